What follows belongs to an exercise in optimizing a design on an open flow for small area; a production flow would make more cautious choices. RTL that was checked went through simulation tests only; none was proved equivalent to the original. Order is by start time. A run may have started before the one above it ended, and the first run may already hold edits. Some runs may be left out. An edit can pass the tests and still lose a function that they never use. Function not checked in runs 4, 5, 12, 13, 20 and 21: the RTL went through the layout flow alone.

===== design/flow/run.sh =====
#!/bin/bash
# synth_recipe.tcl (not shown) runs the flow's synth.tcl, then flattens the netlist and writes it again
# the make line also repeats each setting of config.mk as NAME=value (left out here)
make -C /OpenROAD-flow-scripts/flow DESIGN_CONFIG=/design/flow/config.mk WORK_HOME=/design/flow/orfs CLKGATE_MAP_FILE= SYNTH_SCRIPT=/design/flow/synth_recipe.tcl finish

===== design/flow/config.mk =====
export PLATFORM = sky130hd
export DESIGN_NAME = physic
export DESIGN_NICKNAME = physic
export VERILOG_FILES = /design/flow/design.v
export SDC_FILE = /design/flow/constraint.sdc
export NUM_CORES = 4
export LEC_CHECK = 0
export CAP_MARGIN = 20
export CORE_MARGIN = 2
export CORE_UTILIZATION = 40
export PLACE_DENSITY = 0.6
export SLEW_MARGIN = 20

===== design/flow/constraint.sdc =====
create_clock -name core_clock -period 10.0 [get_ports {clk}]
set_input_delay 2.0000 -clock core_clock [delete_from_list [all_inputs] [get_ports {clk}]]
set_output_delay 2.0000 -clock core_clock [all_outputs]
set_load 0.01 [all_outputs]

===== design/flow/design.v =====
module physic (
    input wire clk,
    input wire rst_n,
    input wire en,  
    input wire p1_move_left, p1_move_right, p1_jump, p1_smash,
    input wire p2_move_left, p2_move_right, p2_jump, p2_smash,
    input wire p1_cover, 
    input wire p2_cover, 
    output wire [9:0] p1_pos_x, p1_pos_y,
    output wire [9:0] p2_pos_x, p2_pos_y,
    output wire [9:0] ball_pos_x, ball_pos_y,
    output wire p1_is_smash,   
    output wire p2_is_smash,   
    output wire ball_is_smash,    
    output reg game_over,
    output reg [1:0] winner,
    output reg valid
);
    localparam signed [15:0] SCALE = 16'd64; 
    localparam signed [15:0] GRAVITY      = 16'd25;    
    localparam signed [15:0] JUMP_FORCE   = 16'd650;   
    localparam signed [15:0] MOVE_SPEED   = 16'd200;   
    localparam signed [15:0] SMASH_X      = 16'd500;   
    localparam signed [15:0] SMASH_Y      = 16'd100;  
    localparam signed [15:0] SMASH_g      = 16'd333;
    localparam signed [15:0] BOUNCE_Y     = -16'd750;  
    localparam signed [15:0] FRICTION = 16'd3;
    localparam signed [19:0] FRICTION_SPEED = 20'd400;
    localparam signed [15:0] SPEED_THRESHOLD = 16'd600; 
    localparam signed [19:0] FLOOR_Y      = 20'd480 * SCALE;
    localparam signed [19:0] SCREEN_W     = 20'd640 * SCALE;
    localparam signed [19:0] BALL_SIZE    = 20'd80  * SCALE;
    localparam signed [19:0] P_H          = 20'd128 * SCALE;
    localparam signed [19:0] P_W          = 20'd128 * SCALE;
    localparam signed [19:0] P1_HIT_START = 20'd64  * SCALE; 
    localparam signed [19:0] P1_HIT_END   = 20'd124 * SCALE;
    localparam signed [19:0] P2_HIT_START = 20'd4   * SCALE; 
    localparam signed [19:0] P2_HIT_END   = 20'd64  * SCALE;
    localparam signed [19:0] HIT_HEAD_H   = 20'd40 * SCALE;
    localparam signed [19:0] NET_H        = 20'd180 * SCALE;
    localparam signed [19:0] NET_X        = 20'd320 * SCALE;
    localparam signed [19:0] BALL_START_L = 20'd120 * SCALE;
    localparam signed [19:0] BALL_START_R = 20'd440 * SCALE;
    reg signed [19:0] p1_x, p1_y, p1_vy;
    reg signed [19:0] p2_x, p2_y, p2_vy;
    reg signed [19:0] ball_x, ball_y, ball_vx, ball_vy;
    reg p1_air, p2_air;
    reg [9:0] cooldown;  
    assign p1_pos_x = p1_x >>> 6;
    assign p1_pos_y = p1_y >>> 6;
    assign p2_pos_x = p2_x >>> 6;
    assign p2_pos_y = p2_y >>> 6;
    assign ball_pos_x = ball_x >>> 6;
    assign ball_pos_y = ball_y >>> 6;
    wire signed [19:0] next_ball_x = ball_x + ball_vx;
    wire signed [19:0] next_ball_y = ball_y + ball_vy + GRAVITY;
    wire p1_hit = (ball_x + BALL_SIZE > p1_x + P1_HIT_START) && (ball_x < p1_x + P1_HIT_END) &&
                  (ball_y + BALL_SIZE > p1_y) && (ball_y < p1_y + P_H);
    wire p2_hit = (ball_x + BALL_SIZE > p2_x + P2_HIT_START) && (ball_x < p2_x + P2_HIT_END) &&
                  (ball_y + BALL_SIZE > p2_y) && (ball_y < p2_y + P_H);
    wire signed [15:0] abs_ball_vx = (ball_vx < 0) ? -ball_vx : ball_vx;
    wire signed [15:0] abs_ball_vy = (ball_vy < 0) ? -ball_vy : ball_vy;
    assign ball_is_smash = (abs_ball_vx > SPEED_THRESHOLD) || (abs_ball_vy > SPEED_THRESHOLD);
    assign p1_is_smash = p1_hit && p1_smash;
    assign p2_is_smash = p2_hit && p2_smash;
    always @(posedge clk or negedge rst_n) begin
        if (!rst_n) begin
            p1_x <= 100 * SCALE; p1_y <= (480 - 128) * SCALE; p1_vy <= 0; p1_air <= 0;
            p2_x <= 520 * SCALE; p2_y <= (480 - 128) * SCALE; p2_vy <= 0; p2_air <= 0;
            ball_x <= BALL_START_L; 
            ball_y <= 50  * SCALE;
            ball_vx <= 0; ball_vy <= 0;
            game_over <= 0; winner <= 0; valid <= 0; cooldown <= 0;
        end 
        else if (en) begin  
            valid <= 1;
            if (p1_move_left && p1_x > 0) p1_x <= p1_x - MOVE_SPEED;
            if (p1_move_right && p1_x < (NET_X - P_W)) p1_x <= p1_x + MOVE_SPEED;
            if (p1_jump && !p1_air) begin p1_vy <= -JUMP_FORCE; p1_air <= 1; end
            else if (p1_air) begin
                p1_vy <= p1_vy + GRAVITY;  
                p1_y <= p1_y + p1_vy;
                if (p1_y >= FLOOR_Y - P_H && p1_vy > 0) begin  
                    p1_y <= FLOOR_Y - P_H; p1_vy <= 0; p1_air <= 0;
                end
            end
            if (p2_move_left && p2_x > (NET_X)) p2_x <= p2_x - MOVE_SPEED;
            if (p2_move_right && p2_x < (SCREEN_W - P_W)) p2_x <= p2_x + MOVE_SPEED;
            if (p2_jump && !p2_air) begin p2_vy <= -JUMP_FORCE; p2_air <= 1; end
            else if (p2_air) begin
                p2_vy <= p2_vy + GRAVITY;
                p2_y <= p2_y + p2_vy;
                if (p2_y >= FLOOR_Y - P_H && p2_vy > 0) begin
                    p2_y <= FLOOR_Y - P_H; p2_vy <= 0; p2_air <= 0;
                end
            end
            if (ball_vx > FRICTION_SPEED) begin
                ball_vx <= ball_vx - FRICTION; 
            end
            else if (ball_vx < -FRICTION_SPEED) begin
                ball_vx <= ball_vx + FRICTION;
            end
            ball_vy <= ball_vy + GRAVITY;
            ball_x <= ball_x + ball_vx;
            ball_y <= ball_y + ball_vy;
            if (cooldown > 0) cooldown <= cooldown - 1;
            else if (p1_hit || p2_hit) begin
                cooldown <= 15;  
                if (p1_hit) begin
                    if ((ball_y + (BALL_SIZE >>> 1)) < (p1_y + HIT_HEAD_H)) begin
                        ball_y <= p1_y - BALL_SIZE;  
                        if (p1_smash) begin
                            if(p1_air) begin
                                ball_vx <= SMASH_X + SMASH_X * ((p1_move_right)?2:1);
                                ball_vy <= SMASH_Y; 
                            end
                            else begin
                                ball_vx <= SMASH_g + SMASH_g * ((p1_move_right)?2:1);
                                ball_vy <= (-SMASH_g) + (-SMASH_g) * ((p1_move_right)?2:1);                                
                            end
                        end
                        else begin
                            if ((ball_x + (BALL_SIZE >>> 1)) > (p1_x + (P_W >>> 1))) 
                                ball_vx <= ball_vx + 5 * SCALE; 
                            else 
                                ball_vx <= ball_vx - 5 * SCALE;
                            if (ball_vy > -8*SCALE) ball_vy <= BOUNCE_Y;
                            else ball_vy <= -ball_vy;
                        end
                    end 
                    else begin
                        if ((ball_x + (BALL_SIZE >>> 1)) > (p1_x + (P_W >>> 1))) begin
                            ball_x <= p1_x + P1_HIT_END + 1;
                            ball_vx <= 16'd400;  
                        end else begin
                            ball_x <= p1_x + P1_HIT_START - BALL_SIZE - 1;
                            ball_vx <= -16'd400;  
                        end
                        if (ball_vy < 0) ball_vy <= 0; 
                    end
                end 
                else if (p2_hit) begin
                    if ((ball_y + (BALL_SIZE >>> 1)) < (p2_y + HIT_HEAD_H)) begin
                        ball_y <= p2_y - BALL_SIZE;
                        if (p2_smash) begin
                            if(p2_air) begin
                                ball_vx <= (-SMASH_X) + (-SMASH_X) * ((p2_move_left)?2:1);
                                ball_vy <= SMASH_Y; 
                            end
                            else begin
                                ball_vx <= (-SMASH_g) + (-SMASH_g) * ((p2_move_left)?2:1);
                                ball_vy <= (-SMASH_g) + (-SMASH_g) * ((p2_move_left)?2:1);
                            end
                        end
                        else begin
                            if ((ball_x + (BALL_SIZE >>> 1)) > (p2_x + (P_W >>> 1))) 
                                ball_vx <= ball_vx + 5 * SCALE;
                            else 
                                ball_vx <= ball_vx - 5 * SCALE;
                            if (ball_vy > -8*SCALE) ball_vy <= BOUNCE_Y;
                            else ball_vy <= -ball_vy;
                        end
                    end
                    else begin
                        if ((ball_x + (BALL_SIZE >>> 1)) > (p2_x + (P_W >>> 1))) begin
                            ball_x <= p2_x + P2_HIT_END + 1;
                            ball_vx <= 16'd400;
                        end else begin
                            ball_x <= p2_x + P2_HIT_START - BALL_SIZE - 1;
                            ball_vx <= -16'd400;
                        end
                        if (ball_vy < 0) ball_vy <= 0;
                    end
                end
            end
            if (ball_x <= 1) begin 
                ball_x <= 2; 
                ball_vx <= -ball_vx; 
            end
            else if (ball_x >= SCREEN_W - BALL_SIZE - 1) begin
                ball_x <= SCREEN_W - BALL_SIZE - 2;
                ball_vx <= -ball_vx;
            end
            if (ball_y >= FLOOR_Y - BALL_SIZE) begin
                game_over <= 1;
                winner <= (ball_x < NET_X) ? 2 : 1;
                ball_y <= FLOOR_Y - BALL_SIZE; ball_vx <= 0; ball_vy <= 0;
            end
            if(ball_y <= 0) begin
                ball_y <= 1;
                ball_vy <= - ball_vy;
            end
            if (next_ball_y + BALL_SIZE > FLOOR_Y - NET_H && next_ball_x + BALL_SIZE > NET_X - 3*SCALE && next_ball_x < NET_X + 3*SCALE) begin
                if ((ball_y + (BALL_SIZE >>> 1) + ((BALL_SIZE >>> 2))) < (FLOOR_Y - NET_H)) begin 
                    if (ball_vy > 0) begin
                        ball_vy <= -ball_vy; 
                    end
                end
                else begin  
                    if ((ball_x + (BALL_SIZE >>> 1)) < NET_X) begin 
                        if (ball_vx > 0) begin
                            ball_vx <= -ball_vx;
                            ball_x <= NET_X - 3*SCALE - BALL_SIZE - 2;
                        end
                    end
                    else begin 
                        if (ball_vx < 0) begin
                            ball_vx <= -ball_vx;
                            ball_x <= NET_X + 3*SCALE + 2;
                        end
                    end
                end
            end
            if (game_over) begin
                p1_x <= 100 * SCALE; p1_y <= (480 - 128) * SCALE; p1_vy <= 0; p1_air <= 0;
                p2_x <= 520 * SCALE; p2_y <= (480 - 128) * SCALE; p2_vy <= 0; p2_air <= 0;
                ball_y <= 50 * SCALE; 
                ball_vx <= 0; 
                ball_vy <= 0;
                if (winner == 1) ball_x <= BALL_START_R;
                else ball_x <= BALL_START_L;
                game_over <= 0;
            end
        end 
        else begin
            valid <= 0;
        end
    end
endmodule

==> results_dict.tcl, run 1 <==
set metrics [dict create \
    postCtsSetupRepairBufs 0 \
    worst_pin_slew_ns 1.15 \
    period_minus_slack_ns 7.96 \
    endpoint "p2_is_smash" \
    clock_skew_ns 0.0281 \
    vias 28926 \
    ys_async_sr_fraction 1.00 \
    port_buffers 77 \
    multi_input_area_um2 21300 \
    path_buf_inv 3 \
    cts_inserted_buffers 30 \
    crit_top_cell "nor3_1" \
    cts-resized-gates 0 \
    synthCells 3749 \
    cts_tree "done" \
    gp_congestion 0.974 \
    drive_gt1_frac 0.0542 \
    htree_num_levels 1 \
    r2r-start "p2_y[16]$_DFFE_PN0P_" \
    globalRouteTotalUtil 0.280 \
    crit_path_cell_trace "clkinv_1 -> nor3_1 -> nand3_1 -> xnor2_1 -> ha_1 -> inv_1 -> a2111oi_2 -> o22ai_1 -> a2111oi_0 -> o311ai_1 -> a2111o_1 -> nor3_1 -> clkdlybuf4s50_1" \
    path_max_fanout 8 \
    dr.pass1.iters 8 \
    setup_tns_ns 0 \
    synth_flop_cell "dfrtp_1" \
    drv_slew 0 \
    cts.sinks 210 \
    core_area_um2 70300 \
    synthesis.area_um2 28500 \
    critical_path_class "reg -> out" \
    holdPathStages 2 \
    cts_max_path_buffers 3 \
    fmax_mhz 126 \
    setup_viol 0 \
    drt-initial-drc-count 3123 \
    grt.overflow.total 0 \
    seq_area_um2 5280 \
    synth.most_common_cell "nand2_1" \
    synth_area_leader_cell "dfrtp_1" \
    nets 4000 \
    grt_first_pass_wirelength_um 163000 \
    cp.depth 13 \
    io_pins 80 \
    r2r_end "ball_vx[5]$_DFFE_PN0P_" \
    die_x_um 271 \
    synthTopCellsByCount "336 x nand2_1, 332 x ha_1, 299 x o21ai_0, 268 x a21oi_1, 252 x nor2_1" \
    drc 0 \
    r2r_cells 17 \
    antenna_found_initial 3 \
    crit_arrival_ns 5.96 \
    cts.clk_slew.worst_paths_ns 0.06 \
    drtAntennaViolNets 0 \
    rsz0062_at_grt "false" \
    fp.dieArea_um2 73400 \
    ctsHoldBuffers 0 \
    synth_seq_cells 210 \
    first_global_vias 26660 \
    die_height_um 271 \
    crit_start "p2_y[16]$_DFFE_PN0P_" \
    avgSynthCellArea_um2 7.60 \
    clockRootBuffer "clkbuf_16" \
    synth_cell_type_count 101 \
    critical_path_required_ns 8.00 \
    start_util 0.405 \
    r2r_slack_ns 3.47 \
    post_synth_main_area_contributors "dfrtp_1 17%, ha_1 15%, xnor2_1 6.2%, o21ai_0 5.3%, a21oi_1 4.7%" \
    crit_path_end_kind "primary output" \
    start_kind "register" \
    avgViaCountPerCell 6.27 \
    max_cap_violations 0 \
    ys_seq_area_frac 0.185 \
    rows 97 \
    grt_max_degree 95 \
    period_share 0.796 \
    crit_family "compound AO/OA/AOI/OAI gates" \
    clk_latency_ns 0.63 \
    cpMaxStageDelayCell "a2111oi_2" \
    relSlewSlack 0.229 \
    wire_per_inst_um 23.2 \
    hold_viol 0 \
    netlist.area_leader.share 0.169 \
    area_growth_pct 7.52 \
    yosys_warnings 1 \
    worstHoldPathType "reg -> reg" \
    dpl.hpwl_um 79500 \
    synth_edf_count 0 \
    drt_wl_total_um 107000 \
    status "timing/DRC/antenna clean" \
    n_fill_cell 7137 \
    cp_slowest_stage_delay_ns 0.82 \
]
stage by stage:
step	worst slack (ns)	std cells	cell area, um^2	hold WS (ns)	util
after floorplan	4.49	3749	28500	0.461	-
after global placement	2.79	4557	29600	0.489	0.422
after detailed placement	2.75	4557	29600	0.505	0.422
after CTS	2.09	4612	30600	0.517	0.436
final	2.04	4613	30600	0.517	0.436
after global routing	1.75	4612	30600	0.568	0.436
worst register-to-register path: stages, from the launching register on:
cell and delay, ns:
dfrtp_1 0.52, clkinv_1 0.30, nor3_1 0.35, nand3_1 0.17
xnor2_1 0.18, ha_1 0.33, inv_1 0.06, a2111oi_2 0.82
o22ai_1 0.20, a2111oi_0 0.46, o311ai_1 0.22, a2111o_1 0.62
o21ai_2 0.32, nand2_1 0.73, a221oi_1 0.72, a21oi_1 0.08
nor3_1 0.24, a211o_1 0.14
cell usage in the layout (no fill, tap or decap), types with 38 or more instances in the layout:
cell type / instances
a21o_1: 53
a21oi_1: 268
a31oi_1: 53
and3_1: 57
buf_4: 50
clkdlybuf4s50_1: 75
dfrtp_1: 192
ha_1: 332
inv_1: 192
mux2i_1: 43
nand2_1: 336
nand3_1: 118
nand4_1: 38
nor2_1: 252
nor3_1: 112
nor4_1: 45
o211ai_1: 42
o21ai_0: 295
o22ai_1: 75
xnor2_1: 203
xor2_1: 92
area by class of cell:
type,count,area share
multi-input cells,3077,0.695
diodes,1,0.0000817
inverters,204,0.0250
flip-flops and latches,210,0.172
well taps,940,0.0384
clock buffers,42,0.0270
repair buffers,126,0.0373
clock inverters,13,0.00462
state kept, by name (all words and copies together), names as in the netlist, 2 cells and up:
signal	cells
p2_x	17
ball_y	20
winner	2
ball_x	20
p2_vy	20
ball_vx	20
p1_x	17
cooldown	10
p1_vy	20
p1_y	20
ball_vy	20
p2_y	20
per-layer routing:
layer | GRT usage | up-vias | wire [um]
met5 | 0 | - | 0
met4 | 0.105 | 0 | 4730
li1 | - | 13607 | -
met1 | 0.371 | 13858 | 45000
met2 | 0.458 | 1206 | 48700
met3 | 0.0422 | 255 | 8640
how the worst min path moves through the flow:
stage | startpoint | endpoint | slack, ns
finish | cooldown[1]$_DFFE_PN0P_ | cooldown[1]$_DFFE_PN0P_ | 0.52
floorplan | cooldown[2]$_DFFE_PN0P_ | cooldown[2]$_DFFE_PN0P_ | 0.46
global route | cooldown[1]$_DFFE_PN0P_ | cooldown[1]$_DFFE_PN0P_ | 0.57
detailed placement | cooldown[2]$_DFFE_PN0P_ | cooldown[2]$_DFFE_PN0P_ | 0.50
CTS | cooldown[2]$_DFFE_PN0P_ | cooldown[2]$_DFFE_PN0P_ | 0.52
global placement | cooldown[2]$_DFFE_PN0P_ | cooldown[2]$_DFFE_PN0P_ | 0.49
kinds of logic (layout without fill, tap and decap cells):
family	Yosys count	after routing	share of synthesized area
buf+inv	462	385	0.0704
fa+ha+maj	338	338	0.150
xor+xnor	297	297	0.0918
simple gates	1185	1185	0.206
other cells	0	1	0
flops	210	210	0.185
mux	51	51	0.0182
compound gates	1206	1206	0.279
Power of run 1 is not shown: the default activity estimate is doubtful for this run.
==> inputs of run 2 (changes only) <==
==> design/flow/design.v (replaced) <==
module physic (
    input wire clk,
    input wire rst_n,
    input wire en,
    input wire p1_move_left, p1_move_right, p1_jump, p1_smash,
    input wire p2_move_left, p2_move_right, p2_jump, p2_smash,
    input wire p1_cover,
    input wire p2_cover,
    output wire [9:0] p1_pos_x, p1_pos_y,
    output wire [9:0] p2_pos_x, p2_pos_y,
    output wire [9:0] ball_pos_x, ball_pos_y,
    output wire p1_is_smash,
    output wire p2_is_smash,
    output wire ball_is_smash,
    output reg game_over,
    output reg [1:0] winner,
    output reg valid
);
    function [1:0] fadd;    
        input a, b, ci;
        fadd = {(a & b) | (ci & (a ^ b)), a ^ b ^ ci};
    endfunction
    function bor;           
        input a, b, bi;
        bor = (~a & b) | (~(a ^ b) & bi);
    endfunction
    wire [19:0] K5120 = 20'd5120, K2560 = 20'd2560, K3840 = 20'd3840, K4096 = 20'd4096;
    wire [19:0] K7936 = 20'd7936, K8192 = 20'd8192, K256 = 20'd256, K5145 = 20'd5145;
    wire [19:0] K22528 = 20'd22528;
    reg  [4:0] c;
    wire busy  = |c;
    wire run   = en | busy;
    wire first = ~busy;
    wire last  = (c == 5'd19);
    always @(posedge clk or negedge rst_n)
        if (!rst_n) c <= 5'd0;
        else        c <= (run & ~last) ? c + 5'd1 : 5'd0;
    reg [10:0] x1_r;  reg [14:0] y1_r;  reg [10:0] v1_r;  reg a1;
    reg [12:0] x2_r;  reg [14:0] y2_r;  reg [10:0] v2_r;  reg a2;
    reg [19:0] bx_r, by_r, vx_r, vy_r;
    reg [3:0]  cd;
    reg f_x1L, f_x1R, f_x2L, f_x2R, f_ld1, f_ld2;
    reg f_frp, f_frn, f_h1, f_h2, f_hd1, f_hd2, f_sd1, f_sd2;
    reg f_vym, f_vyn, f_nbt, f_nbl, f_nbr, f_wl, f_wr, f_fl, f_wn, f_ce, f_bsm;
    assign p1_pos_x   = {2'b00, x1_r[10:3]};
    assign p1_pos_y   = {1'b0, y1_r[14:6]};
    assign p2_pos_x   = x2_r[12:3];
    assign p2_pos_y   = {1'b0, y2_r[14:6]};
    assign ball_pos_x = bx_r[15:6];
    assign ball_pos_y = by_r[15:6];
    assign p1_is_smash   = f_h1 & p1_smash;
    assign p2_is_smash   = f_h2 & p2_smash;
    assign ball_is_smash = f_bsm;
    wire wx1 = (c >= 5'd3) & (c <= 5'd13);
    wire wx2 = (c >= 5'd3) & (c <= 5'd15);
    wire wy  = (c <= 5'd14);
    wire wv  = (c <= 5'd9);
    wire ox1 = wx1 & x1_r[0];
    wire ox2 = wx2 & x2_r[0];
    wire oy1 = wy & y1_r[0];
    wire oy2 = wy & y2_r[0];
    wire ov1 = wv ? v1_r[0] : v1_r[10];
    wire ov2 = wv ? v2_r[0] : v2_r[10];
    wire obx = bx_r[0];
    wire oby = by_r[0];
    wire ovx = vx_r[0];
    wire ovy = vy_r[0];
    wire cdz    = (cd == 4'd0);
    wire hit    = cdz & (f_h1 | f_h2);
    wire hp1    = f_h1;
    wire hd     = hp1 ? f_hd1 : f_hd2;
    wire sd     = hp1 ? f_sd1 : f_sd2;
    wire sm     = hp1 ? p1_smash : p2_smash;
    wire air    = hp1 ? a1 : a2;
    wire dirb   = hp1 ? p1_move_right : p2_move_left;
    wire header = hit & hd;
    wire body   = hit & ~hd;
    wire nbs    = f_nbl | f_nbr;
    wire wall   = f_wl | f_wr;
    wire mvR1 = p1_move_right & f_x1R;
    wire mvL1 = p1_move_left & f_x1L & ~mvR1;
    wire mvR2 = p2_move_right & f_x2R;
    wire mvL2 = p2_move_left & f_x2L & ~mvR2;
    wire js1  = p1_jump & ~a1;
    wire js2  = p2_jump & ~a2;
    wire ld1  = a1 & f_ld1;
    wire ld2  = a2 & f_ld2;
    reg [9:0] acy;
    wire [19:0] kx1 = go_k(game_over, mvR1, mvL1, 20'd6400);
    wire [1:0]  sx1 = fadd(~game_over & ox1, kx1[c], ~first & acy[0]);
    wire nx1 = sx1[0];
    wire [19:0] kx2 = go_k(game_over, mvR2, mvL2, 20'd33280);
    wire [1:0]  sx2 = fadd(~game_over & ox2, kx2[c], ~first & acy[1]);
    wire nx2 = sx2[0];
    function [19:0] go_k;
        input g, r, l;
        input [19:0] home;
        go_k = g ? home : r ? 20'd200 : l ? -20'd200 : 20'd0;
    endfunction
    wire y1set = game_over | ld1;
    wire [1:0] sy1 = fadd(~y1set & oy1,
                          y1set ? K22528[c] : (a1 & ov1),
                          ~first & acy[2]);
    wire ny1 = sy1[0];
    wire [19:0] kv1 = y1set ? 20'd0 : js1 ? -20'd650 : a1 ? 20'd25 : 20'd0;
    wire [1:0] sv1 = fadd(~(y1set | js1) & ov1, kv1[c], ~first & acy[3]);
    wire nv1 = sv1[0];
    wire y2set = game_over | ld2;
    wire [1:0] sy2 = fadd(~y2set & oy2,
                          y2set ? K22528[c] : (a2 & ov2),
                          ~first & acy[4]);
    wire ny2 = sy2[0];
    wire [19:0] kv2 = y2set ? 20'd0 : js2 ? -20'd650 : a2 ? 20'd25 : 20'd0;
    wire [1:0] sv2 = fadd(~(y2set | js2) & ov2, kv2[c], ~first & acy[5]);
    wire nv2 = sv2[0];
    reg vxA, vxN;
    reg [19:0] vxK;
    always @* begin
        vxA = 1'b0; vxN = 1'b0; vxK = 20'd0;
        if (game_over) ;
        else if (nbs | (~f_fl & wall)) vxN = 1'b1;
        else if (f_fl) ;
        else if (header & sm) begin
            if (air) vxK = dirb ? 20'd1500 : 20'd1000;
            else     vxK = dirb ? 20'd999  : 20'd666;
            if (~hp1) vxK = -vxK;
        end
        else if (header) begin vxA = 1'b1; vxK = sd ? 20'd320 : -20'd320; end
        else if (body)   vxK = sd ? 20'd400 : -20'd400;
        else if (f_frp)  begin vxA = 1'b1; vxK = -20'd3; end
        else if (f_frn)  begin vxA = 1'b1; vxK = 20'd3; end
        else vxA = 1'b1;
    end
    wire [1:0] svx = fadd(vxA & ovx, vxN ? ~ovx : vxK[c], first ? vxN : acy[6]);
    wire nvx = svx[0];
    reg vyA, vyN;
    reg [19:0] vyK;
    always @* begin
        vyA = 1'b0; vyN = 1'b0; vyK = 20'd0;
        if (game_over) ;
        else if (f_nbt | f_ce) vyN = 1'b1;
        else if (f_fl) ;
        else if (header & sm) vyK = air ? 20'd100 : dirb ? -20'd999 : -20'd666;
        else if (header) begin
            if (f_vym) vyK = -20'd750;
            else       vyN = 1'b1;
        end
        else if (body & f_vyn) ;
        else begin vyA = 1'b1; vyK = 20'd25; end
    end
    wire [1:0] svy = fadd(vyA & ovy, vyN ? ~ovy : vyK[c], first ? vyN : acy[7]);
    wire nvy = svy[0];
    reg [1:0] bxA;    
    reg bxV;          
    reg [19:0] bxK;
    always @* begin
        bxA = 2'd0; bxV = 1'b0; bxK = 20'd0;
        if (game_over)  bxK = (winner == 2'd1) ? 20'd28160 : 20'd7680;
        else if (f_nbl) bxK = 20'd15166;
        else if (f_nbr) bxK = 20'd20674;
        else if (f_wl)  bxK = 20'd2;
        else if (f_wr)  bxK = 20'd35838;
        else if (body) begin
            bxA = hp1 ? 2'd2 : 2'd3;
            if (hp1) bxK = sd ? 20'd7937 : -20'd1025;
            else     bxK = sd ? 20'd4097 : -20'd4865;
        end
        else begin bxA = 2'd1; bxV = 1'b1; end
    end
    wire abx = (bxA == 2'd1) ? obx : (bxA == 2'd2) ? ox1 : (bxA == 2'd3) ? ox2 : 1'b0;
    wire [1:0] sbx = fadd(abx, bxV ? ovx : bxK[c], ~first & acy[8]);
    wire nbx = sbx[0];
    reg [1:0] byA;    
    reg byV;
    reg [19:0] byK;
    always @* begin
        byA = 2'd0; byV = 1'b0; byK = 20'd0;
        if (game_over)  byK = 20'd3200;
        else if (f_ce)  byK = 20'd1;
        else if (f_fl)  byK = 20'd25600;
        else if (header) begin byA = hp1 ? 2'd2 : 2'd3; byK = -20'd5120; end
        else begin byA = 2'd1; byV = 1'b1; end
    end
    wire aby = (byA == 2'd1) ? oby : (byA == 2'd2) ? oy1 : (byA == 2'd3) ? oy2 : 1'b0;
    wire [1:0] sby = fadd(aby, byV ? ovy : byK[c], ~first & acy[9]);
    wire nby = sby[0];
    always @(posedge clk)
        acy <= {sby[1], sbx[1], svy[1], svx[1], sv2[1], sy2[1], sv1[1], sy1[1], sx2[1], sx1[1]};
    reg [15:0] dcy;
    wire [1:0] d0  = fadd(nbx, K5120[c], ~first & dcy[0]);    
    wire [1:0] d1  = fadd(nbx, K2560[c], ~first & dcy[1]);    
    wire [1:0] d2  = fadd(nby, K5120[c], ~first & dcy[2]);    
    wire [1:0] d3  = fadd(nby, K2560[c], ~first & dcy[3]);    
    wire [1:0] d4  = fadd(nby, K3840[c], ~first & dcy[4]);    
    wire [1:0] d5  = fadd(nx1, K4096[c], ~first & dcy[5]);    
    wire [1:0] d6  = fadd(nx1, K7936[c], ~first & dcy[6]);    
    wire [1:0] d7  = fadd(ny1, K8192[c], ~first & dcy[7]);    
    wire [1:0] d8  = fadd(ny1, K2560[c], ~first & dcy[8]);    
    wire [1:0] d9  = fadd(nx2, K256[c], ~first & dcy[9]);    
    wire [1:0] d10 = fadd(nx2, K4096[c], ~first & dcy[10]);   
    wire [1:0] d11 = fadd(ny2, K8192[c], ~first & dcy[11]);   
    wire [1:0] d12 = fadd(ny2, K2560[c], ~first & dcy[12]);   
    wire [1:0] d13 = fadd(nby, nvy, ~first & dcy[13]);                    
    wire [1:0] d14 = fadd(d13[0], K5145[c], ~first & dcy[14]);  
    wire [1:0] d15 = fadd(nbx, nvx, ~first & dcy[15]);                    
    always @(posedge clk)
        dcy <= {d15[1], d14[1], d13[1], d12[1], d11[1], d10[1], d9[1], d8[1],
                d7[1], d6[1], d5[1], d4[1], d3[1], d2[1], d1[1], d0[1]};
    wire xA = d0[0], xB = d1[0], yA = d2[0], yB = d3[0], yC = d4[0];
    wire x1a = d5[0], x1b = d6[0], y1b = d7[0], y1c = d8[0];
    wire x2a = d9[0], x2b = d10[0], y2b = d11[0], y2c = d12[0];
    wire nyA = d14[0], nxs = d15[0];
    reg [24:0] cq;
    wire lst = last;
    wire [19:0] K400 = 20'd400, KM400 = -20'd400, KM512 = -20'd512;
    wire [19:0] K19200 = 20'd19200, K15168 = 20'd15168, K20672 = 20'd20672;
    wire [19:0] K20480 = 20'd20480, K1 = 20'd1, K35839 = 20'd35839, K25600 = 20'd25600;
    wire c0  = bor((x1a) ^ lst, (xA) ^ lst, ~first & cq[0]);         
    wire c1  = bor((nbx) ^ lst, (x1b) ^ lst, ~first & cq[1]);        
    wire c2  = bor((ny1) ^ lst, (yA) ^ lst, ~first & cq[2]);         
    wire c3  = bor((nby) ^ lst, (y1b) ^ lst, ~first & cq[3]);        
    wire c4  = bor((x2a) ^ lst, (xA) ^ lst, ~first & cq[4]);
    wire c5  = bor((nbx) ^ lst, (x2b) ^ lst, ~first & cq[5]);
    wire c6  = bor((ny2) ^ lst, (yA) ^ lst, ~first & cq[6]);
    wire c7  = bor((nby) ^ lst, (y2b) ^ lst, ~first & cq[7]);
    wire c8  = bor((yB) ^ lst, (y1c) ^ lst, ~first & cq[8]);         
    wire c9  = bor((yB) ^ lst, (y2c) ^ lst, ~first & cq[9]);         
    wire c10 = bor((x1a) ^ lst, (xB) ^ lst, ~first & cq[10]);         
    wire c11 = bor((x2b) ^ lst, (xB) ^ lst, ~first & cq[11]);
    wire c12 = bor((K400[c]) ^ lst, (nvx) ^ lst, ~first & cq[12]);    
    wire c13 = bor((nvx) ^ lst, (KM400[c]) ^ lst, ~first & cq[13]);   
    wire c14 = bor((KM512[c]) ^ lst, (nvy) ^ lst, ~first & cq[14]);   
    wire c15 = bor((K19200[c]) ^ lst, (nyA) ^ lst, ~first & cq[15]);  
    wire c16 = bor((K15168[c]) ^ lst, (nxs) ^ lst, ~first & cq[16]);  
    wire c17 = bor((nxs) ^ lst, (K20672[c]) ^ lst, ~first & cq[17]);  
    wire c18 = bor((yC) ^ lst, (K19200[c]) ^ lst, ~first & cq[18]);   
    wire c19 = bor((xB) ^ lst, (K20480[c]) ^ lst, ~first & cq[19]);   
    wire c20 = bor((K1[c]) ^ lst, (nbx) ^ lst, ~first & cq[20]);      
    wire c21 = bor((nbx) ^ lst, (K35839[c]) ^ lst, ~first & cq[21]);  
    wire c22 = bor((nby) ^ lst, (K25600[c]) ^ lst, ~first & cq[22]);  
    wire c23 = bor((nbx) ^ lst, (K20480[c]) ^ lst, ~first & cq[23]);  
    wire c24 = bor((1'b0) ^ lst, (nby) ^ lst, ~first & cq[24]);       
    reg nzx, nzy;
    wire nzx_n = (~first & nzx) | nvx;
    wire nzy_n = (~first & nzy) | nvy;
    reg [5:0] sq;
    wire hold16 = (c >= 5'd16);
    wire [15:0] K600 = 16'd600, K32768 = 16'd32768, K64936 = 16'd64936;
    wire [3:0] cl = c[3:0];
    wire s0 = hold16 ? sq[0] : bor(K600[cl],   nvx, ~first & sq[0]);   
    wire s1 = hold16 ? sq[1] : bor(K32768[cl], nvx, ~first & sq[1]);   
    wire s2 = hold16 ? sq[2] : bor(nvx, K64936[cl], ~first & sq[2]);   
    wire s3 = hold16 ? sq[3] : bor(K600[cl],   nvy, ~first & sq[3]);
    wire s4 = hold16 ? sq[4] : bor(K32768[cl], nvy, ~first & sq[4]);
    wire s5 = hold16 ? sq[5] : bor(nvy, K64936[cl], ~first & sq[5]);
    always @(posedge clk) begin
        cq <= {c24, c23, c22, c21, c20, c19, c18, c17, c16, c15, c14, c13,
               c12, c11, c10, c9, c8, c7, c6, c5, c4, c3, c2, c1, c0};
        nzx <= nzx_n;
        nzy <= nzy_n;
        sq <= {s5, s4, s3, s2, s1, s0};
    end
    wire bsm_x = nvx ? (sq[1] & sq[2]) : (sq[0] & ~vx_r[16]);
    wire bsm_y = nvy ? (sq[4] & sq[5]) : (sq[3] & ~vy_r[16]);
    localparam [19:0] R_X1 = 20'd6400, R_Y = 20'd22528, R_X2 = 20'd33280;
    localparam [19:0] R_BX = 20'd7680, R_BY = 20'd3200;
    always @(posedge clk or negedge rst_n) begin
        if (!rst_n) begin
            x1_r <= R_X1[13:3]; y1_r <= R_Y[14:0]; v1_r <= 11'd0; a1 <= 1'b0;
            x2_r <= R_X2[15:3]; y2_r <= R_Y[14:0]; v2_r <= 11'd0; a2 <= 1'b0;
            bx_r <= R_BX; by_r <= R_BY; vx_r <= 20'd0; vy_r <= 20'd0;
            cd <= 4'd0; game_over <= 1'b0; winner <= 2'd0; valid <= 1'b0;
            f_x1L <= 1'b1; f_x1R <= 1'b1; f_x2L <= 1'b1; f_x2R <= 1'b0;
            f_ld1 <= 1'b0; f_ld2 <= 1'b0;
            f_frp <= 1'b0; f_frn <= 1'b0; f_h1 <= 1'b0; f_h2 <= 1'b0;
            f_hd1 <= 1'b1; f_hd2 <= 1'b1; f_sd1 <= 1'b0; f_sd2 <= 1'b0;
            f_vym <= 1'b1; f_vyn <= 1'b0; f_nbt <= 1'b0; f_nbl <= 1'b0; f_nbr <= 1'b0;
            f_wl <= 1'b0; f_wr <= 1'b0; f_fl <= 1'b0; f_wn <= 1'b1; f_ce <= 1'b0;
            f_bsm <= 1'b0;
        end else begin
            valid <= last;
            if (run) begin
                bx_r <= {nbx, bx_r[19:1]};
                by_r <= {nby, by_r[19:1]};
                vx_r <= {nvx, vx_r[19:1]};
                vy_r <= {nvy, vy_r[19:1]};
                if (wx1) x1_r <= {nx1, x1_r[10:1]};
                if (wx2) x2_r <= {nx2, x2_r[12:1]};
                if (wy) begin
                    y1_r <= {ny1, y1_r[14:1]};
                    y2_r <= {ny2, y2_r[14:1]};
                end
                if (wv) begin
                    v1_r[9:0] <= {nv1, v1_r[9:1]};
                    v2_r[9:0] <= {nv2, v2_r[9:1]};
                end
            end
            if (last) begin
                v1_r[10] <= nv1;
                v2_r[10] <= nv2;
                a1 <= ~game_over & (js1 | (a1 & ~f_ld1));
                a2 <= ~game_over & (js2 | (a2 & ~f_ld2));
                cd <= ~cdz ? cd - 4'd1 : (f_h1 | f_h2) ? 4'd15 : 4'd0;
                game_over <= ~game_over & f_fl;
                winner <= f_fl ? (f_wn ? 2'd2 : 2'd1) : winner;
                f_x1L <= |x1_r;
                f_x1R <= ~(x1_r[10] & x1_r[9]);
                f_x2L <= (x2_r > 13'd2560);
                f_x2R <= ~x2_r[12];
                f_ld1 <= ({nv1, v1_r[9:0]} == 11'd675);
                f_ld2 <= ({nv2, v2_r[9:0]} == 11'd675);
                f_h1  <= c0 & c1 & c2 & c3;
                f_h2  <= c4 & c5 & c6 & c7;
                f_hd1 <= c8;
                f_hd2 <= c9;
                f_sd1 <= c10;
                f_sd2 <= c11;
                f_frp <= c12;
                f_frn <= c13;
                f_vym <= c14;
                f_vyn <= nvy;
                f_nbt <= c15 & c16 & c17 & c18 & ~nvy & nzy_n;
                f_nbl <= c15 & c16 & c17 & ~c18 & c19 & ~nvx & nzx_n;
                f_nbr <= c15 & c16 & c17 & ~c18 & ~c19 & nvx;
                f_wl  <= ~c20;
                f_wr  <= ~c21;
                f_fl  <= ~c22;
                f_wn  <= c23;
                f_ce  <= ~c24;
                f_bsm <= bsm_x | bsm_y;
            end
        end
    end
endmodule
--- a/design/flow/config.mk
+++ b/design/flow/config.mk
@@ -6,4 +6,5 @@
 export NUM_CORES = 4
 export LEC_CHECK = 0
+export ABC_AREA = 1
 export CAP_MARGIN = 20
 export CORE_MARGIN = 2
==> run 2 against run 1 <==
  * Setup slack improved by 1.3 ns
  * Utilization increased by 1.9 points
  * Sequential share of layout area increased by 25 points
  * Cell area decreased by 52%
  * Register-to-register slack improved by 0.58 ns
  * Via count decreased by 66%
  * Synthesized cell count decreased by 59%
  * Final cell count decreased by 57%
  * Clock skew decreased by 0.016 ns
  * Synthesized area decreased by 54%
  * Sequential cell count increased by 45
==> results_dict.tcl, run 2 <==
set metrics [dict create \
    gp_congestion 0.937 \
    yosys_warnings 1 \
    r2r_slack_ns 4.05 \
    max_cap_violations 0 \
    dpl.hpwl_um 22100 \
    die_height_um 185 \
    cpMaxStageDelayCell "fa_1" \
    largest_reg_flops 25 \
    globalRouteMet1Util 0.265 \
    ys_seq_area_frac 0.470 \
    drive_gt1_frac 0.0940 \
    relSlewSlack 0.359 \
    nets 1602 \
    dr.pass1.iters 5 \
    drt-initial-drc-count 633 \
    drtAntennaViolNets 0 \
    fp.dieArea_um2 34300 \
    mostFrequentLayoutCell "nand2_1" \
    synth_cell_type_count 57 \
    vias 9758 \
    synthTopCellsByCount "248 x nand2_1, 206 x inv_1, 171 x dfrtp_1, 157 x nor2_1, 133 x o21ai_0" \
    antenna_found_initial 0 \
    synthesis.area_um2 13100 \
    synth_area_leader_cell "dfrtp_1" \
    synth_edf_count 6 \
    setup_viol 0 \
    htree_num_levels 1 \
    drc 0 \
    period_minus_slack_ns 6.65 \
    synth_seq_cells 255 \
    clock_skew_ns 0.0123 \
    core_area_um2 32500 \
    crit_path_end_kind "register" \
    critical_path_class "in -> reg" \
    fmax_mhz 150 \
    area_growth_pct 12.5 \
    post_synth_main_area_contributors "dfrtp_1 33%, dfxtp_1 8.1%, nand2_1 7.1%, inv_1 5.9%, o21ai_0 5.1%" \
    critical_path_required_ns 10.40 \
    cp_slowest_stage_delay_ns 0.67 \
    hold_viol 0 \
    worst_pin_slew_ns 0.961 \
    drt_wl_total_um 30700 \
    cts.clk_slew.worst_paths_ns 0.06 \
    globalRouteTotalUtil 0.185 \
    globalRouteMet2Util 0.290 \
    postCtsSetupRepairBufs 0 \
    globalRouteMet3Util 0.0232 \
    instances_no_fill 1984 \
    setup_tns_ns 0 \
    cts.sinks 255 \
    regMostFlops "cq" \
    cts-resized-gates 0 \
    avgSynthCellArea_um2 8.61 \
    grt.overflow.total 0 \
    gr-max-usage-layer "met2" \
    cts_max_path_buffers 3 \
    avgViaCountPerCell 4.92 \
    netlist.area_leader.share 0.326 \
    first_global_vias 9421 \
    start_kind "input port" \
    ys_async_sr_fraction 0.769 \
    dpl-instance-area_um2 13700 \
    antenna_cells 0 \
    finalInstanceArea_um2 14800 \
    n_fill_cell 3188 \
    synthCells 1525 \
    dp.cells 1930 \
    drv_slew 0 \
    synth_flop_cell "dfrtp_1" \
    ctsHoldBuffers 0 \
    layout_common_cells "247 x nand2_1, 206 x inv_1, 171 x dfrtp_1" \
    io_pins 80 \
    synth.most_common_cell "nand2_1" \
    rsz0062_at_grt "false" \
    crit_arrival_ns 7.05 \
    clk_latency_ns 0.56 \
    die_x_um 185 \
    clockRootBuffer "clkbuf_16" \
    worstHoldPathType "reg -> reg" \
    path_max_fanout 6 \
    port_buffers 73 \
    cts_tree "done" \
    status "timing/DRC/antenna clean" \
    cts_inserted_buffers 29 \
    grt_max_degree 119 \
    fin_util 0.455 \
    period_share 0.665 \
    start_util 0.405 \
    grt_first_pass_wirelength_um 50300 \
    rows 66 \
    wire_per_inst_um 15.5 \
]
run 2: changes by cell type in the layout (fill, tap and decap cells not counted), sizes merged, moves of 61 or more:
cell	delta
o21ai	-163
xnor2	-196
xor2	-79
a21oi	-172
ha	-288
nand2	-80
nor2	-88
nand3	-61
o22ai	-71
nor3	-100
run 2: path summary, 6_finish.rpt:
| path | depth (start not counted) | endpoint | startpoint |
|---|---|---|---|
| max reg2reg | 16 | f_nbt$_DFFE_PN0P_ | c[0]$_DFF_PN0_ |
| max | 29 | f_nbr$_DFFE_PN0P_ | p2_move_left |
| min | 2 | nzy$_DFF_P_ | nzy$_DFF_P_ |
| min in group asynchronous | 1 | x2_r[9]$_DFFE_PN0P_ | rst_n |
| min reg2reg | 2 | nzy$_DFF_P_ | nzy$_DFF_P_ |
| max in group asynchronous | 3 | y1_r[10]$_DFFE_PN0P_ | rst_n |
run 2: layout make-up:
| cell class | instances | area, um^2 | area share |
|---|---|---|---|
| clock buffer | 39 | 833 | 0.0564 |
| clock inverter | 15 | 223 | 0.0151 |
| inverter | 212 | 796 | 0.0539 |
| multi-input combinational | 938 | 5380 | 0.364 |
| sequential | 255 | 6180 | 0.418 |
| tap | 442 | 553 | 0.0374 |
| timing repair buffer | 83 | 810 | 0.0548 |
run 2: metal layers:
metal | wire length [um] | vias to the layer above
met5 | 0 | -
met3 | 1250 | 63
met2 | 14000 | 204
li1 | - | 4848
met4 | 974 | 0
met1 | 14500 | 4643
run 2: cell families (layout without fill, tap and decap cells):
family,count (synthesis),count (layout),share of synthesized area
AOI/OAI and AO/OA,320,320,0.138
buffers and inverters,335,349,0.122
other,1,4,0.000286
adders and majority gates,70,70,0.0816
DFF,255,255,0.470
and+or+nand+nor,518,518,0.170
xor gates and xnor gates,22,22,0.0147
muxes,4,4,0.00333
run 2: critical path, delay by kind of cell:
kind	cells	cell delay [ns]
fa+ha+maj	4	1.78
buf+inv	7	1.11
simple gates	13	1.05
compound gates	4	0.88
xor+xnor	1	0.24
run 2: through the flow:
stage	setup slack, ns	hold WS (ns)
global route	2.89	0.497
finish	3.35	0.464
CTS	3.35	0.457
floorplan	4.05	0.417
global placement	2.85	0.432
detailed placement	2.76	0.441
Power of run 2 is not shown: the default activity estimate is doubtful for this run.
==> inputs of run 3 (changes only) <==
--- a/design/flow/config.mk
+++ b/design/flow/config.mk
@@ -9,5 +9,8 @@
 export CAP_MARGIN = 20
 export CORE_MARGIN = 2
-export CORE_UTILIZATION = 40
-export PLACE_DENSITY = 0.6
+export CORE_UTILIZATION = 60
+export CTS_BUF_LIST = sky130_fd_sc_hd__clkbuf_2 sky130_fd_sc_hd__clkbuf_4 sky130_fd_sc_hd__clkbuf_8
+export CTS_CLUSTER_DIAMETER = 60
+export CTS_CLUSTER_SIZE = 20
+export PLACE_DENSITY = 0.7
 export SLEW_MARGIN = 20
==> run 3 against run 2 <==
  * Still clean on timing, DRC and antenna
  * Clock-buffer cell count down 15
  * Routed wire length decreased by 6.0%
  * Sequential cell count stayed put
  * Via count barely moved
  * Synthesized cell count is the same
  * Final cell count decreased by 8.9%
  * Global-route usage up 6.9 points
  * Largest cell class unchanged
==> results_dict.tcl, run 3 <==
set metrics [dict create \
    status "timing/DRC/antenna clean" \
    r2r_end "f_nbr$_DFFE_PN0P_" \
    ys_seq_area_frac 0.470 \
    worst_pin_slew_ns 0.954 \
    yosys.area_share.simple 0.170 \
    synth_cell_type_count 57 \
    worstHoldPathType "reg -> reg" \
    largest_reg_flops 25 \
    ctsHoldBuffers 0 \
    period_share 0.666 \
    crit_arrival_ns 7.15 \
    synth.most_common_cell "nand2_1" \
    post_synth_main_area_contributors "dfrtp_1 33%, dfxtp_1 8.1%, nand2_1 7.1%, inv_1 5.9%, o21ai_0 5.1%" \
    globalRouteTotalUtil 0.253 \
    max_cap_violations 0 \
    synth_flop_cell "dfrtp_1" \
    drv_slew 0 \
    endpoint "f_nbr$_DFFE_PN0P_" \
    synth_xor_area_frac 0.0147 \
    postCtsSetupRepairBufs 0 \
    cts.sinks 255 \
    wire_per_inst_um 16.0 \
    avgViaCountPerCell 5.39 \
    finalInstanceArea_um2 14100 \
    dpl.hpwl_um 20700 \
    drt_wl_total_um 28900 \
    antenna_found_initial 0 \
    synthesis.area_um2 13100 \
    core_area_um2 21600 \
    met3_length_um 1500 \
    critical_path_class "in -> reg" \
    regMostFlops "cq" \
    nets 1595 \
    path_max_fanout 6 \
    htree_num_levels 1 \
    hold_viol 0 \
    setup_viol 0 \
    holdPathStages 2 \
    r2r_slack_ns 4.39 \
    rsz0062_at_grt "false" \
    fmax_mhz 150 \
    grt_max_degree 124 \
    start_util 0.607 \
    drive_gt1_frac 0.0884 \
    worst_slack_ns 3.34 \
    cp.depth 29 \
    antenna_cells 0 \
    clk_latency_ns 0.58 \
    cpMaxStageDelayCell "fa_1" \
    synthAdderAreaFrac 0.0816 \
    drc 0 \
    first_global_vias 9507 \
    crit_start "p2_move_left" \
    drtAntennaViolNets 0 \
    clockRootBuffer "clkbuf_8" \
    cts.clk_slew.worst_paths_ns 0.11 \
    port_buffers 73 \
    io_pins 80 \
    setup_tns_ns 0 \
    dpl-instance-area_um2 13500 \
    avgSynthCellArea_um2 8.61 \
    cts_tree "done" \
    r2r_cells 28 \
    highest_layer "met4" \
    cts_inserted_buffers 23 \
    die_height_um 152 \
    wl_met1_um 13400 \
    grt_first_pass_wirelength_um 48200 \
    cts_max_path_buffers 3 \
    synthMuxAreaShare 0.00333 \
    relSlewSlack 0.364 \
    crit_path_end_kind "register" \
    rows 54 \
    cp_slowest_stage_delay_ns 0.65 \
    mostFrequentLayoutCell "nand2_1" \
    layout_common_cells "247 x nand2_1, 206 x inv_1, 171 x dfrtp_1" \
    crit_family "adder cells" \
    ys_async_sr_fraction 0.769 \
    start_kind "input port" \
    fp.dieArea_um2 23100 \
    r2r-start "f_h1$_DFFE_PN0P_" \
    die_x_um 152 \
    cts-resized-gates 0 \
    synthTopCellsByCount "248 x nand2_1, 206 x inv_1, 171 x dfrtp_1, 157 x nor2_1, 133 x o21ai_0" \
    synth_seq_cells 255 \
    dr.pass1.iters 4 \
    gp_congestion 0.949 \
    synth_area_leader_cell "dfrtp_1" \
    period_minus_slack_ns 6.66 \
    synth_top_family_by_area "simple AND/OR/NAND/NOR gates" \
    critical_path_required_ns 10.49 \
    synth_edf_count 6 \
    vias 9753 \
    netlist.area_leader.share 0.326 \
    synthCells 1525 \
    grt.overflow.total 0 \
    wl_met2_um 13200 \
    yosys_warnings 1 \
    path_buf_inv 7 \
    area_growth_pct 7.12 \
    clock_skew_ns 0.0410 \
    synth_compound_area_frac 0.138 \
    pre_cts_ws_ns 2.78 \
    drt-initial-drc-count 692 \
]
==> run 3: metrics by stage <==
step / cells / utilization / hold slack (ns)
2_1_floorplan: 1528 / - / 0.417
3_3_place_gp: 1766 / 0.624 / 0.429
3_5_place_dp: 1766 / 0.624 / 0.434
4_1_cts: 1807 / 0.649 / 0.463
5_1_grt: 1808 / 0.651 / 0.504
6_report: 1808 / 0.651 / 0.460
==> run 3: worst min path at each step <==
stage                              from                  end  slack, ns
floorplan                   nzy$_DFF_P_          nzy$_DFF_P_       0.42
global placement            nzy$_DFF_P_          nzy$_DFF_P_       0.43
detailed placement          nzy$_DFF_P_          nzy$_DFF_P_       0.43
CTS                         nzy$_DFF_P_          nzy$_DFF_P_       0.46
global route        vy_r[7]$_DFFE_PN0N_  vy_r[6]$_DFFE_PN0N_       0.50
finish                      nzy$_DFF_P_          nzy$_DFF_P_       0.46
==> run 3: cell type report <==
class / count / area (um^2)
Fill cell: 1858 / 7550
Tap cell: 280 / 350
Clock buffer: 24 / 324
Sequential cell: 255 / 6180
Multi-Input combinational cell: 938 / 5380
Clock inverter: 17 / 215
Timing Repair Buffer: 82 / 822
Inverter: 212 / 796
==> run 3: worst reg2reg max path: cells and delay by family, from the launching register on <==
| kind | cells | cell delay, ns |
|---|---|---|
| AO/OA/AOI/OAI | 4 | 1.08 |
| XOR/XNOR | 1 | 0.25 |
| AND/OR/NAND/NOR | 13 | 1.08 |
| flip-flops | 1 | 0.37 |
| adder cells (fa/ha/maj) | 4 | 1.79 |
| buffers and inverters | 6 | 0.96 |
==> run 3: cells by family (layout without fill, tap and decap cells) <==
kind of cell	Yosys count	count (layout)
DFF	255	255
buffers and inverters	335	335
and+or+nand+nor	518	518
muxes	4	4
AOI/OAI and AO/OA	320	320
adders and majority gates	70	70
other	1	4
xor gates and xnor gates	22	22
==> run 3: layer usage <==
metal	vias to the layer above	GRT usage
met1	4655	0.369
met3	45	0.0342
met2	222	0.406
met5	-	0
li1	4831	-
met4	0	0.0645
Power of run 3 is not shown: the default activity estimate is doubtful for this run.
==> inputs of run 4 (changes only) <==
--- a/design/flow/design.v
+++ b/design/flow/design.v
@@ -25,6 +25,5 @@
         bor = (~a & b) | (~(a ^ b) & bi);
     endfunction
-    wire [19:0] K5120 = 20'd5120, K2560 = 20'd2560, K3840 = 20'd3840, K4096 = 20'd4096;
-    wire [19:0] K7936 = 20'd7936, K8192 = 20'd8192, K256 = 20'd256, K5145 = 20'd5145;
+    wire [19:0] K5145 = 20'd5145;
     wire [19:0] K22528 = 20'd22528;
     reg  [4:0] c;
@@ -187,74 +186,90 @@
     always @(posedge clk)
         acy <= {sby[1], sbx[1], svy[1], svx[1], sv2[1], sy2[1], sv1[1], sy1[1], sx2[1], sx1[1]};
-    reg [15:0] dcy;
-    wire [1:0] d0  = fadd(nbx, K5120[c], ~first & dcy[0]);    
-    wire [1:0] d1  = fadd(nbx, K2560[c], ~first & dcy[1]);    
-    wire [1:0] d2  = fadd(nby, K5120[c], ~first & dcy[2]);    
-    wire [1:0] d3  = fadd(nby, K2560[c], ~first & dcy[3]);    
-    wire [1:0] d4  = fadd(nby, K3840[c], ~first & dcy[4]);    
-    wire [1:0] d5  = fadd(nx1, K4096[c], ~first & dcy[5]);    
-    wire [1:0] d6  = fadd(nx1, K7936[c], ~first & dcy[6]);    
-    wire [1:0] d7  = fadd(ny1, K8192[c], ~first & dcy[7]);    
-    wire [1:0] d8  = fadd(ny1, K2560[c], ~first & dcy[8]);    
-    wire [1:0] d9  = fadd(nx2, K256[c], ~first & dcy[9]);    
-    wire [1:0] d10 = fadd(nx2, K4096[c], ~first & dcy[10]);   
-    wire [1:0] d11 = fadd(ny2, K8192[c], ~first & dcy[11]);   
-    wire [1:0] d12 = fadd(ny2, K2560[c], ~first & dcy[12]);   
-    wire [1:0] d13 = fadd(nby, nvy, ~first & dcy[13]);                    
-    wire [1:0] d14 = fadd(d13[0], K5145[c], ~first & dcy[14]);  
-    wire [1:0] d15 = fadd(nbx, nvx, ~first & dcy[15]);                    
-    always @(posedge clk)
-        dcy <= {d15[1], d14[1], d13[1], d12[1], d11[1], d10[1], d9[1], d8[1],
-                d7[1], d6[1], d5[1], d4[1], d3[1], d2[1], d1[1], d0[1]};
-    wire xA = d0[0], xB = d1[0], yA = d2[0], yB = d3[0], yC = d4[0];
-    wire x1a = d5[0], x1b = d6[0], y1b = d7[0], y1c = d8[0];
-    wire x2a = d9[0], x2b = d10[0], y2b = d11[0], y2c = d12[0];
+    reg [2:0] dcy;
+    wire [1:0] d13 = fadd(nby, nvy, ~first & dcy[0]);            
+    wire [1:0] d14 = fadd(d13[0], K5145[c], ~first & dcy[1]);    
+    wire [1:0] d15 = fadd(nbx, nvx, ~first & dcy[2]);            
     wire nyA = d14[0], nxs = d15[0];
-    reg [24:0] cq;
+    function maj;
+        input a, b, ci;
+        maj = (a & b) | (ci & (a | b));
+    endfunction
+    reg [3:0] scy;
+    wire e0 = nbx ^ nx1 ^ (~first & scy[0]);       
+    wire e1 = nby ^ ny1 ^ (~first & scy[1]);       
+    wire e2 = nbx ^ nx2 ^ (~first & scy[2]);       
+    wire e3 = nby ^ ny2 ^ (~first & scy[3]);       
+    wire e0h = nbx | scy[0], e1h = nby | scy[1], e2h = nbx | scy[2], e3h = nby | scy[3];
+    reg [9:0] gq;
+    wire [20:0] KM1024 = -21'd1024, K7936 = 21'd7936, K1536 = 21'd1536, KM5120 = -21'd5120;
+    wire [20:0] K8192 = 21'd8192, KM4864 = -21'd4864, K4096 = 21'd4096;
+    wire g0 = (last ? maj(KM1024[20], ~e0h, bor(KM1024[c], e0, gq[0])) : bor(KM1024[c], e0, ~first & gq[0]));    
+    wire g1 = (last ? maj(e0h, ~K7936[20], bor(e0, K7936[c], gq[1])) : bor(e0, K7936[c], ~first & gq[1]));     
+    wire g2 = (last ? maj(K1536[20], ~e0h, bor(K1536[c], e0, gq[2])) : bor(K1536[c], e0, ~first & gq[2]));     
+    wire g3 = (last ? maj(KM5120[20], ~e1h, bor(KM5120[c], e1, gq[3])) : bor(KM5120[c], e1, ~first & gq[3]));    
+    wire g4 = (last ? maj(e1h, ~K8192[20], bor(e1, K8192[c], gq[4])) : bor(e1, K8192[c], ~first & gq[4]));     
+    wire g5 = (last ? maj(KM4864[20], ~e2h, bor(KM4864[c], e2, gq[5])) : bor(KM4864[c], e2, ~first & gq[5]));    
+    wire g6 = (last ? maj(e2h, ~K4096[20], bor(e2, K4096[c], gq[6])) : bor(e2, K4096[c], ~first & gq[6]));     
+    wire g7 = (last ? maj(K1536[20], ~e2h, bor(K1536[c], e2, gq[7])) : bor(K1536[c], e2, ~first & gq[7]));     
+    wire g8 = (last ? maj(KM5120[20], ~e3h, bor(KM5120[c], e3, gq[8])) : bor(KM5120[c], e3, ~first & gq[8]));    
+    wire g9 = (last ? maj(e3h, ~K8192[20], bor(e3, K8192[c], gq[9])) : bor(e3, K8192[c], ~first & gq[9]));     
+    reg [17:0] cq;
     wire lst = last;
     wire [19:0] K400 = 20'd400, KM400 = -20'd400, KM512 = -20'd512;
     wire [19:0] K19200 = 20'd19200, K15168 = 20'd15168, K20672 = 20'd20672;
-    wire [19:0] K20480 = 20'd20480, K1 = 20'd1, K35839 = 20'd35839, K25600 = 20'd25600;
-    wire c0  = bor((x1a) ^ lst, (xA) ^ lst, ~first & cq[0]);         
-    wire c1  = bor((nbx) ^ lst, (x1b) ^ lst, ~first & cq[1]);        
-    wire c2  = bor((ny1) ^ lst, (yA) ^ lst, ~first & cq[2]);         
-    wire c3  = bor((nby) ^ lst, (y1b) ^ lst, ~first & cq[3]);        
-    wire c4  = bor((x2a) ^ lst, (xA) ^ lst, ~first & cq[4]);
-    wire c5  = bor((nbx) ^ lst, (x2b) ^ lst, ~first & cq[5]);
-    wire c6  = bor((ny2) ^ lst, (yA) ^ lst, ~first & cq[6]);
-    wire c7  = bor((nby) ^ lst, (y2b) ^ lst, ~first & cq[7]);
-    wire c8  = bor((yB) ^ lst, (y1c) ^ lst, ~first & cq[8]);         
-    wire c9  = bor((yB) ^ lst, (y2c) ^ lst, ~first & cq[9]);         
-    wire c10 = bor((x1a) ^ lst, (xB) ^ lst, ~first & cq[10]);         
-    wire c11 = bor((x2b) ^ lst, (xB) ^ lst, ~first & cq[11]);
-    wire c12 = bor((K400[c]) ^ lst, (nvx) ^ lst, ~first & cq[12]);    
-    wire c13 = bor((nvx) ^ lst, (KM400[c]) ^ lst, ~first & cq[13]);   
-    wire c14 = bor((KM512[c]) ^ lst, (nvy) ^ lst, ~first & cq[14]);   
-    wire c15 = bor((K19200[c]) ^ lst, (nyA) ^ lst, ~first & cq[15]);  
-    wire c16 = bor((K15168[c]) ^ lst, (nxs) ^ lst, ~first & cq[16]);  
-    wire c17 = bor((nxs) ^ lst, (K20672[c]) ^ lst, ~first & cq[17]);  
-    wire c18 = bor((yC) ^ lst, (K19200[c]) ^ lst, ~first & cq[18]);   
-    wire c19 = bor((xB) ^ lst, (K20480[c]) ^ lst, ~first & cq[19]);   
-    wire c20 = bor((K1[c]) ^ lst, (nbx) ^ lst, ~first & cq[20]);      
-    wire c21 = bor((nbx) ^ lst, (K35839[c]) ^ lst, ~first & cq[21]);  
-    wire c22 = bor((nby) ^ lst, (K25600[c]) ^ lst, ~first & cq[22]);  
-    wire c23 = bor((nbx) ^ lst, (K20480[c]) ^ lst, ~first & cq[23]);  
-    wire c24 = bor((1'b0) ^ lst, (nby) ^ lst, ~first & cq[24]);       
+    wire [19:0] K1 = 20'd1, K35839 = 20'd35839, K25600 = 20'd25600, K20480 = 20'd20480;
+    wire [19:0] K15360 = 20'd15360, K17920 = 20'd17920;
+    wire [19:0] KW5120 = 20'd519168, KW2560 = 20'd521728, KW3840 = 20'd520448;
+    wire c12 = bor((K400[c]) ^ lst, (nvx) ^ lst, ~first & cq[0]);    
+    wire c13 = bor((nvx) ^ lst, (KM400[c]) ^ lst, ~first & cq[1]);   
+    wire c14 = bor((KM512[c]) ^ lst, (nvy) ^ lst, ~first & cq[2]);   
+    wire c15 = bor((K19200[c]) ^ lst, (nyA) ^ lst, ~first & cq[3]);  
+    wire c16 = bor((K15168[c]) ^ lst, (nxs) ^ lst, ~first & cq[4]);  
+    wire c17 = bor((nxs) ^ lst, (K20672[c]) ^ lst, ~first & cq[5]);  
+    wire c18 = bor((nby) ^ lst, (K15360[c]) ^ lst, ~first & cq[6]);  
+    wire c19 = bor((nbx) ^ lst, (K17920[c]) ^ lst, ~first & cq[7]);  
+    wire c20 = bor((K1[c]) ^ lst, (nbx) ^ lst, ~first & cq[8]);      
+    wire c21 = bor((nbx) ^ lst, (K35839[c]) ^ lst, ~first & cq[9]);  
+    wire c22 = bor((nby) ^ lst, (K25600[c]) ^ lst, ~first & cq[10]);  
+    wire c23 = bor((nbx) ^ lst, (K20480[c]) ^ lst, ~first & cq[11]);  
+    wire c24 = bor((1'b0) ^ lst, (nby) ^ lst, ~first & cq[12]);       
+    wire c25 = bor((nbx) ^ lst, (KW5120[c]) ^ lst, ~first & cq[13]);  
+    wire c26 = bor((nbx) ^ lst, (KW2560[c]) ^ lst, ~first & cq[14]);  
+    wire c27 = bor((nby) ^ lst, (KW5120[c]) ^ lst, ~first & cq[15]);  
+    wire c28 = bor((nby) ^ lst, (KW2560[c]) ^ lst, ~first & cq[16]);  
+    wire c29 = bor((nby) ^ lst, (KW3840[c]) ^ lst, ~first & cq[17]);  
+    wire h1a = c25 & g0;            
+    wire h1b = g1;                  
+    wire h1c = c27 & g3;            
+    wire h1d = g4;                  
+    wire h2a = c25 & g5;            
+    wire h2b = g6;                  
+    wire h2c = c27 & g8;
+    wire h2d = g9;
+    wire hd1n = ~c28 | e1h;         
+    wire hd2n = ~c28 | e3h;
+    wire sd1n = c26 & g2;           
+    wire sd2n = c26 & g7;           
+    wire ntop = ~c29 | c18;         
+    wire nlft = ~c26 | c19;         
     reg nzx, nzy;
     wire nzx_n = (~first & nzx) | nvx;
     wire nzy_n = (~first & nzy) | nvy;
     reg [5:0] sq;
-    wire hold16 = (c >= 5'd16);
-    wire [15:0] K600 = 16'd600, K32768 = 16'd32768, K64936 = 16'd64936;
-    wire [3:0] cl = c[3:0];
-    wire s0 = hold16 ? sq[0] : bor(K600[cl],   nvx, ~first & sq[0]);   
-    wire s1 = hold16 ? sq[1] : bor(K32768[cl], nvx, ~first & sq[1]);   
-    wire s2 = hold16 ? sq[2] : bor(nvx, K64936[cl], ~first & sq[2]);   
-    wire s3 = hold16 ? sq[3] : bor(K600[cl],   nvy, ~first & sq[3]);
-    wire s4 = hold16 ? sq[4] : bor(K32768[cl], nvy, ~first & sq[4]);
-    wire s5 = hold16 ? sq[5] : bor(nvy, K64936[cl], ~first & sq[5]);
+    wire lo16 = ~c[4];
+    wire wx = lo16 & nvx, wyv = lo16 & nvy;
+    wire [19:0] K600 = 20'd600, K32768 = 20'd32768, K64936 = 20'd64936;
+    wire s0 = bor(K600[c],   wx, ~first & sq[0]);   
+    wire s1 = bor(K32768[c], wx, ~first & sq[1]);   
+    wire s2 = bor(wx, K64936[c], ~first & sq[2]);   
+    wire s3 = bor(K600[c],   wyv, ~first & sq[3]);
+    wire s4 = bor(K32768[c], wyv, ~first & sq[4]);
+    wire s5 = bor(wyv, K64936[c], ~first & sq[5]);
     always @(posedge clk) begin
-        cq <= {c24, c23, c22, c21, c20, c19, c18, c17, c16, c15, c14, c13,
-               c12, c11, c10, c9, c8, c7, c6, c5, c4, c3, c2, c1, c0};
+        dcy <= {d15[1], d14[1], d13[1]};
+        scy <= {bor(nby, ny2, ~first & scy[3]), bor(nbx, nx2, ~first & scy[2]),
+                bor(nby, ny1, ~first & scy[1]), bor(nbx, nx1, ~first & scy[0])};
+        gq <= {g9, g8, g7, g6, g5, g4, g3, g2, g1, g0};
+        cq <= {c29, c28, c27, c26, c25, c24, c23, c22, c21, c20, c19, c18, c17, c16, c15, c14, c13, c12};
         nzx <= nzx_n;
         nzy <= nzy_n;
@@ -310,17 +325,17 @@
                 f_ld1 <= ({nv1, v1_r[9:0]} == 11'd675);
                 f_ld2 <= ({nv2, v2_r[9:0]} == 11'd675);
-                f_h1  <= c0 & c1 & c2 & c3;
-                f_h2  <= c4 & c5 & c6 & c7;
-                f_hd1 <= c8;
-                f_hd2 <= c9;
-                f_sd1 <= c10;
-                f_sd2 <= c11;
+                f_h1  <= h1a & h1b & h1c & h1d;
+                f_h2  <= h2a & h2b & h2c & h2d;
+                f_hd1 <= hd1n;
+                f_hd2 <= hd2n;
+                f_sd1 <= sd1n;
+                f_sd2 <= sd2n;
                 f_frp <= c12;
                 f_frn <= c13;
                 f_vym <= c14;
                 f_vyn <= nvy;
-                f_nbt <= c15 & c16 & c17 & c18 & ~nvy & nzy_n;
-                f_nbl <= c15 & c16 & c17 & ~c18 & c19 & ~nvx & nzx_n;
-                f_nbr <= c15 & c16 & c17 & ~c18 & ~c19 & nvx;
+                f_nbt <= c15 & c16 & c17 & ntop & ~nvy & nzy_n;
+                f_nbl <= c15 & c16 & c17 & ~ntop & nlft & ~nvx & nzx_n;
+                f_nbr <= c15 & c16 & c17 & ~ntop & ~nlft & nvx;
                 f_wl  <= ~c20;
                 f_wr  <= ~c21;
==> design/flow/flow/run.sh (new file) <==
#!/bin/bash
# Own layout flow: the standard flow (standard.sh, unchanged synthesis and steps), with
# the smallest buffer for the port buffers and clock tree synthesis without dummy loads.
set -euo pipefail
export BUFFER_PORTS_ARGS="-buffer_cell sky130_fd_sc_hd__buf_1"
export CTS_ARGS="-sink_clustering_enable -repair_clock_nets -dont_use_dummy_load -buf_list sky130_fd_sc_hd__clkbuf_4 -sink_clustering_size 12 -sink_clustering_max_diameter 40"
bash standard.sh > standard_flow.log 2>&1
==> design/flow/standard.sh (new file) <==
#!/bin/bash
# synth_recipe.tcl (not shown) runs the flow's synth.tcl, then flattens the netlist and writes it again
# the make line also repeats each setting of config.mk as NAME=value (left out here)
make -C /OpenROAD-flow-scripts/flow DESIGN_CONFIG=/design/flow/config.mk WORK_HOME=/design/flow/orfs CLKGATE_MAP_FILE= SYNTH_SCRIPT=/design/flow/synth_recipe.tcl "${@:-finish}"
--- a/design/flow/config.mk
+++ b/design/flow/config.mk
@@ -10,7 +10,4 @@
 export CORE_MARGIN = 2
 export CORE_UTILIZATION = 60
-export CTS_BUF_LIST = sky130_fd_sc_hd__clkbuf_2 sky130_fd_sc_hd__clkbuf_4 sky130_fd_sc_hd__clkbuf_8
-export CTS_CLUSTER_DIAMETER = 60
-export CTS_CLUSTER_SIZE = 20
 export PLACE_DENSITY = 0.7
 export SLEW_MARGIN = 20
removed: design/flow/run.sh
==> run 4 against run 3 <==
  * Still clean
  * Fmax increased by 3.2%
  * Critical path depth down 2
  * Sequential share of layout area grew 1.4 points
  * Synthesized cell count is 5.2% higher
  * Clock-buffer cell count rose by 11
  * Hold slack worse by 0.032 ns
  * Die area fell by 0.63%
  * Utilization is 2.4 points lower
  * Global-route usage rose by 2.0 points
  * Critical path type unchanged
==> results_dict.tcl, run 4 <==
set metrics [dict create \
    status "timing/DRC/antenna clean" \
    synth_area_leader_cell "dfrtp_1" \
    min_from "vx_r[2]$_DFFE_PN0N_" \
    crit_start "p2_move_left" \
    grt_max_degree 144 \
    cts.sinks 249 \
    period_share 0.646 \
    grt.overflow.total 0 \
    synth_top_family_by_area "simple AND/OR/NAND/NOR gates" \
    critical_path_required_ns 10.57 \
    dpl.hpwl_um 21100 \
    r2r-start "c[1]$_DFF_PN0_" \
    rsz0062_at_grt "false" \
    drv_slew 0 \
    die_height_um 151 \
    layout_common_cells "468 x nand2_1, 171 x dfrtp_1, 167 x inv_1" \
    ys_seq_area_frac 0.460 \
    clock_skew_ns 0.0878 \
    synth_flop_cell "dfrtp_1" \
    area_growth_pct 1.54 \
    drive_gt1_frac 0.0882 \
    synthMuxAreaShare 0.000863 \
    gp_congestion 0.935 \
    period_minus_slack_ns 6.46 \
    synthTopCellsByCount "470 x nand2_1, 171 x dfrtp_1, 167 x inv_1, 122 x nor2_1, 115 x o21ai_0" \
    avgViaCountPerCell 5.47 \
    yosys.area_share.simple 0.221 \
    synth_xor_area_frac 0.00336 \
    grt_first_pass_wirelength_um 49100 \
    start_util 0.617 \
    crit_path_end_kind "register" \
    synthAdderAreaFrac 0.0788 \
    hold_viol 0 \
    ys_async_sr_fraction 0.787 \
    first_global_vias 9747 \
    path_max_fanout 7 \
    clk_latency_ns 0.65 \
    netlist.area_leader.share 0.328 \
    die_x_um 151 \
    yosys_warnings 1 \
    core_area_um2 21200 \
    post_synth_main_area_contributors "dfrtp_1 33%, nand2_1 14%, dfxtp_1 8.1%, ha_1 5.3%, dfstp_2 5.0%" \
    wire_per_inst_um 16.1 \
    fp.dieArea_um2 22900 \
    htree_num_levels 2 \
    avgSynthCellArea_um2 8.13 \
    start_kind "input port" \
    synth_compound_area_frac 0.122 \
    worstHoldPathType "reg -> reg" \
    drc 0 \
    relSlewSlack 0.363 \
    vias 10259 \
    max_cap_violations 0 \
    fmax_mhz 155 \
    dr.pass1.iters 6 \
    mostFrequentLayoutCell "nand2_1" \
    crit_arrival_ns 7.03 \
    postCtsSetupRepairBufs 0 \
    drtAntennaViolNets 0 \
    setup_tns_ns 0 \
    clockRootBuffer "clkbuf_4" \
    critical_path_class "in -> reg" \
    globalRouteTotalUtil 0.274 \
    setup_viol 0 \
    synth_cell_type_count 59 \
    ctsHoldBuffers 0 \
    cts_inserted_buffers 35 \
    antenna_found_initial 1 \
    cts_tree "done" \
    cts-resized-gates 0 \
    drt_wl_total_um 30200 \
    cts_max_path_buffers 3 \
    io_pins 80 \
    synth_seq_cells 249 \
    port_buffers 73 \
    worst_pin_slew_ns 0.955 \
    rows 53 \
    synthesis.area_um2 13000 \
    synth_edf_count 0 \
    synthCells 1604 \
    nets 1685 \
    cts.clk_slew.worst_paths_ns 0.12 \
    drt-initial-drc-count 876 \
    n_fill_cell 1968 \
    synth.most_common_cell "nand2_1" \
]
## run 4: changes by cell type in the layout (fill, tap and decap cells not counted), moves of 11 or more
| cell | change |
|---|---|
| nand2_1 | +221 |
| buf_1 | +72 |
| clkdlybuf4s50_1 | -72 |
| inv_1 | -39 |
| nor2_1 | -36 |
| a21oi_1 | -35 |
| clkbuf_4 | +35 |
| clkbuf_8 | -24 |
| o21ai_0 | -18 |
| ha_1 | +11 |
## run 4: cells by family (layout without fill, tap and decap cells)
kind of cell,Yosys count,count (layout)
AND/OR/NAND/NOR,700,700
other,1,6
flip-flops,249,249
buffers and inverters,307,298
XOR/XNOR,5,5
AO/OA/AOI/OAI,269,269
multiplexers,1,1
adder cells (fa/ha/maj),72,72
## run 4: cell type report
| cell class | count | area, um^2 | share of cell area |
|---|---|---|---|
| antenna | 2 | 5.00 | 0.000378 |
| clock buffer | 35 | 263 | 0.0198 |
| inverter | 181 | 682 | 0.0515 |
| multi-input combinational | 1051 | 5600 | 0.423 |
| sequential | 249 | 6000 | 0.453 |
| tap | 275 | 344 | 0.0260 |
| timing repair buffer | 82 | 358 | 0.0270 |
## run 4: critical path: stages
cell and delay, ns:
buf_1 0.16, inv_1 0.11, o21ai_0 0.43, inv_1 0.14
ha_1 0.33, or2_2 0.30, nand2_1 0.08, nand2_1 0.05
a21oi_1 0.14, a21oi_1 0.09, o21ai_0 0.10, nand3_1 0.10
nand2_1 0.09, nand2_1 0.05, nand2_1 0.05, nand2_1 0.07
fa_1 0.74, inv_1 0.16, fa_1 0.49, xnor2_1 0.27
inv_1 0.08, ha_1 0.28, a31o_2 0.16, nand3_1 0.13
nor2_2 0.23, o21ai_1 0.11, o22ai_2 0.09
## run 4: worst paths after layout
check                                  endpoint  slack [ns]  cells after the start
hold / removal              vx_r[1]$_DFFE_PN0N_        0.43                      2
hold reg to reg             vx_r[1]$_DFFE_PN0N_        0.43                      2
min in group asynchronous   x2_r[5]$_DFFE_PN0P_        1.44                      1
max in group asynchronous  vy_r[15]$_DFFE_PN0N_        7.33                      2
setup / recovery              f_nbl$_DFFE_PN0P_        3.54                     27
setup reg to reg              f_nbl$_DFFE_PN0P_        4.15                     21
## run 4: per-stage QoR
| step | worst slack, ns | util | instance area [um^2] | hold WS, ns | instances |
|---|---|---|---|---|---|
| floorplan | 3.93 | - | 13100 | 0.419 | 1607 |
| global placement | 3.00 | 0.613 | 13000 | 0.429 | 1838 |
| detailed placement | 3.01 | 0.613 | 13000 | 0.434 | 1838 |
| CTS | 3.66 | 0.626 | 13200 | 0.431 | 1873 |
| global route | 3.23 | 0.626 | 13200 | 0.462 | 1875 |
| finish | 3.54 | 0.626 | 13200 | 0.428 | 1875 |
## run 4: routing by layer
| layer | routed length (um) | vias up | global-route usage |
|---|---|---|---|
| met5 | 0 | - | 0 |
| met4 | 986 | 0 | 0.0930 |
| met3 | 1910 | 73 | 0.0461 |
| met2 | 13700 | 319 | 0.431 |
| met1 | 13600 | 4815 | 0.387 |
| li1 | - | 5052 | - |
Power of run 4 is not shown: the default activity estimate is doubtful for this run.
==> inputs of run 5 (changes only) <==
==> design/flow/flow/run.sh (replaced) <==
#!/bin/bash
# Own layout flow: the standard flow (standard.sh, unchanged synthesis and steps), with
# the smallest buffer for the port buffers and clock tree synthesis without dummy loads.
set -euo pipefail
export BUFFER_PORTS_ARGS="-buffer_cell sky130_fd_sc_hd__buf_1"
export CTS_ARGS="-sink_clustering_enable -repair_clock_nets -dont_use_dummy_load -buf_list sky130_fd_sc_hd__clkbuf_8 -sink_clustering_size 20 -sink_clustering_max_diameter 50"
bash standard.sh > standard_flow.log 2>&1
==> run 5 against run 4 <==
  * Utilization increased by 0.56 points
  * Cell area is 0.89% higher
  * First-iteration DRC count fell by 6.7%
  * Hold slack better by 0.023 ns
  * Fmax is 1.3% lower
  * Non-clock buffer count did not move
  * Critical path type unchanged
  * Setup slack lost 0.085 ns
  * Critical path depth unchanged
  * Still clean on timing, DRC and antenna
  * Sequential cell count stayed put
  * Sequential share of layout area shrank 0.40 points
  * Global-route usage fell by 0.23 points
  * Final cell count decreased by 0.48%
==> results_dict.tcl, run 5 <==
set metrics [dict create \
    htree_num_levels 1 \
    drc 0 \
    netlist.area_leader.share 0.328 \
    grt.overflow.total 0 \
    clk_latency_ns 0.58 \
    wire_per_inst_um 16.2 \
    rows 53 \
    gp_congestion 0.935 \
    cts_inserted_buffers 28 \
    worst_pin_slew_ns 1.01 \
    dp.cells 1838 \
    drt_wl_total_um 30200 \
    avgSynthCellArea_um2 8.13 \
    dpl.hpwl_um 21100 \
    ctsHoldBuffers 0 \
    cts.clk_slew.worst_paths_ns 0.07 \
    ys_seq_area_frac 0.460 \
    drtAntennaViolNets 0 \
    start_kind "input port" \
    rsz0062_at_grt "false" \
    max_cap_violations 0 \
    crit_arrival_ns 7.03 \
    first_global_vias 9646 \
    clockRootBuffer "clkbuf_8" \
    drive_gt1_frac 0.0842 \
    grt_first_pass_wirelength_um 49000 \
    vias 10218 \
    dr.pass1.iters 5 \
    synthTopCellsByCount "470 x nand2_1, 171 x dfrtp_1, 167 x inv_1, 122 x nor2_1, 115 x o21ai_0" \
    critical_path_class "in -> reg" \
    crit_path_end_kind "register" \
    setup_tns_ns 0 \
    hold_viol 0 \
    core_area_um2 21200 \
    die_x_um 151 \
    start_util 0.617 \
    synthesis.area_um2 13000 \
    min_from "nzx$_DFF_P_" \
    synth_edf_count 0 \
    setup_viol 0 \
    synth_seq_cells 249 \
    clock_skew_ns 0.0608 \
    post_synth_main_area_contributors "dfrtp_1 33%, nand2_1 14%, dfxtp_1 8.1%, ha_1 5.3%, dfstp_2 5.0%" \
    antenna_cells 0 \
    layout_common_cells "468 x nand2_1, 171 x dfrtp_1, 167 x inv_1" \
    period_minus_slack_ns 6.54 \
    grt_max_degree 144 \
    period_share 0.654 \
    finalInstanceArea_um2 13400 \
    area_growth_pct 2.45 \
    relSlewSlack 0.324 \
    r2r-start "c[1]$_DFF_PN0_" \
    crit_start "p2_move_left" \
    synthCells 1604 \
    io_pins 80 \
    instances_no_fill 1866 \
    synth_area_leader_cell "dfrtp_1" \
    port_buffers 73 \
    cts_max_path_buffers 3 \
    globalRouteTotalUtil 0.272 \
    ys_async_sr_fraction 0.787 \
    antenna_found_initial 0 \
    synth_flop_cell "dfrtp_1" \
    die_height_um 151 \
    cts.sinks 249 \
    status "timing/DRC/antenna clean" \
    drv_slew 0 \
    dpl-instance-area_um2 13000 \
    drt-initial-drc-count 817 \
    avgViaCountPerCell 5.48 \
    synth.most_common_cell "nand2_1" \
    critical_path_required_ns 10.49 \
    worstHoldPathType "reg -> reg" \
    synth_cell_type_count 59 \
    fp.dieArea_um2 22900 \
    fmax_mhz 153 \
    mostFrequentLayoutCell "nand2_1" \
    path_max_fanout 7 \
    cts-resized-gates 0 \
    nets 1678 \
    yosys_warnings 1 \
    cts_tree "done" \
    postCtsSetupRepairBufs 0 \
]
[run 5: changes by cell type in the layout (fill, tap and decap cells not counted), sizes merged]
cell,before,now
diode,2,0
clkbuf,36,29
[run 5: path summary, 6_finish.rpt]
path	end	slack, ns	depth (start not counted)
hold / removal	nzx$_DFF_P_	0.45	2
hold reg to reg	nzx$_DFF_P_	0.45	2
min in group asynchronous	x1_r[10]$_DFFE_PN0P_	1.54	1
max in group asynchronous	bx_r[1]$_DFFE_PN0N_	7.25	2
setup reg to reg	f_nbl$_DFFE_PN0P_	4.17	20
setup / recovery	f_nbl$_DFFE_PN0P_	3.46	27
[run 5: critical path: stages]
cell	delay, ns
buf_1	0.16
inv_1	0.11
o21ai_0	0.43
inv_1	0.14
ha_1	0.33
or2_2	0.30
nand2_1	0.08
nand2_1	0.05
a21oi_1	0.14
a21oi_1	0.09
o21ai_0	0.10
nand3_1	0.10
nand2_1	0.09
nand2_1	0.05
nand2_1	0.06
nand2_1	0.07
fa_1	0.74
inv_1	0.16
fa_1	0.49
xnor2_1	0.28
inv_1	0.08
ha_1	0.28
a31o_2	0.16
nand3_1	0.13
nor2_2	0.22
o21ai_1	0.11
o22ai_2	0.09
[run 5: layer usage]
metal / global-route usage / part of all wire
met5: 0 / 0
met4: 0.0897 / 0.034
met3: 0.0401 / 0.061
met2: 0.428 / 0.46
met1: 0.388 / 0.45
[run 5: final cells by class]
cell class | count | area [um^2]
fill | 1946 | 7790
sequential | 249 | 6000
multi-input combinational | 1051 | 5600
inverter | 181 | 682
clock buffer | 28 | 385
timing repair buffer | 82 | 358
tap | 275 | 344
[run 5: logic make-up (layout without fill, tap and decap cells)]
group                    after synthesis  after routing  share of synthesized area
buffers and inverters                307            291                      0.114
adder cells (fa/ha/maj)               72             72                     0.0788
flip-flops                           249            249                      0.460
XOR/XNOR                               5              5                    0.00336
AO/OA/AOI/OAI                        269            269                      0.122
multiplexers                           1              1                   0.000863
AND/OR/NAND/NOR                      700            700                      0.221
other                                  1              4                   0.000287
[run 5: metrics by stage]
stage / hold WS (ns) / setup WS (ns) / utilization
after floorplan: 0.419 / 3.93 / -
final: 0.452 / 3.46 / 0.632
after global routing: 0.479 / 3.14 / 0.632
after CTS: 0.451 / 3.57 / 0.632
after global placement: 0.429 / 3.00 / 0.613
after detailed placement: 0.434 / 3.01 / 0.613
Power of run 5 is not shown: the default activity estimate is doubtful for this run.
==> inputs of run 6 (changes only) <==
--- a/design/flow/design.v
+++ b/design/flow/design.v
@@ -23,5 +23,5 @@
     function bor;           
         input a, b, bi;
-        bor = (~a & b) | (~(a ^ b) & bi);
+        bor = (~a & b) | (bi & (~a | b));
     endfunction
     wire [19:0] K5145 = 20'd5145;
@@ -86,15 +86,18 @@
     wire ld2  = a2 & f_ld2;
     reg [9:0] acy;
-    wire [19:0] kx1 = go_k(game_over, mvR1, mvL1, 20'd6400);
-    wire [1:0]  sx1 = fadd(~game_over & ox1, kx1[c], ~first & acy[0]);
+    wire [19:0] M200 = 20'd200, M6400 = 20'd6400, M33280 = 20'd33280, M650 = 20'd650, M25 = 20'd25;
+    wire [19:0] M1500 = 20'd1500, M1000 = 20'd1000, M999 = 20'd999, M666 = 20'd666, M320 = 20'd320;
+    wire [19:0] M400 = 20'd400, M3 = 20'd3, M100 = 20'd100, M750 = 20'd750;
+    wire [19:0] M28160 = 20'd28160, M7680 = 20'd7680, M15166 = 20'd15166, M20674 = 20'd20674;
+    wire [19:0] M2 = 20'd2, M35838 = 20'd35838, M7937 = 20'd7937, M1025 = 20'd1025, M4097 = 20'd4097;
+    wire [19:0] M4865 = 20'd4865, M3200 = 20'd3200, M1 = 20'd1, M25600 = 20'd25600, M5120 = 20'd5120;
+    wire x1m = (game_over & M6400[c]) | (~game_over & (mvR1 | mvL1) & M200[c]);
+    wire x1s = ~game_over & ~mvR1 & mvL1;
+    wire [1:0] sx1 = fadd(~game_over & ox1, x1s ^ x1m, first ? x1s : acy[0]);
     wire nx1 = sx1[0];
-    wire [19:0] kx2 = go_k(game_over, mvR2, mvL2, 20'd33280);
-    wire [1:0]  sx2 = fadd(~game_over & ox2, kx2[c], ~first & acy[1]);
+    wire x2m = (game_over & M33280[c]) | (~game_over & (mvR2 | mvL2) & M200[c]);
+    wire x2s = ~game_over & ~mvR2 & mvL2;
+    wire [1:0] sx2 = fadd(~game_over & ox2, x2s ^ x2m, first ? x2s : acy[1]);
     wire nx2 = sx2[0];
-    function [19:0] go_k;
-        input g, r, l;
-        input [19:0] home;
-        go_k = g ? home : r ? 20'd200 : l ? -20'd200 : 20'd0;
-    endfunction
     wire y1set = game_over | ld1;
     wire [1:0] sy1 = fadd(~y1set & oy1,
@@ -102,6 +105,7 @@
                           ~first & acy[2]);
     wire ny1 = sy1[0];
-    wire [19:0] kv1 = y1set ? 20'd0 : js1 ? -20'd650 : a1 ? 20'd25 : 20'd0;
-    wire [1:0] sv1 = fadd(~(y1set | js1) & ov1, kv1[c], ~first & acy[3]);
+    wire v1s = ~y1set & js1;                               
+    wire v1m = (v1s & M650[c]) | (~y1set & ~js1 & a1 & M25[c]);
+    wire [1:0] sv1 = fadd(~(y1set | js1) & ov1, v1s ^ v1m, first ? v1s : acy[3]);
     wire nv1 = sv1[0];
     wire y2set = game_over | ld2;
@@ -110,77 +114,94 @@
                           ~first & acy[4]);
     wire ny2 = sy2[0];
-    wire [19:0] kv2 = y2set ? 20'd0 : js2 ? -20'd650 : a2 ? 20'd25 : 20'd0;
-    wire [1:0] sv2 = fadd(~(y2set | js2) & ov2, kv2[c], ~first & acy[5]);
+    wire v2s = ~y2set & js2;
+    wire v2m = (v2s & M650[c]) | (~y2set & ~js2 & a2 & M25[c]);
+    wire [1:0] sv2 = fadd(~(y2set | js2) & ov2, v2s ^ v2m, first ? v2s : acy[5]);
     wire nv2 = sv2[0];
-    reg vxA, vxN;
-    reg [19:0] vxK;
+    reg vxA, vxV, vxS;
+    reg m1500, m1000, m999, m666, m320, m400, m3;
     always @* begin
-        vxA = 1'b0; vxN = 1'b0; vxK = 20'd0;
+        vxA = 1'b0; vxV = 1'b0; vxS = 1'b0;
+        {m1500, m1000, m999, m666, m320, m400, m3} = 7'd0;
         if (game_over) ;
-        else if (nbs | (~f_fl & wall)) vxN = 1'b1;
+        else if (nbs | (~f_fl & wall)) begin vxV = 1'b1; vxS = 1'b1; end
         else if (f_fl) ;
         else if (header & sm) begin
-            if (air) vxK = dirb ? 20'd1500 : 20'd1000;
-            else     vxK = dirb ? 20'd999  : 20'd666;
-            if (~hp1) vxK = -vxK;
+            vxS = ~hp1;
+            if (air) begin m1500 = dirb; m1000 = ~dirb; end
+            else     begin m999  = dirb; m666  = ~dirb; end
         end
-        else if (header) begin vxA = 1'b1; vxK = sd ? 20'd320 : -20'd320; end
-        else if (body)   vxK = sd ? 20'd400 : -20'd400;
-        else if (f_frp)  begin vxA = 1'b1; vxK = -20'd3; end
-        else if (f_frn)  begin vxA = 1'b1; vxK = 20'd3; end
+        else if (header) begin vxA = 1'b1; m320 = 1'b1; vxS = ~sd; end
+        else if (body)   begin m400 = 1'b1; vxS = ~sd; end
+        else if (f_frp)  begin vxA = 1'b1; m3 = 1'b1; vxS = 1'b1; end
+        else if (f_frn)  begin vxA = 1'b1; m3 = 1'b1; end
         else vxA = 1'b1;
     end
-    wire [1:0] svx = fadd(vxA & ovx, vxN ? ~ovx : vxK[c], first ? vxN : acy[6]);
+    wire vxM = (m1500 & M1500[c]) | (m1000 & M1000[c]) | (m999 & M999[c]) | (m666 & M666[c]) |
+               (m320 & M320[c]) | (m400 & M400[c]) | (m3 & M3[c]);
+    wire [1:0] svx = fadd(vxA & ovx, vxS ^ (vxV ? ovx : vxM), first ? vxS : acy[6]);
     wire nvx = svx[0];
-    reg vyA, vyN;
-    reg [19:0] vyK;
+    reg vyA, vyV, vyS;
+    reg n25, n100, n999, n666, n750;
     always @* begin
-        vyA = 1'b0; vyN = 1'b0; vyK = 20'd0;
+        vyA = 1'b0; vyV = 1'b0; vyS = 1'b0;
+        {n25, n100, n999, n666, n750} = 5'd0;
         if (game_over) ;
-        else if (f_nbt | f_ce) vyN = 1'b1;
+        else if (f_nbt | f_ce) begin vyV = 1'b1; vyS = 1'b1; end
         else if (f_fl) ;
-        else if (header & sm) vyK = air ? 20'd100 : dirb ? -20'd999 : -20'd666;
+        else if (header & sm) begin
+            if (air) n100 = 1'b1;
+            else begin vyS = 1'b1; n999 = dirb; n666 = ~dirb; end
+        end
         else if (header) begin
-            if (f_vym) vyK = -20'd750;
-            else       vyN = 1'b1;
+            vyS = 1'b1;
+            if (f_vym) n750 = 1'b1;
+            else       vyV = 1'b1;
         end
         else if (body & f_vyn) ;
-        else begin vyA = 1'b1; vyK = 20'd25; end
+        else begin vyA = 1'b1; n25 = 1'b1; end
     end
-    wire [1:0] svy = fadd(vyA & ovy, vyN ? ~ovy : vyK[c], first ? vyN : acy[7]);
+    wire vyM = (n25 & M25[c]) | (n100 & M100[c]) | (n999 & M999[c]) | (n666 & M666[c]) | (n750 & M750[c]);
+    wire [1:0] svy = fadd(vyA & ovy, vyS ^ (vyV ? ovy : vyM), first ? vyS : acy[7]);
     wire nvy = svy[0];
     reg [1:0] bxA;    
-    reg bxV;          
-    reg [19:0] bxK;
+    reg bxV, bxS;
+    reg q28160, q7680, q15166, q20674, q2, q35838, q7937, q1024, q4097, q4864;
     always @* begin
-        bxA = 2'd0; bxV = 1'b0; bxK = 20'd0;
-        if (game_over)  bxK = (winner == 2'd1) ? 20'd28160 : 20'd7680;
-        else if (f_nbl) bxK = 20'd15166;
-        else if (f_nbr) bxK = 20'd20674;
-        else if (f_wl)  bxK = 20'd2;
-        else if (f_wr)  bxK = 20'd35838;
+        bxA = 2'd0; bxV = 1'b0; bxS = 1'b0;
+        {q28160, q7680, q15166, q20674, q2, q35838, q7937, q1024, q4097, q4864} = 10'd0;
+        if (game_over) begin q28160 = (winner == 2'd1); q7680 = (winner != 2'd1); end
+        else if (f_nbl) q15166 = 1'b1;
+        else if (f_nbr) q20674 = 1'b1;
+        else if (f_wl)  q2 = 1'b1;
+        else if (f_wr)  q35838 = 1'b1;
         else if (body) begin
             bxA = hp1 ? 2'd2 : 2'd3;
-            if (hp1) bxK = sd ? 20'd7937 : -20'd1025;
-            else     bxK = sd ? 20'd4097 : -20'd4865;
+            bxS = ~sd;
+            if (hp1) begin q7937 = sd; q1024 = ~sd; end
+            else     begin q4097 = sd; q4864 = ~sd; end
         end
         else begin bxA = 2'd1; bxV = 1'b1; end
     end
+    wire bxM = (q28160 & M28160[c]) | (q7680 & M7680[c]) | (q15166 & M15166[c]) | (q20674 & M20674[c]) |
+               (q2 & M2[c]) | (q35838 & M35838[c]) | (q7937 & M7937[c]) | (q1024 & M1025[c]) |
+               (q4097 & M4097[c]) | (q4864 & M4865[c]);
     wire abx = (bxA == 2'd1) ? obx : (bxA == 2'd2) ? ox1 : (bxA == 2'd3) ? ox2 : 1'b0;
-    wire [1:0] sbx = fadd(abx, bxV ? ovx : bxK[c], ~first & acy[8]);
+    wire [1:0] sbx = fadd(abx, bxS ^ (bxV ? ovx : bxM), first ? bxS : acy[8]);
     wire nbx = sbx[0];
     reg [1:0] byA;    
-    reg byV;
-    reg [19:0] byK;
+    reg byV, byS;
+    reg r3200, r1, r25600;
     always @* begin
-        byA = 2'd0; byV = 1'b0; byK = 20'd0;
-        if (game_over)  byK = 20'd3200;
-        else if (f_ce)  byK = 20'd1;
-        else if (f_fl)  byK = 20'd25600;
-        else if (header) begin byA = hp1 ? 2'd2 : 2'd3; byK = -20'd5120; end
+        byA = 2'd0; byV = 1'b0; byS = 1'b0;
+        {r3200, r1, r25600} = 3'd0;
+        if (game_over)  r3200 = 1'b1;
+        else if (f_ce)  r1 = 1'b1;
+        else if (f_fl)  r25600 = 1'b1;
+        else if (header) begin byA = hp1 ? 2'd2 : 2'd3; byS = 1'b1; end
         else begin byA = 2'd1; byV = 1'b1; end
     end
+    wire byM = (r3200 & M3200[c]) | (r1 & M1[c]) | (r25600 & M25600[c]) | (byS & M5120[c]);
     wire aby = (byA == 2'd1) ? oby : (byA == 2'd2) ? oy1 : (byA == 2'd3) ? oy2 : 1'b0;
-    wire [1:0] sby = fadd(aby, byV ? ovy : byK[c], ~first & acy[9]);
+    wire [1:0] sby = fadd(aby, byS ^ (byV ? ovy : byM), first ? byS : acy[9]);
     wire nby = sby[0];
     always @(posedge clk)
@@ -221,22 +242,22 @@
     wire [19:0] K15360 = 20'd15360, K17920 = 20'd17920;
     wire [19:0] KW5120 = 20'd519168, KW2560 = 20'd521728, KW3840 = 20'd520448;
-    wire c12 = bor((K400[c]) ^ lst, (nvx) ^ lst, ~first & cq[0]);    
-    wire c13 = bor((nvx) ^ lst, (KM400[c]) ^ lst, ~first & cq[1]);   
-    wire c14 = bor((KM512[c]) ^ lst, (nvy) ^ lst, ~first & cq[2]);   
-    wire c15 = bor((K19200[c]) ^ lst, (nyA) ^ lst, ~first & cq[3]);  
-    wire c16 = bor((K15168[c]) ^ lst, (nxs) ^ lst, ~first & cq[4]);  
-    wire c17 = bor((nxs) ^ lst, (K20672[c]) ^ lst, ~first & cq[5]);  
-    wire c18 = bor((nby) ^ lst, (K15360[c]) ^ lst, ~first & cq[6]);  
-    wire c19 = bor((nbx) ^ lst, (K17920[c]) ^ lst, ~first & cq[7]);  
-    wire c20 = bor((K1[c]) ^ lst, (nbx) ^ lst, ~first & cq[8]);      
-    wire c21 = bor((nbx) ^ lst, (K35839[c]) ^ lst, ~first & cq[9]);  
-    wire c22 = bor((nby) ^ lst, (K25600[c]) ^ lst, ~first & cq[10]);  
-    wire c23 = bor((nbx) ^ lst, (K20480[c]) ^ lst, ~first & cq[11]);  
-    wire c24 = bor((1'b0) ^ lst, (nby) ^ lst, ~first & cq[12]);       
-    wire c25 = bor((nbx) ^ lst, (KW5120[c]) ^ lst, ~first & cq[13]);  
-    wire c26 = bor((nbx) ^ lst, (KW2560[c]) ^ lst, ~first & cq[14]);  
-    wire c27 = bor((nby) ^ lst, (KW5120[c]) ^ lst, ~first & cq[15]);  
-    wire c28 = bor((nby) ^ lst, (KW2560[c]) ^ lst, ~first & cq[16]);  
-    wire c29 = bor((nby) ^ lst, (KW3840[c]) ^ lst, ~first & cq[17]);  
+    wire c12 = (lst ? bor(~(K400[c]), ~(nvx), cq[0]) : bor(K400[c], nvx, ~first & cq[0]));    
+    wire c13 = (lst ? bor(~(nvx), ~(KM400[c]), cq[1]) : bor(nvx, KM400[c], ~first & cq[1]));   
+    wire c14 = (lst ? bor(~(KM512[c]), ~(nvy), cq[2]) : bor(KM512[c], nvy, ~first & cq[2]));   
+    wire c15 = (lst ? bor(~(K19200[c]), ~(nyA), cq[3]) : bor(K19200[c], nyA, ~first & cq[3]));  
+    wire c16 = (lst ? bor(~(K15168[c]), ~(nxs), cq[4]) : bor(K15168[c], nxs, ~first & cq[4]));  
+    wire c17 = (lst ? bor(~(nxs), ~(K20672[c]), cq[5]) : bor(nxs, K20672[c], ~first & cq[5]));  
+    wire c18 = (lst ? bor(~(nby), ~(K15360[c]), cq[6]) : bor(nby, K15360[c], ~first & cq[6]));  
+    wire c19 = (lst ? bor(~(nbx), ~(K17920[c]), cq[7]) : bor(nbx, K17920[c], ~first & cq[7]));  
+    wire c20 = (lst ? bor(~(K1[c]), ~(nbx), cq[8]) : bor(K1[c], nbx, ~first & cq[8]));      
+    wire c21 = (lst ? bor(~(nbx), ~(K35839[c]), cq[9]) : bor(nbx, K35839[c], ~first & cq[9]));  
+    wire c22 = (lst ? bor(~(nby), ~(K25600[c]), cq[10]) : bor(nby, K25600[c], ~first & cq[10]));  
+    wire c23 = (lst ? bor(~(nbx), ~(K20480[c]), cq[11]) : bor(nbx, K20480[c], ~first & cq[11]));  
+    wire c24 = (lst ? bor(~(1'b0), ~(nby), cq[12]) : bor(1'b0, nby, ~first & cq[12]));       
+    wire c25 = (lst ? bor(~(nbx), ~(KW5120[c]), cq[13]) : bor(nbx, KW5120[c], ~first & cq[13]));  
+    wire c26 = (lst ? bor(~(nbx), ~(KW2560[c]), cq[14]) : bor(nbx, KW2560[c], ~first & cq[14]));  
+    wire c27 = (lst ? bor(~(nby), ~(KW5120[c]), cq[15]) : bor(nby, KW5120[c], ~first & cq[15]));  
+    wire c28 = (lst ? bor(~(nby), ~(KW2560[c]), cq[16]) : bor(nby, KW2560[c], ~first & cq[16]));  
+    wire c29 = (lst ? bor(~(nby), ~(KW3840[c]), cq[17]) : bor(nby, KW3840[c], ~first & cq[17]));  
     wire h1a = c25 & g0;            
     wire h1b = g1;                  
==> design/flow/flow/run.sh (replaced) <==
#!/bin/bash
# Own layout flow: the standard flow (standard.sh, unchanged synthesis and steps), with
# the smallest buffer for the port buffers and clock tree synthesis without dummy loads.
set -euo pipefail
export BUFFER_PORTS_ARGS="-buffer_cell sky130_fd_sc_hd__buf_1"
export CTS_ARGS="-sink_clustering_enable -repair_clock_nets -dont_use_dummy_load -buf_list sky130_fd_sc_hd__clkbuf_4 -sink_clustering_size 10 -sink_clustering_max_diameter 35"
bash standard.sh > standard_flow.log 2>&1
==> run 6 against run 5 <==
  * Sequential share of layout area rose by 1.6 points
  * Setup slack improved by 1.1 ns
  * Global-route usage down 1.3 points
  * Sequential cell count is the same
  * Clock-buffer cell count increased by 15
  * Synthesized area is 2.6% lower
  * Hold slack worse by 0.0049 ns
  * Cell area decreased by 3.5%
  * Register-to-register slack gained 0.45 ns
  * Via count shrank 2.6%
  * Utilization decreased by 1.4 points
==> results_dict.tcl, run 6 <==
set metrics [dict create \
    status "timing/DRC/antenna clean" \
    rows 53 \
    r2r_cells 21 \
    cts_max_path_buffers 3 \
    cts.clk_slew.worst_paths_ns 0.10 \
    synthCells 1590 \
    synthesis.area_um2 12700 \
    endpoint "f_nbr$_DFFE_PN0P_" \
    clockRootBuffer "clkbuf_4" \
    r2r_end "f_nbr$_DFFE_PN0P_" \
    globalRouteTotalUtil 0.259 \
    rsz0062_at_grt "false" \
    synth_xor_area_frac 0.00335 \
    die_x_um 150 \
    hold_viol 0 \
    drive_gt1_frac 0.0841 \
    first_global_vias 9216 \
    io_pins 80 \
    synth_edf_count 0 \
    setup_tns_ns 0 \
    synth_flop_cell "dfrtp_1" \
    ys_async_sr_fraction 0.787 \
    crit_start "p1_smash" \
    critical_path_class "in -> reg" \
    r2r_slack_ns 4.62 \
    synthAdderAreaFrac 0.0411 \
    avgSynthCellArea_um2 8.00 \
    crit_family "simple AND/OR/NAND/NOR gates" \
    drtAntennaViolNets 0 \
    start_util 0.609 \
    setup_viol 0 \
    layout_common_cells "512 x nand2_1, 171 x dfrtp_1, 170 x inv_1" \
    cp_slowest_stage_delay_ns 0.68 \
    dpl-instance-area_um2 12600 \
    cts.sinks 249 \
    synth_area_leader_cell "dfrtp_1" \
    synth_compound_area_frac 0.105 \
    fin_util 0.618 \
    cpMaxStageDelayCell "fa_1" \
    clk_latency_ns 0.64 \
    worst_pin_slew_ns 0.953 \
    core_area_um2 20900 \
    cts_inserted_buffers 43 \
    port_buffers 73 \
    yosys_warnings 1 \
    post_synth_main_area_contributors "dfrtp_1 34%, nand2_1 15%, dfxtp_1 8.3%, dfstp_2 5.2%, inv_1 5.0%" \
    drc 0 \
    drt_wl_total_um 28400 \
    area_growth_pct 1.50 \
    n_fill_cell 1913 \
    netlist.area_leader.share 0.337 \
    synthMuxAreaShare 0.00699 \
    crit_top_cell "nand2_1" \
    cts_tree "done" \
    cts-resized-gates 0 \
    gp_congestion 0.994 \
    start_kind "input port" \
    finalInstanceArea_um2 12900 \
    vias 9955 \
    critical_path_required_ns 10.56 \
    dpl.hpwl_um 19600 \
    relSlewSlack 0.365 \
    fmax_mhz 184 \
    ys_seq_area_frac 0.472 \
    multi_input_area_um2 5200 \
    period_share 0.543 \
    seq_area_um2 6000 \
    period_minus_slack_ns 5.43 \
    drt-initial-drc-count 602 \
    synth_seq_cells 249 \
    die_height_um 150 \
    cp.depth 26 \
    clock_skew_ns 0.0984 \
    postCtsSetupRepairBufs 0 \
    synth_top_family_by_area "simple AND/OR/NAND/NOR gates" \
    htree_num_levels 2 \
    path_max_fanout 6 \
    synth.most_common_cell "nand2_1" \
    grt.overflow.total 0 \
    nets 1639 \
    fp.dieArea_um2 22400 \
    worstHoldPathType "reg -> reg" \
    crit_arrival_ns 5.99 \
    dr.pass1.iters 5 \
    grt_first_pass_wirelength_um 46300 \
    crit_path_end_kind "register" \
    ctsHoldBuffers 0 \
    mostFrequentLayoutCell "nand2_1" \
    yosys.area_share.simple 0.251 \
    antenna_found_initial 1 \
    max_cap_violations 0 \
    path_buf_inv 4 \
    grt_max_degree 83 \
    synthTopCellsByCount "513 x nand2_1, 171 x dfrtp_1, 170 x inv_1, 111 x nor2_1, 89 x o21ai_0" \
    r2r-start "c[1]$_DFF_PN0_" \
    avgViaCountPerCell 5.32 \
    wire_per_inst_um 15.2 \
    synth_cell_type_count 64 \
    drv_slew 0 \
]
-- run 6: metal layers --
layer,vias to the layer above,wire length (um),share of wire,track usage
met1,4684,13100,0.46,0.363
met2,243,12800,0.45,0.407
met5,-,0,0,0
li1,4970,-,-,-
met3,58,1790,0.063,0.0546
met4,0,727,0.026,0.0786
-- run 6: through the flow --
step                cells  setup WS (ns)  hold WS, ns
global route         1870           4.30        0.463
CTS                  1867           4.66        0.453
finish               1870           4.57        0.447
detailed placement   1824           4.02        0.432
global placement     1824           4.06        0.430
floorplan            1593           4.65        0.419
-- run 6: worst register-to-register path: stages (launching register included) --
cell     delay, ns
dfrtp_1       0.48
inv_1         0.38
ha_1          0.33
inv_1         0.12
nor2_4        0.12
nand2_4       0.34
inv_2         0.61
o21ai_0       0.21
fa_1          0.68
inv_1         0.18
fa_1          0.52
inv_1         0.06
fa_1          0.53
inv_1         0.06
a21oi_1       0.14
or2_1         0.11
nand2_1       0.07
nor2_2        0.12
nand2_1       0.07
nor2_2        0.11
nand2_1       0.07
nand2_1       0.06
-- run 6: final cells by class --
cell class	count	share of cell area
Clock buffer	43	0.0250
Multi-Input combinational cell	1040	0.403
Tap cell	275	0.0267
Timing Repair Buffer	82	0.0273
Antenna cell	2	0.000388
Sequential cell	249	0.465
Inverter	179	0.0525
-- run 6: worst min-delay path by stage --
stage	startpoint	endpoint	slack, ns	cells past startpoint
final	by_r[5]$_DFFE_PN0N_	by_r[4]$_DFFE_PN0N_	0.45	2
after global routing	by_r[19]$_DFFE_PN0N_	by_r[18]$_DFFE_PN0N_	0.46	2
after CTS	by_r[5]$_DFFE_PN0N_	by_r[4]$_DFFE_PN0N_	0.45	2
after detailed placement	nzx$_DFF_P_	nzx$_DFF_P_	0.43	2
after global placement	nzx$_DFF_P_	nzx$_DFF_P_	0.43	2
after floorplan	nzx$_DFF_P_	nzx$_DFF_P_	0.42	2
-- run 6: cell families after synthesis --
family                     count (synthesis)
and+or+nand+nor                          759
buffers and inverters                    304
DFF                                      249
AOI/OAI and AO/OA                        231
adders and majority gates                 34
muxes                                      8
xor gates and xnor gates                   4
other                                      1
Power of run 6 is not shown: the default activity estimate is doubtful for this run.
==> inputs of run 7 (changes only) <==
==> design/flow/flow/run.sh (replaced) <==
#!/bin/bash
# Own layout flow: the standard flow (standard.sh, unchanged synthesis and steps), with
# the smallest buffer for the port buffers and clock tree synthesis without dummy loads.
set -euo pipefail
export BUFFER_PORTS_ARGS="-buffer_cell sky130_fd_sc_hd__buf_1"
export CTS_ARGS="-sink_clustering_enable -repair_clock_nets -dont_use_dummy_load -buf_list {sky130_fd_sc_hd__clkbuf_2 sky130_fd_sc_hd__clkbuf_4} -sink_clustering_size 8 -sink_clustering_max_diameter 30"
bash standard.sh > standard_flow.log 2>&1
==> run 7 against run 6 <==
  * Still clean
  * Final cell count grew 0.32%
  * First-iteration DRC count down 7.5%
  * Non-clock buffer count stayed put
  * Clock-buffer cell count up 7
  * Routed wire length about the same
  * Sequential cell count did not move
  * Global-route usage is essentially flat
  * Cell area is 0.39% higher
  * Sequential share of layout area down 0.18 points
  * Fmax up 0.36%
  * Setup slack gained 0.019 ns
  * Largest cell class unchanged
  * Highest routed layer unchanged
==> results_dict.tcl, run 7 <==
set metrics [dict create \
    setup_tns_ns 0 \
    worstHoldPathType "reg -> reg" \
    grt.overflow.total 0 \
    dr.pass1.iters 6 \
    clk_latency_ns 0.67 \
    synth.most_common_cell "nand2_1" \
    cts.sinks 249 \
    clock_skew_ns 0.105 \
    grt_first_pass_wirelength_um 46300 \
    fmax_mhz 185 \
    layout_common_cells "512 x nand2_1, 171 x dfrtp_1, 170 x inv_1" \
    synth_edf_count 0 \
    drive_gt1_frac 0.0881 \
    avgViaCountPerCell 5.32 \
    cts-resized-gates 0 \
    die_height_um 150 \
    wire_per_inst_um 15.2 \
    fp.dieArea_um2 22400 \
    netlist.area_leader.share 0.337 \
    core_area_um2 20900 \
    io_pins 80 \
    critical_path_class "in -> reg" \
    drc 0 \
    post_synth_main_area_contributors "dfrtp_1 34%, nand2_1 15%, dfxtp_1 8.3%, dfstp_2 5.2%, inv_1 5.0%" \
    ys_async_sr_fraction 0.787 \
    synthAdderAreaFrac 0.0411 \
    port_buffers 73 \
    mostFrequentLayoutCell "nand2_1" \
    first_global_vias 9298 \
    globalRouteTotalUtil 0.259 \
    cts.clk_slew.worst_paths_ns 0.07 \
    max_cap_violations 0 \
    synthMuxAreaShare 0.00699 \
    period_share 0.541 \
    cts_tree "done" \
    grt_max_degree 83 \
    rows 53 \
    postCtsSetupRepairBufs 0 \
    hold_viol 0 \
    path_max_fanout 6 \
    crit_arrival_ns 5.98 \
    yosys_warnings 1 \
    synth_compound_area_frac 0.105 \
    start_util 0.609 \
    synth_cell_type_count 64 \
    setup_viol 0 \
    worst_pin_slew_ns 0.953 \
    area_growth_pct 1.89 \
    synth_xor_area_frac 0.00335 \
    synthesis.area_um2 12700 \
    nets 1646 \
    status "timing/DRC/antenna clean" \
    drt_wl_total_um 28400 \
    cts_max_path_buffers 3 \
    relSlewSlack 0.365 \
    synth_seq_cells 249 \
    synthTopCellsByCount "513 x nand2_1, 171 x dfrtp_1, 170 x inv_1, 111 x nor2_1, 89 x o21ai_0" \
    synthCells 1590 \
    cp_slowest_stage_delay_ns 0.67 \
    cts_inserted_buffers 50 \
    ys_seq_area_frac 0.472 \
    drt-initial-drc-count 557 \
    critical_path_required_ns 10.57 \
    period_minus_slack_ns 5.41 \
    clockRootBuffer "clkbuf_4" \
    avgSynthCellArea_um2 8.00 \
    synth_flop_cell "dfrtp_1" \
    cpMaxStageDelayCell "fa_1" \
    antenna_found_initial 1 \
    synth_top_family_by_area "simple AND/OR/NAND/NOR gates" \
    drv_slew 0 \
    rsz0062_at_grt "false" \
    dpl.hpwl_um 19600 \
    ctsHoldBuffers 0 \
    yosys.area_share.simple 0.251 \
    die_x_um 150 \
    start_kind "input port" \
    crit_path_end_kind "register" \
    drtAntennaViolNets 0 \
    vias 9974 \
    synth_area_leader_cell "dfrtp_1" \
    htree_num_levels 2 \
    crit_top_cell "nand2_1" \
    gp_congestion 0.994 \
]
-- run 7: cell types whose count changed in the layout (fill, tap and decap cells not counted), sizes merged --
cell,before,now
clkbuf,44,51
diode,2,1
-- run 7: logic make-up after synthesis --
logic type | Yosys count
buf+inv | 304
flops | 249
xor+xnor | 4
simple gates | 759
compound gates | 231
other cells | 1
mux | 8
fa+ha+maj | 34
-- run 7: stage by stage --
stage | cell area [um^2] | hold slack (ns) | cells | worst slack (ns) | util
4_1_cts | 12900 | 0.445 | 1874 | 4.67 | 0.619
2_1_floorplan | 12700 | 0.419 | 1593 | 4.65 | -
6_report | 13000 | 0.442 | 1876 | 4.59 | 0.620
5_1_grt | 13000 | 0.461 | 1876 | 4.30 | 0.620
3_3_place_gp | 12600 | 0.430 | 1824 | 4.06 | 0.601
3_5_place_dp | 12600 | 0.432 | 1824 | 4.02 | 0.601
-- run 7: final timing paths --
kind                                startpoint                    to  slack [ns]  depth (start not counted)
hold reg to reg            vx_r[4]$_DFFE_PN0N_   vx_r[3]$_DFFE_PN0N_        0.44                          2
hold / removal             vx_r[4]$_DFFE_PN0N_   vx_r[3]$_DFFE_PN0N_        0.44                          2
setup reg to reg                c[1]$_DFF_PN0_     f_nbr$_DFFE_PN0P_        4.61                         21
max in group asynchronous                rst_n  y2_r[10]$_DFFE_PN0P_        7.04                          2
setup / recovery                      p1_smash     f_nbr$_DFFE_PN0P_        4.59                         26
min in group asynchronous                rst_n   vy_r[2]$_DFFE_PN0N_        1.51                          1
-- run 7: worst max-delay path: cells and delay by family --
kind / cells / cell delay (ns)
adders and majority gates: 3 / 1.72
buffers and inverters: 4 / 0.36
AOI/OAI and AO/OA: 1 / 0.13
and+or+nand+nor: 18 / 1.75
-- run 7: area by class of cell --
class	count	area [um^2]
diodes	1	2.50
clock buffers	50	375
fillers	1919	7940
inverters	179	677
multi-input cells	1040	5200
flip-flops and latches	249	6000
well taps	275	344
repair buffers	82	353
-- run 7: per-layer routing --
| metal | vias to the layer above | GRT usage | routed length, um |
|---|---|---|---|
| li1 | 4981 | - | - |
| met1 | 4666 | 0.356 | 13000 |
| met2 | 266 | 0.406 | 12800 |
| met3 | 61 | 0.0607 | 1910 |
| met4 | 0 | 0.0890 | 784 |
| met5 | - | 0 | 0 |
Power of run 7 is not shown: the default activity estimate is doubtful for this run.
==> inputs of run 8 (changes only) <==
--- a/design/flow/design.v
+++ b/design/flow/design.v
@@ -51,8 +51,8 @@
     assign p2_is_smash   = f_h2 & p2_smash;
     assign ball_is_smash = f_bsm;
-    wire wx1 = (c >= 5'd3) & (c <= 5'd13);
-    wire wx2 = (c >= 5'd3) & (c <= 5'd15);
-    wire wy  = (c <= 5'd14);
-    wire wv  = (c <= 5'd9);
+    wire wx1 = (c[4] | (c[3] | (c[2] | (c[1] & c[0])))) & ~(c[4] | (c[3] & (c[2] & c[1])));
+    wire wx2 = (c[4] | (c[3] | (c[2] | (c[1] & c[0])))) & ~c[4];
+    wire wy  = ~(c[4] | (c[3] & (c[2] & (c[1] & c[0]))));
+    wire wv  = ~(c[4] | (c[3] & (c[2] | c[1])));
     wire ox1 = wx1 & x1_r[0];
     wire ox2 = wx2 & x2_r[0];
@@ -235,5 +235,5 @@
     wire g8 = (last ? maj(KM5120[20], ~e3h, bor(KM5120[c], e3, gq[8])) : bor(KM5120[c], e3, ~first & gq[8]));    
     wire g9 = (last ? maj(e3h, ~K8192[20], bor(e3, K8192[c], gq[9])) : bor(e3, K8192[c], ~first & gq[9]));     
-    reg [17:0] cq;
+    reg [2:0] cq;
     wire lst = last;
     wire [19:0] K400 = 20'd400, KM400 = -20'd400, KM512 = -20'd512;
@@ -242,22 +242,26 @@
     wire [19:0] K15360 = 20'd15360, K17920 = 20'd17920;
     wire [19:0] KW5120 = 20'd519168, KW2560 = 20'd521728, KW3840 = 20'd520448;
-    wire c12 = (lst ? bor(~(K400[c]), ~(nvx), cq[0]) : bor(K400[c], nvx, ~first & cq[0]));    
-    wire c13 = (lst ? bor(~(nvx), ~(KM400[c]), cq[1]) : bor(nvx, KM400[c], ~first & cq[1]));   
-    wire c14 = (lst ? bor(~(KM512[c]), ~(nvy), cq[2]) : bor(KM512[c], nvy, ~first & cq[2]));   
-    wire c15 = (lst ? bor(~(K19200[c]), ~(nyA), cq[3]) : bor(K19200[c], nyA, ~first & cq[3]));  
-    wire c16 = (lst ? bor(~(K15168[c]), ~(nxs), cq[4]) : bor(K15168[c], nxs, ~first & cq[4]));  
-    wire c17 = (lst ? bor(~(nxs), ~(K20672[c]), cq[5]) : bor(nxs, K20672[c], ~first & cq[5]));  
-    wire c18 = (lst ? bor(~(nby), ~(K15360[c]), cq[6]) : bor(nby, K15360[c], ~first & cq[6]));  
-    wire c19 = (lst ? bor(~(nbx), ~(K17920[c]), cq[7]) : bor(nbx, K17920[c], ~first & cq[7]));  
-    wire c20 = (lst ? bor(~(K1[c]), ~(nbx), cq[8]) : bor(K1[c], nbx, ~first & cq[8]));      
-    wire c21 = (lst ? bor(~(nbx), ~(K35839[c]), cq[9]) : bor(nbx, K35839[c], ~first & cq[9]));  
-    wire c22 = (lst ? bor(~(nby), ~(K25600[c]), cq[10]) : bor(nby, K25600[c], ~first & cq[10]));  
-    wire c23 = (lst ? bor(~(nbx), ~(K20480[c]), cq[11]) : bor(nbx, K20480[c], ~first & cq[11]));  
-    wire c24 = (lst ? bor(~(1'b0), ~(nby), cq[12]) : bor(1'b0, nby, ~first & cq[12]));       
-    wire c25 = (lst ? bor(~(nbx), ~(KW5120[c]), cq[13]) : bor(nbx, KW5120[c], ~first & cq[13]));  
-    wire c26 = (lst ? bor(~(nbx), ~(KW2560[c]), cq[14]) : bor(nbx, KW2560[c], ~first & cq[14]));  
-    wire c27 = (lst ? bor(~(nby), ~(KW5120[c]), cq[15]) : bor(nby, KW5120[c], ~first & cq[15]));  
-    wire c28 = (lst ? bor(~(nby), ~(KW2560[c]), cq[16]) : bor(nby, KW2560[c], ~first & cq[16]));  
-    wire c29 = (lst ? bor(~(nby), ~(KW3840[c]), cq[17]) : bor(nby, KW3840[c], ~first & cq[17]));  
+    wire c15 = (lst ? bor(~(K19200[c]), ~(nyA), cq[3-3]) : bor(K19200[c], nyA, ~first & cq[3-3]));  
+    wire c16 = (lst ? bor(~(K15168[c]), ~(nxs), cq[4-3]) : bor(K15168[c], nxs, ~first & cq[4-3]));  
+    wire c17 = (lst ? bor(~(nxs), ~(K20672[c]), cq[5-3]) : bor(nxs, K20672[c], ~first & cq[5-3]));  
+    wire [19:0] NX = {nbx, bx_r[19:1]};
+    wire [19:0] NY = {nby, by_r[19:1]};
+    wire [19:0] NVX = {nvx, vx_r[19:1]};
+    wire [19:0] NVY = {nvy, vy_r[19:1]};
+    wire c12 = ~NVX[19] & (NVX[18] | (NVX[17] | (NVX[16] | (NVX[15] | (NVX[14] | (NVX[13] | (NVX[12] | (NVX[11] | (NVX[10] | (NVX[9] | (NVX[8] & (NVX[7] & (NVX[6] | (NVX[5] | (NVX[4] & (NVX[3] | (NVX[2] | (NVX[1] | NVX[0]))))))))))))))))));     
+    wire c13 = NVX[19] & ~(NVX[18] & (NVX[17] & (NVX[16] & (NVX[15] & (NVX[14] & (NVX[13] & (NVX[12] & (NVX[11] & (NVX[10] & (NVX[9] & (NVX[8] | (NVX[7] | (NVX[6] & (NVX[5] & NVX[4]))))))))))))));    
+    wire c14 = ~NVY[19] | (NVY[18] & (NVY[17] & (NVY[16] & (NVY[15] & (NVY[14] & (NVY[13] & (NVY[12] & (NVY[11] & (NVY[10] & (NVY[9] & (NVY[8] | (NVY[7] | (NVY[6] | (NVY[5] | (NVY[4] | (NVY[3] | (NVY[2] | (NVY[1] | NVY[0]))))))))))))))))));    
+    wire c18 = (NY[19] | ~(NY[18] | (NY[17] | (NY[16] | (NY[15] | (NY[14] | (NY[13] & (NY[12] & (NY[11] & NY[10])))))))));     
+    wire c19 = (NX[19] | ~(NX[18] | (NX[17] | (NX[16] | (NX[15] | (NX[14] & (NX[13] | (NX[12] | (NX[11] | (NX[10] & NX[9]))))))))));     
+    wire c20 = (~NX[19] & (NX[18] | (NX[17] | (NX[16] | (NX[15] | (NX[14] | (NX[13] | (NX[12] | (NX[11] | (NX[10] | (NX[9] | (NX[8] | (NX[7] | (NX[6] | (NX[5] | (NX[4] | (NX[3] | (NX[2] | NX[1]))))))))))))))))));         
+    wire c21 = (NX[19] | ~(NX[18] | (NX[17] | (NX[16] | (NX[15] & (NX[14] | (NX[13] | (NX[12] | (NX[11] & (NX[10] | (NX[9] & (NX[8] & (NX[7] & (NX[6] & (NX[5] & (NX[4] & (NX[3] & (NX[2] & (NX[1] & NX[0])))))))))))))))))));     
+    wire c22 = (NY[19] | ~(NY[18] | (NY[17] | (NY[16] | (NY[15] | (NY[14] & (NY[13] & (NY[12] | (NY[11] | NY[10])))))))));     
+    wire c23 = (NX[19] | ~(NX[18] | (NX[17] | (NX[16] | (NX[15] | (NX[14] & (NX[13] | NX[12])))))));     
+    wire c24 = (~NY[19] & (NY[18] | (NY[17] | (NY[16] | (NY[15] | (NY[14] | (NY[13] | (NY[12] | (NY[11] | (NY[10] | (NY[9] | (NY[8] | (NY[7] | (NY[6] | (NY[5] | (NY[4] | (NY[3] | (NY[2] | (NY[1] | NY[0])))))))))))))))))));         
+    wire c25 = (NX[19] | ~(NX[18] & (NX[17] & (NX[16] & (NX[15] & (NX[14] & (NX[13] & (NX[12] | (NX[11] & NX[10])))))))));    
+    wire c26 = (NX[19] | ~(NX[18] & (NX[17] & (NX[16] & (NX[15] & (NX[14] & (NX[13] & (NX[12] & (NX[11] | (NX[10] & NX[9]))))))))));    
+    wire c27 = (NY[19] | ~(NY[18] & (NY[17] & (NY[16] & (NY[15] & (NY[14] & (NY[13] & (NY[12] | (NY[11] & NY[10])))))))));    
+    wire c28 = (NY[19] | ~(NY[18] & (NY[17] & (NY[16] & (NY[15] & (NY[14] & (NY[13] & (NY[12] & (NY[11] | (NY[10] & NY[9]))))))))));    
+    wire c29 = (NY[19] | ~(NY[18] & (NY[17] & (NY[16] & (NY[15] & (NY[14] & (NY[13] & (NY[12] & (NY[11] | (NY[10] | (NY[9] | NY[8])))))))))));    
     wire h1a = c25 & g0;            
     wire h1b = g1;                  
@@ -274,17 +278,10 @@
     wire ntop = ~c29 | c18;         
     wire nlft = ~c26 | c19;         
-    reg nzx, nzy;
-    wire nzx_n = (~first & nzx) | nvx;
-    wire nzy_n = (~first & nzy) | nvy;
-    reg [5:0] sq;
-    wire lo16 = ~c[4];
-    wire wx = lo16 & nvx, wyv = lo16 & nvy;
-    wire [19:0] K600 = 20'd600, K32768 = 20'd32768, K64936 = 20'd64936;
-    wire s0 = bor(K600[c],   wx, ~first & sq[0]);   
-    wire s1 = bor(K32768[c], wx, ~first & sq[1]);   
-    wire s2 = bor(wx, K64936[c], ~first & sq[2]);   
-    wire s3 = bor(K600[c],   wyv, ~first & sq[3]);
-    wire s4 = bor(K32768[c], wyv, ~first & sq[4]);
-    wire s5 = bor(wyv, K64936[c], ~first & sq[5]);
+    wire nzx_n = nvx | (|vx_r[19:1]);
+    wire nzy_n = nvy | (|vy_r[19:1]);
+    wire bsm_x = NVX[19] ? (NVX[15] & (|NVX[14:0]) & ~(NVX[14] & (NVX[13] & (NVX[12] & (NVX[11] & (NVX[10] & (NVX[9] | (NVX[8] & (NVX[7] & (NVX[6] | (NVX[5] & (NVX[4] | NVX[3]))))))))))))
+                         : (~NVX[15] & (NVX[14] | (NVX[13] | (NVX[12] | (NVX[11] | (NVX[10] | (NVX[9] & (NVX[8] | (NVX[7] | (NVX[6] & (NVX[5] | (NVX[4] & (NVX[3] & (NVX[2] | (NVX[1] | NVX[0])))))))))))))));
+    wire bsm_y = NVY[19] ? (NVY[15] & (|NVY[14:0]) & ~(NVY[14] & (NVY[13] & (NVY[12] & (NVY[11] & (NVY[10] & (NVY[9] | (NVY[8] & (NVY[7] & (NVY[6] | (NVY[5] & (NVY[4] | NVY[3]))))))))))))
+                         : (~NVY[15] & (NVY[14] | (NVY[13] | (NVY[12] | (NVY[11] | (NVY[10] | (NVY[9] & (NVY[8] | (NVY[7] | (NVY[6] & (NVY[5] | (NVY[4] & (NVY[3] & (NVY[2] | (NVY[1] | NVY[0])))))))))))))));
     always @(posedge clk) begin
         dcy <= {d15[1], d14[1], d13[1]};
@@ -292,11 +289,6 @@
                 bor(nby, ny1, ~first & scy[1]), bor(nbx, nx1, ~first & scy[0])};
         gq <= {g9, g8, g7, g6, g5, g4, g3, g2, g1, g0};
-        cq <= {c29, c28, c27, c26, c25, c24, c23, c22, c21, c20, c19, c18, c17, c16, c15, c14, c13, c12};
-        nzx <= nzx_n;
-        nzy <= nzy_n;
-        sq <= {s5, s4, s3, s2, s1, s0};
+        cq <= {c17, c16, c15};
     end
-    wire bsm_x = nvx ? (sq[1] & sq[2]) : (sq[0] & ~vx_r[16]);
-    wire bsm_y = nvy ? (sq[4] & sq[5]) : (sq[3] & ~vy_r[16]);
     localparam [19:0] R_X1 = 20'd6400, R_Y = 20'd22528, R_X2 = 20'd33280;
     localparam [19:0] R_BX = 20'd7680, R_BY = 20'd3200;
@@ -342,5 +334,5 @@
                 f_x1L <= |x1_r;
                 f_x1R <= ~(x1_r[10] & x1_r[9]);
-                f_x2L <= (x2_r > 13'd2560);
+                f_x2L <= (x2_r[12] | (x2_r[11] & (x2_r[10] | (x2_r[9] & (x2_r[8] | (x2_r[7] | (x2_r[6] | (x2_r[5] | (x2_r[4] | (x2_r[3] | (x2_r[2] | (x2_r[1] | x2_r[0]))))))))))));
                 f_x2R <= ~x2_r[12];
                 f_ld1 <= ({nv1, v1_r[9:0]} == 11'd675);
==> design/flow/flow/run.sh (replaced) <==
#!/bin/bash
# Own layout flow: the standard flow (standard.sh, unchanged synthesis and steps), with
# the smallest buffer for the port buffers and clock tree synthesis without dummy loads.
set -euo pipefail
export BUFFER_PORTS_ARGS="-buffer_cell sky130_fd_sc_hd__buf_1"
export CTS_ARGS="-sink_clustering_enable -repair_clock_nets -dont_use_dummy_load -buf_list sky130_fd_sc_hd__clkbuf_4 -sink_clustering_size 10 -sink_clustering_max_diameter 35"
bash standard.sh > standard_flow.log 2>&1
==> run 8 against run 7 <==
  * Still clean
  * Via count shrank 5.7%
  * Critical path depth is 1 lower
  * First-iteration DRC count fell by 3.2%
  * Non-clock buffer count shrank 4
  * Die area down 6.1%
  * Synthesized area is 6.2% lower
  * Cell area fell by 6.9%
  * Final cell count is 6.2% lower
==> results_dict.tcl, run 8 <==
set metrics [dict create \
    path_buf_inv 7 \
    synthCells 1484 \
    die_height_um 145 \
    cts_tree "done" \
    area_growth_pct 1.15 \
    cpMaxStageDelayCell "fa_1" \
    clockRootBuffer "clkbuf_4" \
    drt_wl_total_um 25500 \
    max_cap_violations 0 \
    finalInstanceArea_um2 12100 \
    antenna_found_initial 0 \
    hold_viol 0 \
    die_x_um 145 \
    setup_tns_ns 0 \
    setup_viol 0 \
    dp.cells 1720 \
    drive_gt1_frac 0.0723 \
    mostFrequentLayoutCell "nand2_1" \
    core_area_um2 19500 \
    synth_area_leader_cell "dfrtp_1" \
    nets 1536 \
    relSlewSlack 0.407 \
    r2r_slack_ns 4.90 \
    synthesis.area_um2 11900 \
    globalRouteTotalUtil 0.249 \
    crit_path_end_kind "register" \
    worstHoldPathType "reg -> reg" \
    layout_common_cells "318 x nand2_1, 205 x inv_1, 171 x dfrtp_1" \
    instances_no_fill 1759 \
    min_from "by_r[17]$_DFFE_PN0N_" \
    critical_path_required_ns 10.57 \
    path_max_fanout 5 \
    cp_slowest_stage_delay_ns 0.59 \
    drt-initial-drc-count 539 \
    grt_first_pass_wirelength_um 43400 \
    drtAntennaViolNets 0 \
    globalRouteMet1Util 0.344 \
    rsz0062_at_grt "false" \
    globalRouteMet3Util 0.0415 \
    r2r-start "c[2]$_DFF_PN0_" \
    ys_seq_area_frac 0.464 \
    crit_arrival_ns 5.88 \
    holdPathStages 2 \
    wire_per_inst_um 14.5 \
    grt.overflow.total 0 \
    synth_seq_cells 226 \
    port_buffers 73 \
    avgSynthCellArea_um2 8.03 \
    crit_family "adder cells" \
    critical_path_class "in -> reg" \
    antenna_cells 0 \
    clk_latency_ns 0.66 \
    synth.most_common_cell "nand2_1" \
    grt_max_degree 117 \
    cts_inserted_buffers 39 \
    globalRouteMet2Util 0.389 \
    period_minus_slack_ns 5.31 \
    synth_flop_cell "dfrtp_1" \
    cts_max_path_buffers 3 \
    io_pins 80 \
    dpl.hpwl_um 17700 \
    post_synth_main_area_contributors "dfrtp_1 36%, nand2_1 10%, inv_1 6.5%, dfstp_2 5.5%, dfxtp_1 5.0%" \
    synth_edf_count 0 \
    drc 0 \
    cts.clk_slew.worst_paths_ns 0.10 \
    gp_congestion 0.944 \
    period_share 0.531 \
    drv_slew 0 \
    cts.sinks 226 \
    yosys_warnings 1 \
    cts-resized-gates 0 \
    vias 9405 \
    worst_pin_slew_ns 0.886 \
    fmax_mhz 188 \
    min_to "by_r[16]$_DFFE_PN0N_" \
    netlist.area_leader.share 0.359 \
    dpl-instance-area_um2 11800 \
    start_util 0.612 \
    postCtsSetupRepairBufs 0 \
    ctsHoldBuffers 0 \
    fp.dieArea_um2 21000 \
    avgViaCountPerCell 5.35 \
    r2r_end "f_nbl$_DFFE_PN0P_" \
    gr-max-usage-layer "met2" \
    dr.pass1.iters 5 \
    start_kind "input port" \
    synth_cell_type_count 55 \
    htree_num_levels 2 \
    status "timing/DRC/antenna clean" \
    synthTopCellsByCount "318 x nand2_1, 205 x inv_1, 171 x dfrtp_1, 146 x nor2_1, 115 x o21ai_0" \
    ys_async_sr_fraction 0.867 \
    clock_skew_ns 0.0767 \
    crit_top_cell "nand2_1" \
    rows 51 \
    first_global_vias 8861 \
    r2r_cells 20 \
]
[run 8: cell types whose count changed after synthesis, moves of 17 or more]
cell	delta
o21ai_0	+26
inv_1	+35
o21ai_1	+17
nor3_1	+19
nor2_1	+35
dfxtp_1	-23
nand2_1	-195
[run 8: cell type report]
| cell class | count | area (um^2) |
|---|---|---|
| clock buffers | 39 | 293 |
| fillers | 1823 | 7400 |
| inverters | 213 | 805 |
| multi-input cells | 938 | 4770 |
| flip-flops and latches | 226 | 5540 |
| well taps | 265 | 332 |
| repair buffers | 78 | 323 |
[run 8: per-stage QoR]
stage               setup WS, ns  hold WS (ns)   util
floorplan                   4.67         0.450      -
global placement            4.19         0.463  0.604
detailed placement          4.11         0.468  0.604
CTS                         4.77         0.474  0.619
global route                4.35         0.504  0.620
finish                      4.69         0.474  0.620
[run 8: logic make-up after synthesis]
logic type,count (synthesis),share of synthesized area
muxes,6,0.00693
xor gates and xnor gates,5,0.00367
DFF,226,0.464
AOI/OAI and AO/OA,272,0.127
buffers and inverters,323,0.137
adders and majority gates,27,0.0384
other,1,0.000315
and+or+nand+nor,624,0.223
[run 8: worst max path at each step]
| stage | endpoint | cells after the start | slack, ns | start |
|---|---|---|---|---|
| floorplan | f_nbl$_DFFE_PN0P_ | 24 | 4.67 | p1_smash |
| global placement | f_nbl$_DFFE_PN0P_ | 25 | 4.19 | p1_smash |
| detailed placement | f_nbl$_DFFE_PN0P_ | 25 | 4.11 | p1_smash |
| CTS | f_nbl$_DFFE_PN0P_ | 25 | 4.77 | p1_smash |
| global route | f_nbt$_DFFE_PN0P_ | 25 | 4.35 | p1_smash |
| finish | f_nbl$_DFFE_PN0P_ | 25 | 4.69 | p1_smash |
[run 8: per-layer routing]
metal  up-vias  wire [um]
met5         -          0
met4         0       1040
met3        66       1200
met2       212      11500
met1      4385      11800
li1       4742          -
[run 8: worst register-to-register path, cell delays in order (launching register included)]
cell	delay, ns
dfrtp_1	0.75
inv_4	0.18
nand2_2	0.16
inv_2	0.06
nand2_4	0.25
inv_1	0.37
a31oi_1	0.33
nand3_1	0.12
nand3_1	0.08
nand2_1	0.08
fa_1	0.85
fa_1	0.51
inv_1	0.09
fa_1	0.39
inv_1	0.11
nor2_1	0.06
o21ai_0	0.16
nand2_1	0.09
nor2_1	0.22
nand4_1	0.11
nand2_1	0.08
Power of run 8 is not shown: the default activity estimate is doubtful for this run.
==> inputs of run 9 (changes only) <==
==> design/flow/flow/run.sh (replaced) <==
#!/bin/bash
# Own layout flow: the standard flow (standard.sh, unchanged synthesis and steps), with
# the smallest buffer for the port buffers and clock tree synthesis without dummy loads.
set -euo pipefail
export BUFFER_PORTS_ARGS="-buffer_cell sky130_fd_sc_hd__buf_1"
export CTS_ARGS="-sink_clustering_enable -repair_clock_nets -dont_use_dummy_load -buf_list sky130_fd_sc_hd__clkbuf_4 -sink_clustering_size 16 -sink_clustering_max_diameter 45"
bash standard.sh > standard_flow.log 2>&1
==> run 9 against run 8 <==
  * Sequential share of layout area is 0.21 points higher
  * Critical path depth stayed put
  * Setup slack better by 0.091 ns
  * Synthesized cell count stayed put
  * Final cell count is 0.34% lower
  * Clock-buffer cell count is 8 lower
  * Sequential cell count stayed put
  * Global-route usage is 0.13 points lower
  * Fmax is 1.7% higher
  * Still clean on timing, DRC and antenna
  * Routed wire length is 0.45% lower
  * Clock skew is 0.0047 ns lower
  * Die area stayed put
==> results_dict.tcl, run 9 <==
set metrics [dict create \
    status "timing/DRC/antenna clean" \
    r2r_slack_ns 4.93 \
    n_fill_cell 1817 \
    area_growth_pct 0.693 \
    critical_path_required_ns 10.66 \
    rsz0062_at_grt "false" \
    rows 51 \
    synthesis.area_um2 11900 \
    drv_slew 0 \
    synth.most_common_cell "nand2_1" \
    ys_async_sr_fraction 0.867 \
    period_share 0.522 \
    crit_start "p1_smash" \
    synthCells 1484 \
    synth_area_leader_cell "dfrtp_1" \
    clock_skew_ns 0.0721 \
    die_height_um 145 \
    globalRouteTotalUtil 0.247 \
    critical_path_class "in -> reg" \
    grt_max_degree 117 \
    cts.clk_slew.worst_paths_ns 0.10 \
    cts_inserted_buffers 31 \
    r2r-start "c[2]$_DFF_PN0_" \
    r2r_cells 20 \
    drt-initial-drc-count 572 \
    crit_arrival_ns 5.88 \
    cts_tree "done" \
    fp.dieArea_um2 21000 \
    ys_seq_area_frac 0.464 \
    gr-max-usage-layer "met2" \
    start_util 0.612 \
    avgViaCountPerCell 5.33 \
    synthTopCellsByCount "318 x nand2_1, 205 x inv_1, 171 x dfrtp_1, 146 x nor2_1, 115 x o21ai_0" \
    relSlewSlack 0.406 \
    ctsHoldBuffers 0 \
    drt_wl_total_um 25400 \
    nets 1528 \
    cts-resized-gates 0 \
    fmax_mhz 192 \
    grt.overflow.total 0 \
    globalRouteMet3Util 0.0368 \
    antenna_found_initial 1 \
    synth_seq_cells 226 \
    yosys_warnings 1 \
    avgSynthCellArea_um2 8.03 \
    vias 9336 \
    first_global_vias 8765 \
    clockRootBuffer "clkbuf_4" \
    synth_edf_count 0 \
    drive_gt1_frac 0.0673 \
    dpl.hpwl_um 17700 \
    drc 0 \
    worstHoldPathType "reg -> reg" \
    synth_cell_type_count 55 \
    synth_flop_cell "dfrtp_1" \
    netlist.area_leader.share 0.359 \
    core_area_um2 19500 \
    r2r_end "f_nbl$_DFFE_PN0P_" \
    path_max_fanout 5 \
    gp_congestion 0.944 \
    dr.pass1.iters 5 \
    htree_num_levels 1 \
    die_x_um 145 \
    grt_first_pass_wirelength_um 43400 \
    drtAntennaViolNets 0 \
    globalRouteMet1Util 0.349 \
    period_minus_slack_ns 5.22 \
    max_cap_violations 0 \
    port_buffers 73 \
    globalRouteMet2Util 0.388 \
    cts_max_path_buffers 3 \
    endpoint "f_nbl$_DFFE_PN0P_" \
    setup_viol 0 \
    worst_pin_slew_ns 0.889 \
    start_kind "input port" \
    hold_viol 0 \
    io_pins 80 \
    mostFrequentLayoutCell "nand2_1" \
    clk_latency_ns 0.72 \
    setup_tns_ns 0 \
    postCtsSetupRepairBufs 0 \
    layout_common_cells "318 x nand2_1, 205 x inv_1, 171 x dfrtp_1" \
    crit_path_end_kind "register" \
    wire_per_inst_um 14.5 \
    cts.sinks 226 \
    holdPathStages 2 \
    post_synth_main_area_contributors "dfrtp_1 36%, nand2_1 10%, inv_1 6.5%, dfstp_2 5.5%, dfxtp_1 5.0%" \
]
run 9: cell counts after synthesis:
No cell type changed its count.
run 9: layout make-up:
cell class,instances,area [um^2],area share
Multi-Input combinational cell,938,4770,0.397
Inverter,213,805,0.0670
Antenna cell,2,5.00,0.000417
Clock buffer,31,233,0.0194
Sequential cell,226,5540,0.461
Tap cell,265,332,0.0276
Timing Repair Buffer,78,323,0.0269
run 9: kinds of logic after synthesis:
kind of cell,Yosys count,synth area share
other,1,0.000315
buffers and inverters,323,0.137
multiplexers,6,0.00693
adder cells (fa/ha/maj),27,0.0384
XOR/XNOR,5,0.00367
flip-flops,226,0.464
AND/OR/NAND/NOR,624,0.223
AO/OA/AOI/OAI,272,0.127
run 9: worst min-delay path by stage:
stage                     slack [ns]                    to                  from
final                           0.46   vx_r[2]$_DFFE_PN0N_   vx_r[3]$_DFFE_PN0N_
after global routing            0.51  y1_r[11]$_DFFE_PN1P_  y1_r[11]$_DFFE_PN1P_
after CTS                       0.47   vx_r[2]$_DFFE_PN0N_   vx_r[3]$_DFFE_PN0N_
after detailed placement        0.47  y2_r[11]$_DFFE_PN1P_  y2_r[11]$_DFFE_PN1P_
after global placement          0.46      f_wn$_DFFE_PN1P_      f_wn$_DFFE_PN1P_
after floorplan                 0.45     f_nbt$_DFFE_PN0P_     f_nbt$_DFFE_PN0P_
run 9: worst max-delay path, cell delays in order:
cell and delay (ns):
buf_1 0.07, nand2_1 0.06, inv_1 0.11, a21oi_1 0.19, inv_1 0.09, nor2_2 0.19, nand3_1 0.09, nand2_1 0.08
inv_1 0.04, nand2_1 0.07, o21ai_0 0.09, nand2_1 0.07, nand2_1 0.06, fa_1 0.60, inv_1 0.14, fa_1 0.56
inv_1 0.06, fa_1 0.47, inv_1 0.11, nor2_1 0.06, o21ai_0 0.17, nand2_1 0.09, nor2_1 0.22, nand4_1 0.11
nand2_1 0.08
run 9: stage by stage:
stage | utilization | hold slack, ns | instances | area [um^2] | setup WS, ns
5_1_grt | 0.617 | 0.509 | 1753 | 12000 | 4.45
6_report | 0.617 | 0.462 | 1753 | 12000 | 4.78
3_5_place_dp | 0.604 | 0.468 | 1720 | 11800 | 4.11
2_1_floorplan | - | 0.450 | 1487 | 11900 | 4.67
3_3_place_gp | 0.604 | 0.463 | 1720 | 11800 | 4.19
4_1_cts | 0.616 | 0.475 | 1751 | 12000 | 4.86
run 9: routing by layer:
layer	vias up	routed length, um
met1	4340	11700
met5	-	0
met4	0	1010
li1	4722	-
met2	213	11500
met3	61	1170
Power of run 9 is not shown: the default activity estimate is doubtful for this run.
==> inputs of run 10 (changes only) <==
==> design/flow/flow/run.sh (replaced) <==
#!/bin/bash
# Own layout flow: the standard flow (standard.sh, unchanged synthesis and steps), with
# the smallest buffer for the port buffers and clock tree synthesis without dummy loads.
set -euo pipefail
export BUFFER_PORTS_ARGS="-buffer_cell sky130_fd_sc_hd__buf_1"
export CTS_ARGS="-sink_clustering_enable -repair_clock_nets -dont_use_dummy_load -buf_list {sky130_fd_sc_hd__clkbuf_2 sky130_fd_sc_hd__clkbuf_4} -sink_clustering_size 12 -sink_clustering_max_diameter 35"
bash standard.sh > standard_flow.log 2>&1
==> run 10 against run 9 <==
  * Critical path type unchanged
  * Hold slack better by 0.012 ns
  * Synthesized cell count stayed put
  * Sequential share of layout area is 0.21 points lower
  * Still clean on timing, DRC and antenna
  * Die area stayed put
  * Via count is 0.74% higher
  * Critical path depth stayed put
  * Setup slack worse by 0.091 ns
  * Non-clock buffer count stayed put
==> results_dict.tcl, run 10 <==
set metrics [dict create \
    worst_slack_ns 4.69 \
    worstHoldPathType "reg -> reg" \
    clock_skew_ns 0.0767 \
    synth_area_leader_cell "dfrtp_1" \
    holdPathStages 2 \
    period_minus_slack_ns 5.31 \
    synth.most_common_cell "nand2_1" \
    start_util 0.612 \
    postCtsSetupRepairBufs 0 \
    cts_inserted_buffers 39 \
    hold_viol 0 \
    layout_common_cells "318 x nand2_1, 205 x inv_1, 171 x dfrtp_1" \
    setup_tns_ns 0 \
    setup_viol 0 \
    met3_length_um 1200 \
    fp.dieArea_um2 21000 \
    cts.clk_slew.worst_paths_ns 0.10 \
    r2r_cells 20 \
    whs_ns 0.474 \
    critical_path_class "in -> reg" \
    wl_met1_um 11800 \
    synth_compound_area_frac 0.127 \
    drtAntennaViolNets 0 \
    worst_pin_slew_ns 0.886 \
    first_global_vias 8861 \
    die_height_um 145 \
    netlist.area_leader.share 0.359 \
    drt_wl_total_um 25500 \
    globalRouteTotalUtil 0.249 \
    synthCells 1484 \
    highest_layer "met4" \
    antenna_found_initial 0 \
    synthTopCellsByCount "318 x nand2_1, 205 x inv_1, 171 x dfrtp_1, 146 x nor2_1, 115 x o21ai_0" \
    post_synth_main_area_contributors "dfrtp_1 36%, nand2_1 10%, inv_1 6.5%, dfstp_2 5.5%, dfxtp_1 5.0%" \
    die_x_um 145 \
    core_area_um2 19500 \
    synth_edf_count 0 \
    max_cap_violations 0 \
    ys_async_sr_fraction 0.867 \
    synth_flop_cell "dfrtp_1" \
    start_kind "input port" \
    synth_seq_cells 226 \
    r2r-start "c[2]$_DFF_PN0_" \
    vias 9405 \
    dr.pass1.iters 5 \
    yosys.area_share.simple 0.223 \
    rsz0062_at_grt "false" \
    crit_path_end_kind "register" \
    yosys_warnings 1 \
    period_share 0.531 \
    min_to "by_r[16]$_DFFE_PN0N_" \
    mostFrequentLayoutCell "nand2_1" \
    dpl-instance-area_um2 11800 \
    cts.sinks 226 \
    r2r_slack_ns 4.90 \
    grt_max_degree 117 \
    antenna_cells 0 \
    synth_top_family_by_area "simple AND/OR/NAND/NOR gates" \
    synthMuxAreaShare 0.00693 \
    status "timing/DRC/antenna clean" \
    rows 51 \
    synth_cell_type_count 55 \
    min_from "by_r[17]$_DFFE_PN0N_" \
    cts_max_path_buffers 3 \
    io_pins 80 \
    cts_tree "done" \
    critical_path_required_ns 10.57 \
    drive_gt1_frac 0.0723 \
    r2r_end "f_nbl$_DFFE_PN0P_" \
    ys_seq_area_frac 0.464 \
    drt-initial-drc-count 539 \
    pre_cts_ws_ns 4.11 \
    path_max_fanout 5 \
    grt_first_pass_wirelength_um 43400 \
    avgViaCountPerCell 5.35 \
    drc 0 \
    synthesis.area_um2 11900 \
    port_buffers 73 \
    clockRootBuffer "clkbuf_4" \
    nets 1536 \
    htree_num_levels 2 \
    wire_per_inst_um 14.5 \
    grt.overflow.total 0 \
    ctsHoldBuffers 0 \
    drv_slew 0 \
    synthAdderAreaFrac 0.0384 \
    synth_xor_area_frac 0.00367 \
    cts-resized-gates 0 \
    gp_congestion 0.944 \
    finalInstanceArea_um2 12100 \
    crit_arrival_ns 5.88 \
    clk_latency_ns 0.66 \
    avgSynthCellArea_um2 8.03 \
    area_growth_pct 1.15 \
    wl_met2_um 11500 \
    fmax_mhz 188 \
    dpl.hpwl_um 17700 \
    relSlewSlack 0.407 \
]
## run 10: cell counts after synthesis
No cell type changed its count.
## run 10: worst max-delay path by stage
stage | from | end | slack [ns] | cells past startpoint
after detailed placement | p1_smash | f_nbl$_DFFE_PN0P_ | 4.11 | 25
after CTS | p1_smash | f_nbl$_DFFE_PN0P_ | 4.77 | 25
after global routing | p1_smash | f_nbt$_DFFE_PN0P_ | 4.35 | 25
after floorplan | p1_smash | f_nbl$_DFFE_PN0P_ | 4.67 | 24
final | p1_smash | f_nbl$_DFFE_PN0P_ | 4.69 | 25
after global placement | p1_smash | f_nbl$_DFFE_PN0P_ | 4.19 | 25
## run 10: worst max-delay path, cell delays in order
cell      delay (ns)
buf_1           0.07
nand2_1         0.06
inv_1           0.11
a21oi_1         0.19
inv_1           0.09
nor2_2          0.19
nand3_1         0.09
nand2_1         0.08
inv_1           0.04
nand2_1         0.07
o21ai_0         0.09
nand2_1         0.07
nand2_1         0.06
fa_1            0.59
inv_1           0.14
fa_1            0.55
inv_1           0.06
fa_1            0.53
inv_1           0.07
a21boi_1        0.13
or2_2           0.11
nand2_1         0.06
nor2_1          0.22
nand4_1         0.11
nand2_1         0.08
## run 10: kinds of logic after synthesis
group,Yosys count
multiplexers,6
AND/OR/NAND/NOR,624
AO/OA/AOI/OAI,272
flip-flops,226
XOR/XNOR,5
other,1
buffers and inverters,323
adder cells (fa/ha/maj),27
## run 10: layout make-up
cell class | count | area [um^2]
multi-input combinational | 938 | 4770
inverter | 213 | 805
fill | 1823 | 7400
timing repair buffer | 78 | 323
clock buffer | 39 | 293
tap | 265 | 332
sequential | 226 | 5540
## run 10: per-layer routing
layer,GRT usage,up-vias
met3,0.0415,66
li1,-,4742
met4,0.111,0
met2,0.389,212
met1,0.344,4385
met5,0,-
## run 10: through the flow
| stage | util | std cells |
|---|---|---|
| floorplan | - | 1487 |
| global placement | 0.604 | 1720 |
| detailed placement | 0.604 | 1720 |
| CTS | 0.619 | 1759 |
| global route | 0.620 | 1759 |
| finish | 0.620 | 1759 |
Power of run 10 is not shown: the default activity estimate is doubtful for this run.
==> inputs of run 11 (changes only) <==
==> design/flow/flow/run.sh (replaced) <==
#!/bin/bash
# Own layout flow: the standard flow (standard.sh, unchanged synthesis and steps), with
# the smallest buffer for the port buffers and clock tree synthesis without dummy loads.
set -euo pipefail
export BUFFER_PORTS_ARGS="-buffer_cell sky130_fd_sc_hd__buf_1"
export CTS_ARGS="-sink_clustering_enable -repair_clock_nets -dont_use_dummy_load -buf_list sky130_fd_sc_hd__clkbuf_8 -sink_clustering_size 32 -sink_clustering_max_diameter 60"
bash standard.sh > standard_flow.log 2>&1
==> run 11 against run 10 <==
  * Utilization down 0.23 points
  * Routed wire length is 1.2% lower
  * Non-clock buffer count did not move
  * Critical endpoint unchanged
  * Still clean
  * Highest routed layer unchanged
  * Synthesized area stayed put
==> results_dict.tcl, run 11 <==
set metrics [dict create \
    gp_congestion 0.944 \
    setup_tns_ns 0 \
    synthAdderAreaFrac 0.0384 \
    rsz0062_at_grt "false" \
    layout_common_cells "318 x nand2_1, 205 x inv_1, 171 x dfrtp_1" \
    hold_viol 0 \
    cts.sinks 226 \
    setup_viol 0 \
    yosys_warnings 1 \
    n_fill_cell 1798 \
    cp_slowest_stage_delay_ns 0.60 \
    drc 0 \
    rows 51 \
    clk_latency_ns 0.55 \
    core_area_um2 19500 \
    dpl.hpwl_um 17700 \
    avgViaCountPerCell 5.34 \
    cts-resized-gates 0 \
    yosys.area_share.simple 0.223 \
    nets 1515 \
    critical_path_required_ns 10.42 \
    drv_slew 0 \
    grt_max_degree 117 \
    relSlewSlack 0.412 \
    drt_wl_total_um 25200 \
    period_minus_slack_ns 5.44 \
    crit_arrival_ns 5.87 \
    antenna_found_initial 0 \
    synthesis.area_um2 11900 \
    port_buffers 73 \
    ctsHoldBuffers 0 \
    synth_seq_cells 226 \
    avgSynthCellArea_um2 8.03 \
    clock_skew_ns 0.0699 \
    grt.overflow.total 0 \
    crit_family "adder cells" \
    mostFrequentLayoutCell "nand2_1" \
    ys_async_sr_fraction 0.867 \
    cts_inserted_buffers 18 \
    netlist.area_leader.share 0.359 \
    synth.most_common_cell "nand2_1" \
    wire_per_inst_um 14.5 \
    start_util 0.612 \
    ys_seq_area_frac 0.464 \
    synth_compound_area_frac 0.127 \
    die_height_um 145 \
    synthTopCellsByCount "318 x nand2_1, 205 x inv_1, 171 x dfrtp_1, 146 x nor2_1, 115 x o21ai_0" \
    post_synth_main_area_contributors "dfrtp_1 36%, nand2_1 10%, inv_1 6.5%, dfstp_2 5.5%, dfxtp_1 5.0%" \
    period_share 0.544 \
    clockRootBuffer "clkbuf_8" \
    path_buf_inv 7 \
    drive_gt1_frac 0.0591 \
    critical_path_class "in -> reg" \
    die_x_um 145 \
    synthMuxAreaShare 0.00693 \
    grt_first_pass_wirelength_um 42900 \
    crit_path_end_kind "register" \
    worstHoldPathType "reg -> reg" \
    dr.pass1.iters 5 \
    synthCells 1484 \
    cts_tree "done" \
    cts_max_path_buffers 3 \
    drtAntennaViolNets 0 \
    synth_area_leader_cell "dfrtp_1" \
    first_global_vias 8667 \
    synth_edf_count 0 \
    fp.dieArea_um2 21000 \
    max_cap_violations 0 \
    crit_top_cell "nand2_1" \
    globalRouteTotalUtil 0.245 \
    synth_xor_area_frac 0.00367 \
    synth_flop_cell "dfrtp_1" \
    cts.clk_slew.worst_paths_ns 0.10 \
    path_max_fanout 5 \
    cpMaxStageDelayCell "fa_1" \
    worst_pin_slew_ns 0.879 \
    start_kind "input port" \
    antenna_cells 0 \
    status "timing/DRC/antenna clean" \
    drt-initial-drc-count 543 \
    vias 9287 \
    postCtsSetupRepairBufs 0 \
    synth_top_family_by_area "simple AND/OR/NAND/NOR gates" \
    fmax_mhz 184 \
    synth_cell_type_count 55 \
    area_growth_pct 0.777 \
    htree_num_levels 1 \
    io_pins 80 \
]
## run 11: cell types whose count changed in the layout (fill, tap and decap cells not counted)
cell	delta
clkbuf_4	-39
clkbuf_8	+18
## run 11: area by class of cell
cell class | count | area [um^2] | share of cell area
timing repair buffer | 78 | 323 | 0.0269
sequential | 226 | 5540 | 0.461
tap | 265 | 332 | 0.0276
multi-input combinational | 938 | 4770 | 0.397
inverter | 213 | 805 | 0.0670
clock buffer | 18 | 248 | 0.0206
## run 11: worst register-to-register path, stage by stage, from the launching register on
cell,delay [ns]
dfrtp_1,0.75
inv_4,0.18
nand2_2,0.16
inv_2,0.06
nand2_4,0.25
inv_1,0.37
a31oi_1,0.32
nand3_1,0.12
nand3_1,0.08
nand2_1,0.08
fa_1,0.84
fa_1,0.51
inv_1,0.09
fa_1,0.39
inv_1,0.11
nor2_1,0.07
o21ai_0,0.17
nand2_1,0.09
nor2_1,0.22
nand4_1,0.11
nand2_1,0.08
## run 11: metal layers
layer,up-vias,GRT usage,share of wire
li1,4671,-,-
met3,55,0.0308,0.043
met4,0,0.0886,0.037
met1,4350,0.350,0.46
met2,211,0.387,0.46
met5,-,0,0
## run 11: final timing paths
kind | startpoint | end | slack (ns) | cells after the start
setup reg to reg | c[2]$_DFF_PN0_ | f_nbl$_DFFE_PN0P_ | 4.89 | 20
max in group asynchronous | rst_n | vx_r[13]$_DFFE_PN0N_ | 7.11 | 2
setup / recovery | p1_smash | f_nbl$_DFFE_PN0P_ | 4.56 | 25
hold reg to reg | bx_r[10]$_DFFE_PN1N_ | bx_r[9]$_DFFE_PN1N_ | 0.47 | 2
min in group asynchronous | rst_n | x2_r[0]$_DFFE_PN0P_ | 1.58 | 1
hold / removal | bx_r[10]$_DFFE_PN1N_ | bx_r[9]$_DFFE_PN1N_ | 0.47 | 2
## run 11: cell families (layout without fill, tap and decap cells)
| group | Yosys count | after routing |
|---|---|---|
| simple gates | 624 | 624 |
| buf+inv | 323 | 309 |
| compound gates | 272 | 272 |
| flops | 226 | 226 |
| fa+ha+maj | 27 | 27 |
| mux | 6 | 6 |
| xor+xnor | 5 | 5 |
| other cells | 1 | 4 |
## run 11: per-stage QoR
step,hold slack [ns],setup WS [ns],instance area (um^2),cells,utilization
6_report,0.466,4.56,12000,1738,0.617
5_1_grt,0.490,4.20,12000,1738,0.617
4_1_cts,0.466,4.60,12000,1738,0.617
3_5_place_dp,0.468,4.11,11800,1720,0.604
3_3_place_gp,0.463,4.19,11800,1720,0.604
2_1_floorplan,0.450,4.67,11900,1487,-
Power of run 11 is not shown: the default activity estimate is doubtful for this run.
==> inputs of run 12 (changes only) <==
--- a/design/flow/design.v
+++ b/design/flow/design.v
@@ -40,6 +40,8 @@
     reg [3:0]  cd;
     reg f_x1L, f_x1R, f_x2L, f_x2R, f_ld1, f_ld2;
-    reg f_frp, f_frn, f_h1, f_h2, f_hd1, f_hd2, f_sd1, f_sd2;
-    reg f_vym, f_vyn, f_nbt, f_nbl, f_nbr, f_wl, f_wr, f_fl, f_wn, f_ce, f_bsm;
+    reg f_frp, f_frn, f_h1, f_h2, f_hd, f_sd;
+    reg f_vyq, f_na, f_nb, f_wl, f_wr, f_fa, f_fb, f_bsm;
+    wire f_nbt = ~f_na & f_nb, f_nbl = f_na & ~f_nb, f_nbr = f_na & f_nb;
+    wire f_fl = f_fa, f_ce = ~f_fa & f_fb, f_wn = f_fb;
     assign p1_pos_x   = {2'b00, x1_r[10:3]};
     assign p1_pos_y   = {1'b0, y1_r[14:6]};
@@ -68,6 +70,6 @@
     wire hit    = cdz & (f_h1 | f_h2);
     wire hp1    = f_h1;
-    wire hd     = hp1 ? f_hd1 : f_hd2;
-    wire sd     = hp1 ? f_sd1 : f_sd2;
+    wire hd     = f_hd;
+    wire sd     = f_sd;
     wire sm     = hp1 ? p1_smash : p2_smash;
     wire air    = hp1 ? a1 : a2;
@@ -75,5 +77,5 @@
     wire header = hit & hd;
     wire body   = hit & ~hd;
-    wire nbs    = f_nbl | f_nbr;
+    wire nbs    = f_na;
     wire wall   = f_wl | f_wr;
     wire mvR1 = p1_move_right & f_x1R;
@@ -155,8 +157,8 @@
         else if (header) begin
             vyS = 1'b1;
-            if (f_vym) n750 = 1'b1;
+            if (f_vyq) n750 = 1'b1;
             else       vyV = 1'b1;
         end
-        else if (body & f_vyn) ;
+        else if (body & f_vyq) ;
         else begin vyA = 1'b1; n25 = 1'b1; end
     end
@@ -272,4 +274,6 @@
     wire h2c = c27 & g8;
     wire h2d = g9;
+    wire net = c15 & c16 & c17;
+    wire hit1n = h1a & h1b & h1c & h1d;
     wire hd1n = ~c28 | e1h;         
     wire hd2n = ~c28 | e3h;
@@ -302,7 +306,7 @@
             f_ld1 <= 1'b0; f_ld2 <= 1'b0;
             f_frp <= 1'b0; f_frn <= 1'b0; f_h1 <= 1'b0; f_h2 <= 1'b0;
-            f_hd1 <= 1'b1; f_hd2 <= 1'b1; f_sd1 <= 1'b0; f_sd2 <= 1'b0;
-            f_vym <= 1'b1; f_vyn <= 1'b0; f_nbt <= 1'b0; f_nbl <= 1'b0; f_nbr <= 1'b0;
-            f_wl <= 1'b0; f_wr <= 1'b0; f_fl <= 1'b0; f_wn <= 1'b1; f_ce <= 1'b0;
+            f_hd <= 1'b1; f_sd <= 1'b0;
+            f_vyq <= 1'b1; f_na <= 1'b0; f_nb <= 1'b0;
+            f_wl <= 1'b0; f_wr <= 1'b0; f_fa <= 1'b0; f_fb <= 1'b0;
             f_bsm <= 1'b0;
         end else begin
@@ -338,22 +342,17 @@
                 f_ld1 <= ({nv1, v1_r[9:0]} == 11'd675);
                 f_ld2 <= ({nv2, v2_r[9:0]} == 11'd675);
-                f_h1  <= h1a & h1b & h1c & h1d;
+                f_h1  <= hit1n;
                 f_h2  <= h2a & h2b & h2c & h2d;
-                f_hd1 <= hd1n;
-                f_hd2 <= hd2n;
-                f_sd1 <= sd1n;
-                f_sd2 <= sd2n;
+                f_hd  <= hit1n ? hd1n : hd2n;
+                f_sd  <= hit1n ? sd1n : sd2n;
                 f_frp <= c12;
                 f_frn <= c13;
-                f_vym <= c14;
-                f_vyn <= nvy;
-                f_nbt <= c15 & c16 & c17 & ntop & ~nvy & nzy_n;
-                f_nbl <= c15 & c16 & c17 & ~ntop & nlft & ~nvx & nzx_n;
-                f_nbr <= c15 & c16 & c17 & ~ntop & ~nlft & nvx;
+                f_vyq <= (hit1n ? hd1n : hd2n) ? c14 : nvy;
+                f_na  <= net & ~ntop & (nlft ? (~nvx & nzx_n) : nvx);
+                f_nb  <= net & (ntop ? (~nvy & nzy_n) : ~nlft & nvx);
                 f_wl  <= ~c20;
                 f_wr  <= ~c21;
-                f_fl  <= ~c22;
-                f_wn  <= c23;
-                f_ce  <= ~c24;
+                f_fa  <= ~c22;
+                f_fb  <= ~c22 ? c23 : ~c24;
                 f_bsm <= bsm_x | bsm_y;
             end
==> design/flow/flow/run.sh (replaced) <==
#!/bin/bash
# Own layout flow: the standard flow (standard.sh, unchanged synthesis and steps), with
# the smallest buffer for the port buffers and clock tree synthesis without dummy loads.
set -euo pipefail
export BUFFER_PORTS_ARGS="-buffer_cell sky130_fd_sc_hd__buf_1"
export CTS_ARGS="-sink_clustering_enable -repair_clock_nets -dont_use_dummy_load -buf_list sky130_fd_sc_hd__clkbuf_4 -sink_clustering_size 12 -sink_clustering_max_diameter 38"
bash standard.sh > standard_flow.log 2>&1
--- a/design/flow/config.mk
+++ b/design/flow/config.mk
@@ -6,5 +6,6 @@
 export NUM_CORES = 4
 export LEC_CHECK = 0
-export ABC_AREA = 1
+export ABC_AREA = 0
+export ABC_CLOCK_PERIOD_IN_PS = 100000
 export CAP_MARGIN = 20
 export CORE_MARGIN = 2
==> run 12 against run 11 <==
  * Synthesized area decreased by 4.6%
  * Largest cell class unchanged
  * Still clean
  * Routed wire length decreased by 4.7%
  * Die area decreased by 4.4%
  * Non-clock buffer count increased by 7
  * Utilization increased by 0.83 points
  * Cell area decreased by 2.9%
  * Register-to-register slack got worse by 0.72 ns
  * Via count decreased by 7.3%
  * Critical path depth decreased by 8
  * First-iteration DRC count increased by 1.8%
  * Hold slack got worse by 0.023 ns
  * Critical endpoint is now f_vyq$_DFFE_PN1P_
==> results_dict.tcl, run 12 <==
set metrics [dict create \
    status "timing/DRC/antenna clean" \
    rows 50 \
    crit_family "adder cells" \
    avgViaCountPerCell 5.81 \
    crit_path_end_kind "register" \
    ctsHoldBuffers 0 \
    finalInstanceArea_um2 11700 \
    critical_path_required_ns 10.52 \
    port_buffers 73 \
    rsz0062_at_grt "false" \
    cts_max_path_buffers 3 \
    fmax_mhz 171 \
    r2r-start "c[1]$_DFF_PN0_" \
    start_util 0.610 \
    globalRouteMet3Util 0.0425 \
    worst_pin_slew_ns 1.02 \
    fin_util 0.626 \
    r2r_slack_ns 4.17 \
    synth_area_leader_cell "dfrtp_1" \
    start_kind "register" \
    crit_arrival_ns 6.35 \
    min_to "v2_r[2]$_DFFE_PN0P_" \
    synth_cell_type_count 72 \
    min_from "v2_r[3]$_DFFE_PN0P_" \
    cts-resized-gates 0 \
    relSlewSlack 0.303 \
    crit_path_cell_trace "inv_1 -> ha_1 -> nor2_1 -> o22ai_1 -> a221oi_1 -> a221oi_1 -> mux2_1 -> o31ai_1 -> fa_1 -> inv_1 -> fa_1 -> a32oi_1 -> o22ai_1 -> nand3_1 -> nor3b_2 -> mux2_4 -> mux2i_1" \
    fp.dieArea_um2 20100 \
    drtAntennaViolNets 0 \
    ys_seq_area_frac 0.475 \
    synthTopCellsByCount "320 x nand2_1, 168 x dfrtp_1, 73 x nor2_1, 62 x mux2_1, 60 x buf_4" \
    grt_first_pass_wirelength_um 39200 \
    ys_async_sr_fraction 0.864 \
    area_growth_pct 2.52 \
    synthesis.area_um2 11400 \
    antenna_found_initial 1 \
    cts.clk_slew.worst_paths_ns 0.12 \
    drc 0 \
    grt_max_degree 84 \
    dr.pass1.iters 9 \
    die_x_um 142 \
    path_buf_inv 2 \
    drt-initial-drc-count 553 \
    dpl.hpwl_um 16200 \
    setup_viol 0 \
    holdPathStages 1 \
    synth_seq_cells 221 \
    globalRouteTotalUtil 0.241 \
    cts_inserted_buffers 37 \
    synth.most_common_cell "nand2_1" \
    grt.overflow.total 0 \
    globalRouteMet2Util 0.383 \
    max_cap_violations 0 \
    die_height_um 142 \
    period_minus_slack_ns 5.83 \
    dpl-instance-area_um2 11400 \
    path_max_fanout 16 \
    period_share 0.583 \
    r2r_cells 17 \
    clk_latency_ns 0.63 \
    cts.sinks 221 \
    globalRouteMet1Util 0.334 \
    r2r_end "f_vyq$_DFFE_PN1P_" \
    core_area_um2 18600 \
    synth_edf_count 0 \
    worstHoldPathType "reg -> reg" \
    layout_common_cells "320 x nand2_1, 168 x dfrtp_1, 72 x nor2_1, 72 x buf_1, 62 x mux2_1" \
    mostFrequentLayoutCell "nand2_1" \
    clock_skew_ns 0.0592 \
    cpMaxStageDelayCell "fa_1" \
    synthCells 1239 \
    drive_gt1_frac 0.0737 \
    netlist.area_leader.share 0.370 \
    io_pins 80 \
    first_global_vias 7973 \
    nets 1291 \
    clockRootBuffer "clkbuf_4" \
    vias 8609 \
    htree_num_levels 2 \
    n_fill_cell 1691 \
    gr-max-usage-layer "met2" \
    critical_path_class "reg -> reg" \
    avgSynthCellArea_um2 9.18 \
    cts_tree "done" \
    postCtsSetupRepairBufs 0 \
    gp_congestion 0.895 \
    wire_per_inst_um 16.2 \
    hold_viol 0 \
    whs_ns 0.443 \
    drv_slew 0 \
    cp_slowest_stage_delay_ns 0.84 \
    setup_tns_ns 0 \
    drt_wl_total_um 24000 \
    yosys_warnings 1 \
    synth_flop_cell "dfrtp_1" \
    post_synth_main_area_contributors "dfrtp_1 37%, nand2_1 11%, mux2_1 6.1%, dfstp_2 5.3%, dfxtp_1 5.3%" \
]
[run 12: cell count changes after synthesis, sizes merged, moves of 13 or more]
cell    before  now
nor2       153   73
nand3       73   27
a21oi       67   50
buf        103   79
mux2i        0   15
mux2         6   76
clkbuf       7   37
nand4       26   13
o21ai      157   64
inv        211   41
[run 12: per-stage QoR]
stage | setup slack [ns] | std cells
global route | 3.78 | 1483
CTS | 4.28 | 1482
finish | 4.17 | 1483
detailed placement | 3.74 | 1445
global placement | 3.83 | 1445
floorplan | 4.45 | 1242
[run 12: worst max-delay path by stage]
stage              startpoint                 to  slack (ns)  cells after the start
5_1_grt        c[1]$_DFF_PN0_  f_vyq$_DFFE_PN1P_        3.78                     17
3_3_place_gp         p1_smash   f_na$_DFFE_PN0P_        3.83                     16
6_report       c[1]$_DFF_PN0_  f_vyq$_DFFE_PN1P_        4.17                     17
3_5_place_dp         p1_smash   f_na$_DFFE_PN0P_        3.74                     16
4_1_cts        c[1]$_DFF_PN0_  f_vyq$_DFFE_PN1P_        4.28                     17
2_1_floorplan        p1_smash   f_na$_DFFE_PN0P_        4.45                     15
[run 12: area by class of cell]
| cell class | instances | area, um^2 | area share |
|---|---|---|---|
| timing repair buffer | 85 | 372 | 0.0319 |
| sequential | 221 | 5410 | 0.464 |
| antenna | 1 | 2.50 | 0.000215 |
| multi-input combinational | 863 | 5150 | 0.442 |
| tap | 234 | 293 | 0.0251 |
| inverter | 42 | 158 | 0.0135 |
| clock buffer | 37 | 278 | 0.0238 |
[run 12: cell families after synthesis]
family                     count (synthesis)  share of synthesized area
muxes                                     91                     0.0888
buffers and inverters                    158                     0.0734
and+or+nand+nor                          537                      0.207
xor gates and xnor gates                   1                   0.000770
adders and majority gates                 31                     0.0453
other                                      1                   0.000330
DFF                                      221                      0.475
AOI/OAI and AO/OA                        199                      0.109
[run 12: routing by layer]
metal	wire, um	vias up	share of wire
li1	-	4189	-
met2	11000	232	0.46
met5	0	-	0
met3	1200	71	0.050
met4	859	0	0.036
met1	10900	4117	0.46
Power of run 12 is not shown: the default activity estimate is doubtful for this run.
==> inputs of run 13 (changes only) <==
==> design/flow/flow/run.sh (replaced) <==
#!/bin/bash
# Own layout flow: the standard flow (standard.sh, unchanged synthesis and steps), with
# the smallest buffer for the port buffers and clock tree synthesis without dummy loads.
set -euo pipefail
export BUFFER_PORTS_ARGS="-buffer_cell sky130_fd_sc_hd__buf_1"
export CTS_ARGS="-sink_clustering_enable -repair_clock_nets -dont_use_dummy_load -buf_list sky130_fd_sc_hd__clkbuf_4 -sink_clustering_size 10 -sink_clustering_max_diameter 35"
bash standard.sh > standard_flow.log 2>&1
==> run 13 against run 12 <==
  * Hold slack better by 0.013 ns
  * Routed wire length is 0.24% higher
  * Sequential share of layout area is 0.090 points lower
  * Fmax is 1.3% higher
  * Clock-buffer cell count is 3 higher
  * Critical path type unchanged
==> results_dict.tcl, run 13 <==
set metrics [dict create \
    htree_num_levels 2 \
    holdPathStages 1 \
    fp.dieArea_um2 20100 \
    synth_cell_type_count 72 \
    mostFrequentLayoutCell "nand2_1" \
    synth_area_leader_cell "dfrtp_1" \
    drt_wl_total_um 24100 \
    cts_tree "done" \
    multi_input_area_um2 5150 \
    avgSynthCellArea_um2 9.18 \
    netlist.area_leader.share 0.370 \
    synth.most_common_cell "nand2_1" \
    worstHoldPathType "reg -> reg" \
    max_cap_violations 0 \
    fin_util 0.627 \
    gp_congestion 0.895 \
    drtAntennaViolNets 0 \
    crit_path_end_kind "register" \
    first_global_vias 8005 \
    port_buffers 73 \
    cp.depth 17 \
    nets 1294 \
    path_max_fanout 16 \
    vias 8593 \
    io_pins 80 \
    synth_seq_cells 221 \
    yosys_warnings 1 \
    cts_max_path_buffers 3 \
    post_synth_main_area_contributors "dfrtp_1 37%, nand2_1 11%, mux2_1 6.1%, dfstp_2 5.3%, dfxtp_1 5.3%" \
    cpMaxStageDelayCell "fa_1" \
    crit_arrival_ns 6.28 \
    synthCells 1239 \
    crit_path_cell_trace "inv_1 -> ha_1 -> nor2_1 -> o22ai_1 -> a221oi_1 -> a221oi_1 -> mux2_1 -> o31ai_1 -> fa_1 -> inv_1 -> fa_1 -> a32oi_1 -> o22ai_1 -> nand3_1 -> nor3b_2 -> mux2_4 -> mux2i_1" \
    rows 50 \
    grt_max_degree 84 \
    period_share 0.576 \
    rsz0062_at_grt "false" \
    avgViaCountPerCell 5.78 \
    dr.pass1.iters 7 \
    clock_skew_ns 0.0644 \
    worst_pin_slew_ns 1.01 \
    relSlewSlack 0.307 \
    grt_first_pass_wirelength_um 39300 \
    critical_path_class "reg -> reg" \
    area_growth_pct 2.72 \
    cts.clk_slew.worst_paths_ns 0.11 \
    synthesis.area_um2 11400 \
    clk_latency_ns 0.64 \
    ys_async_sr_fraction 0.864 \
    cts.sinks 221 \
    layout_common_cells "320 x nand2_1, 168 x dfrtp_1, 72 x nor2_1, 72 x buf_1, 62 x mux2_1" \
    hold_viol 0 \
    ctsHoldBuffers 0 \
    drt-initial-drc-count 484 \
    path_buf_inv 2 \
    drc 0 \
    cts_inserted_buffers 40 \
    cp_slowest_stage_delay_ns 0.85 \
    wire_per_inst_um 16.2 \
    dpl.hpwl_um 16200 \
    seq_area_um2 5410 \
    ys_seq_area_frac 0.475 \
    crit_family "adder cells" \
    drive_gt1_frac 0.0759 \
    period_minus_slack_ns 5.76 \
    setup_tns_ns 0 \
    r2r_cells 17 \
    die_x_um 142 \
    clockRootBuffer "clkbuf_4" \
    core_area_um2 18600 \
    critical_path_required_ns 10.52 \
    postCtsSetupRepairBufs 0 \
    synth_flop_cell "dfrtp_1" \
    setup_viol 0 \
    synth_edf_count 0 \
    die_height_um 142 \
    fmax_mhz 174 \
    antenna_found_initial 1 \
    status "timing/DRC/antenna clean" \
    n_fill_cell 1679 \
    drv_slew 0 \
    grt.overflow.total 0 \
    start_util 0.610 \
    cts-resized-gates 0 \
    synthTopCellsByCount "320 x nand2_1, 168 x dfrtp_1, 73 x nor2_1, 62 x mux2_1, 60 x buf_4" \
    start_kind "register" \
    globalRouteTotalUtil 0.242 \
]
## run 13: final cells by class
cell class,instances,share of cell area
inverter,42,0.0135
sequential,221,0.463
tap,234,0.0251
timing repair buffer,85,0.0318
multi-input combinational,863,0.441
clock buffer,40,0.0257
antenna,1,0.000214
## run 13: kinds of logic after synthesis
logic type | Yosys count | share of synthesized area
muxes | 91 | 0.0888
buffers and inverters | 158 | 0.0734
AOI/OAI and AO/OA | 199 | 0.109
and+or+nand+nor | 537 | 0.207
other | 1 | 0.000330
xor gates and xnor gates | 1 | 0.000770
adders and majority gates | 31 | 0.0453
DFF | 221 | 0.475
## run 13: worst register-to-register path, cell delays in order (launching register included)
cell and delay (ns):
dfrtp_1 0.68, inv_1 0.27, ha_1 0.39, nor2_1 0.29
o22ai_1 0.12, a221oi_1 0.28, a221oi_1 0.14, mux2_1 0.25
o31ai_1 0.08, fa_1 0.85, inv_1 0.27, fa_1 0.63
a32oi_1 0.10, o22ai_1 0.23, nand3_1 0.14, nor3b_2 0.40
mux2_4 0.37, mux2i_1 0.17
## run 13: path summary, 6_finish.rpt
| kind | slack [ns] | endpoint | startpoint |
|---|---|---|---|
| min in group asynchronous | 1.39 | y2_r[1]$_DFFE_PN0P_ | rst_n |
| worst max register to register | 4.24 | f_vyq$_DFFE_PN1P_ | c[1]$_DFF_PN0_ |
| worst max-delay path | 4.24 | f_vyq$_DFFE_PN1P_ | c[1]$_DFF_PN0_ |
| worst min-delay path | 0.46 | v2_r[2]$_DFFE_PN0P_ | v2_r[3]$_DFFE_PN0P_ |
| worst min register to register | 0.46 | v2_r[2]$_DFFE_PN0P_ | v2_r[3]$_DFFE_PN0P_ |
| max in group asynchronous | 7.27 | valid$_DFF_PN0_ | rst_n |
## run 13: per-stage QoR
stage / setup WS (ns) / hold WS (ns) / instance area [um^2] / cells
after floorplan: 4.45 / 0.432 / 11400 / 1242
after global placement: 3.83 / 0.457 / 11400 / 1445
after detailed placement: 3.74 / 0.464 / 11400 / 1445
after CTS: 4.27 / 0.465 / 11700 / 1485
after global routing: 3.84 / 0.480 / 11700 / 1486
final: 4.24 / 0.455 / 11700 / 1486
## run 13: per-layer routing
| layer | track usage | vias to the layer above | wire length (um) |
|---|---|---|---|
| li1 | - | 4202 | - |
| met1 | 0.333 | 4095 | 10800 |
| met2 | 0.383 | 233 | 11100 |
| met3 | 0.0425 | 63 | 1280 |
| met4 | 0.101 | 0 | 877 |
| met5 | 0 | - | 0 |
Power of run 13 is not shown: the default activity estimate is doubtful for this run.
==> inputs of run 14 (changes only) <==
--- a/design/flow/design.v
+++ b/design/flow/design.v
@@ -34,5 +34,5 @@
     always @(posedge clk or negedge rst_n)
         if (!rst_n) c <= 5'd0;
-        else        c <= (run & ~last) ? c + 5'd1 : 5'd0;
+        else        c <= (run & ~last) ? {c[4] ^ (&c[3:0]), c[3] ^ (&c[2:0]), c[2] ^ (&c[1:0]), c[1] ^ c[0], ~c[0]} : 5'd0;
     reg [10:0] x1_r;  reg [14:0] y1_r;  reg [10:0] v1_r;  reg a1;
     reg [12:0] x2_r;  reg [14:0] y2_r;  reg [10:0] v2_r;  reg a2;
@@ -333,5 +333,5 @@
                 a1 <= ~game_over & (js1 | (a1 & ~f_ld1));
                 a2 <= ~game_over & (js2 | (a2 & ~f_ld2));
-                cd <= ~cdz ? cd - 4'd1 : (f_h1 | f_h2) ? 4'd15 : 4'd0;
+                cd <= ~cdz ? {cd[3] ^ ~(|cd[2:0]), cd[2] ^ ~(|cd[1:0]), cd[1] ^ ~cd[0], ~cd[0]} : {4{f_h1 | f_h2}};
                 game_over <= ~game_over & f_fl;
                 winner <= f_fl ? (f_wn ? 2'd2 : 2'd1) : winner;
==> run 14 against run 13 <==
  * Still clean on timing, DRC and antenna
  * Routed wire length rose by 1.1%
  * Fmax increased by 2.0%
  * Sequential share of layout area is 0.085 points higher
  * Cell area is 0.18% lower
  * Utilization down 0.32 points
  * Final cell count fell by 1.1%
  * Setup slack improved by 0.11 ns
  * First-iteration DRC count rose by 33%
  * Clock skew is 0.029 ns higher
  * Critical path depth stayed put
  * Global-route usage grew 0.73 points
  * Largest cell class unchanged
  * Highest routed layer unchanged
==> results_dict.tcl, run 14 <==
set metrics [dict create \
    cpMaxStageDelayCell "fa_1" \
    multi_input_area_um2 5170 \
    dr.pass1.iters 5 \
    period_minus_slack_ns 5.64 \
    crit_path_end_kind "register" \
    cts.clk_slew.worst_paths_ns 0.09 \
    rows 50 \
    yosys_warnings 1 \
    drive_gt1_frac 0.127 \
    first_global_vias 8274 \
    critical_path_class "reg -> reg" \
    io_pins 80 \
    path_max_fanout 10 \
    htree_num_levels 2 \
    synthCells 1229 \
    mostFrequentLayoutCell "nand2_1" \
    core_area_um2 18700 \
    fp.dieArea_um2 20200 \
    setup_tns_ns 0 \
    postCtsSetupRepairBufs 0 \
    synth.most_common_cell "nand2_1" \
    drtAntennaViolNets 0 \
    cp_slowest_stage_delay_ns 0.84 \
    synth_flop_cell "dfrtp_1" \
    crit_family "adder cells" \
    avgSynthCellArea_um2 9.30 \
    clk_latency_ns 0.67 \
    fin_util 0.624 \
    relSlewSlack 0.394 \
    gp_congestion 0.914 \
    fmax_mhz 177 \
    synthTopCellsByCount "311 x nand2_1, 168 x dfrtp_1, 73 x mux2_2, 65 x buf_4, 62 x o21ai_0" \
    start_kind "register" \
    synthesis.area_um2 11400 \
    r2r_slack_ns 4.36 \
    hold_viol 0 \
    setup_viol 0 \
    crit_arrival_ns 6.19 \
    status "timing/DRC/antenna clean" \
    n_fill_cell 1649 \
    cts_max_path_buffers 3 \
    die_height_um 142 \
    grt_first_pass_wirelength_um 40700 \
    drv_slew 0 \
    seq_area_um2 5410 \
    synth_cell_type_count 72 \
    clockRootBuffer "clkbuf_4" \
    whs_ns 0.478 \
    synth_edf_count 0 \
    vias 8576 \
    drc 0 \
    start_util 0.611 \
    path_buf_inv 2 \
    ys_seq_area_frac 0.473 \
    max_cap_violations 0 \
    r2r_end "f_vyq$_DFFE_PN1P_" \
    port_buffers 73 \
    globalRouteTotalUtil 0.249 \
    ys_async_sr_fraction 0.864 \
    crit_path_cell_trace "inv_1 -> ha_1 -> nor3b_1 -> o21a_1 -> nand2_1 -> o21ai_0 -> nand4b_1 -> a31o_2 -> fa_1 -> inv_1 -> fa_1 -> a31oi_1 -> o32ai_1 -> and3_1 -> nand3_1 -> a211oi_2 -> mux2_1" \
    post_synth_main_area_contributors "dfrtp_1 37%, nand2_1 10%, mux2_2 7.2%, dfstp_2 5.3%, dfxtp_1 5.3%" \
    dpl.hpwl_um 16600 \
    rsz0062_at_grt "false" \
    cts-resized-gates 0 \
    cts_inserted_buffers 37 \
    clock_skew_ns 0.0934 \
    min_from "by_r[7]$_DFFE_PN1N_" \
    grt_max_degree 86 \
    finalInstanceArea_um2 11700 \
    cts.sinks 221 \
    drt-initial-drc-count 646 \
    antenna_found_initial 1 \
    drt_wl_total_um 24400 \
    synth_seq_cells 221 \
    synth_area_leader_cell "dfrtp_1" \
    r2r_cells 17 \
    dpl-instance-area_um2 11400 \
    wire_per_inst_um 16.6 \
    worst_pin_slew_ns 0.910 \
    grt.overflow.total 0 \
    ctsHoldBuffers 0 \
    critical_path_required_ns 10.55 \
    worstHoldPathType "reg -> reg" \
    netlist.area_leader.share 0.368 \
    area_growth_pct 2.01 \
    holdPathStages 2 \
    r2r-start "cd[0]$_DFFE_PN0P_" \
    nets 1280 \
    cts_tree "done" \
    layout_common_cells "310 x nand2_1, 168 x dfrtp_1, 73 x mux2_2" \
    min_to "by_r[7]$_DFFE_PN1N_" \
    die_x_um 142 \
    period_share 0.564 \
    avgViaCountPerCell 5.84 \
]
-- run 14: final cells by class --
class,instances,area share
Clock buffer,37,0.0238
Multi-Input combinational cell,852,0.444
Antenna cell,1,0.000215
Timing Repair Buffer,83,0.0303
Sequential cell,221,0.464
Inverter,41,0.0133
Tap cell,234,0.0251
-- run 14: kinds of logic (layout without fill, tap and decap cells) --
logic type | count (synthesis) | count (layout) | share of synthesized area
xor gates and xnor gates | 1 | 1 | 0.000766
AOI/OAI and AO/OA | 202 | 202 | 0.111
and+or+nand+nor | 524 | 524 | 0.206
buffers and inverters | 159 | 161 | 0.0763
other | 1 | 5 | 0.000328
adders and majority gates | 36 | 36 | 0.0501
muxes | 85 | 85 | 0.0825
DFF | 221 | 221 | 0.473
-- run 14: worst reg2reg max path, stage by stage, from the launching register on --
cell      delay [ns]
dfrtp_1         0.38
inv_1           0.08
ha_1            0.16
nor3b_1         0.60
o21a_1          0.42
nand2_1         0.22
o21ai_0         0.20
nand4b_1        0.13
a31o_2          0.23
fa_1            0.84
inv_1           0.25
fa_1            0.61
a31oi_1         0.09
o32ai_1         0.32
and3_1          0.23
nand3_1         0.18
a211oi_2        0.30
mux2_1          0.34
-- run 14: worst max path at each step --
stage / endpoint / cells after the start / slack, ns / from
global placement: f_na$_DFFE_PN0P_ / 17 / 3.97 / p1_smash
CTS: f_vyq$_DFFE_PN1P_ / 17 / 4.34 / cd[0]$_DFFE_PN0P_
finish: f_vyq$_DFFE_PN1P_ / 17 / 4.36 / cd[0]$_DFFE_PN0P_
global route: f_vyq$_DFFE_PN1P_ / 17 / 3.82 / cd[0]$_DFFE_PN0P_
floorplan: f_na$_DFFE_PN0P_ / 16 / 4.53 / p1_smash
detailed placement: f_na$_DFFE_PN0P_ / 16 / 3.90 / p1_smash
-- run 14: layer usage --
metal | GRT usage | wire length, um | vias up
met5 | 0 | 0 | -
met3 | 0.0511 | 1490 | 42
met4 | 0.0800 | 502 | 0
li1 | - | - | 4163
met1 | 0.354 | 11200 | 4121
met2 | 0.387 | 11200 | 250
-- run 14: metrics by stage --
step	std cells	setup WS, ns
after floorplan	1232	4.53
after global placement	1431	3.97
after CTS	1468	4.34
after detailed placement	1431	3.90
after global routing	1469	3.82
final	1469	4.36
Power of run 14 is not shown: the default activity estimate is doubtful for this run.
==> inputs of run 15 (changes only) <==
--- a/design/flow/design.v
+++ b/design/flow/design.v
@@ -15,5 +15,5 @@
     output reg game_over,
     output reg [1:0] winner,
-    output reg valid
+    output wire valid
 );
     function [1:0] fadd;    
@@ -29,10 +29,13 @@
     reg  [4:0] c;
     wire busy  = |c;
-    wire run   = en | busy;
+    wire done  = c[4] & c[2];           
+    wire run   = en | (busy & ~done);
     wire first = ~busy;
     wire last  = (c == 5'd19);
     always @(posedge clk or negedge rst_n)
         if (!rst_n) c <= 5'd0;
-        else        c <= (run & ~last) ? {c[4] ^ (&c[3:0]), c[3] ^ (&c[2:0]), c[2] ^ (&c[1:0]), c[1] ^ c[0], ~c[0]} : 5'd0;
+        else        c <= (run & ~last) ? {c[4] ^ (&c[3:0]), c[3] ^ (&c[2:0]), c[2] ^ (&c[1:0]), c[1] ^ c[0], ~c[0]} :
+                         last ? 5'd20 : 5'd0;
+    assign valid = done;
     reg [10:0] x1_r;  reg [14:0] y1_r;  reg [10:0] v1_r;  reg a1;
     reg [12:0] x2_r;  reg [14:0] y2_r;  reg [10:0] v2_r;  reg a2;
@@ -302,5 +305,5 @@
             x2_r <= R_X2[15:3]; y2_r <= R_Y[14:0]; v2_r <= 11'd0; a2 <= 1'b0;
             bx_r <= R_BX; by_r <= R_BY; vx_r <= 20'd0; vy_r <= 20'd0;
-            cd <= 4'd0; game_over <= 1'b0; winner <= 2'd0; valid <= 1'b0;
+            cd <= 4'd0; game_over <= 1'b0; winner <= 2'd0;
             f_x1L <= 1'b1; f_x1R <= 1'b1; f_x2L <= 1'b1; f_x2R <= 1'b0;
             f_ld1 <= 1'b0; f_ld2 <= 1'b0;
@@ -311,5 +314,4 @@
             f_bsm <= 1'b0;
         end else begin
-            valid <= last;
             if (run) begin
                 bx_r <= {nbx, bx_r[19:1]};
==> run 15 against run 14 <==
  * Clock-buffer cell count rose by 2
  * Sequential share of layout area is 0.72 points lower
  * First-iteration DRC count shrank 7.0%
  * Die area up 0.75%
  * Fmax down 3.4%
  * Utilization up 0.49 points
  * Sequential cell count shrank 1
  * Register-to-register slack got worse by 0.20 ns
  * Global-route usage fell by 0.34 points
  * Critical path depth grew 1
  * Routed wire length up 0.98%
  * Synthesized cell count grew 0.41%
==> results_dict.tcl, run 15 <==
set metrics [dict create \
    avgSynthCellArea_um2 9.34 \
    cts.sinks 220 \
    nets 1291 \
    period_minus_slack_ns 5.84 \
    synthTopCellsByCount "319 x nand2_1, 167 x dfrtp_1, 63 x buf_4, 62 x nor2_1, 54 x o21ai_0" \
    critical_path_class "reg -> reg" \
    yosys_warnings 1 \
    start_kind "register" \
    drv_slew 0 \
    grt_first_pass_wirelength_um 40300 \
    netlist.area_leader.share 0.363 \
    die_x_um 143 \
    layout_common_cells "319 x nand2_1, 167 x dfrtp_1, 72 x buf_1" \
    avgViaCountPerCell 5.81 \
    holdPathStages 1 \
    clk_latency_ns 0.63 \
    cpMaxStageDelayCell "fa_1" \
    postCtsSetupRepairBufs 0 \
    area_growth_pct 2.36 \
    crit_path_end_kind "register" \
    synth_edf_count 0 \
    die_height_um 143 \
    cts_inserted_buffers 39 \
    fp.dieArea_um2 20300 \
    crit_arrival_ns 6.36 \
    first_global_vias 8016 \
    cts_max_path_buffers 3 \
    instances_no_fill 1480 \
    cts.clk_slew.worst_paths_ns 0.09 \
    worstHoldPathType "reg -> reg" \
    grt_max_degree 87 \
    antenna_found_initial 1 \
    clockRootBuffer "clkbuf_4" \
    clock_skew_ns 0.0586 \
    grt.overflow.total 0 \
    synth_flop_cell "dfrtp_1" \
    drive_gt1_frac 0.117 \
    drtAntennaViolNets 0 \
    ctsHoldBuffers 0 \
    core_area_um2 18800 \
    gp_congestion 0.898 \
    drt-initial-drc-count 601 \
    mostFrequentLayoutCell "nand2_1" \
    ys_async_sr_fraction 0.864 \
    fmax_mhz 171 \
    setup_tns_ns 0 \
    drc 0 \
    period_share 0.584 \
    critical_path_required_ns 10.52 \
    htree_num_levels 2 \
    pre_cts_ws_ns 3.70 \
    dp.cells 1440 \
    synth.most_common_cell "nand2_1" \
    post_synth_main_area_contributors "dfrtp_1 36%, nand2_1 10%, dfstp_2 5.2%, dfxtp_1 5.2%, mux2_2 4.7%" \
    max_cap_violations 0 \
    hold_viol 0 \
    worst_slack_ns 4.16 \
    vias 8606 \
    crit_path_cell_trace "inv_1 -> ha_1 -> nand2b_2 -> o211ai_1 -> a2111o_1 -> nand4_1 -> o2111ai_1 -> nor3_1 -> a311oi_1 -> fa_1 -> inv_1 -> fa_1 -> a32oi_1 -> o22ai_1 -> nand3_1 -> a211oi_2 -> mux2i_1 -> mux2_1" \
    cp_slowest_stage_delay_ns 0.88 \
    cts-resized-gates 0 \
    ys_seq_area_frac 0.467 \
    synth_area_leader_cell "dfrtp_1" \
    synth_seq_cells 220 \
    worst_pin_slew_ns 0.941 \
    relSlewSlack 0.373 \
    wire_per_inst_um 16.6 \
    drt_wl_total_um 24600 \
    fin_util 0.628 \
    path_max_fanout 16 \
    dr.pass1.iters 5 \
    synthesis.area_um2 11500 \
    setup_viol 0 \
    status "timing/DRC/antenna clean" \
    rsz0062_at_grt "false" \
    port_buffers 73 \
    io_pins 80 \
    start_util 0.614 \
    r2r_cells 18 \
    n_fill_cell 1623 \
    cts_tree "done" \
    rows 50 \
    synthCells 1234 \
    dpl.hpwl_um 16600 \
    globalRouteTotalUtil 0.246 \
    synth_cell_type_count 84 \
]
run 15: cell type report:
class | instances | area [um^2] | share of cell area
Timing Repair Buffer | 87 | 383 | 0.0325
Sequential cell | 220 | 5380 | 0.457
Antenna cell | 1 | 2.50 | 0.000212
Inverter | 47 | 176 | 0.0150
Tap cell | 234 | 293 | 0.0248
Multi-Input combinational cell | 852 | 5260 | 0.446
Clock buffer | 39 | 293 | 0.0248
run 15: final timing paths:
path / from / endpoint / slack, ns
min in group asynchronous: rst_n / y1_r[10]$_DFFE_PN0P_ / 1.28
hold / removal: y2_r[4]$_DFFE_PN0P_ / y2_r[3]$_DFFE_PN0P_ / 0.45
hold reg to reg: y2_r[4]$_DFFE_PN0P_ / y2_r[3]$_DFFE_PN0P_ / 0.45
max in group asynchronous: rst_n / f_hd$_DFFE_PN1P_ / 7.10
setup / recovery: c[1]$_DFF_PN0_ / f_vyq$_DFFE_PN1P_ / 4.16
setup reg to reg: c[1]$_DFF_PN0_ / f_vyq$_DFFE_PN1P_ / 4.16
run 15: routing by layer:
metal / global-route usage / wire [um] / vias up / share of wire
met2: 0.386 / 11200 / 202 / 0.45
met5: 0 / 0 / - / 0
met4: 0.0813 / 636 / 0 / 0.026
met1: 0.349 / 11500 / 4162 / 0.47
met3: 0.0424 / 1280 / 52 / 0.052
li1: - / - / 4190 / -
run 15: kinds of logic after synthesis:
kind of cell	Yosys count	synth area share
xor+xnor	2	0.00152
fa+ha+maj	37	0.0507
mux	89	0.0860
flops	220	0.467
other cells	1	0.000325
compound gates	195	0.113
buf+inv	165	0.0775
simple gates	525	0.203
run 15: critical path, delay by kind of cell, from the launching register on:
| kind | cells | cell delay [ns] |
|---|---|---|
| mux | 2 | 0.77 |
| simple gates | 4 | 0.65 |
| buf+inv | 2 | 0.51 |
| flops | 1 | 0.58 |
| fa+ha+maj | 3 | 1.82 |
| compound gates | 7 | 1.41 |
run 15: per-stage QoR:
step | area, um^2 | hold WS, ns
floorplan | 11500 | 0.433
global placement | 11500 | 0.460
detailed placement | 11500 | 0.467
CTS | 11800 | 0.458
global route | 11800 | 0.474
finish | 11800 | 0.455
Power of run 15 is not shown: the default activity estimate is doubtful for this run.
==> inputs of run 16 (changes only) <==
--- a/design/flow/config.mk
+++ b/design/flow/config.mk
@@ -7,5 +7,5 @@
 export LEC_CHECK = 0
 export ABC_AREA = 0
-export ABC_CLOCK_PERIOD_IN_PS = 100000
+export ABC_CLOCK_PERIOD_IN_PS = 30000
 export CAP_MARGIN = 20
 export CORE_MARGIN = 2
==> run 16 against run 15 <==
  * Still clean on timing, DRC and antenna
  * Clock skew unchanged
  * Routed wire length is the same
  * Final cell count did not move
  * Sequential cell count did not move
  * Utilization did not move
  * First-iteration DRC count is the same
  * Largest cell class unchanged
==> results_dict.tcl, run 16 <==
set metrics [dict create \
    status "timing/DRC/antenna clean" \
    critical_path_required_ns 10.52 \
    ctsHoldBuffers 0 \
    critical_path_class "reg -> reg" \
    crit_path_cell_trace "inv_1 -> ha_1 -> nand2b_2 -> o211ai_1 -> a2111o_1 -> nand4_1 -> o2111ai_1 -> nor3_1 -> a311oi_1 -> fa_1 -> inv_1 -> fa_1 -> a32oi_1 -> o22ai_1 -> nand3_1 -> a211oi_2 -> mux2i_1 -> mux2_1" \
    die_x_um 143 \
    rows 50 \
    yosys_warnings 1 \
    postCtsSetupRepairBufs 0 \
    drt_wl_total_um 24600 \
    synthTopCellsByCount "319 x nand2_1, 167 x dfrtp_1, 63 x buf_4, 62 x nor2_1, 54 x o21ai_0" \
    grt_first_pass_wirelength_um 40300 \
    cts.clk_slew.worst_paths_ns 0.09 \
    worstHoldPathType "reg -> reg" \
    crit_arrival_ns 6.36 \
    clockRootBuffer "clkbuf_4" \
    mostFrequentLayoutCell "nand2_1" \
    cts_max_path_buffers 3 \
    dpl.hpwl_um 16600 \
    path_max_fanout 16 \
    synth_flop_cell "dfrtp_1" \
    synth_seq_cells 220 \
    gp_congestion 0.898 \
    globalRouteTotalUtil 0.246 \
    period_share 0.584 \
    setup_tns_ns 0 \
    drt-initial-drc-count 601 \
    io_pins 80 \
    avgViaCountPerCell 5.81 \
    vias 8606 \
    ys_seq_area_frac 0.467 \
    fp.dieArea_um2 20300 \
    synth_edf_count 0 \
    cpMaxStageDelayCell "fa_1" \
    avgSynthCellArea_um2 9.34 \
    drive_gt1_frac 0.117 \
    synth_area_leader_cell "dfrtp_1" \
    worst_pin_slew_ns 0.941 \
    dr.pass1.iters 5 \
    drtAntennaViolNets 0 \
    cts_tree "done" \
    antenna_found_initial 1 \
    die_height_um 143 \
    post_synth_main_area_contributors "dfrtp_1 36%, nand2_1 10%, dfstp_2 5.2%, dfxtp_1 5.2%, mux2_2 4.7%" \
    ys_async_sr_fraction 0.864 \
    cts_inserted_buffers 39 \
    drc 0 \
    finalInstanceArea_um2 11800 \
    port_buffers 73 \
    start_util 0.614 \
    whs_ns 0.455 \
    grt_max_degree 87 \
    fmax_mhz 171 \
    dpl-instance-area_um2 11500 \
    synth.most_common_cell "nand2_1" \
    synth_cell_type_count 84 \
    clk_latency_ns 0.63 \
    wire_per_inst_um 16.6 \
    synthesis.area_um2 11500 \
    core_area_um2 18800 \
    cp_slowest_stage_delay_ns 0.88 \
    hold_viol 0 \
    crit_path_end_kind "register" \
    setup_viol 0 \
    grt.overflow.total 0 \
    cts.sinks 220 \
    clock_skew_ns 0.0586 \
    start_kind "register" \
    rsz0062_at_grt "false" \
    netlist.area_leader.share 0.363 \
    path_buf_inv 2 \
    htree_num_levels 2 \
    crit_family "adder cells" \
    period_minus_slack_ns 5.84 \
    relSlewSlack 0.373 \
    max_cap_violations 0 \
    drv_slew 0 \
    area_growth_pct 2.36 \
    synthCells 1234 \
    nets 1291 \
    cts-resized-gates 0 \
    first_global_vias 8016 \
    layout_common_cells "319 x nand2_1, 167 x dfrtp_1, 72 x buf_1" \
]
[run 16: layout make-up]
| class | instances | area, um^2 |
|---|---|---|
| Sequential cell | 220 | 5380 |
| Multi-Input combinational cell | 852 | 5260 |
| Fill cell | 1623 | 6970 |
| Clock buffer | 39 | 293 |
| Antenna cell | 1 | 2.50 |
| Inverter | 47 | 176 |
| Timing Repair Buffer | 87 | 383 |
| Tap cell | 234 | 293 |
[run 16: routing by layer]
metal / track usage / wire [um] / vias to the layer above
li1: - / - / 4190
met1: 0.349 / 11500 / 4162
met2: 0.386 / 11200 / 202
met3: 0.0424 / 1280 / 52
met4: 0.0813 / 636 / 0
met5: 0 / 0 / -
[run 16: worst paths after layout]
check | depth (start not counted) | end | from | slack, ns
worst max-delay path | 18 | f_vyq$_DFFE_PN1P_ | c[1]$_DFF_PN0_ | 4.16
worst min-delay path | 1 | y2_r[3]$_DFFE_PN0P_ | y2_r[4]$_DFFE_PN0P_ | 0.45
worst max register to register | 18 | f_vyq$_DFFE_PN1P_ | c[1]$_DFF_PN0_ | 4.16
worst min register to register | 1 | y2_r[3]$_DFFE_PN0P_ | y2_r[4]$_DFFE_PN0P_ | 0.45
max in group asynchronous | 3 | f_hd$_DFFE_PN1P_ | rst_n | 7.10
min in group asynchronous | 1 | y1_r[10]$_DFFE_PN0P_ | rst_n | 1.28
[run 16: metrics by stage]
stage / util / worst slack [ns] / instances
finish: 0.628 / 4.16 / 1480
global route: 0.628 / 3.85 / 1480
CTS: 0.628 / 4.16 / 1479
floorplan: - / 4.19 / 1237
detailed placement: 0.613 / 3.70 / 1440
global placement: 0.613 / 3.73 / 1440
[run 16: logic make-up (layout without fill, tap and decap cells)]
family | after synthesis | after routing | synth area share
flip-flops | 220 | 220 | 0.467
buffers and inverters | 165 | 173 | 0.0775
AO/OA/AOI/OAI | 195 | 195 | 0.113
other | 1 | 5 | 0.000325
adder cells (fa/ha/maj) | 37 | 37 | 0.0507
XOR/XNOR | 2 | 2 | 0.00152
AND/OR/NAND/NOR | 525 | 525 | 0.203
multiplexers | 89 | 89 | 0.0860
Power of run 16 is not shown: the default activity estimate is doubtful for this run.
==> inputs of run 17 (changes only) <==
--- a/design/flow/design.v
+++ b/design/flow/design.v
@@ -15,5 +15,5 @@
     output reg game_over,
     output reg [1:0] winner,
-    output wire valid
+    output reg valid
 );
     function [1:0] fadd;    
@@ -29,13 +29,10 @@
     reg  [4:0] c;
     wire busy  = |c;
-    wire done  = c[4] & c[2];           
-    wire run   = en | (busy & ~done);
+    wire run   = en | busy;
     wire first = ~busy;
     wire last  = (c == 5'd19);
     always @(posedge clk or negedge rst_n)
         if (!rst_n) c <= 5'd0;
-        else        c <= (run & ~last) ? {c[4] ^ (&c[3:0]), c[3] ^ (&c[2:0]), c[2] ^ (&c[1:0]), c[1] ^ c[0], ~c[0]} :
-                         last ? 5'd20 : 5'd0;
-    assign valid = done;
+        else        c <= (run & ~last) ? {c[4] ^ (&c[3:0]), c[3] ^ (&c[2:0]), c[2] ^ (&c[1:0]), c[1] ^ c[0], ~c[0]} : 5'd0;
     reg [10:0] x1_r;  reg [14:0] y1_r;  reg [10:0] v1_r;  reg a1;
     reg [12:0] x2_r;  reg [14:0] y2_r;  reg [10:0] v2_r;  reg a2;
@@ -305,5 +302,5 @@
             x2_r <= R_X2[15:3]; y2_r <= R_Y[14:0]; v2_r <= 11'd0; a2 <= 1'b0;
             bx_r <= R_BX; by_r <= R_BY; vx_r <= 20'd0; vy_r <= 20'd0;
-            cd <= 4'd0; game_over <= 1'b0; winner <= 2'd0;
+            cd <= 4'd0; game_over <= 1'b0; winner <= 2'd0; valid <= 1'b0;
             f_x1L <= 1'b1; f_x1R <= 1'b1; f_x2L <= 1'b1; f_x2R <= 1'b0;
             f_ld1 <= 1'b0; f_ld2 <= 1'b0;
@@ -314,4 +311,5 @@
             f_bsm <= 1'b0;
         end else begin
+            valid <= last;
             if (run) begin
                 bx_r <= {nbx, bx_r[19:1]};
--- a/design/flow/config.mk
+++ b/design/flow/config.mk
@@ -7,8 +7,8 @@
 export LEC_CHECK = 0
 export ABC_AREA = 0
-export ABC_CLOCK_PERIOD_IN_PS = 30000
+export ABC_CLOCK_PERIOD_IN_PS = 100000
 export CAP_MARGIN = 20
 export CORE_MARGIN = 2
-export CORE_UTILIZATION = 60
-export PLACE_DENSITY = 0.7
+export CORE_UTILIZATION = 40
+export PLACE_DENSITY = 0.6
 export SLEW_MARGIN = 20
==> run 17 against run 16 <==
  * Still clean
  * Via count decreased by 1.1%
  * Hold slack improved by 0.0033 ns
  * Global-route usage decreased by 7.1 points
  * Critical path depth decreased by 2
  * Non-clock buffer count decreased by 4
  * First-iteration DRC count decreased by 1.7%
  * Setup slack got worse by 0.089 ns
  * Utilization decreased by 20 points
  * Die area increased by 47%
  * Sequential share of layout area about the same
  * Clock skew increased by 0.040 ns
  * Critical endpoint unchanged
  * Largest cell class unchanged
  * Highest routed layer unchanged
==> results_dict.tcl, run 17 <==
set metrics [dict create \
    rows 61 \
    path_max_fanout 34 \
    synth_area_leader_cell "dfrtp_1" \
    gp_congestion 0.859 \
    cts_max_path_buffers 3 \
    period_minus_slack_ns 5.93 \
    post_synth_main_area_contributors "dfrtp_1 37%, nand2_1 10%, mux2_2 7.2%, dfstp_2 5.3%, dfxtp_1 5.3%" \
    cpMaxStageDelayCell "dfrtp_1" \
    r2r_slack_ns 4.07 \
    first_global_vias 8259 \
    globalRouteTotalUtil 0.175 \
    drive_gt1_frac 0.128 \
    worstHoldPathType "reg -> reg" \
    synth_cell_type_count 72 \
    cp_slowest_stage_delay_ns 1.00 \
    pre_cts_ws_ns 3.84 \
    port_buffers 73 \
    start_util 0.409 \
    htree_num_levels 2 \
    avgSynthCellArea_um2 9.30 \
    rsz0062_at_grt "false" \
    drt-initial-drc-count 591 \
    synth.most_common_cell "nand2_1" \
    vias 8510 \
    mostFrequentLayoutCell "nand2_1" \
    layout_common_cells "311 x nand2_1, 168 x dfrtp_1, 73 x mux2_2" \
    setup_viol 0 \
    drt_wl_total_um 26000 \
    synth_flop_cell "dfrtp_1" \
    netlist.area_leader.share 0.368 \
    clk_latency_ns 0.66 \
    seq_area_um2 5410 \
    fp.dieArea_um2 30000 \
    fmax_mhz 169 \
    core_area_um2 27900 \
    critical_path_required_ns 10.53 \
    die_x_um 173 \
    ys_seq_area_frac 0.473 \
    max_cap_violations 0 \
    ctsHoldBuffers 0 \
    crit_family "adder cells" \
    multi_input_area_um2 5170 \
    drv_slew 0 \
    crit_path_end_kind "register" \
    hold_viol 0 \
    cts_inserted_buffers 39 \
    relSlewSlack 0.338 \
    clock_skew_ns 0.0982 \
    critical_path_class "reg -> reg" \
    wire_per_inst_um 16.1 \
    yosys_warnings 1 \
    nets 1282 \
    start_kind "register" \
    avgViaCountPerCell 5.27 \
    synth_seq_cells 221 \
    synth_edf_count 0 \
    synthesis.area_um2 11400 \
    period_share 0.593 \
    worst_slack_ns 4.07 \
    cts_tree "done" \
    cts.clk_slew.worst_paths_ns 0.08 \
    synthTopCellsByCount "311 x nand2_1, 168 x dfrtp_1, 73 x mux2_2, 65 x buf_4, 62 x o21ai_0" \
    area_growth_pct 3.70 \
    drtAntennaViolNets 0 \
    grt_max_degree 88 \
    cts.sinks 221 \
    io_pins 80 \
    crit_arrival_ns 6.46 \
    drc 0 \
    dpl.hpwl_um 17600 \
    die_height_um 173 \
    path_buf_inv 2 \
    clockRootBuffer "clkbuf_4" \
    grt_first_pass_wirelength_um 43400 \
    crit_path_cell_trace "inv_1 -> nor2_1 -> a21oi_1 -> or3_1 -> nand4b_1 -> a31oi_1 -> a31o_2 -> fa_1 -> inv_1 -> fa_1 -> a31oi_1 -> o32ai_1 -> and3_1 -> nand3_1 -> a211oi_2 -> mux2_1" \
    n_fill_cell 2849 \
    synthCells 1229 \
    status "timing/DRC/antenna clean" \
    ys_async_sr_fraction 0.864 \
    cts-resized-gates 0 \
    antenna_found_initial 1 \
    setup_tns_ns 0 \
    dr.pass1.iters 5 \
    grt.overflow.total 0 \
    worst_pin_slew_ns 0.993 \
    postCtsSetupRepairBufs 0 \
]
## run 17: cell types whose count changed in the layout (fill, tap and decap cells not counted), sizes merged, moves of 5 or more
cell	delta
o21ai	+8
or3	+6
inv	-7
mux2	-6
and3	+5
nand2	-9
## run 17: cell families after synthesis
family,Yosys count,share of synthesized area
other cells,1,0.000328
fa+ha+maj,36,0.0501
compound gates,202,0.111
simple gates,524,0.206
mux,85,0.0825
buf+inv,159,0.0763
xor+xnor,1,0.000766
flops,221,0.473
## run 17: final cells by class
type,instances,share of cell area
Antenna cell,1,0.000211
Clock buffer,39,0.0247
Inverter,41,0.0131
Multi-Input combinational cell,852,0.436
Sequential cell,221,0.456
Tap cell,378,0.0399
Timing Repair Buffer,83,0.0298
## run 17: final timing paths
kind,depth (start not counted),to,from
worst max-delay path,16,f_vyq$_DFFE_PN1P_,c[2]$_DFF_PN0_
worst min-delay path,2,vy_r[1]$_DFFE_PN0N_,vy_r[2]$_DFFE_PN0N_
worst max register to register,16,f_vyq$_DFFE_PN1P_,c[2]$_DFF_PN0_
worst min register to register,2,vy_r[1]$_DFFE_PN0N_,vy_r[2]$_DFFE_PN0N_
max in group asynchronous,2,x1_r[10]$_DFFE_PN0P_,rst_n
min in group asynchronous,1,bx_r[13]$_DFFE_PN0N_,rst_n
## run 17: routing by layer
layer  vias to the layer above  routed length, um  global-route usage
met5                         -                  0                   0
met4                         0                563              0.0554
met3                        45               1430              0.0385
met2                       210              12000               0.279
met1                      4093              11900               0.237
li1                       4162                  -                   -
## run 17: metrics by stage
| stage | area, um^2 | std cells | hold slack (ns) | util |
|---|---|---|---|---|
| 2_1_floorplan | 11400 | 1232 | 0.439 | - |
| 3_3_place_gp | 11600 | 1575 | 0.463 | 0.414 |
| 3_5_place_dp | 11600 | 1575 | 0.468 | 0.414 |
| 4_1_cts | 11900 | 1614 | 0.460 | 0.424 |
| 5_1_grt | 11900 | 1615 | 0.471 | 0.424 |
| 6_report | 11900 | 1615 | 0.458 | 0.424 |
## run 17: tightest hold or removal path: stages (launching register included)
cell and delay (ns):
dfrtp_1 0.35, nand2_1 0.05, nand2_1 0.05
Power of run 17 is not shown: the default activity estimate is doubtful for this run.
==> inputs of run 18 (changes only) <==
--- a/design/flow/config.mk
+++ b/design/flow/config.mk
@@ -10,5 +10,5 @@
 export CAP_MARGIN = 20
 export CORE_MARGIN = 2
-export CORE_UTILIZATION = 40
-export PLACE_DENSITY = 0.6
+export CORE_UTILIZATION = 75
+export PLACE_DENSITY = 0.85
 export SLEW_MARGIN = 20
==> run 18 against run 17 <==
  * Clock-buffer cell count is the same
  * Critical endpoint unchanged
  * Non-clock buffer count shrank 1
  * Register-to-register slack lost 0.02 ns
==> results_dict.tcl, run 18 <==
set metrics [dict create \
    status "timing/DRC/antenna clean" \
    critical_path_required_ns 10.55 \
    mostFrequentLayoutCell "nand2_1" \
    globalRouteTotalUtil 0.315 \
    gp_congestion 0.953 \
    clockRootBuffer "clkbuf_4" \
    n_fill_cell 1102 \
    crit_path_cell_trace "inv_1 -> nor2_1 -> a21oi_1 -> or3_1 -> nand4b_1 -> a31oi_1 -> a31o_2 -> fa_1 -> inv_1 -> fa_1 -> a31oi_1 -> o32ai_1 -> and3_1 -> nand3_1 -> a211oi_2 -> mux2_1" \
    setup_tns_ns 0 \
    hold_viol 0 \
    relSlewSlack 0.364 \
    path_buf_inv 2 \
    area_growth_pct 1.62 \
    layout_common_cells "311 x nand2_1, 168 x dfrtp_1, 73 x mux2_2" \
    worstHoldPathType "reg -> reg" \
    die_x_um 127 \
    synth_edf_count 0 \
    synth_cell_type_count 72 \
    die_height_um 127 \
    crit_path_end_kind "register" \
    crit_family "adder cells" \
    port_buffers 73 \
    instances_no_fill 1424 \
    finalInstanceArea_um2 11600 \
    avgSynthCellArea_um2 9.30 \
    cpMaxStageDelayCell "dfrtp_1" \
    core_area_um2 15000 \
    avgViaCountPerCell 6.19 \
    synthTopCellsByCount "311 x nand2_1, 168 x dfrtp_1, 73 x mux2_2, 65 x buf_4, 62 x o21ai_0" \
    ys_seq_area_frac 0.473 \
    critical_path_class "reg -> reg" \
    drive_gt1_frac 0.127 \
    clk_latency_ns 0.65 \
    rows 45 \
    post_synth_main_area_contributors "dfrtp_1 37%, nand2_1 10%, mux2_2 7.2%, dfstp_2 5.3%, dfxtp_1 5.3%" \
    synth_area_leader_cell "dfrtp_1" \
    cts_tree "done" \
    synthCells 1229 \
    drt-initial-drc-count 732 \
    cts_max_path_buffers 3 \
    synth_flop_cell "dfrtp_1" \
    netlist.area_leader.share 0.368 \
    dp.cells 1384 \
    fp.dieArea_um2 16200 \
    first_global_vias 8547 \
    cts-resized-gates 0 \
    vias 8811 \
    postCtsSetupRepairBufs 0 \
    start_util 0.761 \
    max_cap_violations 0 \
    synth.most_common_cell "nand2_1" \
    grt_max_degree 88 \
    synth_seq_cells 221 \
    cts_inserted_buffers 39 \
    ctsHoldBuffers 0 \
    ys_async_sr_fraction 0.864 \
    cts.clk_slew.worst_paths_ns 0.10 \
    htree_num_levels 2 \
    drc 0 \
    antenna_found_initial 1 \
    cts.sinks 221 \
    start_kind "register" \
    rsz0062_at_grt "false" \
    fmax_mhz 168 \
    synthesis.area_um2 11400 \
    io_pins 80 \
    nets 1281 \
    drv_slew 0 \
    grt.overflow.total 0 \
    drt_wl_total_um 24700 \
    worst_pin_slew_ns 0.954 \
    yosys_warnings 1 \
    dpl.hpwl_um 16900 \
    setup_viol 0 \
    fin_util 0.773 \
    period_share 0.595 \
    period_minus_slack_ns 5.95 \
    dpl-instance-area_um2 11300 \
    cp_slowest_stage_delay_ns 0.96 \
    dr.pass1.iters 5 \
    clock_skew_ns 0.0793 \
    path_max_fanout 34 \
    drtAntennaViolNets 0 \
    wire_per_inst_um 17.4 \
    grt_first_pass_wirelength_um 41500 \
    crit_arrival_ns 6.50 \
]
[run 18: cell counts after synthesis]
No cell type changed its count.
[run 18: worst paths after layout]
path / start / end / slack [ns] / cells after the start
min: vy_r[11]$_DFFE_PN0N_ / vy_r[10]$_DFFE_PN0N_ / 0.45 / 2
min reg2reg: vy_r[11]$_DFFE_PN0N_ / vy_r[10]$_DFFE_PN0N_ / 0.45 / 2
max: c[2]$_DFF_PN0_ / f_vyq$_DFFE_PN1P_ / 4.05 / 16
min in group asynchronous: rst_n / v2_r[7]$_DFFE_PN0P_ / 1.50 / 1
max reg2reg: c[2]$_DFF_PN0_ / f_vyq$_DFFE_PN1P_ / 4.05 / 16
max in group asynchronous: rst_n / vy_r[12]$_DFFE_PN0N_ / 6.39 / 3
[run 18: stage by stage]
step                hold WS [ns]  setup slack (ns)
floorplan                  0.439              4.53
global placement           0.459              4.02
detailed placement         0.463              3.95
CTS                        0.449              4.17
global route               0.487              3.70
finish                     0.451              4.05
[run 18: logic make-up after synthesis]
family                     share of synthesized area
xor gates and xnor gates                    0.000766
and+or+nand+nor                                0.206
adders and majority gates                     0.0501
DFF                                            0.473
other                                       0.000328
muxes                                         0.0825
AOI/OAI and AO/OA                              0.111
buffers and inverters                         0.0763
[run 18: routing by layer]
layer	part of all wire	wire length, um	track usage
met5	0	0	0
met4	0.028	694	0.119
met3	0.069	1700	0.0666
met2	0.48	11800	0.499
met1	0.43	10600	0.435
[run 18: layout make-up]
type	count	area [um^2]	share of cell area
diodes	1	2.50	0.000215
clock buffers	39	293	0.0252
inverters	41	155	0.0134
multi-input cells	852	5170	0.445
flip-flops and latches	221	5410	0.466
well taps	188	235	0.0202
repair buffers	82	353	0.0304
[run 18: worst reg2reg max path, stage by stage (launching register included)]
cell,delay [ns]
dfrtp_1,0.96
inv_1,0.45
nor2_1,0.30
a21oi_1,0.09
or3_1,0.35
nand4b_1,0.14
a31oi_1,0.10
a31o_2,0.25
fa_1,0.85
inv_1,0.23
fa_1,0.61
a31oi_1,0.09
o32ai_1,0.38
and3_1,0.24
nand3_1,0.19
a211oi_2,0.32
mux2_1,0.34
Power of run 18 is not shown: the default activity estimate is doubtful for this run.
==> inputs of run 19 (changes only) <==
--- a/design/flow/design.v
+++ b/design/flow/design.v
@@ -15,5 +15,5 @@
     output reg game_over,
     output reg [1:0] winner,
-    output reg valid
+    output wire valid
 );
     function [1:0] fadd;    
@@ -29,10 +29,13 @@
     reg  [4:0] c;
     wire busy  = |c;
-    wire run   = en | busy;
+    wire done  = c[4] & c[2];           
+    wire run   = en | (busy & ~done);
     wire first = ~busy;
     wire last  = (c == 5'd19);
     always @(posedge clk or negedge rst_n)
         if (!rst_n) c <= 5'd0;
-        else        c <= (run & ~last) ? {c[4] ^ (&c[3:0]), c[3] ^ (&c[2:0]), c[2] ^ (&c[1:0]), c[1] ^ c[0], ~c[0]} : 5'd0;
+        else        c <= (run & ~last) ? {c[4] ^ (&c[3:0]), c[3] ^ (&c[2:0]), c[2] ^ (&c[1:0]), c[1] ^ c[0], ~c[0]} :
+                         last ? 5'd20 : 5'd0;
+    assign valid = done;
     reg [10:0] x1_r;  reg [14:0] y1_r;  reg [10:0] v1_r;  reg a1;
     reg [12:0] x2_r;  reg [14:0] y2_r;  reg [10:0] v2_r;  reg a2;
@@ -41,5 +44,5 @@
     reg f_x1L, f_x1R, f_x2L, f_x2R, f_ld1, f_ld2;
     reg f_frp, f_frn, f_h1, f_h2, f_hd, f_sd;
-    reg f_vyq, f_na, f_nb, f_wl, f_wr, f_fa, f_fb, f_bsm;
+    reg f_vyq, f_na, f_nb, f_wl, f_wr, f_fa, f_fb;
     wire f_nbt = ~f_na & f_nb, f_nbl = f_na & ~f_nb, f_nbr = f_na & f_nb;
     wire f_fl = f_fa, f_ce = ~f_fa & f_fb, f_wn = f_fb;
@@ -52,5 +55,5 @@
     assign p1_is_smash   = f_h1 & p1_smash;
     assign p2_is_smash   = f_h2 & p2_smash;
-    assign ball_is_smash = f_bsm;
+    assign ball_is_smash = bsm_x | bsm_y;
     wire wx1 = (c[4] | (c[3] | (c[2] | (c[1] & c[0])))) & ~(c[4] | (c[3] & (c[2] & c[1])));
     wire wx2 = (c[4] | (c[3] | (c[2] | (c[1] & c[0])))) & ~c[4];
@@ -284,8 +287,8 @@
     wire nzx_n = nvx | (|vx_r[19:1]);
     wire nzy_n = nvy | (|vy_r[19:1]);
-    wire bsm_x = NVX[19] ? (NVX[15] & (|NVX[14:0]) & ~(NVX[14] & (NVX[13] & (NVX[12] & (NVX[11] & (NVX[10] & (NVX[9] | (NVX[8] & (NVX[7] & (NVX[6] | (NVX[5] & (NVX[4] | NVX[3]))))))))))))
-                         : (~NVX[15] & (NVX[14] | (NVX[13] | (NVX[12] | (NVX[11] | (NVX[10] | (NVX[9] & (NVX[8] | (NVX[7] | (NVX[6] & (NVX[5] | (NVX[4] & (NVX[3] & (NVX[2] | (NVX[1] | NVX[0])))))))))))))));
-    wire bsm_y = NVY[19] ? (NVY[15] & (|NVY[14:0]) & ~(NVY[14] & (NVY[13] & (NVY[12] & (NVY[11] & (NVY[10] & (NVY[9] | (NVY[8] & (NVY[7] & (NVY[6] | (NVY[5] & (NVY[4] | NVY[3]))))))))))))
-                         : (~NVY[15] & (NVY[14] | (NVY[13] | (NVY[12] | (NVY[11] | (NVY[10] | (NVY[9] & (NVY[8] | (NVY[7] | (NVY[6] & (NVY[5] | (NVY[4] & (NVY[3] & (NVY[2] | (NVY[1] | NVY[0])))))))))))))));
+    wire bsm_x = vx_r[19] ? (vx_r[15] & (|vx_r[14:0]) & ~(vx_r[14] & (vx_r[13] & (vx_r[12] & (vx_r[11] & (vx_r[10] & (vx_r[9] | (vx_r[8] & (vx_r[7] & (vx_r[6] | (vx_r[5] & (vx_r[4] | vx_r[3]))))))))))))
+                         : (~vx_r[15] & (vx_r[14] | (vx_r[13] | (vx_r[12] | (vx_r[11] | (vx_r[10] | (vx_r[9] & (vx_r[8] | (vx_r[7] | (vx_r[6] & (vx_r[5] | (vx_r[4] & (vx_r[3] & (vx_r[2] | (vx_r[1] | vx_r[0])))))))))))))));
+    wire bsm_y = vy_r[19] ? (vy_r[15] & (|vy_r[14:0]) & ~(vy_r[14] & (vy_r[13] & (vy_r[12] & (vy_r[11] & (vy_r[10] & (vy_r[9] | (vy_r[8] & (vy_r[7] & (vy_r[6] | (vy_r[5] & (vy_r[4] | vy_r[3]))))))))))))
+                         : (~vy_r[15] & (vy_r[14] | (vy_r[13] | (vy_r[12] | (vy_r[11] | (vy_r[10] | (vy_r[9] & (vy_r[8] | (vy_r[7] | (vy_r[6] & (vy_r[5] | (vy_r[4] & (vy_r[3] & (vy_r[2] | (vy_r[1] | vy_r[0])))))))))))))));
     always @(posedge clk) begin
         dcy <= {d15[1], d14[1], d13[1]};
@@ -302,5 +305,5 @@
             x2_r <= R_X2[15:3]; y2_r <= R_Y[14:0]; v2_r <= 11'd0; a2 <= 1'b0;
             bx_r <= R_BX; by_r <= R_BY; vx_r <= 20'd0; vy_r <= 20'd0;
-            cd <= 4'd0; game_over <= 1'b0; winner <= 2'd0; valid <= 1'b0;
+            cd <= 4'd0; game_over <= 1'b0; winner <= 2'd0;
             f_x1L <= 1'b1; f_x1R <= 1'b1; f_x2L <= 1'b1; f_x2R <= 1'b0;
             f_ld1 <= 1'b0; f_ld2 <= 1'b0;
@@ -309,7 +312,5 @@
             f_vyq <= 1'b1; f_na <= 1'b0; f_nb <= 1'b0;
             f_wl <= 1'b0; f_wr <= 1'b0; f_fa <= 1'b0; f_fb <= 1'b0;
-            f_bsm <= 1'b0;
         end else begin
-            valid <= last;
             if (run) begin
                 bx_r <= {nbx, bx_r[19:1]};
@@ -355,5 +356,4 @@
                 f_fa  <= ~c22;
                 f_fb  <= ~c22 ? c23 : ~c24;
-                f_bsm <= bsm_x | bsm_y;
             end
         end
--- a/design/flow/config.mk
+++ b/design/flow/config.mk
@@ -10,5 +10,5 @@
 export CAP_MARGIN = 20
 export CORE_MARGIN = 2
-export CORE_UTILIZATION = 75
-export PLACE_DENSITY = 0.85
+export CORE_UTILIZATION = 60
+export PLACE_DENSITY = 0.7
 export SLEW_MARGIN = 20
==> run 19 against run 18 <==
  * Critical path type unchanged
  * Clock-buffer cell count up 1
  * Global-route usage down 6.9 points
  * Cell area up 1.1%
==> results_dict.tcl, run 19 <==
set metrics [dict create \
    setup_viol 0 \
    ys_seq_area_frac 0.469 \
    critical_path_class "reg -> reg" \
    cts_tree "done" \
    cp_slowest_stage_delay_ns 0.96 \
    mostFrequentLayoutCell "nand2_1" \
    clockRootBuffer "clkbuf_4" \
    setup_tns_ns 0 \
    area_growth_pct 2.82 \
    relSlewSlack 0.399 \
    drv_slew 0 \
    crit_arrival_ns 6.51 \
    htree_num_levels 2 \
    period_share 0.598 \
    synthesis.area_um2 11400 \
    nets 1274 \
    fp.dieArea_um2 20200 \
    dpl.hpwl_um 16500 \
    cts_inserted_buffers 40 \
    post_synth_main_area_contributors "dfrtp_1 36%, nand2_1 11%, mux2_2 7.4%, dfstp_2 5.3%, dfxtp_1 5.3%" \
    critical_path_required_ns 10.54 \
    grt_first_pass_wirelength_um 40000 \
    clk_latency_ns 0.64 \
    cts_max_path_buffers 3 \
    synth.most_common_cell "nand2_1" \
    globalRouteTotalUtil 0.246 \
    wire_per_inst_um 16.6 \
    synth_flop_cell "dfrtp_1" \
    crit_path_cell_trace "inv_1 -> ha_1 -> nor2b_1 -> nand2_1 -> o21ai_0 -> a211oi_1 -> a211o_1 -> xnor2_1 -> o22ai_1 -> fa_1 -> inv_1 -> fa_1 -> a32oi_1 -> o22ai_2 -> nand3_1 -> a211oi_2 -> mux2i_1 -> mux2_1" \
    core_area_um2 18700 \
    fin_util 0.628 \
    path_buf_inv 2 \
    crit_path_end_kind "register" \
    synth_cell_type_count 78 \
    worst_pin_slew_ns 0.898 \
    yosys_warnings 1 \
    synth_seq_cells 219 \
    postCtsSetupRepairBufs 0 \
    drive_gt1_frac 0.138 \
    worstHoldPathType "reg -> reg" \
    drc 0 \
    period_minus_slack_ns 5.98 \
    synth_area_leader_cell "dfrtp_1" \
    rsz0062_at_grt "false" \
    grt_max_degree 86 \
    port_buffers 73 \
    cts.sinks 219 \
    first_global_vias 8032 \
    drt_wl_total_um 24300 \
    cts.clk_slew.worst_paths_ns 0.07 \
    gp_congestion 0.867 \
    start_kind "register" \
    vias 8551 \
    antenna_found_initial 1 \
    crit_family "adder cells" \
    dr.pass1.iters 5 \
    start_util 0.611 \
    instances_no_fill 1465 \
    drtAntennaViolNets 0 \
    rows 50 \
    cts-resized-gates 0 \
    ys_async_sr_fraction 0.863 \
    synthCells 1218 \
    grt.overflow.total 0 \
    max_cap_violations 0 \
    hold_viol 0 \
    dp.cells 1423 \
    io_pins 80 \
    synth_edf_count 0 \
    clock_skew_ns 0.0895 \
    drt-initial-drc-count 506 \
    fmax_mhz 167 \
    status "timing/DRC/antenna clean" \
    netlist.area_leader.share 0.364 \
    die_x_um 142 \
    avgViaCountPerCell 5.84 \
    layout_common_cells "326 x nand2_1, 166 x dfrtp_1, 75 x mux2_2" \
    ctsHoldBuffers 0 \
    avgSynthCellArea_um2 9.38 \
    path_max_fanout 13 \
    synthTopCellsByCount "326 x nand2_1, 166 x dfrtp_1, 75 x mux2_2, 61 x buf_4, 51 x o21ai_0" \
    die_height_um 142 \
    cpMaxStageDelayCell "fa_1" \
]
-- run 19: per-layer routing --
metal  part of all wire  vias up  global-route usage
li1                   -     4135                   -
met1               0.45     4137               0.342
met2               0.47      230               0.398
met3              0.053       49              0.0431
met4              0.022        0              0.0774
met5                  0        -                   0
-- run 19: worst min-delay path: cells and delay by family (launching register included) --
family	cells	cell delay [ns]
simple gates	2	0.09
flops	1	0.38
-- run 19: logic make-up (layout without fill, tap and decap cells) --
group,after synthesis,count (layout),share of synthesized area
AO/OA/AOI/OAI,189,189,0.110
multiplexers,97,97,0.0935
XOR/XNOR,3,3,0.00230
AND/OR/NAND/NOR,516,516,0.202
buffers and inverters,159,167,0.0748
flip-flops,219,219,0.469
other,1,6,0.000328
adder cells (fa/ha/maj),34,34,0.0482
-- run 19: worst paths after layout --
path	start	endpoint	slack, ns	cells past startpoint
max	c[1]$_DFF_PN0_	f_vyq$_DFFE_PN1P_	4.02	18
min	by_r[7]$_DFFE_PN1P_	by_r[7]$_DFFE_PN1P_	0.47	2
max reg2reg	c[1]$_DFF_PN0_	f_vyq$_DFFE_PN1P_	4.02	18
min reg2reg	by_r[7]$_DFFE_PN1P_	by_r[7]$_DFFE_PN1P_	0.47	2
max in group asynchronous	rst_n	vx_r[11]$_DFFE_PN0P_	7.56	2
min in group asynchronous	rst_n	by_r[12]$_DFFE_PN0P_	1.34	1
-- run 19: stage by stage --
stage / worst slack [ns] / hold WS (ns) / instance area (um^2)
final: 4.02 / 0.473 / 11800
after floorplan: 4.57 / 0.438 / 11400
after global placement: 3.92 / 0.459 / 11400
after detailed placement: 3.90 / 0.462 / 11400
after global routing: 3.66 / 0.507 / 11800
after CTS: 4.05 / 0.473 / 11700
-- run 19: final cells by class --
| cell class | instances | area, um^2 |
|---|---|---|
| Antenna cell | 2 | 5.00 |
| Clock buffer | 40 | 300 |
| Inverter | 40 | 150 |
| Timing Repair Buffer | 87 | 390 |
| Sequential cell | 219 | 5360 |
| Multi-Input combinational cell | 843 | 5250 |
| Tap cell | 234 | 293 |
| Fill cell | 1606 | 6960 |
Power of run 19 is not shown: the default activity estimate is doubtful for this run.
==> inputs of run 20 (changes only) <==
--- a/design/flow/design.v
+++ b/design/flow/design.v
@@ -39,5 +39,5 @@
     assign valid = done;
     reg [10:0] x1_r;  reg [14:0] y1_r;  reg [10:0] v1_r;  reg a1;
-    reg [12:0] x2_r;  reg [14:0] y2_r;  reg [10:0] v2_r;  reg a2;
+    reg [10:0] x2_r;  reg [14:0] y2_r;  reg [10:0] v2_r;  reg a2;
     reg [19:0] bx_r, by_r, vx_r, vy_r;
     reg [3:0]  cd;
@@ -49,5 +49,5 @@
     assign p1_pos_x   = {2'b00, x1_r[10:3]};
     assign p1_pos_y   = {1'b0, y1_r[14:6]};
-    assign p2_pos_x   = x2_r[12:3];
+    assign p2_pos_x   = {2'b00, x2_r[10:3]} + 10'd320;    
     assign p2_pos_y   = {1'b0, y2_r[14:6]};
     assign ball_pos_x = bx_r[15:6];
@@ -57,9 +57,8 @@
     assign ball_is_smash = bsm_x | bsm_y;
     wire wx1 = (c[4] | (c[3] | (c[2] | (c[1] & c[0])))) & ~(c[4] | (c[3] & (c[2] & c[1])));
-    wire wx2 = (c[4] | (c[3] | (c[2] | (c[1] & c[0])))) & ~c[4];
     wire wy  = ~(c[4] | (c[3] & (c[2] & (c[1] & c[0]))));
     wire wv  = ~(c[4] | (c[3] & (c[2] | c[1])));
     wire ox1 = wx1 & x1_r[0];
-    wire ox2 = wx2 & x2_r[0];
+    wire ox2 = wx1 & x2_r[0];             
     wire oy1 = wy & y1_r[0];
     wire oy2 = wy & y2_r[0];
@@ -91,15 +90,15 @@
     wire ld2  = a2 & f_ld2;
     reg [9:0] acy;
-    wire [19:0] M200 = 20'd200, M6400 = 20'd6400, M33280 = 20'd33280, M650 = 20'd650, M25 = 20'd25;
+    wire [19:0] M200 = 20'd200, M6400 = 20'd6400, M12800 = 20'd12800, M650 = 20'd650, M25 = 20'd25;
     wire [19:0] M1500 = 20'd1500, M1000 = 20'd1000, M999 = 20'd999, M666 = 20'd666, M320 = 20'd320;
     wire [19:0] M400 = 20'd400, M3 = 20'd3, M100 = 20'd100, M750 = 20'd750;
     wire [19:0] M28160 = 20'd28160, M7680 = 20'd7680, M15166 = 20'd15166, M20674 = 20'd20674;
-    wire [19:0] M2 = 20'd2, M35838 = 20'd35838, M7937 = 20'd7937, M1025 = 20'd1025, M4097 = 20'd4097;
-    wire [19:0] M4865 = 20'd4865, M3200 = 20'd3200, M1 = 20'd1, M25600 = 20'd25600, M5120 = 20'd5120;
+    wire [19:0] M2 = 20'd2, M35838 = 20'd35838, M7937 = 20'd7937, M1025 = 20'd1025, M24577 = 20'd24577;
+    wire [19:0] M15615 = 20'd15615, M3200 = 20'd3200, M1 = 20'd1, M25600 = 20'd25600, M5120 = 20'd5120;
     wire x1m = (game_over & M6400[c]) | (~game_over & (mvR1 | mvL1) & M200[c]);
     wire x1s = ~game_over & ~mvR1 & mvL1;
     wire [1:0] sx1 = fadd(~game_over & ox1, x1s ^ x1m, first ? x1s : acy[0]);
     wire nx1 = sx1[0];
-    wire x2m = (game_over & M33280[c]) | (~game_over & (mvR2 | mvL2) & M200[c]);
+    wire x2m = (game_over & M12800[c]) | (~game_over & (mvR2 | mvL2) & M200[c]);
     wire x2s = ~game_over & ~mvR2 & mvL2;
     wire [1:0] sx2 = fadd(~game_over & ox2, x2s ^ x2m, first ? x2s : acy[1]);
@@ -182,5 +181,5 @@
         else if (body) begin
             bxA = hp1 ? 2'd2 : 2'd3;
-            bxS = ~sd;
+            bxS = hp1 & ~sd;
             if (hp1) begin q7937 = sd; q1024 = ~sd; end
             else     begin q4097 = sd; q4864 = ~sd; end
@@ -190,5 +189,5 @@
     wire bxM = (q28160 & M28160[c]) | (q7680 & M7680[c]) | (q15166 & M15166[c]) | (q20674 & M20674[c]) |
                (q2 & M2[c]) | (q35838 & M35838[c]) | (q7937 & M7937[c]) | (q1024 & M1025[c]) |
-               (q4097 & M4097[c]) | (q4864 & M4865[c]);
+               (q4097 & M24577[c]) | (q4864 & M15615[c]);
     wire abx = (bxA == 2'd1) ? obx : (bxA == 2'd2) ? ox1 : (bxA == 2'd3) ? ox2 : 1'b0;
     wire [1:0] sbx = fadd(abx, bxS ^ (bxV ? ovx : bxM), first ? bxS : acy[8]);
@@ -229,5 +228,5 @@
     reg [9:0] gq;
     wire [20:0] KM1024 = -21'd1024, K7936 = 21'd7936, K1536 = 21'd1536, KM5120 = -21'd5120;
-    wire [20:0] K8192 = 21'd8192, KM4864 = -21'd4864, K4096 = 21'd4096;
+    wire [20:0] K8192 = 21'd8192, K15616 = 21'd15616, K24576 = 21'd24576, K22016 = 21'd22016;
     wire g0 = (last ? maj(KM1024[20], ~e0h, bor(KM1024[c], e0, gq[0])) : bor(KM1024[c], e0, ~first & gq[0]));    
     wire g1 = (last ? maj(e0h, ~K7936[20], bor(e0, K7936[c], gq[1])) : bor(e0, K7936[c], ~first & gq[1]));     
@@ -235,7 +234,7 @@
     wire g3 = (last ? maj(KM5120[20], ~e1h, bor(KM5120[c], e1, gq[3])) : bor(KM5120[c], e1, ~first & gq[3]));    
     wire g4 = (last ? maj(e1h, ~K8192[20], bor(e1, K8192[c], gq[4])) : bor(e1, K8192[c], ~first & gq[4]));     
-    wire g5 = (last ? maj(KM4864[20], ~e2h, bor(KM4864[c], e2, gq[5])) : bor(KM4864[c], e2, ~first & gq[5]));    
-    wire g6 = (last ? maj(e2h, ~K4096[20], bor(e2, K4096[c], gq[6])) : bor(e2, K4096[c], ~first & gq[6]));     
-    wire g7 = (last ? maj(K1536[20], ~e2h, bor(K1536[c], e2, gq[7])) : bor(K1536[c], e2, ~first & gq[7]));     
+    wire g5 = (last ? maj(K15616[20], ~e2h, bor(K15616[c], e2, gq[5])) : bor(K15616[c], e2, ~first & gq[5]));    
+    wire g6 = (last ? maj(e2h, ~K24576[20], bor(e2, K24576[c], gq[6])) : bor(e2, K24576[c], ~first & gq[6]));    
+    wire g7 = (last ? maj(K22016[20], ~e2h, bor(K22016[c], e2, gq[7])) : bor(K22016[c], e2, ~first & gq[7]));    
     wire g8 = (last ? maj(KM5120[20], ~e3h, bor(KM5120[c], e3, gq[8])) : bor(KM5120[c], e3, ~first & gq[8]));    
     wire g9 = (last ? maj(e3h, ~K8192[20], bor(e3, K8192[c], gq[9])) : bor(e3, K8192[c], ~first & gq[9]));     
@@ -303,5 +302,5 @@
         if (!rst_n) begin
             x1_r <= R_X1[13:3]; y1_r <= R_Y[14:0]; v1_r <= 11'd0; a1 <= 1'b0;
-            x2_r <= R_X2[15:3]; y2_r <= R_Y[14:0]; v2_r <= 11'd0; a2 <= 1'b0;
+            x2_r <= 11'd1600; y2_r <= R_Y[14:0]; v2_r <= 11'd0; a2 <= 1'b0;
             bx_r <= R_BX; by_r <= R_BY; vx_r <= 20'd0; vy_r <= 20'd0;
             cd <= 4'd0; game_over <= 1'b0; winner <= 2'd0;
@@ -319,5 +318,5 @@
                 vy_r <= {nvy, vy_r[19:1]};
                 if (wx1) x1_r <= {nx1, x1_r[10:1]};
-                if (wx2) x2_r <= {nx2, x2_r[12:1]};
+                if (wx1) x2_r <= {nx2, x2_r[10:1]};
                 if (wy) begin
                     y1_r <= {ny1, y1_r[14:1]};
@@ -339,6 +338,6 @@
                 f_x1L <= |x1_r;
                 f_x1R <= ~(x1_r[10] & x1_r[9]);
-                f_x2L <= (x2_r[12] | (x2_r[11] & (x2_r[10] | (x2_r[9] & (x2_r[8] | (x2_r[7] | (x2_r[6] | (x2_r[5] | (x2_r[4] | (x2_r[3] | (x2_r[2] | (x2_r[1] | x2_r[0]))))))))))));
-                f_x2R <= ~x2_r[12];
+                f_x2L <= |x2_r;
+                f_x2R <= ~(x2_r[10] & x2_r[9]);
                 f_ld1 <= ({nv1, v1_r[9:0]} == 11'd675);
                 f_ld2 <= ({nv2, v2_r[9:0]} == 11'd675);
==> run 20 against run 19 <==
  * Global-route usage is 0.21 points higher
  * Critical path depth is 3 lower
  * Setup slack better by 0.43 ns
  * Critical path type is now in -> reg
==> results_dict.tcl, run 20 <==
set metrics [dict create \
    status "timing/DRC/antenna clean" \
    setup_tns_ns 0 \
    cpMaxStageDelayCell "fa_1" \
    area_growth_pct 2.95 \
    postCtsSetupRepairBufs 0 \
    io_pins 80 \
    crit_top_cell "fa_1" \
    drv_slew 0 \
    start_kind "input port" \
    htree_num_levels 2 \
    drt-initial-drc-count 493 \
    gp_congestion 0.916 \
    dr.pass1.iters 7 \
    hold_viol 0 \
    antenna_found_initial 1 \
    ys_seq_area_frac 0.468 \
    grt_first_pass_wirelength_um 40600 \
    synthesis.area_um2 11400 \
    cts_inserted_buffers 40 \
    crit_path_cell_trace "buf_1 -> mux2i_1 -> or4_1 -> or2_2 -> a31oi_1 -> xor2_1 -> nand2b_1 -> fa_1 -> inv_1 -> fa_1 -> inv_1 -> fa_1 -> nand3_1 -> nor3_1 -> a32o_1" \
    synth_flop_cell "dfrtp_1" \
    die_x_um 142 \
    synth.most_common_cell "nand2_1" \
    period_minus_slack_ns 5.55 \
    port_buffers 73 \
    synth_area_leader_cell "dfrtp_1" \
    r2r_slack_ns 4.46 \
    critical_path_required_ns 10.54 \
    rows 50 \
    drt_wl_total_um 24200 \
    ctsHoldBuffers 0 \
    globalRouteTotalUtil 0.248 \
    clock_skew_ns 0.0703 \
    die_height_um 142 \
    mostFrequentLayoutCell "nand2_1" \
    fp.dieArea_um2 20000 \
    clk_latency_ns 0.62 \
    post_synth_main_area_contributors "dfrtp_1 36%, nand2_1 11%, mux2_2 7.1%, dfstp_2 5.6%, dfxtp_1 5.3%" \
    dpl.hpwl_um 16200 \
    worst_pin_slew_ns 0.932 \
    cts-resized-gates 0 \
    layout_common_cells "324 x nand2_1, 163 x dfrtp_1, 72 x mux2_2, 72 x buf_1, 65 x nor2_1" \
    cp_slowest_stage_delay_ns 0.65 \
    yosys_warnings 1 \
    synth_cell_type_count 75 \
    rsz0062_at_grt "false" \
    clockRootBuffer "clkbuf_4" \
    synth_seq_cells 217 \
    crit_arrival_ns 6.09 \
    path_max_fanout 4 \
    setup_viol 0 \
    grt.overflow.total 0 \
    ys_async_sr_fraction 0.862 \
    cts_max_path_buffers 3 \
    nets 1287 \
    netlist.area_leader.share 0.359 \
    core_area_um2 18600 \
    cts.clk_slew.worst_paths_ns 0.06 \
    avgViaCountPerCell 5.81 \
    synthTopCellsByCount "324 x nand2_1, 163 x dfrtp_1, 72 x mux2_2, 65 x nor2_1, 57 x buf_4" \
    relSlewSlack 0.378 \
    wire_per_inst_um 16.4 \
    synthCells 1227 \
    avgSynthCellArea_um2 9.26 \
    cts.sinks 217 \
    worstHoldPathType "reg -> reg" \
    critical_path_class "in -> reg" \
    period_share 0.555 \
    first_global_vias 8088 \
    max_cap_violations 0 \
    grt_max_degree 88 \
    vias 8558 \
    crit_path_end_kind "register" \
    cts_tree "done" \
    drc 0 \
    synth_edf_count 0 \
    drtAntennaViolNets 0 \
    start_util 0.609 \
    drive_gt1_frac 0.134 \
    fmax_mhz 180 \
]
-- run 20: cell count changes after synthesis, moves of 5 or more --
cell	change
nor2_1	+15
a21oi_1	+12
nand2b_1	+5
a32oi_1	+5
a211oi_1	-5
a22oi_1	-5
mux2i_1	-7
-- run 20: metrics by stage --
step	hold slack [ns]	setup slack [ns]	std cells	utilization	cell area, um^2
CTS	0.474	4.53	1473	0.627	11700
global route	0.494	4.06	1474	0.627	11700
finish	0.472	4.45	1474	0.627	11700
detailed placement	0.463	3.93	1433	0.611	11400
global placement	0.456	3.91	1433	0.611	11400
floorplan	0.438	4.54	1230	-	11400
-- run 20: cell type report --
class | instances | area, um^2
Sequential cell | 217 | 5310
Antenna cell | 1 | 2.50
Tap cell | 234 | 293
Multi-Input combinational cell | 854 | 5250
Fill cell | 1649 | 6950
Clock buffer | 40 | 300
Timing Repair Buffer | 86 | 375
Inverter | 42 | 158
-- run 20: worst paths after layout --
check | start | end | depth (start not counted)
max | p2_smash | f_na$_DFFE_PN0P_ | 15
min | f_x2R$_DFFE_PN0P_ | f_x2R$_DFFE_PN0P_ | 2
max reg2reg | c[1]$_DFF_PN0_ | f_vyq$_DFFE_PN1P_ | 19
min reg2reg | f_x2R$_DFFE_PN0P_ | f_x2R$_DFFE_PN0P_ | 2
max in group asynchronous | rst_n | vy_r[15]$_DFFE_PN0P_ | 2
min in group asynchronous | rst_n | by_r[5]$_DFFE_PN0P_ | 1
-- run 20: metal layers --
layer | up-vias | part of all wire | track usage
met5 | - | 0 | 0
met4 | 0 | 0.034 | 0.103
met3 | 53 | 0.050 | 0.0391
met2 | 238 | 0.45 | 0.377
met1 | 4094 | 0.47 | 0.359
li1 | 4173 | - | -
-- run 20: worst max-delay path, delay by kind of cell --
family / cells / cell delay [ns]
muxes: 1 / 0.17
xor gates and xnor gates: 1 / 0.17
and+or+nand+nor: 5 / 1.28
buffers and inverters: 3 / 0.32
AOI/OAI and AO/OA: 2 / 0.42
adders and majority gates: 3 / 1.73
-- run 20: cells by family after synthesis --
| group | after synthesis | share of synthesized area |
|---|---|---|
| compound gates | 197 | 0.114 |
| xor+xnor | 3 | 0.00231 |
| fa+ha+maj | 36 | 0.0509 |
| buf+inv | 159 | 0.0739 |
| flops | 217 | 0.468 |
| mux | 85 | 0.0830 |
| other cells | 1 | 0.000330 |
| simple gates | 529 | 0.208 |
Power of run 20 is not shown: the default activity estimate is doubtful for this run.
==> inputs of run 21 (changes only) <==
--- a/design/flow/design.v
+++ b/design/flow/design.v
@@ -15,5 +15,5 @@
     output reg game_over,
     output reg [1:0] winner,
-    output wire valid
+    output reg valid
 );
     function [1:0] fadd;    
@@ -29,13 +29,10 @@
     reg  [4:0] c;
     wire busy  = |c;
-    wire done  = c[4] & c[2];           
-    wire run   = en | (busy & ~done);
+    wire run   = en | busy;
     wire first = ~busy;
     wire last  = (c == 5'd19);
     always @(posedge clk or negedge rst_n)
         if (!rst_n) c <= 5'd0;
-        else        c <= (run & ~last) ? {c[4] ^ (&c[3:0]), c[3] ^ (&c[2:0]), c[2] ^ (&c[1:0]), c[1] ^ c[0], ~c[0]} :
-                         last ? 5'd20 : 5'd0;
-    assign valid = done;
+        else        c <= (run & ~last) ? {c[4] ^ (&c[3:0]), c[3] ^ (&c[2:0]), c[2] ^ (&c[1:0]), c[1] ^ c[0], ~c[0]} : 5'd0;
     reg [10:0] x1_r;  reg [14:0] y1_r;  reg [10:0] v1_r;  reg a1;
     reg [10:0] x2_r;  reg [14:0] y2_r;  reg [10:0] v2_r;  reg a2;
@@ -304,5 +301,5 @@
             x2_r <= 11'd1600; y2_r <= R_Y[14:0]; v2_r <= 11'd0; a2 <= 1'b0;
             bx_r <= R_BX; by_r <= R_BY; vx_r <= 20'd0; vy_r <= 20'd0;
-            cd <= 4'd0; game_over <= 1'b0; winner <= 2'd0;
+            cd <= 4'd0; game_over <= 1'b0; winner <= 2'd0; valid <= 1'b0;
             f_x1L <= 1'b1; f_x1R <= 1'b1; f_x2L <= 1'b1; f_x2R <= 1'b0;
             f_ld1 <= 1'b0; f_ld2 <= 1'b0;
@@ -312,4 +309,5 @@
             f_wl <= 1'b0; f_wr <= 1'b0; f_fa <= 1'b0; f_fb <= 1'b0;
         end else begin
+            valid <= last;
             if (run) begin
                 bx_r <= {nbx, bx_r[19:1]};
==> run 21 against run 20 <==
  * Register-to-register slack worse by 0.32 ns
  * Clock-buffer cell count down 3
  * First-iteration DRC count is 35% higher
  * Still clean on timing, DRC and antenna
  * Fmax is 5.3% lower
  * Die area rose by 0.64%
  * Critical path type is now reg -> reg
  * Synthesized cell count grew 0.57%
==> results_dict.tcl, run 21 <==
set metrics [dict create \
    status "timing/DRC/antenna clean" \
    die_height_um 142 \
    gp_congestion 0.961 \
    crit_arrival_ns 6.41 \
    avgSynthCellArea_um2 9.26 \
    ys_async_sr_fraction 0.862 \
    critical_path_class "reg -> reg" \
    setup_tns_ns 0 \
    critical_path_required_ns 10.55 \
    cts_tree "done" \
    clockRootBuffer "clkbuf_4" \
    cts_inserted_buffers 37 \
    drc 0 \
    synth_area_leader_cell "dfrtp_1" \
    start_util 0.611 \
    synthTopCellsByCount "331 x nand2_1, 164 x dfrtp_1, 65 x mux2_2, 62 x buf_4, 61 x nor2_1" \
    die_x_um 142 \
    avgViaCountPerCell 5.87 \
    dp.cells 1438 \
    setup_viol 0 \
    drv_slew 0 \
    cp_slowest_stage_delay_ns 0.92 \
    fmax_mhz 171 \
    postCtsSetupRepairBufs 0 \
    antenna_found_initial 1 \
    netlist.area_leader.share 0.359 \
    wire_per_inst_um 17.2 \
    core_area_um2 18700 \
    crit_top_cell "inv_1" \
    cpMaxStageDelayCell "fa_1" \
    synth_edf_count 0 \
    cts-resized-gates 0 \
    grt_max_degree 89 \
    nets 1291 \
    rsz0062_at_grt "false" \
    io_pins 80 \
    ys_seq_area_frac 0.467 \
    grt_first_pass_wirelength_um 42000 \
    mostFrequentLayoutCell "nand2_1" \
    clock_skew_ns 0.0581 \
    clk_latency_ns 0.64 \
    synth_flop_cell "dfrtp_1" \
    area_growth_pct 2.02 \
    post_synth_main_area_contributors "dfrtp_1 36%, nand2_1 11%, mux2_2 6.4%, dfstp_2 5.5%, dfxtp_1 5.3%" \
    port_buffers 73 \
    drt_wl_total_um 25400 \
    drt-initial-drc-count 668 \
    worst_pin_slew_ns 1.14 \
    synthesis.area_um2 11400 \
    instances_no_fill 1476 \
    cts_max_path_buffers 3 \
    vias 8665 \
    globalRouteTotalUtil 0.258 \
    drtAntennaViolNets 0 \
    relSlewSlack 0.220 \
    rows 50 \
    synthCells 1234 \
    n_fill_cell 1685 \
    whs_ns 0.479 \
    synth.most_common_cell "nand2_1" \
    synth_seq_cells 218 \
    path_max_fanout 10 \
    worstHoldPathType "reg -> reg" \
    period_minus_slack_ns 5.86 \
    layout_common_cells "331 x nand2_1, 164 x dfrtp_1, 72 x buf_1" \
    ctsHoldBuffers 0 \
    grt.overflow.total 0 \
    crit_path_end_kind "register" \
    drive_gt1_frac 0.122 \
    fp.dieArea_um2 20200 \
    cts.sinks 218 \
    start_kind "register" \
    crit_path_cell_trace "inv_1 -> ha_1 -> inv_1 -> o311a_1 -> o41ai_1 -> nand2_1 -> a31oi_1 -> a21bo_2 -> fa_1 -> inv_1 -> fa_1 -> a32oi_1 -> o22ai_1 -> nand4_1 -> a21oi_2 -> mux2i_1 -> mux2_1" \
    hold_viol 0 \
    period_share 0.586 \
    cts.clk_slew.worst_paths_ns 0.10 \
    synth_cell_type_count 77 \
    htree_num_levels 2 \
    dr.pass1.iters 5 \
    first_global_vias 8223 \
    dpl.hpwl_um 17300 \
    yosys_warnings 1 \
    max_cap_violations 0 \
]
==> run 21: changes by cell type after synthesis, sizes merged, moves of 3 or more <==
cell    before  now
a21oi       45   40
a22o         6    2
buf         76   85
clkbuf      41   33
mux2i       12   15
nand2      324  331
nand2b      17   10
nand4       12   16
nand4b       5    2
nor2        65   62
nor3        16   26
o31ai       14    9
or4          9    4
==> run 21: critical path: cells and delay by family, from the launching register on <==
family | cells | cell delay (ns)
mux | 2 | 0.77
fa+ha+maj | 3 | 1.89
compound gates | 7 | 1.62
simple gates | 2 | 0.24
buf+inv | 3 | 0.75
flops | 1 | 0.51
==> run 21: cell families (layout without fill, tap and decap cells) <==
group                    count (synthesis)  in the layout  synth area share
AO/OA/AOI/OAI                          187            187             0.107
buffers and inverters                  162            166            0.0782
multiplexers                            86             86            0.0831
adder cells (fa/ha/maj)                 38             38            0.0528
XOR/XNOR                                 2              2           0.00153
AND/OR/NAND/NOR                        540            540             0.210
flip-flops                             218            218             0.467
other                                    1              5          0.000328
==> run 21: final cells by class <==
class	count	area, um^2	area share
clock buffers	37	278	0.0238
well taps	234	293	0.0251
multi-input cells	857	5220	0.448
inverters	44	165	0.0142
flip-flops and latches	218	5340	0.457
repair buffers	85	368	0.0315
diodes	1	2.50	0.000215
==> run 21: metrics by stage <==
stage / worst slack [ns] / util / area, um^2
2_1_floorplan: 4.56 / - / 11400
3_3_place_gp: 4.03 / 0.608 / 11400
3_5_place_dp: 3.93 / 0.608 / 11400
4_1_cts: 4.19 / 0.623 / 11700
5_1_grt: 3.88 / 0.623 / 11700
6_report: 4.14 / 0.623 / 11700
==> run 21: final timing paths <==
path                                      startpoint                    to  slack [ns]  depth (start not counted)
worst max-delay path                  c[1]$_DFF_PN0_     f_vyq$_DFFE_PN1P_        4.14                         17
worst min-delay path            v2_r[10]$_DFFE_PN0P_  v2_r[10]$_DFFE_PN0P_        0.48                          2
worst max register to register        c[1]$_DFF_PN0_     f_vyq$_DFFE_PN1P_        4.14                         17
worst min register to register  v2_r[10]$_DFFE_PN0P_  v2_r[10]$_DFFE_PN0P_        0.48                          2
max in group asynchronous                      rst_n   v1_r[7]$_DFFE_PN0P_        6.97                          2
min in group asynchronous                      rst_n   bx_r[8]$_DFFE_PN0N_        1.53                          1
==> run 21: per-layer routing <==
layer,vias to the layer above,track usage,wire [um]
li1,4187,-,-
met1,4200,0.383,11900
met2,230,0.389,11500
met3,48,0.0404,1400
met4,0,0.0853,628
met5,-,0,0
Power of run 21 is not shown: the default activity estimate is doubtful for this run.
==> inputs of run 22 (changes only) <==
--- a/design/flow/design.v
+++ b/design/flow/design.v
@@ -52,5 +52,4 @@
     assign p1_is_smash   = f_h1 & p1_smash;
     assign p2_is_smash   = f_h2 & p2_smash;
-    assign ball_is_smash = bsm_x | bsm_y;
     wire wx1 = (c[4] | (c[3] | (c[2] | (c[1] & c[0])))) & ~(c[4] | (c[3] & (c[2] & c[1])));
     wire wy  = ~(c[4] | (c[3] & (c[2] & (c[1] & c[0]))));
@@ -120,8 +119,8 @@
     wire nv2 = sv2[0];
     reg vxA, vxV, vxS;
-    reg m1500, m1000, m999, m666, m320, m400, m3;
+    reg u1500, u1000, u999, u666, u320, u400, u3;
     always @* begin
         vxA = 1'b0; vxV = 1'b0; vxS = 1'b0;
-        {m1500, m1000, m999, m666, m320, m400, m3} = 7'd0;
+        {u1500, u1000, u999, u666, u320, u400, u3} = 7'd0;
         if (game_over) ;
         else if (nbs | (~f_fl & wall)) begin vxV = 1'b1; vxS = 1'b1; end
@@ -129,15 +128,15 @@
         else if (header & sm) begin
             vxS = ~hp1;
-            if (air) begin m1500 = dirb; m1000 = ~dirb; end
-            else     begin m999  = dirb; m666  = ~dirb; end
+            if (air) begin u1500 = dirb; u1000 = ~dirb; end
+            else     begin u999  = dirb; u666  = ~dirb; end
         end
-        else if (header) begin vxA = 1'b1; m320 = 1'b1; vxS = ~sd; end
-        else if (body)   begin m400 = 1'b1; vxS = ~sd; end
-        else if (f_frp)  begin vxA = 1'b1; m3 = 1'b1; vxS = 1'b1; end
-        else if (f_frn)  begin vxA = 1'b1; m3 = 1'b1; end
+        else if (header) begin vxA = 1'b1; u320 = 1'b1; vxS = ~sd; end
+        else if (body)   begin u400 = 1'b1; vxS = ~sd; end
+        else if (f_frp)  begin vxA = 1'b1; u3 = 1'b1; vxS = 1'b1; end
+        else if (f_frn)  begin vxA = 1'b1; u3 = 1'b1; end
         else vxA = 1'b1;
     end
-    wire vxM = (m1500 & M1500[c]) | (m1000 & M1000[c]) | (m999 & M999[c]) | (m666 & M666[c]) |
-               (m320 & M320[c]) | (m400 & M400[c]) | (m3 & M3[c]);
+    wire vxM = (u1500 & M1500[c]) | (u1000 & M1000[c]) | (u999 & M999[c]) | (u666 & M666[c]) |
+               (u320 & M320[c]) | (u400 & M400[c]) | (u3 & M3[c]);
     wire [1:0] svx = fadd(vxA & ovx, vxS ^ (vxV ? ovx : vxM), first ? vxS : acy[6]);
     wire nvx = svx[0];
@@ -238,19 +237,15 @@
     reg [2:0] cq;
     wire lst = last;
-    wire [19:0] K400 = 20'd400, KM400 = -20'd400, KM512 = -20'd512;
     wire [19:0] K19200 = 20'd19200, K15168 = 20'd15168, K20672 = 20'd20672;
-    wire [19:0] K1 = 20'd1, K35839 = 20'd35839, K25600 = 20'd25600, K20480 = 20'd20480;
-    wire [19:0] K15360 = 20'd15360, K17920 = 20'd17920;
-    wire [19:0] KW5120 = 20'd519168, KW2560 = 20'd521728, KW3840 = 20'd520448;
-    wire c15 = (lst ? bor(~(K19200[c]), ~(nyA), cq[3-3]) : bor(K19200[c], nyA, ~first & cq[3-3]));  
-    wire c16 = (lst ? bor(~(K15168[c]), ~(nxs), cq[4-3]) : bor(K15168[c], nxs, ~first & cq[4-3]));  
-    wire c17 = (lst ? bor(~(nxs), ~(K20672[c]), cq[5-3]) : bor(nxs, K20672[c], ~first & cq[5-3]));  
+    wire c15 = (lst ? bor(~(K19200[c]), ~(nyA), cq[0]) : bor(K19200[c], nyA, ~first & cq[0]));  
+    wire c16 = (lst ? bor(~(K15168[c]), ~(nxs), cq[1]) : bor(K15168[c], nxs, ~first & cq[1]));  
+    wire c17 = (lst ? bor(~(nxs), ~(K20672[c]), cq[2]) : bor(nxs, K20672[c], ~first & cq[2]));  
     wire [19:0] NX = {nbx, bx_r[19:1]};
     wire [19:0] NY = {nby, by_r[19:1]};
-    wire [19:0] NVX = {nvx, vx_r[19:1]};
-    wire [19:0] NVY = {nvy, vy_r[19:1]};
-    wire c12 = ~NVX[19] & (NVX[18] | (NVX[17] | (NVX[16] | (NVX[15] | (NVX[14] | (NVX[13] | (NVX[12] | (NVX[11] | (NVX[10] | (NVX[9] | (NVX[8] & (NVX[7] & (NVX[6] | (NVX[5] | (NVX[4] & (NVX[3] | (NVX[2] | (NVX[1] | NVX[0]))))))))))))))))));     
-    wire c13 = NVX[19] & ~(NVX[18] & (NVX[17] & (NVX[16] & (NVX[15] & (NVX[14] & (NVX[13] & (NVX[12] & (NVX[11] & (NVX[10] & (NVX[9] & (NVX[8] | (NVX[7] | (NVX[6] & (NVX[5] & NVX[4]))))))))))))));    
-    wire c14 = ~NVY[19] | (NVY[18] & (NVY[17] & (NVY[16] & (NVY[15] & (NVY[14] & (NVY[13] & (NVY[12] & (NVY[11] & (NVY[10] & (NVY[9] & (NVY[8] | (NVY[7] | (NVY[6] | (NVY[5] | (NVY[4] | (NVY[3] | (NVY[2] | (NVY[1] | NVY[0]))))))))))))))))));    
+    wire [19:0] VXF = {nvx, vx_r[19:1]};
+    wire [19:0] VYF = {nvy, vy_r[19:1]};
+    wire c12 = ~VXF[19] & (VXF[18] | (VXF[17] | (VXF[16] | (VXF[15] | (VXF[14] | (VXF[13] | (VXF[12] | (VXF[11] | (VXF[10] | (VXF[9] | (VXF[8] & (VXF[7] & (VXF[6] | (VXF[5] | (VXF[4] & (VXF[3] | (VXF[2] | (VXF[1] | VXF[0]))))))))))))))))));     
+    wire c13 = VXF[19] & ~(VXF[18] & (VXF[17] & (VXF[16] & (VXF[15] & (VXF[14] & (VXF[13] & (VXF[12] & (VXF[11] & (VXF[10] & (VXF[9] & (VXF[8] | (VXF[7] | (VXF[6] & (VXF[5] & VXF[4]))))))))))))));    
+    wire c14 = ~VYF[19] | (VYF[18] & (VYF[17] & (VYF[16] & (VYF[15] & (VYF[14] & (VYF[13] & (VYF[12] & (VYF[11] & (VYF[10] & (VYF[9] & (VYF[8] | (VYF[7] | (VYF[6] | (VYF[5] | (VYF[4] | (VYF[3] | (VYF[2] | (VYF[1] | VYF[0]))))))))))))))))));    
     wire c18 = (NY[19] | ~(NY[18] | (NY[17] | (NY[16] | (NY[15] | (NY[14] | (NY[13] & (NY[12] & (NY[11] & NY[10])))))))));     
     wire c19 = (NX[19] | ~(NX[18] | (NX[17] | (NX[16] | (NX[15] | (NX[14] & (NX[13] | (NX[12] | (NX[11] | (NX[10] & NX[9]))))))))));     
@@ -287,4 +282,5 @@
     wire bsm_y = vy_r[19] ? (vy_r[15] & (|vy_r[14:0]) & ~(vy_r[14] & (vy_r[13] & (vy_r[12] & (vy_r[11] & (vy_r[10] & (vy_r[9] | (vy_r[8] & (vy_r[7] & (vy_r[6] | (vy_r[5] & (vy_r[4] | vy_r[3]))))))))))))
                          : (~vy_r[15] & (vy_r[14] | (vy_r[13] | (vy_r[12] | (vy_r[11] | (vy_r[10] | (vy_r[9] & (vy_r[8] | (vy_r[7] | (vy_r[6] & (vy_r[5] | (vy_r[4] & (vy_r[3] & (vy_r[2] | (vy_r[1] | vy_r[0])))))))))))))));
+    assign ball_is_smash = bsm_x | bsm_y;
     always @(posedge clk) begin
         dcy <= {d15[1], d14[1], d13[1]};
@@ -294,5 +290,5 @@
         cq <= {c17, c16, c15};
     end
-    localparam [19:0] R_X1 = 20'd6400, R_Y = 20'd22528, R_X2 = 20'd33280;
+    localparam [19:0] R_X1 = 20'd6400, R_Y = 20'd22528;
     localparam [19:0] R_BX = 20'd7680, R_BY = 20'd3200;
     always @(posedge clk or negedge rst_n) begin
==> run 22 against run 21 <==
  * Critical path type unchanged
  * Clock-buffer cell count up 2
  * Via count is 1.7% lower
  * Utilization up 0.21 points
  * Hold slack worse by 0.0057 ns
  * Still clean
  * Non-clock buffer count down 1
  * Clock skew down 0.0020 ns
  * Register-to-register slack better by 0.12 ns
==> results_dict.tcl, run 22 <==
set metrics [dict create \
    synthesis.area_um2 11300 \
    period_share 0.574 \
    drt_wl_total_um 24100 \
    critical_path_class "reg -> reg" \
    cts_inserted_buffers 39 \
    port_buffers 73 \
    synth_area_leader_cell "dfrtp_1" \
    clockRootBuffer "clkbuf_4" \
    max_cap_violations 0 \
    n_fill_cell 1636 \
    worst_pin_slew_ns 1.05 \
    io_pins 80 \
    avgSynthCellArea_um2 9.34 \
    period_minus_slack_ns 5.74 \
    ctsHoldBuffers 0 \
    crit_start "c[2]$_DFF_PN0_" \
    relSlewSlack 0.301 \
    nets 1277 \
    grt_max_degree 189 \
    layout_common_cells "332 x nand2_1, 164 x dfrtp_1, 72 x buf_1" \
    mostFrequentLayoutCell "nand2_1" \
    gp_congestion 0.950 \
    cts.sinks 218 \
    whs_ns 0.474 \
    post_synth_main_area_contributors "dfrtp_1 36%, nand2_1 11%, mux2_2 7.0%, dfstp_2 5.6%, dfxtp_1 5.3%" \
    drc 0 \
    wire_per_inst_um 16.5 \
    critical_path_required_ns 10.55 \
    avgViaCountPerCell 5.83 \
    synth_flop_cell "dfrtp_1" \
    synth.most_common_cell "nand2_1" \
    clk_latency_ns 0.63 \
    globalRouteTotalUtil 0.248 \
    antenna_found_initial 1 \
    r2r_cells 15 \
    die_x_um 141 \
    area_growth_pct 2.91 \
    first_global_vias 8070 \
    ys_async_sr_fraction 0.862 \
    synthTopCellsByCount "332 x nand2_1, 164 x dfrtp_1, 70 x mux2_2, 60 x buf_4, 59 x nor2_1" \
    drtAntennaViolNets 0 \
    cts.clk_slew.worst_paths_ns 0.09 \
    crit_arrival_ns 6.29 \
    min_from "by_r[7]$_DFFE_PN1N_" \
    r2r-start "c[2]$_DFF_PN0_" \
    start_kind "register" \
    synth_seq_cells 218 \
    holdPathStages 2 \
    start_util 0.608 \
    synth_edf_count 0 \
    cts_max_path_buffers 3 \
    setup_viol 0 \
    postCtsSetupRepairBufs 0 \
    setup_tns_ns 0 \
    path_max_fanout 32 \
    drt-initial-drc-count 598 \
    cts_tree "done" \
    crit_path_end_kind "register" \
    fp.dieArea_um2 20000 \
    yosys_warnings 1 \
    dpl.hpwl_um 16000 \
    min_to "by_r[7]$_DFFE_PN1N_" \
    rsz0062_at_grt "false" \
    crit_family "adder cells" \
    path_buf_inv 2 \
    ys_seq_area_frac 0.471 \
    hold_viol 0 \
    r2r_end "f_vyq$_DFFE_PN1P_" \
    synth_cell_type_count 81 \
    clock_skew_ns 0.0560 \
    cts-resized-gates 0 \
    core_area_um2 18600 \
    fmax_mhz 174 \
    cp_slowest_stage_delay_ns 0.97 \
    status "timing/DRC/antenna clean" \
    dr.pass1.iters 5 \
    cpMaxStageDelayCell "dfrtp_1" \
    synthCells 1213 \
    drive_gt1_frac 0.127 \
    crit_path_cell_trace "clkinv_1 -> ha_1 -> nor3_1 -> o41a_1 -> o22ai_1 -> mux2i_1 -> fa_1 -> inv_1 -> fa_1 -> a32oi_1 -> o22ai_1 -> and3_1 -> and3_4 -> mux2i_2 -> mux2i_1" \
    htree_num_levels 2 \
    netlist.area_leader.share 0.362 \
    drv_slew 0 \
    vias 8521 \
    grt_first_pass_wirelength_um 40400 \
    worstHoldPathType "reg -> reg" \
    grt.overflow.total 0 \
    r2r_slack_ns 4.26 \
    rows 50 \
    die_height_um 141 \
]
-- run 22: cell count changes after synthesis, moves of 5 or more --
cell and delta:
buf_2 +5, mux2_2 +5, nor3_1 -6, nand4_1 -5
buf_6 -5, mux2_1 -5
-- run 22: per-stage QoR --
stage                     worst slack [ns]  cell area (um^2)  cells  utilization
final                                 4.26             11700   1462        0.626
after global routing                  3.79             11700   1462        0.626
after CTS                             4.27             11600   1460        0.624
after detailed placement              4.19             11300   1421        0.608
after global placement                4.23             11300   1421        0.608
after floorplan                       4.75             11300   1216            -
-- run 22: final cells by class --
cell class | count | area (um^2) | share of cell area
diodes | 1 | 2.50 | 0.000215
inverters | 45 | 169 | 0.0145
repair buffers | 84 | 393 | 0.0337
flip-flops and latches | 218 | 5340 | 0.457
well taps | 234 | 293 | 0.0251
clock buffers | 39 | 293 | 0.0251
multi-input cells | 841 | 5180 | 0.444
-- run 22: per-layer routing --
metal | up-vias | GRT usage | routed length [um]
met5 | - | 0 | 0
li1 | 4139 | - | -
met1 | 4131 | 0.366 | 11400
met2 | 206 | 0.373 | 10900
met4 | 0 | 0.0821 | 641
met3 | 45 | 0.0459 | 1180
-- run 22: cell families (layout without fill, tap and decap cells) --
kind of cell / after synthesis / after routing / synth area share
compound gates: 183 / 183 / 0.107
other cells: 1 / 5 / 0.000331
xor+xnor: 3 / 3 / 0.00232
fa+ha+maj: 38 / 38 / 0.0532
flops: 218 / 218 / 0.471
simple gates: 524 / 524 / 0.205
buf+inv: 157 / 168 / 0.0738
mux: 89 / 89 / 0.0868
-- run 22: how the worst max path moves through the flow --
stage | endpoint | cells past startpoint
3_5_place_dp | f_nb$_DFFE_PN0P_ | 15
4_1_cts | f_vyq$_DFFE_PN1P_ | 15
3_3_place_gp | f_nb$_DFFE_PN0P_ | 15
2_1_floorplan | f_nb$_DFFE_PN0P_ | 15
5_1_grt | f_nb$_DFFE_PN0P_ | 16
6_report | f_vyq$_DFFE_PN1P_ | 15
-- run 22: worst reg2reg max path, cell delays in order, from the launching register on --
cell and delay [ns]:
dfrtp_1 0.97, clkinv_1 0.64, ha_1 0.47, nor3_1 0.04, o41a_1 0.33, o22ai_1 0.17, mux2i_1 0.13, fa_1 0.80
inv_1 0.24, fa_1 0.64, a32oi_1 0.11, o22ai_1 0.18, and3_1 0.17, and3_4 0.22, mux2i_2 0.37, mux2i_1 0.23
Power of run 22 is not shown: the default activity estimate is doubtful for this run.
==> inputs of run 23 (changes only) <==
--- a/design/flow/config.mk
+++ b/design/flow/config.mk
@@ -8,7 +8,7 @@
 export ABC_AREA = 0
 export ABC_CLOCK_PERIOD_IN_PS = 100000
-export CAP_MARGIN = 20
+export CAP_MARGIN = 0
 export CORE_MARGIN = 2
 export CORE_UTILIZATION = 60
 export PLACE_DENSITY = 0.7
-export SLEW_MARGIN = 20
+export SLEW_MARGIN = 0
==> run 23 against run 22 <==
  * Register-to-register slack got worse by 0.04 ns
  * Hold slack barely moved
  * Cell area fell by 0.24%
  * Clock skew rose by 0.0014 ns
  * Non-clock buffer count fell by 1
  * Routed wire length fell by 0.19%
  * Setup slack got worse by 0.037 ns
  * Critical path depth rose by 1
  * Final cell count barely moved
  * Sequential share of layout area rose by 0.11 points
  * Sequential cell count did not move
  * Critical endpoint is now f_nb$_DFFE_PN0P_
==> results_dict.tcl, run 23 <==
set metrics [dict create \
    status "timing/DRC/antenna clean" \
    area_growth_pct 2.67 \
    synth.most_common_cell "nand2_1" \
    die_x_um 141 \
    grt_max_degree 189 \
    fmax_mhz 173 \
    crit_top_cell "inv_1" \
    grt_first_pass_wirelength_um 40400 \
    seq_area_um2 5340 \
    multi_input_area_um2 5180 \
    synth_xor_area_frac 0.00232 \
    clk_latency_ns 0.63 \
    vias 8515 \
    critical_path_class "reg -> reg" \
    path_max_fanout 32 \
    yosys_warnings 1 \
    synth_seq_cells 218 \
    n_fill_cell 1639 \
    synth_cell_type_count 81 \
    synthTopCellsByCount "332 x nand2_1, 164 x dfrtp_1, 70 x mux2_2, 60 x buf_4, 59 x nor2_1" \
    avgSynthCellArea_um2 9.34 \
    synthesis.area_um2 11300 \
    cts_tree "done" \
    dpl.hpwl_um 16000 \
    synthAdderAreaFrac 0.0532 \
    r2r_cells 16 \
    ys_seq_area_frac 0.471 \
    setup_viol 0 \
    start_kind "register" \
    worstHoldPathType "reg -> reg" \
    crit_arrival_ns 6.32 \
    io_pins 80 \
    crit_family "adder cells" \
    dr.pass1.iters 5 \
    grt.overflow.total 0 \
    crit_path_cell_trace "clkinv_1 -> ha_1 -> inv_1 -> a21oi_1 -> o311a_1 -> o2111ai_1 -> o211ai_1 -> or4b_1 -> and3_1 -> fa_1 -> inv_1 -> fa_1 -> inv_1 -> o32ai_1 -> nand3_1 -> o21ai_0" \
    path_buf_inv 4 \
    synth_edf_count 0 \
    htree_num_levels 2 \
    min_to "by_r[7]$_DFFE_PN1N_" \
    drt-initial-drc-count 544 \
    cts.clk_slew.worst_paths_ns 0.07 \
    synth_flop_cell "dfrtp_1" \
    holdPathStages 2 \
    port_buffers 73 \
    clock_skew_ns 0.0574 \
    post_synth_main_area_contributors "dfrtp_1 36%, nand2_1 11%, mux2_2 7.0%, dfstp_2 5.6%, dfxtp_1 5.3%" \
    drtAntennaViolNets 0 \
    critical_path_required_ns 10.54 \
    cts_inserted_buffers 39 \
    ctsHoldBuffers 0 \
    wire_per_inst_um 16.5 \
    gp_congestion 0.950 \
    postCtsSetupRepairBufs 0 \
    cpMaxStageDelayCell "dfrtp_1" \
    rsz0062_at_grt "false" \
    synthMuxAreaShare 0.0868 \
    period_minus_slack_ns 5.78 \
    max_cap_violations 0 \
    start_util 0.608 \
    fp.dieArea_um2 20000 \
    layout_common_cells "332 x nand2_1, 164 x dfrtp_1, 72 x buf_1" \
    core_area_um2 18600 \
    first_global_vias 8070 \
    relSlewSlack 0.221 \
    fin_util 0.624 \
    drv_slew 0 \
    r2r-start "c[2]$_DFF_PN0_" \
    drc 0 \
    cts.sinks 218 \
    synthCells 1213 \
    crit_path_end_kind "register" \
    hold_viol 0 \
    nets 1276 \
    die_height_um 141 \
    ys_async_sr_fraction 0.862 \
    synth_area_leader_cell "dfrtp_1" \
    drive_gt1_frac 0.126 \
    clockRootBuffer "clkbuf_4" \
    worst_pin_slew_ns 1.17 \
    min_from "by_r[7]$_DFFE_PN1N_" \
    synth_top_family_by_area "simple AND/OR/NAND/NOR gates" \
    cts_max_path_buffers 3 \
    antenna_found_initial 1 \
    period_share 0.578 \
    cp_slowest_stage_delay_ns 0.98 \
    mostFrequentLayoutCell "nand2_1" \
    cts-resized-gates 0 \
    avgViaCountPerCell 5.83 \
    r2r_end "f_nb$_DFFE_PN0P_" \
    setup_tns_ns 0 \
    globalRouteTotalUtil 0.248 \
    drt_wl_total_um 24100 \
    yosys.area_share.simple 0.205 \
    rows 50 \
    r2r_slack_ns 4.22 \
    synth_compound_area_frac 0.107 \
    netlist.area_leader.share 0.362 \
]
[run 23: cell counts after synthesis]
Identical to the previous run, type by type.
[run 23: area by class of cell]
type                            instances  area share
Antenna cell                            1    0.000215
Clock buffer                           39      0.0252
Inverter                               45      0.0145
Multi-Input combinational cell        841       0.445
Sequential cell                       218       0.459
Tap cell                              234      0.0252
Timing Repair Buffer                   83      0.0314
[run 23: cells by family after synthesis]
logic type               after synthesis
AO/OA/AOI/OAI                        183
XOR/XNOR                               3
AND/OR/NAND/NOR                      524
flip-flops                           218
multiplexers                          89
buffers and inverters                157
other                                  1
adder cells (fa/ha/maj)               38
[run 23: layer usage]
metal  vias to the layer above  global-route usage  share of wire
li1                       4131                   -              -
met4                         0              0.0821          0.025
met3                        44              0.0459          0.052
met5                         -                   0              0
met1                      4127               0.366           0.47
met2                       213               0.373           0.45
[run 23: worst min-delay path: stages (launching register included)]
cell and delay, ns:
dfstp_2 0.38, nand2_1 0.05, nand2_1 0.05
[run 23: per-stage QoR]
step	area, um^2	std cells	worst slack, ns	hold WS, ns
after floorplan	11300	1216	4.75	0.438
after global placement	11300	1421	4.23	0.456
after detailed placement	11300	1421	4.19	0.461
after CTS	11600	1460	4.27	0.473
after global routing	11600	1461	3.79	0.500
final	11600	1461	4.22	0.474
[run 23: worst max path at each step]
stage	depth (start not counted)	startpoint	slack (ns)	end
finish	16	c[2]$_DFF_PN0_	4.22	f_nb$_DFFE_PN0P_
global route	16	c[2]$_DFF_PN0_	3.79	f_nb$_DFFE_PN0P_
CTS	15	c[2]$_DFF_PN0_	4.27	f_vyq$_DFFE_PN1P_
detailed placement	15	p1_move_right	4.19	f_nb$_DFFE_PN0P_
global placement	15	p1_move_right	4.23	f_nb$_DFFE_PN0P_
floorplan	15	p1_move_right	4.75	f_nb$_DFFE_PN0P_
Power of run 23 is not shown: the default activity estimate is doubtful for this run.
==> inputs of run 24 (changes only) <==
==> design/flow/flow/run.sh (replaced) <==
#!/bin/bash
# Own layout flow: the standard flow (standard.sh, unchanged synthesis and steps), with
# the smallest buffer for the port buffers and clock tree synthesis without dummy loads.
set -euo pipefail
export BUFFER_PORTS_ARGS="-buffer_cell sky130_fd_sc_hd__buf_1"
export CTS_ARGS="-sink_clustering_enable -repair_clock_nets -dont_use_dummy_load -buf_list sky130_fd_sc_hd__clkbuf_4 -root_buf sky130_fd_sc_hd__clkbuf_4 -tree_buf sky130_fd_sc_hd__clkbuf_2 -sink_clustering_size 10 -sink_clustering_max_diameter 35"
bash standard.sh > standard_flow.log 2>&1
==> run 24 against run 23 <==
  * Non-clock buffer count unchanged
  * Sequential cell count unchanged
  * Critical endpoint unchanged
  * Synthesized cell count unchanged
==> results_dict.tcl, run 24 <==
set metrics [dict create \
    status "timing/DRC/antenna clean" \
    drt_wl_total_um 24100 \
    layout_common_cells "332 x nand2_1, 164 x dfrtp_1, 72 x buf_1" \
    core_area_um2 18600 \
    netlist.area_leader.share 0.362 \
    mostFrequentLayoutCell "nand2_1" \
    fmax_mhz 173 \
    cts.sinks 218 \
    gr-max-usage-layer "met2" \
    crit_arrival_ns 6.32 \
    synth_area_leader_cell "dfrtp_1" \
    clk_latency_ns 0.63 \
    synth_cell_type_count 81 \
    drc 0 \
    ys_async_sr_fraction 0.862 \
    cts.clk_slew.worst_paths_ns 0.07 \
    drtAntennaViolNets 0 \
    htree_num_levels 2 \
    synth_seq_cells 218 \
    globalRouteMet3Util 0.0459 \
    wire_per_inst_um 16.5 \
    drt-initial-drc-count 544 \
    clock_skew_ns 0.0574 \
    setup_viol 0 \
    synth_flop_cell "dfrtp_1" \
    period_share 0.578 \
    period_minus_slack_ns 5.78 \
    rows 50 \
    globalRouteTotalUtil 0.248 \
    gp_congestion 0.950 \
    fp.dieArea_um2 20000 \
    postCtsSetupRepairBufs 0 \
    synth_edf_count 0 \
    synthTopCellsByCount "332 x nand2_1, 164 x dfrtp_1, 70 x mux2_2, 60 x buf_4, 59 x nor2_1" \
    grt_max_degree 189 \
    vias 8515 \
    dp.cells 1421 \
    start_util 0.608 \
    critical_path_required_ns 10.54 \
    n_fill_cell 1639 \
    critical_path_class "reg -> reg" \
    drv_slew 0 \
    yosys_warnings 1 \
    die_x_um 141 \
    path_max_fanout 32 \
    globalRouteMet1Util 0.366 \
    area_growth_pct 2.67 \
    avgSynthCellArea_um2 9.34 \
    instances_no_fill 1461 \
    globalRouteMet2Util 0.373 \
    port_buffers 73 \
    grt.overflow.total 0 \
    dr.pass1.iters 5 \
    relSlewSlack 0.221 \
    cts_tree "done" \
    nets 1276 \
    first_global_vias 8070 \
    synthesis.area_um2 11300 \
    dpl.hpwl_um 16000 \
    die_height_um 141 \
    cts-resized-gates 0 \
    synthCells 1213 \
    multi_input_area_um2 5180 \
    grt_first_pass_wirelength_um 40400 \
    rsz0062_at_grt "false" \
    setup_tns_ns 0 \
    ctsHoldBuffers 0 \
    max_cap_violations 0 \
    clockRootBuffer "clkbuf_4" \
    hold_viol 0 \
    cts_max_path_buffers 3 \
    cts_inserted_buffers 39 \
    io_pins 80 \
    ys_seq_area_frac 0.471 \
    post_synth_main_area_contributors "dfrtp_1 36%, nand2_1 11%, mux2_2 7.0%, dfstp_2 5.6%, dfxtp_1 5.3%" \
    antenna_found_initial 1 \
    worst_pin_slew_ns 1.17 \
    crit_path_end_kind "register" \
    worstHoldPathType "reg -> reg" \
    avgViaCountPerCell 5.83 \
    drive_gt1_frac 0.126 \
    seq_area_um2 5340 \
    start_kind "register" \
    synth.most_common_cell "nand2_1" \
]
[run 24: path summary, 6_finish.rpt]
check / from / endpoint / slack (ns) / depth (start not counted)
setup reg to reg: c[2]$_DFF_PN0_ / f_nb$_DFFE_PN0P_ / 4.22 / 16
min in group asynchronous: rst_n / bx_r[8]$_DFFE_PN0N_ / 1.51 / 2
max in group asynchronous: rst_n / valid$_DFF_PN0_ / 7.52 / 2
setup / recovery: c[2]$_DFF_PN0_ / f_nb$_DFFE_PN0P_ / 4.22 / 16
hold reg to reg: by_r[7]$_DFFE_PN1N_ / by_r[7]$_DFFE_PN1N_ / 0.47 / 2
hold / removal: by_r[7]$_DFFE_PN1N_ / by_r[7]$_DFFE_PN1N_ / 0.47 / 2
[run 24: per-stage QoR]
step | setup WS, ns | instance area [um^2] | util | hold slack [ns]
after floorplan | 4.75 | 11300 | - | 0.438
after global placement | 4.23 | 11300 | 0.608 | 0.456
after detailed placement | 4.19 | 11300 | 0.608 | 0.461
after CTS | 4.27 | 11600 | 0.624 | 0.473
after global routing | 3.79 | 11600 | 0.624 | 0.500
final | 4.22 | 11600 | 0.624 | 0.474
[run 24: cells by family (layout without fill, tap and decap cells)]
group           after synthesis  after routing  share of synthesized area
simple gates                524            524                      0.205
flops                       218            218                      0.471
compound gates              183            183                      0.107
buf+inv                     157            167                     0.0738
mux                          89             89                     0.0868
fa+ha+maj                    38             38                     0.0532
xor+xnor                      3              3                    0.00232
other cells                   1              5                   0.000331
[run 24: critical path: stages, from the launching register on]
cell	delay [ns]
dfrtp_1	0.98
clkinv_1	0.64
ha_1	0.44
inv_1	0.10
a21oi_1	0.18
o311a_1	0.21
o2111ai_1	0.21
o211ai_1	0.17
or4b_1	0.50
and3_1	0.18
fa_1	0.64
inv_1	0.13
fa_1	0.56
inv_1	0.07
o32ai_1	0.32
nand3_1	0.20
o21ai_0	0.19
[run 24: layer usage]
layer  vias up  part of all wire
met4         0             0.025
met2       213              0.45
met5         -                 0
met3        44             0.052
met1      4127              0.47
li1       4131                 -
[run 24: final cells by class]
cell class | count | share of cell area
Multi-Input combinational cell | 841 | 0.445
Tap cell | 234 | 0.0252
Clock buffer | 39 | 0.0252
Timing Repair Buffer | 83 | 0.0314
Sequential cell | 218 | 0.459
Inverter | 45 | 0.0145
Antenna cell | 1 | 0.000215
Power of run 24 is not shown: the default activity estimate is doubtful for this run.

what the ideal ports hide:
The results above use ideal ports. As a check the final layouts listed here were re-extracted and re-timed, cells and wires unchanged. Step 1, drivers: a clkbuf_16 drives clk and a buf_2 each remaining input, both assumed. Step 2 moves the port delays by t, midway between the first and last clock arrival at a register: inputs arrive t later, outputs are due t later. That takes back most of the time a late clock gives input paths. Slacks: ideal / step 1 / step 2; pairs: ideal / step 1.
run	t (ns)	setup slack, ns	clock arrival spread, ns
run 1	0.680	2.043 / 1.982 / 2.662	0.029 / 0.029
run 2	0.599	3.348 / 3.365 / 2.767	0.012 / 0.013
run 3	0.607	3.337 / 3.358 / 2.752	0.041 / 0.041
run 4	0.657	3.540 / 3.547 / 2.890	0.109 / 0.109
run 5	0.592	3.456 / 3.462 / 2.871	0.061 / 0.061
run 6	0.636	4.570 / 4.589 / 3.953	0.098 / 0.098
run 7	0.664	4.589 / 4.611 / 3.947	0.106 / 0.106
run 8	0.659	4.689 / 4.705 / 4.046	0.078 / 0.078
run 9	0.721	4.779 / 4.796 / 4.075	0.072 / 0.072
run 10	0.659	4.689 / 4.705 / 4.046	0.078 / 0.078
run 11	0.559	4.556 / 4.578 / 4.018	0.071 / 0.071
run 12	0.639	4.168 / 4.168 / 3.673	0.062 / 0.062
run 13	0.646	4.242 / 4.242 / 3.732	0.070 / 0.070
run 14	0.660	4.357 / 4.357 / 3.865	0.093 / 0.094
run 15	0.632	4.158 / 4.158 / 3.679	0.064 / 0.064
run 16	0.632	4.158 / 4.158 / 3.679	0.064 / 0.064
run 17	0.653	4.069 / 4.069 / 3.870	0.098 / 0.098
run 18	0.647	4.048 / 4.048 / 3.890	0.081 / 0.081
run 19	0.633	4.024 / 4.024 / 3.839	0.090 / 0.089
run 20	0.627	4.450 / 4.455 / 3.836	0.079 / 0.079
run 21	0.647	4.138 / 4.138 / 3.859	0.058 / 0.058
run 22	0.644	4.261 / 4.261 / 4.149	0.056 / 0.056
run 23	0.643	4.224 / 4.224 / 4.130	0.057 / 0.058
run 24	0.643	4.224 / 4.224 / 4.130	0.057 / 0.058
After both steps every run listed still meets setup and hold. For run 9, which loses most, drivers alone change the setup slack by +0.017 ns; drivers and shift together by -0.704 ns.
